What follows belongs to an exercise in optimizing a design on an open flow for small area; a production flow would make more cautious choices.
RTL that was checked went through simulation tests only; none was proved equivalent to the original.
Runs are listed by start time; runs that overlapped did not see each other's results, and the first one shown may already differ from the original design.
Some runs may be left out. An edit can pass the tests and still lose a function that they never use.
The RTL of runs 4, 11 and 12 was laid out without a check of its function.
Power and IR drop assume default switching activity.

`flow/design.v`:
```
`timescale 1ns / 1ps
module display(
    input [3:0] number,
	 output reg [6:0] seg
	 );
	 always @* begin
		case(number)
			0: seg = 7'b1000000;
			1: seg = 7'b1111001;
			2: seg = 7'b0100100;
			3: seg = 7'b0110000;
			4: seg = 7'b0011001;
			5: seg = 7'b0010010;
			6: seg = 7'b0000010;
			7: seg = 7'b1111000;
			8: seg = 7'b0000000;
			9: seg = 7'b0010000;
			default: seg = 7'b1111111;  
		endcase
	 end
endmodule
`timescale 1ns / 1ps
module gamelogic(
    input master_clk,
	 input game_speed_clk,
	 input tick_rise,
	 input [1:0] direction,
	 input [9:0] index,
	 input rst,
	 output reg [9:0] score,
	 output reg won,
	 output reg lost,
	 output is_snake,
	 output is_food
	 );
parameter MAX = 30;
parameter WIN = 18;
reg [29:0] check_snake;
reg [9:0] snake_body [29:0];
reg [9:0] length;
reg [9:0] food;
reg [4:0] rng1;
reg [4:0] rng2;
reg [9:0] next_head;
integer i;
assign is_food = (food == index);
always @(posedge master_clk)
begin
	for (i=0; i<30; i=i+1) begin
		if (rst)
			check_snake[i] <= 1'b0;
		else
			check_snake[i] <= (index == snake_body[i]);
	end
end
assign is_snake = |check_snake;
wire game_over = (|check_snake[29:1] & check_snake[0]);
always @(posedge master_clk) begin
	if (rst)
		next_head <= 10'd0;
	else if (tick_rise) begin
		case(direction)
			2'd0:
			begin
				if ((snake_body[0] % 30) == 0)
					next_head <= snake_body[0] + 10'd29;
				else
					next_head <= snake_body[0] - 10'd1;
			end
			2'd1:
			begin
				if ((snake_body[0] % 30) == 29)
					next_head <= snake_body[0] - 10'd29;
				else
					next_head <= snake_body[0] + 10'd1;
			end
			2'd2:
			begin
				if ((snake_body[0] / 30) == 0)
					next_head <= snake_body[0] + 10'd870;
				else
					next_head <= snake_body[0] - 10'd30;
			end
			2'd3:
			begin
				if ((snake_body[0] / 30) == 29)
					next_head <= snake_body[0] - 10'd870;
				else
					next_head <= snake_body[0] + 10'd30;
			end
		endcase
	end
end
reg [9:0] snake_transition [29:1];
always @(posedge master_clk) begin
	if (rst) begin
		rng1 <= 5'd1;
		rng2 <= 5'd3;
		for (i=4; i<30; i=i+1) begin
			snake_body[i] <= 10'd1020;
		end
		food <= 10'd88;
		snake_body[0] <= 10'd3;
		snake_body[1] <= 10'd2;
		snake_body[2] <= 10'd1;
		snake_body[3] <= 10'd0;
		length <= 10'd4;
		won <= 0;
		lost <= 0;
		score <= 0;
	end
	else begin
		rng1 <= { rng1[3:0], rng1[4] ^ rng1[2]};
		rng2 <= { rng2[3:0], rng2[4] ^ rng2[2]};
		if (game_over) begin
			lost <= 1;
		end
		if (game_speed_clk & ~lost) begin
			if ((direction == 2'd0 && (snake_body[0] % 30) == 0) || (direction == 2'd1 && (snake_body[0] % 30) == 29) || (direction == 2'd2 && (snake_body[0] / 30) == 0) || (direction == 2'd3 && (snake_body[0] / 30) == 29)) begin
				lost <= 1;
			end
			else begin
				for (i=29; i!=0; i=i-1) begin
					if (i<length)
						snake_body[i] <= snake_transition[i];
				end
				snake_body[0] <= next_head;
			end
		end
		if (~game_speed_clk & ~lost) begin
			for (i=29; i!=0; i=i-1) begin
				if (i<length)
					snake_transition[i] <= snake_body[i-1];
			end
			if (next_head == food) begin
				length <= length + 1;
				score <= score + 1;
				food <= {rng1,rng2}%900;
			end
		end
	end
end
endmodule
`timescale 1ns / 1ps
module main(
	input clk,
	input rst,
	input btnu,
	input btnd,
	input btnl,
	input btnr,
	output reg [7:0] rgb,
	output hsync1,
	output vsync1,
	output reg [9:0] h_counter,
	output reg [9:0] v_counter,
	output reg [3:0] an,
	output reg [6:0] seg,
	output reg [1:0] direction
    );
	parameter BACKGROUND = 8'b00000000;
	parameter SNAKE_COLOR = 8'b00100011;
	parameter FOOD_COLOR = 8'b00000011;
	parameter WHITE = 8'b11111111;
	parameter MAX = 30;
	parameter WIN = 18;
	parameter TICK_HALF = 16383;
	parameter FAST_HALF = 12499;
	reg [31:0] count_2hz;
	reg clk_2hz;
	always @(posedge clk) begin
		if (rst) begin
			count_2hz <= 0;
			clk_2hz <= 0;
		end
		else if (count_2hz == TICK_HALF) begin
			count_2hz <= 0;
			clk_2hz <= ~clk_2hz;
		end
		else begin
			count_2hz <= count_2hz + 1;
		end
	end
	wire tick_rise = (count_2hz == TICK_HALF) & ~clk_2hz;
	reg [31:0] count_fast;
	reg clk_fast;
	always @(posedge clk) begin
		if (rst) begin
			count_fast <= 0;
			clk_fast <= 0;
		end
		else if (count_fast == FAST_HALF) begin
			count_fast <= 0;
			clk_fast <= ~clk_fast;
		end
		else begin
			count_fast <= count_fast + 1;
		end
	end
	wire fast_rise = (count_fast == FAST_HALF) & ~clk_fast;
	wire is_snake;
	wire is_food;
	reg in_display;
	reg is_border;
	always @(posedge clk) begin
		if (rst)
			in_display <= 0;
		else if (h_counter > 223 && h_counter < 705 && v_counter > 33 && v_counter <515)
			in_display <= 1;
		else
			in_display <= 0;
	end
	reg [9:0] index_reg;
	wire [9:0] index;
	assign index = index_reg;
	always @(posedge clk) begin
		if (rst)
			index_reg <= 0;
		else
			index_reg <= (h_counter - 224) / 16 + (v_counter - 35) / 16 * 30;
	end
	always @(posedge clk) begin
		if (rst)
			is_border <= 0;
		else if ((h_counter - 224) % 16 == 0 | (v_counter - 35) % 16 == 0 | v_counter == 514)
			is_border <= 1;
		else
			is_border <= 0;
	end
	wire won;
	wire lost;
	always @(posedge clk) begin
		if (rst)
			rgb <= BACKGROUND;
		else if (in_display) begin
			if (is_border)
				rgb <= WHITE;
			else if (is_snake)
				rgb <= SNAKE_COLOR;
			else if (is_food)
				rgb <= FOOD_COLOR;
			else
				rgb <= BACKGROUND;
		end
		else
			rgb <= BACKGROUND;
	end
	reg [1:0] next_direction;
	always @(posedge clk) begin
		if (rst) begin
			direction <= 2'd1;
			next_direction <= 2'd1;
		end
		else if (clk_2hz)
			direction <= next_direction;
		else if (btnr) begin
			if (direction != 2'd0)
				next_direction <= 2'd1;
		end
		else if (btnl) begin
			if (direction != 2'd1)
				next_direction <= 2'd0;
		end
		else if (btnu) begin
			if (direction != 2'd3)
				next_direction <= 2'd2;
		end
		else if (btnd) begin
			if (direction != 2'd2)
				next_direction <= 2'd3;
		end
	end
	wire [9:0] score;
	parameter hpixels = 800; 
	parameter vlines = 521;  
	parameter hpulse = 96; 	 
	parameter vpulse = 2; 	 
	always @(posedge clk)
	begin
		if (rst) begin
			h_counter <= 0;
			v_counter <= 0;
		end
		else if (h_counter < hpixels - 1)
			h_counter <= h_counter + 1;
		else
		begin
			h_counter <= 0;
			if (v_counter < vlines - 1)
				v_counter <= v_counter + 1;
			else
				v_counter <= 0;
		end
	end
	assign hsync1 = (h_counter < hpulse) ? 0:1;
	assign vsync1 = (v_counter < vpulse) ? 0:1;
	gamelogic gamelogic(
		.master_clk(clk),
		.game_speed_clk(clk_2hz),
		.tick_rise(tick_rise),
		.direction(direction),
		.index(index),
		.rst(rst),
		.score(score),
		.won(won),
		.lost(lost),
		.is_snake(is_snake),
		.is_food(is_food)
	);
	wire [6:0] seg_fourth_dig;
	wire [6:0] seg_third_dig;
	wire [6:0] seg_second_dig;
	wire [6:0] seg_first_dig;
	wire [3:0] first_dig;
	wire [3:0] second_dig;
	wire [3:0] third_dig;
	wire [3:0] fourth_dig;
	assign first_dig = score % 10;
	assign second_dig = (score / 10) % 10;
	assign third_dig = (score / 100) % 10;
	assign fourth_dig = (score / 1000) % 10;
	display firstdig(
		.number(first_dig),
		.seg(seg_first_dig)
	);
	display seconddig(
		.number(second_dig),
		.seg(seg_second_dig)
	);
	display thirddig(
		.number(third_dig),
		.seg(seg_third_dig)
	);
	display fourthdig(
		.number(fourth_dig),
		.seg(seg_fourth_dig)
	);
	reg [1:0] an_count;
	always @(posedge clk) begin
		if (rst) begin
			an_count <= 0;
			an <= 4'b1111;
			seg <= 7'b1111111;
		end
		else if (fast_rise) begin
			if (an_count ==0) begin
				an <= 4'b0111;
				an_count <= an_count + 1;
				seg <= seg_fourth_dig;
			end
			else if (an_count == 1) begin
				an <= 4'b1011;
				an_count <= an_count + 1;
				seg <= seg_third_dig;
			end
			else if (an_count == 2) begin
				an <= 4'b1101;
				an_count <= an_count + 1;
				seg <= seg_second_dig;
			end
			else begin
				an <= 4'b1110;
				an_count <= an_count + 1;
				seg <= seg_first_dig;
			end
		end
	end
endmodule
```
`flow/run.sh`:
```
#!/bin/bash
# synth_recipe.tcl (not shown) runs the flow's synth.tcl, then flattens the netlist and writes it again
# the make line also repeats each setting of config.mk as NAME=value (left out here)
make -C /OpenROAD-flow-scripts/flow DESIGN_CONFIG=/design/flow/config.mk WORK_HOME=/design/flow/orfs CLKGATE_MAP_FILE= SYNTH_SCRIPT=/design/flow/synth_recipe.tcl finish
```
`flow/config.mk`:
```
export PLATFORM = sky130hd
export DESIGN_NAME = main
export DESIGN_NICKNAME = main
export VERILOG_FILES = /design/flow/design.v
export SDC_FILE = /design/flow/constraint.sdc
export NUM_CORES = 4
export LEC_CHECK = 0
export CAP_MARGIN = 20
export CORE_MARGIN = 2
export CORE_UTILIZATION = 40
export PLACE_DENSITY = 0.6
export SLEW_MARGIN = 20
```
`flow/constraint.sdc`:
```
create_clock -name core_clock -period 12.0 [get_ports {clk}]
set_input_delay 2.4000 -clock core_clock [delete_from_list [all_inputs] [get_ports {clk}]]
set_output_delay 2.4000 -clock core_clock [all_outputs]
set_load 0.01 [all_outputs]
```
==> results by group, run 1 <==
Outcome
  – Status: timing/DRC/antenna clean

Final layout
  – Area grow syn2layout: 11.5%
  – Final core occ: 44.9%
  – Most frequent cells in the layout: dfxtp_1 (489), xnor2_1 (388), nand2_1 (372)
  – Layout net count: 3673
  – Share of cells above drive strength 1: 6.81%
  – Commonest non-fill, non-tap cell in the layout: dfxtp_1
  – Biggest registers after layout: gamelogic.snake_body x300, gamelogic.snake_transition x290
  – Max reg flops: 300
  – Largest reg by FF count: gamelogic.snake_body
  – N_diodes: 0

Placed design
  – IO buf count: 48
  – Gpl congestion: 0.846
  – Worst slack, placed: 3660 ps
  – DPL Wire Length: 52800 um

Setup path
  – Arr. time, crit path: 8990 ps
  – R2r endpoint: seg[6]
  – Critical path startpoint category: flip-flop
  – Slowest stage delay, CP: 790 ps
  – FF-to-FF path depth: 31
  – Worst reg-to-reg setup slack: 3570 ps
  – Crit Path Max Fanout: 24
  – Worst r2r src: gamelogic.score[7]
  – CP endpoint kind: flip-flop
  – Worst EP required: 12560 ps
  – Cell mode on critical path: ha_1
  – Slowest cell on crit path: dfxtp_1
  – Type of the worst setup path: reg2reg

Global route
  – Global-route wire length before repair: 131000 um
  – Pin count of the biggest net entering global routing: 86
  – Initial antenna violation count: 0
  – GRT Total Usage: 17.0%
  – Total congestion overflow: 0
  – Vias in the first global route: 24200

Clocking
  – Resize count post-CTS: 0
  – Clock sink total: 789
  – Total CTS buffers: 84
  – Post-CTS setup buffers: 0
  – CTS Hold Bufs: 0
  – Max clock buf depth: 3
  – Root buf cell: clkbuf_16
  – CTS tree: done
  – H-Tree Depth: 3
  – Clock-pin slew on the worst setup and hold paths: 60 ps
  – Worst skew pair latency: 640 ps

Floorplanning
  – CORE AREA: 91400 um^2
  – Die Area: 94500 um^2
  – Die height: 307 um
  – DIE WIDTH: 307 um
  – I/O pin count: 49
  – Site row count: 111
  – Initial core utilization: 40.3%

Synth
  – Top cell type's share of synthesized area: 27.1%
  – Yosys top cell by area: dfxtp_1
  – Post-synth EDFFs: 290
  – Netlist cell types: 110
  – Largest cells by area after synthesis: dfxtp_1 (27%), edfxtp_1 (24%), xnor2_1 (9.2%)
  – Syn Area/Cell: 10.2 um^2
  – Share of the yosys chip area belonging to registers: 50.8%
  – Ys async rst share: 0%
  – Cells after synthesis: 3600
  – Synth warnings: 5
  – Synth Register Bits: 789
  – Syn Nets: 3700
  – Area of the mapped netlist: 36800 um^2
  – Dominant synthesized flop cell: dfxtp_1

Pwr
  – Switching part of the total power: 21.2%
  – Peak VDD IR: 0.000112 V
  – Tot Pwr: 5440 uW
  – Int Pwr: 4290 uW
  – Reg power frac: 51.0%
  – Comb pwr share: 1.8%
  – Clock power share: 47.2%
  – Pleak: 0.0139 uW
  – Switching power: 1160 uW
  – Cell Pwr Density: 133 nW/um^2

STA
  – Slew margin rel.: 30.1%
  – Fin crit share: 70.3%
  – Hold Vio Cnt, Final: 0
  – Setup total negative slack: 0 ps
  – Setup clock skew after layout: 20.4 ps
  – Slew @ Worst Pin: 1030 ps
  – Worst hold slack: 442 ps
  – Setup violations, final: 0
  – Final setup margin: 3570 ps
  – Fin. max-slew vios: 0
  – Min cycle time layout: 8430 ps
  – Fmax: 119 MHz
  – Unrepaired setup endpoints after global routing: false

Worst hold path
  – Hold path startpoint: gamelogic.rng2[0]
  – Worst Hold Path EP: gamelogic.rng2[1]
  – Hold crit path type: reg2reg
  – Hold depth: 1

Detailed routing
  – Vias per cell: 5.15
  – DRC Markers: 0
  – Drt pass-1 iters: 5
  – Final wirelength: 81000 um
  – DR iter-0 viols: 1313
  – Post-route ant nets: 0
  – WL per Instance: 16.8 um
  – Via Count: 24875

Job
  – Max Cap Viol: 0
==> how the worst max path moves through the flow <==
stage | endpoint | from | slack (ps)
after detailed placement | seg[6] | gamelogic.score[7] | 3660
after global placement | seg[6] | gamelogic.score[7] | 3800
after global routing | seg[6] | gamelogic.score[7] | 2810
after CTS | seg[6] | gamelogic.score[7] | 3650
after floorplan | seg[6] | gamelogic.score[7] | 5190
final | seg[6] | gamelogic.score[7] | 3570
==> final cells by class <==
type / instances / area [um^2]
Inverter: 101 / 389
Timing Repair Buffer: 81 / 742
Sequential cell: 789 / 18700
Multi-Input combinational cell: 2516 / 16900
Clock buffer: 123 / 2440
Fill cell: 8612 / 50400
Clock inverter: 33 / 320
Tap cell: 1186 / 1480
==> metal layers <==
metal	vias to the layer above	track usage (%)	wire [um]	part of all wire [%]
met5	-	0	0	0
met2	381	27.2	36400	45
li1	12476	-	-	-
met3	112	2.43	2820	3.5
met1	11906	24.2	40200	50
met4	0	4.46	1650	2.0
==> kinds of logic (layout without fill, tap and decap cells) <==
family,after synthesis,count (layout),share of synthesized area [%]
multiplexers,287,287,7.85
buffers and inverters,295,338,3.23
AO/OA/AOI/OAI,469,469,8.15
XOR/XNOR,474,474,11.3
AND/OR/NAND/NOR,1190,1190,15.1
flip-flops,789,789,50.8
adder cells (fa/ha/maj),96,96,3.51
==> stage by stage <==
stage / instance area [um^2] / cells
detailed placement: 38200 / 4672
global placement: 38200 / 4671
global route: 41000 / 4829
finish: 41000 / 4829
CTS: 41000 / 4828
floorplan: 36800 / 3600
==> cell usage after synthesis, types with 31 or more instances <==
cell	count
nor2_1	341
dfxtp_1	499
edfxtp_1	290
ha_1	81
nand2_1	372
nand3_1	125
nand4_1	86
mux2i_1	282
xnor2_1	388
nor3_1	69
inv_1	95
a21oi_1	146
xor2_1	84
buf_1	31
clkbuf_1	129
o21ai_0	126
==> power groups by stage <==
stage	Sequential (uW)	Clock [uW]	Combinational, uW
final	2770	2570	99.2
after global routing	2770	2740	109
after CTS	2770	2640	100
after detailed placement	2830	0	99.9
after global placement	2830	0	99.1
after floorplan	2830	0	71.5
==> worst max-delay path, delay by kind of cell (launching register included) <==
family,cells,cell delay (ps)
compound gates,11,2330
xor+xnor,1,330
fa+ha+maj,3,950
buf+inv,3,320
flops,1,790
mux,2,400
simple gates,11,3240
==> run 2, diff against run 1 <==
==> flow/design.v (replaced) <==
`timescale 1ns / 1ps
module display(
	input [3:0] number,
	output reg [6:0] seg
	);
	always @* begin
		case(number)
			0: seg = 7'b1000000;
			1: seg = 7'b1111001;
			2: seg = 7'b0100100;
			3: seg = 7'b0110000;
			4: seg = 7'b0011001;
			5: seg = 7'b0010010;
			6: seg = 7'b0000010;
			7: seg = 7'b1111000;
			8: seg = 7'b0000000;
			9: seg = 7'b0010000;
			default: seg = 7'b1111111;  
		endcase
	end
endmodule
`timescale 1ns / 1ps
module gamelogic(
	input clk,
	input rst,
	input clk_2hz,
	input tick_move,
	input [1:0] direction,
	input [9:0] index,
	output reg sc_th,
	output reg [3:0] sc_hu,
	output reg [3:0] sc_te,
	output reg [3:0] sc_un,
	output reg is_snake,
	output is_food
	);
	reg [9:0] head;
	reg [4:0] hrow, hcol;
	reg [9:0] body [1:29];
	reg [9:0] food;
	reg [4:0] rng1, rng2;
	reg lost;
	reg game_over;
	integer i;
	assign is_food = (food == index);
	wire wall = (direction == 2'd0 && hcol == 5'd0) || (direction == 2'd1 && hcol == 5'd29) ||
	            (direction == 2'd2 && hrow == 5'd0) || (direction == 2'd3 && hrow == 5'd29);
	reg [9:0] nh;
	always @* begin
		case (direction)
			2'd0: nh = head - 10'd1;
			2'd1: nh = head + 10'd1;
			2'd2: nh = head - 10'd30;
			default: nh = head + 10'd30;
		endcase
	end
	wire [4:0] s_small = sc_te * 5'd10 + sc_un;
	wire in_small = ~sc_th && sc_hu == 4'd0 && sc_te <= 4'd2;
	wire wrapzone = sc_th && sc_hu == 4'd0 && sc_te == 4'd2;
	reg [4:0] k;
	always @* begin
		if (wrapzone)
			k = {1'b0, sc_un};
		else if (in_small && s_small < 5'd26)
			k = s_small + 5'd4;
		else
			k = 5'd30;
	end
	reg [29:1] hit;
	always @* begin
		for (i = 1; i < 30; i = i + 1)
			hit[i] = (index == body[i]);
	end
	wire hit0 = (index == head);
	always @(posedge clk) begin
		if (rst) begin
			is_snake <= 0;
			game_over <= 0;
		end
		else begin
			is_snake <= hit0 | (|hit);
			game_over <= hit0 & (|hit);
		end
	end
	wire eat = ~clk_2hz & ~lost & (head == food);
	wire move = tick_move & ~lost & ~wall;
	always @(posedge clk) begin
		if (rst) begin
			rng1 <= 5'd1;
			rng2 <= 5'd3;
			food <= 10'd88;
			head <= 10'd3;
			hrow <= 5'd0;
			hcol <= 5'd3;
			body[1] <= 10'd2;
			body[2] <= 10'd1;
			body[3] <= 10'd0;
			for (i = 4; i < 30; i = i + 1)
				body[i] <= 10'd1020;
			lost <= 0;
			sc_th <= 0;
			sc_hu <= 0;
			sc_te <= 0;
			sc_un <= 0;
		end
		else begin
			rng1 <= {rng1[3:0], rng1[4] ^ rng1[2]};
			rng2 <= {rng2[3:0], rng2[4] ^ rng2[2]};
			if (game_over | (clk_2hz & ~lost & wall))
				lost <= 1;
			if (move) begin
				head <= nh;
				case (direction)
					2'd0: hcol <= hcol - 5'd1;
					2'd1: hcol <= hcol + 5'd1;
					2'd2: hrow <= hrow - 5'd1;
					default: hrow <= hrow + 5'd1;
				endcase
				for (i = 1; i < 30; i = i + 1)
					if (i < k)
						body[i] <= (i == 1) ? head : body[i - 1];
			end
			if (eat) begin
				food <= {rng1, rng2} % 10'd900;
				if (sc_th && sc_hu == 4'd0 && sc_te == 4'd2 && sc_un == 4'd3) begin
					sc_th <= 0; sc_te <= 0; sc_un <= 0;
				end
				else if (sc_un != 4'd9)
					sc_un <= sc_un + 4'd1;
				else begin
					sc_un <= 0;
					if (sc_te != 4'd9)
						sc_te <= sc_te + 4'd1;
					else begin
						sc_te <= 0;
						if (sc_hu != 4'd9)
							sc_hu <= sc_hu + 4'd1;
						else begin
							sc_hu <= 0;
							sc_th <= 1;
						end
					end
				end
			end
		end
	end
endmodule
`timescale 1ns / 1ps
module main(
	input clk,
	input rst,
	input btnu,
	input btnd,
	input btnl,
	input btnr,
	output [7:0] rgb,
	output hsync1,
	output vsync1,
	output reg [9:0] h_counter,
	output reg [9:0] v_counter,
	output reg [3:0] an,
	output [6:0] seg,
	output reg [1:0] direction
    );
	reg [13:0] count_2hz;
	reg clk_2hz;
	always @(posedge clk) begin
		if (rst) begin
			count_2hz <= 0;
			clk_2hz <= 0;
		end
		else begin
			count_2hz <= count_2hz + 14'd1;
			if (&count_2hz)
				clk_2hz <= ~clk_2hz;
		end
	end
	wire tick_move = clk_2hz & (count_2hz == 14'd0);
	reg [13:0] count_fast;
	reg clk_fast;
	wire fast_wrap = (count_fast == 14'd12499);
	always @(posedge clk) begin
		if (rst) begin
			count_fast <= 0;
			clk_fast <= 0;
		end
		else if (fast_wrap) begin
			count_fast <= 0;
			clk_fast <= ~clk_fast;
		end
		else
			count_fast <= count_fast + 14'd1;
	end
	wire fast_rise = fast_wrap & ~clk_fast;
	always @(posedge clk) begin
		if (rst) begin
			h_counter <= 0;
			v_counter <= 0;
		end
		else if (h_counter < 10'd799)
			h_counter <= h_counter + 10'd1;
		else begin
			h_counter <= 0;
			if (v_counter < 10'd520)
				v_counter <= v_counter + 10'd1;
			else
				v_counter <= 0;
		end
	end
	assign hsync1 = ~(h_counter < 10'd96);
	assign vsync1 = ~(v_counter < 10'd2);
	reg in_display;
	reg is_border;
	reg [9:0] index_reg;
	wire [13:0] hq = {4'b0, h_counter} - 14'd224;
	wire [13:0] vq = {4'b0, v_counter} - 14'd35;
	wire [9:0] index_calc = hq[13:4] + vq[13:4] * 10'd30;
	always @(posedge clk) begin
		if (rst) begin
			in_display <= 0;
			is_border <= 0;
			index_reg <= 0;
		end
		else begin
			in_display <= (h_counter > 10'd223) && (h_counter < 10'd705) && (v_counter > 10'd33) && (v_counter < 10'd515);
			is_border <= (h_counter[3:0] == 4'd0) | (v_counter[3:0] == 4'd3) | (v_counter == 10'd514);
			index_reg <= index_calc;
		end
	end
	wire is_snake;
	wire is_food;
	reg rgb_w, rgb_s, rgb_f;
	always @(posedge clk) begin
		if (rst | ~in_display) begin
			rgb_w <= 0; rgb_s <= 0; rgb_f <= 0;
		end
		else begin
			rgb_w <= is_border;
			rgb_s <= is_border | is_snake;
			rgb_f <= is_border | is_snake | is_food;
		end
	end
	assign rgb = {rgb_w, rgb_w, rgb_s, rgb_w, rgb_w, rgb_w, rgb_f, rgb_f};
	reg [1:0] next_direction;
	always @(posedge clk) begin
		if (rst) begin
			direction <= 2'd1;
			next_direction <= 2'd1;
		end
		else if (clk_2hz)
			direction <= next_direction;
		else if (btnr) begin
			if (direction != 2'd0)
				next_direction <= 2'd1;
		end
		else if (btnl) begin
			if (direction != 2'd1)
				next_direction <= 2'd0;
		end
		else if (btnu) begin
			if (direction != 2'd3)
				next_direction <= 2'd2;
		end
		else if (btnd) begin
			if (direction != 2'd2)
				next_direction <= 2'd3;
		end
	end
	wire sc_th;
	wire [3:0] sc_hu, sc_te, sc_un;
	gamelogic gamelogic(
		.clk(clk),
		.rst(rst),
		.clk_2hz(clk_2hz),
		.tick_move(tick_move),
		.direction(direction),
		.index(index_reg),
		.sc_th(sc_th),
		.sc_hu(sc_hu),
		.sc_te(sc_te),
		.sc_un(sc_un),
		.is_snake(is_snake),
		.is_food(is_food)
	);
	wire [3:0] an_next = (&an) ? 4'b0111 : {an[0], an[3:1]};
	reg [3:0] digit;
	always @(posedge clk) begin
		if (rst) begin
			an <= 4'b1111;
			digit <= 4'hf;
		end
		else if (fast_rise) begin
			an <= an_next;
			digit <= ({4{~an_next[3]}} & {3'b0, sc_th})
			       | ({4{~an_next[2]}} & sc_hu)
			       | ({4{~an_next[1]}} & sc_te)
			       | ({4{~an_next[0]}} & sc_un);
		end
	end
	display segdisplay(
		.number(digit),
		.seg(seg)
	);
endmodule
==> run 2 against run 1 <==
Sequential power is 48% lower. Fmax grew 64%. Non-clock buffer count shrank 8. Clock-buffer cell count is 52 lower. Sequential share of layout area fell by 11 points. Synthesized cell count is 28% lower. Critical path type unchanged. Critical endpoint is now index_reg[9].
==> results by group, run 2 <==
Outcome
  – Status: timing/DRC/antenna clean (unchanged)

Placed design
  – Area after DPL: 23500 um^2 (was 38200 um^2)
  – DPL Wire Length: 36800 um (was 52800 um)
  – Gpl congestion: 0.812 (was 0.846)
  – IO buf count: 48 (unchanged)

Clocking
  – Clock sink total: 430 (was 789)
  – Resize count post-CTS: 0 (unchanged)
  – Max clock buf depth: 3 (unchanged)
  – Post-CTS setup buffers: 0 (unchanged)
  – Worst skew pair latency: 590 ps (was 640 ps)
  – H-Tree Depth: 2 (was 3)
  – Root buf cell: clkbuf_16 (unchanged)
  – Total CTS buffers: 48 (was 84)
  – Clock-pin slew on the worst setup and hold paths: 60 ps (about the same)
  – CTS tree: done (unchanged)
  – CTS Hold Bufs: 0 (unchanged)

Final layout
  – Layout net count: 2615 (was 3673)
  – Share of cells above drive strength 1: 6.33% (was 6.81%)
  – Largest reg by FF count: gamelogic.body (was gamelogic.snake_body)
  – Max reg flops: 290 (was 300)
  – Commonest non-fill, non-tap cell in the layout: dfxtp_1 (unchanged)
  – Area of the multi-input gates: 13000 um^2 (was 16900 um^2)
  – Biggest registers after layout: gamelogic.body x290, count_2hz x14, count_fast x14 (was gamelogic.snake_body x300, gamelogic.snake_transition x290)
  – Most frequent cells in the layout: dfxtp_1 (420), nor2_1 (303), xnor2_1 (242) (was dfxtp_1 (489), xnor2_1 (388), nand2_1 (372))
  – N_diodes: 0 (unchanged)
  – Fin area: 25100 um^2 (was 41000 um^2)
  – Register area: 8620 um^2 (was 18700 um^2)
  – Fillcell total: 5513 (was 8612)
  – Area grow syn2layout: 11.2% (was 11.5%)
  – Final core occ: 44.8% (was 44.9%)

STA
  – Slew margin rel.: 19.2% (was 30.1%)
  – Setup clock skew after layout: 31.6 ps (was 20.4 ps)
  – Fin. max-slew vios: 0 (unchanged)
  – Fmax: 195 MHz (was 119 MHz)
  – Fin crit share: 42.7% (was 70.3%)
  – Setup violations, final: 0 (unchanged)
  – Min cycle time layout: 5130 ps (was 8430 ps)
  – Setup total negative slack: 0 ps (unchanged)
  – Unrepaired setup endpoints after global routing: false (unchanged)
  – Hold Vio Cnt, Final: 0 (unchanged)
  – Slew @ Worst Pin: 1210 ps (was 1030 ps)

Synth
  – Synth warnings: 4 (was 5)
  – Dominant synthesized flop cell: dfxtp_1 (unchanged)
  – Count leader, synth: dfxtp_1 (unchanged)
  – Post-synth EDFFs: 0 (was 290)
  – Synth Register Bits: 430 (was 789)
  – Netlist cell types: 82 (was 110)
  – Yosys top cell by area: dfxtp_1 (unchanged)
  – Largest cells by area after synthesis: dfxtp_1 (38%), xnor2_1 (9.4%), mux2i_1 (8.0%) (was dfxtp_1 (27%), edfxtp_1 (24%), xnor2_1 (9.2%))
  – Post-synth top cells: dfxtp_1 (430), nor2_1 (303), xnor2_1 (242) (was dfxtp_1 (499), xnor2_1 (388), nand2_1 (372))
  – Syn Area/Cell: 8.72 um^2 (was 10.2 um^2)
  – Syn Nets: 2671 (was 3700)
  – Ys async rst share: 0% (unchanged)
  – Area of the mapped netlist: 22600 um^2 (was 36800 um^2)
  – Top cell type's share of synthesized area: 38.1% (was 27.1%)
  – Share of the yosys chip area belonging to registers: 38.1% (was 50.8%)
  – Cells after synthesis: 2591 (was 3600)

Setup path
  – Critical path startpoint: v_counter[1] (was gamelogic.score[7])
  – Worst reg-to-reg setup slack: 6870 ps (was 3570 ps)
  – Crit Path Max Fanout: 10 (was 24)
  – CP endpoint kind: flip-flop (unchanged)
  – Critical path startpoint category: flip-flop (unchanged)
  – Type of the worst setup path: reg2reg (unchanged)
  – Arr. time, crit path: 5640 ps (was 8990 ps)
  – R2r endpoint: index_reg[9] (was seg[6])
  – Worst r2r src: v_counter[1] (was gamelogic.score[7])
  – FF-to-FF path depth: 18 (was 31)
  – Worst EP required: 12510 ps (was 12560 ps)

Floorplanning
  – DIE WIDTH: 242 um (was 307 um)
  – I/O pin count: 49 (unchanged)
  – Die Area: 58400 um^2 (was 94500 um^2)
  – Initial core utilization: 40.2% (was 40.3%)
  – Die height: 242 um (was 307 um)
  – Site row count: 87 (was 111)
  – CORE AREA: 56200 um^2 (was 91400 um^2)

Detailed routing
  – Post-route ant nets: 0 (unchanged)
  – DR iter-0 viols: 1048 (was 1313)
  – Final wirelength: 55800 um (was 81000 um)
  – Vias per cell: 5.28 (was 5.15)
  – Drt pass-1 iters: 7 (was 5)
  – Via Count: 17585 (was 24875)
  – WL per Instance: 16.7 um (was 16.8 um)
  – DRC Markers: 0 (unchanged)

Worst hold path
  – Worst Hold Path EP: gamelogic.rng2[1] (unchanged)
  – Hold depth: 1 (unchanged)
  – Hold path startpoint: gamelogic.rng2[0] (unchanged)
  – Hold crit path type: reg2reg (unchanged)

Job
  – Max Cap Viol: 0 (unchanged)

Global route
  – Vias in the first global route: 17220 (was 24200)
  – Initial antenna violation count: 0 (unchanged)
  – Global-route wire length before repair: 91500 um (was 131000 um)
  – GRT Total Usage: 18.7% (was 17.0%)
  – Total congestion overflow: 0 (unchanged)
  – Pin count of the biggest net entering global routing: 242 (was 86)

Pwr
  – Peak VDD IR: 0.0000932 V (was 0.000112 V)
  – Pleak: 0.00912 uW (was 0.0139 uW)
  – Cell Pwr Density: 121 nW/um^2 (was 133 nW/um^2)
run 2: cell types whose count changed after synthesis, sizes merged, moves of 28 or more:
cell,before,now
nor2,355,303
xor2,84,168
xnor2,390,242
clkbuf,130,102
nor3,75,121
nand2,373,213
inv,99,58
nand3,126,56
edfxtp,290,0
o21ai,138,75
dfxtp,499,430
mux2i,283,180
nor4,25,54
run 2: how the worst max path moves through the flow:
stage	to	slack, ps
after global placement	count_fast[12]	6970
after global routing	index_reg[9]	6540
after detailed placement	count_fast[12]	6860
final	index_reg[9]	6870
after floorplan	index_reg[9]	7330
after CTS	index_reg[9]	6870
run 2: area by class of cell:
class                           instances  area share (%)
Inverter                               59           0.891
Tap cell                              756            3.76
Sequential cell                       430            34.3
Clock buffer                           71            5.53
Multi-Input combinational cell       1923            51.8
Timing Repair Buffer                   73            2.73
Clock inverter                         19           0.956
run 2: cell families after synthesis:
| kind of cell | synth area share, % |
|---|---|
| flops | 38.1 |
| mux | 8.22 |
| xor+xnor | 16.1 |
| buf+inv | 4.64 |
| fa+ha+maj | 4.49 |
| simple gates | 18.8 |
| compound gates | 9.65 |
run 2: layer usage:
layer  global-route usage [%]  share of wire [%]  vias to the layer above
li1                         -                  -                     8758
met1                     25.6                 47                     8431
met2                     31.3                 47                      319
met3                     2.21                3.9                       77
met4                     5.01                1.9                        0
met5                        0                  0                        -
run 2: critical path: stages, from the launching register on:
cell     delay, ps
dfxtp_1        390
ha_1           290
o41ai_1        520
nand2_1        140
xnor2_1        740
xnor2_1        160
ha_1           310
inv_1           50
fa_1           490
inv_1           40
ha_1           330
xnor2_1        150
ha_1           330
or2_2          290
a21oi_1        150
a31oi_1         60
and3_1         160
or3_1          330
mux2i_1        120
run 2: where the power goes:
group	internal [uW]	total [uW]	switching [uW]	leakage, uW
clock	912	1520	609	0.000798
sequential	1430	1440	8.13	0.00348
combinational	27.7	87.9	60.2	0.00484
run 2: per-stage QoR:
stage | power, uW | worst slack, ps | hold slack (ps) | instances
finish | 3050 | 6870 | 444 | 3331
global route | 3150 | 6540 | 465 | 3331
CTS | 3080 | 6870 | 444 | 3330
detailed placement | 1560 | 6860 | 427 | 3240
global placement | 1560 | 6970 | 426 | 3240
floorplan | 1540 | 7330 | 417 | 2591
==> run 3, diff against run 2 <==
--- a/flow/design.v
+++ b/flow/design.v
@@ -27,6 +27,7 @@
 	input tick_move,
 	input [1:0] direction,
 	input [9:0] index,
+	input [9:0] h_counter,
 	output reg sc_th,
 	output reg [3:0] sc_hu,
 	output reg [3:0] sc_te,
@@ -36,12 +37,10 @@
 	);
 	reg [9:0] head;
 	reg [4:0] hrow, hcol;
-	reg [9:0] body [1:29];
 	reg [9:0] food;
 	reg [4:0] rng1, rng2;
 	reg lost;
 	reg game_over;
-	integer i;
 	assign is_food = (food == index);
 	wire wall = (direction == 2'd0 && hcol == 5'd0) || (direction == 2'd1 && hcol == 5'd29) ||
 	            (direction == 2'd2 && hrow == 5'd0) || (direction == 2'd3 && hrow == 5'd29);
@@ -66,24 +65,96 @@
 		else
 			k = 5'd30;
 	end
-	reg [29:1] hit;
+	wire k2 = (k >= 5'd2);           
+	wire [4:0] kx = k - 5'd1;        
+	reg [9:0] ring [0:28];
+	reg [4:0] jin;                   
+	reg init;                        
+	reg pend;                        
+	reg strm;                        
+	reg [9:0] xhead;                 
+	wire [9:0] port_a = ring[28];
+	wire [9:0] port_b = ring[13];
+	wire [4:0] jb = (jin > 5'd14) ? jin - 5'd14 : jin + 5'd15;
+	wire window = (h_counter >= 10'd704) || (h_counter < 10'd176);
+	wire active = pend & (strm | (window & (jin == 5'd1)));
+	wire last = (jin == kx);
+	reg [9:0] port_out;
 	always @* begin
-		for (i = 1; i < 30; i = i + 1)
-			hit[i] = (index == body[i]);
+		if (init)
+			port_out = {{8{jin >= 5'd4}}, jin == 5'd2, jin == 5'd1};
+		else if (active)
+			port_out = xhead;
+		else
+			port_out = port_a;
 	end
-	wire hit0 = (index == head);
+	integer i;
+	always @(posedge clk) begin
+		for (i = 1; i < 29; i = i + 1)
+			ring[i] <= ring[i - 1];
+		ring[0] <= port_out;
+	end
+	wire move = tick_move & ~lost & ~wall;
 	always @(posedge clk) begin
 		if (rst) begin
-			is_snake <= 0;
-			game_over <= 0;
+			jin <= 5'd1;
+			init <= 1;
+			pend <= 0;
+			strm <= 0;
+		end
+		else begin
+			jin <= (jin == 5'd29) ? 5'd1 : jin + 5'd1;
+			if (jin == 5'd29)
+				init <= 0;
+			if (move & k2)
+				pend <= 1;
+			else if (active & last)
+				pend <= 0;
+			strm <= active & ~last;
+		end
+		if (move)
+			xhead <= head;
+		else if (active)
+			xhead <= port_a;
+	end
+	wire mask_a = k2 & (jin == kx);
+	wire mask_b = k2 & (jb == kx);
+	wire [9:0] target = index + 10'd1;
+	wire ma = (port_a == target);
+	wire mb = (port_b == target);
+	reg acc_all, acc_keep, cur_all, cur_keep;
+	always @(posedge clk) begin
+		if (h_counter[3:0] == 4'd0) begin
+			cur_all <= acc_all;
+			cur_keep <= acc_keep;
+			acc_all <= 0;
+			acc_keep <= 0;
 		end
 		else begin
-			is_snake <= hit0 | (|hit);
-			game_over <= hit0 & (|hit);
+			acc_all <= acc_all | ma | mb;
+			acc_keep <= acc_keep | (ma & ~mask_a) | (mb & ~mask_b);
 		end
 	end
+	reg acc_sc, selfcol_next, selfcol;
+	wire msc = (port_a == nh) & ~mask_a;
+	always @(posedge clk) begin
+		if (jin == 5'd29) begin
+			selfcol_next <= acc_sc | msc;
+			acc_sc <= 0;
+		end
+		else
+			acc_sc <= acc_sc | msc;
+	end
+	wire hit0 = (index == head);
+	wire hitx = (index == xhead);
+	always @(posedge clk) begin
+		is_snake <= (pend ? (cur_keep | hitx) : cur_all) | hit0;
+		if (rst)
+			game_over <= 0;
+		else
+			game_over <= hit0 & selfcol;
+	end
 	wire eat = ~clk_2hz & ~lost & (head == food);
-	wire move = tick_move & ~lost & ~wall;
 	always @(posedge clk) begin
 		if (rst) begin
 			rng1 <= 5'd1;
@@ -92,11 +163,7 @@
 			head <= 10'd3;
 			hrow <= 5'd0;
 			hcol <= 5'd3;
-			body[1] <= 10'd2;
-			body[2] <= 10'd1;
-			body[3] <= 10'd0;
-			for (i = 4; i < 30; i = i + 1)
-				body[i] <= 10'd1020;
+			selfcol <= 0;
 			lost <= 0;
 			sc_th <= 0;
 			sc_hu <= 0;
@@ -110,15 +177,13 @@
 				lost <= 1;
 			if (move) begin
 				head <= nh;
+				selfcol <= selfcol_next;
 				case (direction)
 					2'd0: hcol <= hcol - 5'd1;
 					2'd1: hcol <= hcol + 5'd1;
 					2'd2: hrow <= hrow - 5'd1;
 					default: hrow <= hrow + 5'd1;
 				endcase
-				for (i = 1; i < 30; i = i + 1)
-					if (i < k)
-						body[i] <= (i == 1) ? head : body[i - 1];
 			end
 			if (eat) begin
 				food <= {rng1, rng2} % 10'd900;
@@ -275,6 +340,7 @@
 		.tick_move(tick_move),
 		.direction(direction),
 		.index(index_reg),
+		.h_counter(h_counter),
 		.sc_th(sc_th),
 		.sc_hu(sc_hu),
 		.sc_te(sc_te),
==> run 3 against run 2 <==
Sequential power increased by 21%. Cell area decreased by 24%. Sequential cell count increased by 25. Sequential share of layout area increased by 14 points. Utilization increased by 2.1 points. Area after synthesis decreased by 26%. Clock-buffer cell count decreased by 13. Highest routed layer unchanged. Via count decreased by 39%. Cell count decreased by 35%. Still clean on timing, DRC and antenna. Clock power about the same. Routed wire length decreased by 43%.
==> results by group, run 3 <==
Placed design
  – IO buf count: 48 (unchanged)
  – Worst slack, placed: 6690 ps (was 6860 ps)
  – Gpl congestion: 0.850 (was 0.812)
  – DPL Wire Length: 21600 um (was 36800 um)

Synth
  – Area of the mapped netlist: 16700 um^2 (was 22600 um^2)
  – Post-synth top cells: dfxtp_1 (442), nor2_1 (129), xnor2_1 (97) (was dfxtp_1 (430), nor2_1 (303), xnor2_1 (242))
  – Syn Area/Cell: 10.6 um^2 (was 8.72 um^2)
  – Largest cells by area after synthesis: dfxtp_1 (53%), ha_1 (5.5%), xnor2_1 (5.1%) (was dfxtp_1 (38%), xnor2_1 (9.4%), mux2i_1 (8.0%))
  – Syn Nets: 1667 (was 2671)
  – Dominant synthesized flop cell: dfxtp_1 (unchanged)
  – Yosys top cell by area: dfxtp_1 (unchanged)
  – Synth warnings: 4 (unchanged)
  – Share of the yosys chip area belonging to registers: 55.2% (was 38.1%)
  – Top cell type's share of synthesized area: 52.9% (was 38.1%)
  – Post-synth EDFFs: 13 (was 0)
  – Cells after synthesis: 1576 (was 2591)
  – Count leader, synth: dfxtp_1 (unchanged)
  – Ys async rst share: 0% (unchanged)
  – Synth Register Bits: 455 (was 430)
  – Netlist cell types: 77 (was 82)

Clocking
  – Root buf cell: clkbuf_16 (unchanged)
  – Total CTS buffers: 45 (was 48)
  – Post-CTS setup buffers: 0 (unchanged)
  – Clock sink total: 455 (was 430)
  – Resize count post-CTS: 0 (unchanged)
  – CTS tree: done (unchanged)
  – CTS Hold Bufs: 0 (unchanged)
  – H-Tree Depth: 2 (unchanged)
  – Max clock buf depth: 3 (unchanged)
  – Clock-pin slew on the worst setup and hold paths: 60 ps (about the same)
  – Worst skew pair latency: 600 ps (was 590 ps)

Setup path
  – Worst path bufs/invs: 2 (unchanged)
  – Critical path startpoint category: flip-flop (unchanged)
  – CP Cell Sequence: ha_1, o41ai_1, xor2_1, fa_1, fa_1, inv_1, fa_1, inv_1, ha_1, o21ai_0, a21boi_0, o21ai_0, a21oi_1, o21ai_0, a21oi_1, o21ai_0, nor3b_1 (was ha_1, o41ai_1, nand2_1, xnor2_1, xnor2_1, ha_1, inv_1, fa_1, inv_1, ha_1, xnor2_1, ha_1, or2_2, a21oi_1, a31oi_1, and3_1, or3_1, mux2i_1)
  – FF-to-FF path depth: 17 (was 18)
  – Arr. time, crit path: 5890 ps (was 5640 ps)
  – CP endpoint kind: flip-flop (unchanged)
  – Slowest stage delay, CP: 750 ps (was 740 ps)
  – Slowest cell on crit path: o41ai_1 (was xnor2_1)
  – Worst reg-to-reg setup slack: 6530 ps (was 6870 ps)
  – Worst r2r src: v_counter[0] (was v_counter[1])
  – Type of the worst setup path: reg2reg (unchanged)
  – Cell mode on critical path: o21ai_0 (was ha_1)
  – Top delay family on crit path: adder cells (unchanged)
  – Crit Path Max Fanout: 10 (unchanged)
  – R2r endpoint: index_reg[9] (unchanged)
  – Worst EP required: 12420 ps (was 12510 ps)

STA
  – Fin. max-slew vios: 0 (unchanged)
  – Min cycle time layout: 5470 ps (was 5130 ps)
  – Setup violations, final: 0 (unchanged)
  – Worst hold slack: 299 ps (was 444 ps)
  – Slew @ Worst Pin: 1020 ps (was 1210 ps)
  – Slew margin rel.: 32.0% (was 19.2%)
  – Hold Vio Cnt, Final: 0 (unchanged)
  – Setup total negative slack: 0 ps (unchanged)
  – Unrepaired setup endpoints after global routing: false (unchanged)
  – Fmax: 183 MHz (was 195 MHz)
  – Final setup margin: 6530 ps (was 6870 ps)
  – Fin crit share: 45.6% (was 42.7%)
  – Setup clock skew after layout: 38.9 ps (was 31.6 ps)

Final layout
  – Largest reg by FF count: gamelogic.ring (was gamelogic.body)
  – Register area: 9240 um^2 (was 8620 um^2)
  – Layout net count: 1696 (was 2615)
  – Commonest non-fill, non-tap cell in the layout: dfxtp_1 (unchanged)
  – Fillcell total: 3753 (was 5513)
  – Biggest registers after layout: gamelogic.ring x290, count_2hz x14, count_fast x14 (was gamelogic.body x290, count_2hz x14, count_fast x14)
  – Share of cells above drive strength 1: 6.78% (was 6.33%)
  – Most frequent cells in the layout: dfxtp_1 (442), nor2_1 (128), xnor2_1 (97) (was dfxtp_1 (420), nor2_1 (303), xnor2_1 (242))
  – Area grow syn2layout: 14.9% (was 11.2%)
  – Area of the multi-input gates: 6910 um^2 (was 13000 um^2)
  – Max reg flops: 290 (unchanged)
  – N_diodes: 0 (unchanged)

Detailed routing
  – DRC Markers: 0 (unchanged)
  – WL per Instance: 14.6 um (was 16.7 um)
  – Final wirelength: 31700 um (was 55800 um)
  – Post-route ant nets: 0 (unchanged)
  – Drt pass-1 iters: 5 (was 7)
  – DR iter-0 viols: 625 (was 1048)
  – Vias per cell: 4.95 (was 5.28)
  – Via Count: 10731 (was 17585)

Global route
  – Pin count of the biggest net entering global routing: 82 (was 242)
  – GRT Total Usage: 14.8% (was 18.7%)
  – Initial antenna violation count: 0 (unchanged)
  – Vias in the first global route: 10314 (was 17220)
  – Global-route wire length before repair: 52500 um (was 91500 um)
  – Total congestion overflow: 0 (unchanged)

Floorplanning
  – DIE WIDTH: 208 um (was 242 um)
  – CORE AREA: 41000 um^2 (was 56200 um^2)
  – I/O pin count: 49 (unchanged)
  – Initial core utilization: 40.8% (was 40.2%)
  – Die Area: 43500 um^2 (was 58400 um^2)
  – Site row count: 74 (was 87)
  – Die height: 208 um (was 242 um)

Pwr
  – Tot Pwr: 3320 uW (was 3050 uW)
  – Comb pwr share: 2.6% (was 2.9%)
  – Cell Pwr Density: 173 nW/um^2 (was 121 nW/um^2)
  – Int Pwr: 2630 uW (was 2370 uW)
  – Reg power frac: 52.4% (was 47.3%)
  – Pleak: 0.00787 uW (was 0.00912 uW)
  – Peak VDD IR: 0.000161 V (was 0.0000932 V)
  – Clock power share: 45.0% (was 49.9%)
  – Switching power: 694 uW (was 677 uW)
  – Switching part of the total power: 20.9% (was 22.2%)

Outcome
  – Status: timing/DRC/antenna clean (unchanged)

Job
  – Max Cap Viol: 0 (unchanged)

Worst hold path
  – Hold crit path type: reg2reg (unchanged)
  – Worst Hold Path EP: gamelogic.ring[26][9] (was gamelogic.rng2[1])
  – Hold depth: 0 (was 1)
  – Hold path startpoint: gamelogic.ring[25][9] (was gamelogic.rng2[0])
## run 3: changes by cell type in the layout (fill, tap and decap cells not counted), sizes merged, moves of 23 or more
cell	before	now
nor2	303	129
nor4	54	18
o21ai	75	52
nand4	69	15
xor2	168	93
mux2i	180	33
nor3	121	35
nand2	213	83
a21oi	159	75
xnor2	242	98
## run 3: worst reg2reg max path: stages, from the launching register on
cell,delay [ps]
dfxtp_1,400
ha_1,350
o41ai_1,750
xor2_1,530
fa_1,560
fa_1,530
inv_1,60
fa_1,520
inv_1,50
ha_1,280
o21ai_0,110
a21boi_0,260
o21ai_0,140
a21oi_1,210
o21ai_0,130
a21oi_1,190
o21ai_0,110
nor3b_1,140
## run 3: per-layer routing
layer	vias to the layer above	GRT usage, %	routed length, um
met4	0	5.43	769
li1	5394	-	-
met1	5108	20.3	15600
met5	-	0	0
met2	175	23.1	13900
met3	54	2.84	1450
## run 3: worst max path at each step
stage	startpoint	slack [ps]	cells after the start	to
after floorplan	v_counter[0]	7190	18	index_reg[9]
after global placement	v_counter[0]	6810	17	index_reg[9]
after detailed placement	v_counter[0]	6690	17	index_reg[9]
after CTS	v_counter[0]	6570	17	index_reg[9]
after global routing	v_counter[0]	6050	17	index_reg[9]
final	v_counter[0]	6530	17	index_reg[9]
## run 3: final cells by class
class / instances / share of cell area, %
Clock buffer: 58 / 6.59
Multi-Input combinational cell: 978 / 36.0
Inverter: 71 / 1.39
Clock inverter: 21 / 1.84
Tap cell: 532 / 3.46
Sequential cell: 455 / 48.1
Timing Repair Buffer: 54 / 2.71
## run 3: kinds of logic (layout without fill, tap and decap cells)
kind of cell	after synthesis	in the layout	share of synthesized area [%]
muxes	43	43	2.65
buffers and inverters	143	204	3.46
DFF	455	455	55.2
AOI/OAI and AO/OA	230	230	8.90
and+or+nand+nor	425	425	12.3
xor gates and xnor gates	194	194	10.5
adders and majority gates	86	86	6.96
## run 3: stage by stage
| stage | cells | utilization, % | cell area (um^2) |
|---|---|---|---|
| floorplan | 1576 | - | 16700 |
| global placement | 2090 | 42.9 | 17600 |
| detailed placement | 2090 | 42.9 | 17600 |
| CTS | 2169 | 46.9 | 19200 |
| global route | 2169 | 46.9 | 19200 |
| finish | 2169 | 46.9 | 19200 |
## run 3: power by group through the flow
stage	registers, uW	clock network (uW)	logic, uW
2_1_floorplan	1750	0	69.6
3_3_place_gp	1770	0	85.9
3_5_place_dp	1780	0	87.1
4_1_cts	1750	1540	88.0
5_1_grt	1760	1600	98.1
6_report	1740	1490	87.3
==> run 4, diff against run 3 <==
--- a/flow/design.v
+++ b/flow/design.v
@@ -38,7 +38,8 @@
 	reg [9:0] head;
 	reg [4:0] hrow, hcol;
 	reg [9:0] food;
-	reg [4:0] rng1, rng2;
+	reg [4:0] rng1;
+	wire [4:0] rng2 = {rng1[3] ^ rng1[4], rng1[2] ^ rng1[3], rng1[1] ^ rng1[2], rng1[0] ^ rng1[1], rng1[0] ^ rng1[2] ^ rng1[4]};
 	reg lost;
 	reg game_over;
 	assign is_food = (food == index);
@@ -158,7 +159,6 @@
 	always @(posedge clk) begin
 		if (rst) begin
 			rng1 <= 5'd1;
-			rng2 <= 5'd3;
 			food <= 10'd88;
 			head <= 10'd3;
 			hrow <= 5'd0;
@@ -172,7 +172,6 @@
 		end
 		else begin
 			rng1 <= {rng1[3:0], rng1[4] ^ rng1[2]};
-			rng2 <= {rng2[3:0], rng2[4] ^ rng2[2]};
 			if (game_over | (clk_2hz & ~lost & wall))
 				lost <= 1;
 			if (move) begin
@@ -229,21 +228,23 @@
     );
 	reg [13:0] count_2hz;
 	reg clk_2hz;
+	wire c2_low0 = ~|count_2hz[12:0];
+	wire c2_wrap = count_2hz[13] & c2_low0;
 	always @(posedge clk) begin
 		if (rst) begin
 			count_2hz <= 0;
 			clk_2hz <= 0;
 		end
 		else begin
-			count_2hz <= count_2hz + 14'd1;
-			if (&count_2hz)
+			count_2hz <= {count_2hz[12:0], count_2hz[13] ^ count_2hz[12] ^ count_2hz[11] ^ count_2hz[1] ^ c2_low0};
+			if (c2_wrap)
 				clk_2hz <= ~clk_2hz;
 		end
 	end
-	wire tick_move = clk_2hz & (count_2hz == 14'd0);
+	wire tick_move = clk_2hz & ~count_2hz[13] & c2_low0;
 	reg [13:0] count_fast;
 	reg clk_fast;
-	wire fast_wrap = (count_fast == 14'd12499);
+	wire fast_wrap = (count_fast == 14'd10522);
 	always @(posedge clk) begin
 		if (rst) begin
 			count_fast <= 0;
@@ -254,7 +255,7 @@
 			clk_fast <= ~clk_fast;
 		end
 		else
-			count_fast <= count_fast + 14'd1;
+			count_fast <= {count_fast[12:0], ~(count_fast[13] ^ count_fast[12] ^ count_fast[11] ^ count_fast[1])};
 	end
 	wire fast_rise = fast_wrap & ~clk_fast;
 	always @(posedge clk) begin
@@ -277,19 +278,27 @@
 	reg in_display;
 	reg is_border;
 	reg [9:0] index_reg;
-	wire [13:0] hq = {4'b0, h_counter} - 14'd224;
-	wire [13:0] vq = {4'b0, v_counter} - 14'd35;
-	wire [9:0] index_calc = hq[13:4] + vq[13:4] * 10'd30;
+	reg [9:0] index_step;
+	always @* begin
+		if (h_counter != 10'd0)
+			index_step = {9'd0, h_counter[3:0] == 4'd0};
+		else if (v_counter == 10'd0)
+			index_step = -10'd15;
+		else if (v_counter[3:0] == 4'd3)
+			index_step = -10'd19;
+		else
+			index_step = -10'd49;
+	end
 	always @(posedge clk) begin
 		if (rst) begin
 			in_display <= 0;
 			is_border <= 0;
-			index_reg <= 0;
+			index_reg <= 10'd935;
 		end
 		else begin
 			in_display <= (h_counter > 10'd223) && (h_counter < 10'd705) && (v_counter > 10'd33) && (v_counter < 10'd515);
 			is_border <= (h_counter[3:0] == 4'd0) | (v_counter[3:0] == 4'd3) | (v_counter == 10'd514);
-			index_reg <= index_calc;
+			index_reg <= index_reg + index_step;
 		end
 	end
 	wire is_snake;
==> run 4 against run 3 <==
Largest cell class unchanged. Sequential power grew 2%. Highest routed layer unchanged. Sequential cell count fell by 5. Clock power barely moved. Worst hold slack improved by 17 ps. Cell count fell by 5.9%. Fmax up 6.3%. Global-route usage rose by 0.43 points. Power grew 5.0%. Combinational power grew to 2.8 times the previous value. Via count shrank 8.2%.
==> results by group, run 4 <==
Placed design
  – IO buf count: 48 (unchanged)
  – Worst slack, placed: 7420 ps (was 6690 ps)
  – Area after DPL: 16500 um^2 (was 17600 um^2)
  – DPL Wire Length: 20100 um (was 21600 um)
  – Gpl congestion: 0.822 (was 0.850)

Clocking
  – Clock-pin slew on the worst setup and hold paths: 60 ps (about the same)
  – Post-CTS setup buffers: 0 (unchanged)
  – Worst skew pair latency: 580 ps (was 600 ps)
  – H-Tree Depth: 2 (unchanged)
  – Resize count post-CTS: 0 (unchanged)
  – Max clock buf depth: 3 (unchanged)
  – Root buf cell: clkbuf_16 (unchanged)
  – Clock sink total: 450 (was 455)
  – CTS tree: done (unchanged)
  – CTS Hold Bufs: 0 (unchanged)
  – Total CTS buffers: 44 (was 45)

Final layout
  – Area grow syn2layout: 15.7% (was 14.9%)
  – Commonest non-fill, non-tap cell in the layout: dfxtp_1 (unchanged)
  – Share of cells above drive strength 1: 5.58% (was 6.78%)
  – Most frequent cells in the layout: dfxtp_1 (437), nand2_1 (122), nor2_1 (99) (was dfxtp_1 (442), nor2_1 (128), xnor2_1 (97))
  – N_diodes: 0 (unchanged)
  – Layout net count: 1571 (was 1696)
  – Biggest registers after layout: gamelogic.ring x290, count_2hz x14, count_fast x14 (unchanged)
  – Area of the multi-input gates: 6010 um^2 (was 6910 um^2)
  – Register area: 9140 um^2 (was 9240 um^2)
  – Largest reg by FF count: gamelogic.ring (unchanged)
  – Fin area: 18100 um^2 (was 19200 um^2)
  – Fillcell total: 3513 (was 3753)
  – Max reg flops: 290 (unchanged)

Synth
  – Dominant synthesized flop cell: dfxtp_1 (unchanged)
  – Share of the yosys chip area belonging to registers: 58.4% (was 55.2%)
  – Syn Area/Cell: 10.7 um^2 (was 10.6 um^2)
  – Synth Register Bits: 450 (was 455)
  – Ys async rst share: 0% (unchanged)
  – Yosys top cell by area: dfxtp_1 (unchanged)
  – Post-synth top cells: dfxtp_1 (437), nand2_1 (122), nor2_1 (99) (was dfxtp_1 (442), nor2_1 (129), xnor2_1 (97))
  – Syn Nets: 1534 (was 1667)
  – Largest cells by area after synthesis: dfxtp_1 (56%), xnor2_1 (5.4%), ha_1 (5.4%) (was dfxtp_1 (53%), ha_1 (5.5%), xnor2_1 (5.1%))
  – Synth warnings: 4 (unchanged)
  – Top cell type's share of synthesized area: 55.9% (was 52.9%)
  – Cells after synthesis: 1455 (was 1576)
  – Area of the mapped netlist: 15600 um^2 (was 16700 um^2)
  – Count leader, synth: dfxtp_1 (unchanged)
  – Post-synth EDFFs: 13 (unchanged)
  – Netlist cell types: 69 (was 77)

Global route
  – Grt met3 use: 3.05% (was 2.84%)
  – GRT busiest layer: met2 (unchanged)
  – Vias in the first global route: 9720 (was 10314)
  – Met1 Resource Use GR: 21.1% (was 20.3%)
  – Initial antenna violation count: 0 (unchanged)
  – Global-route wire length before repair: 50200 um (was 52500 um)
  – Pin count of the biggest net entering global routing: 77 (was 82)
  – GRT Total Usage: 15.2% (was 14.8%)
  – Met2 usage: 23.1% (about the same)
  – Total congestion overflow: 0 (unchanged)

STA
  – Unrepaired setup endpoints after global routing: false (unchanged)
  – Fmax: 194 MHz (was 183 MHz)
  – Slew @ Worst Pin: 1070 ps (was 1020 ps)
  – Slew margin rel.: 28.1% (was 32.0%)
  – Min cycle time layout: 5150 ps (was 5470 ps)
  – Fin crit share: 42.9% (was 45.6%)
  – Fin. max-slew vios: 0 (unchanged)
  – Final setup margin: 6850 ps (was 6530 ps)
  – Hold Vio Cnt, Final: 0 (unchanged)
  – Setup clock skew after layout: 23.8 ps (was 38.9 ps)
  – Setup total negative slack: 0 ps (unchanged)
  – Setup violations, final: 0 (unchanged)

Detailed routing
  – DRC Markers: 0 (unchanged)
  – Post-route ant nets: 0 (unchanged)
  – Final wirelength: 30000 um (was 31700 um)
  – Via Count: 9853 (was 10731)
  – Vias per cell: 4.83 (was 4.95)
  – DR iter-0 viols: 529 (was 625)
  – Drt pass-1 iters: 5 (unchanged)
  – WL per Instance: 14.7 um (was 14.6 um)

Floorplanning
  – DIE WIDTH: 202 um (was 208 um)
  – Die height: 202 um (was 208 um)
  – CORE AREA: 38600 um^2 (was 41000 um^2)
  – Initial core utilization: 40.5% (was 40.8%)
  – Die Area: 40700 um^2 (was 43500 um^2)
  – Site row count: 72 (was 74)
  – I/O pin count: 49 (unchanged)

Setup path
  – Slowest stage delay, CP: 480 ps (was 750 ps)
  – Cell mode on critical path: or3_1 (was o21ai_0)
  – CP endpoint kind: primary output (was flip-flop)
  – Critical path startpoint category: flip-flop (unchanged)
  – Type of the worst setup path: reg2out (was reg2reg)
  – Crit Path Max Fanout: 5 (was 10)
  – Worst EP required: 9600 ps (was 12420 ps)
  – Slowest cell on crit path: clkdlybuf4s50_1 (was o41ai_1)
  – Arr. time, crit path: 2750 ps (was 5890 ps)
  – CP Cell Sequence: or3_1, or3_1, or3_1, nor2_1, nand2_1, clkdlybuf4s50_1 (was ha_1, o41ai_1, xor2_1, fa_1, fa_1, inv_1, fa_1, inv_1, ha_1, o21ai_0, a21boi_0, o21ai_0, a21oi_1, o21ai_0, a21oi_1, o21ai_0, nor3b_1)

Outcome
  – Status: timing/DRC/antenna clean (unchanged)

Pwr
  – Cell Pwr Density: 193 nW/um^2 (was 173 nW/um^2)
  – Peak VDD IR: 0.000143 V (was 0.000161 V)
  – Tot Pwr: 3490 uW (was 3320 uW)
  – Pleak: 0.00734 uW (was 0.00787 uW)

Job
  – Max Cap Viol: 0 (unchanged)

Worst hold path
  – Hold crit path type: reg2reg (unchanged)
run 4: logic make-up (layout without fill, tap and decap cells):
| group | after synthesis | after routing | synth area share, % |
|---|---|---|---|
| multiplexers | 27 | 27 | 1.75 |
| AND/OR/NAND/NOR | 413 | 413 | 12.7 |
| AO/OA/AOI/OAI | 211 | 211 | 8.59 |
| adder cells (fa/ha/maj) | 73 | 73 | 6.13 |
| flip-flops | 450 | 450 | 58.4 |
| XOR/XNOR | 157 | 157 | 9.16 |
| buffers and inverters | 124 | 192 | 3.18 |
run 4: path summary, 6_finish.rpt:
path	startpoint	endpoint	slack [ps]	cells after the start
max	v_counter[6]	vsync1	6850	6
min	gamelogic.ring[5][1]	gamelogic.ring[6][1]	320	0
max reg2reg	direction[1]	gamelogic.selfcol_next	7990	12
min reg2reg	gamelogic.ring[5][1]	gamelogic.ring[6][1]	320	0
run 4: worst max-delay path, delay by kind of cell, from the launching register on:
kind	cells	cell delay, ps
and+or+nand+nor	5	1350
buffers and inverters	1	480
DFF	1	350
run 4: layer usage:
layer	routed length (um)	share of wire, %	up-vias
met2	13100	44	189
met5	0	0	-
li1	-	-	4969
met1	14700	49	4632
met4	758	2.5	0
met3	1470	4.9	63
run 4: layout make-up:
| cell class | instances | area share, % |
|---|---|---|
| clock buffers | 64 | 7.07 |
| clock inverters | 13 | 1.54 |
| inverters | 62 | 1.29 |
| multi-input cells | 881 | 33.2 |
| flip-flops and latches | 450 | 50.5 |
| well taps | 518 | 3.58 |
| repair buffers | 53 | 2.83 |
run 4: report_power, final:
group	total [uW]	switching [uW]	internal [uW]	leakage [uW]
registers	1780	102	1680	0.00371
logic	247	127	120	0.00288
clock network	1460	563	896	0.000748
total	3490	792	2700	0.00734
run 4: per-stage QoR:
stage,instances,hold slack (ps),util [%]
floorplan,1455,310,-
finish,2041,316,46.8
detailed placement,1964,312,42.8
global placement,1964,310,42.8
global route,2041,326,46.8
CTS,2041,316,46.8
==> run 5, diff against run 4 <==
--- a/flow/design.v
+++ b/flow/design.v
@@ -36,7 +36,7 @@
 	output is_food
 	);
 	reg [9:0] head;
-	reg [4:0] hrow, hcol;
+	reg [4:0] hcol;                  
 	reg [9:0] food;
 	reg [4:0] rng1;
 	wire [4:0] rng2 = {rng1[3] ^ rng1[4], rng1[2] ^ rng1[3], rng1[1] ^ rng1[2], rng1[0] ^ rng1[1], rng1[0] ^ rng1[2] ^ rng1[4]};
@@ -44,30 +44,33 @@
 	reg game_over;
 	assign is_food = (food == index);
 	wire wall = (direction == 2'd0 && hcol == 5'd0) || (direction == 2'd1 && hcol == 5'd29) ||
-	            (direction == 2'd2 && hrow == 5'd0) || (direction == 2'd3 && hrow == 5'd29);
-	reg [9:0] nh;
+	            (direction == 2'd2 && head < 10'd30) || (direction == 2'd3 && head >= 10'd870);
+	reg [9:0] nh_step;
 	always @* begin
 		case (direction)
-			2'd0: nh = head - 10'd1;
-			2'd1: nh = head + 10'd1;
-			2'd2: nh = head - 10'd30;
-			default: nh = head + 10'd30;
+			2'd0: nh_step = -10'd1;
+			2'd1: nh_step = 10'd1;
+			2'd2: nh_step = -10'd30;
+			default: nh_step = 10'd30;
 		endcase
 	end
-	wire [4:0] s_small = sc_te * 5'd10 + sc_un;
-	wire in_small = ~sc_th && sc_hu == 4'd0 && sc_te <= 4'd2;
-	wire wrapzone = sc_th && sc_hu == 4'd0 && sc_te == 4'd2;
-	reg [4:0] k;
+	wire [9:0] nh = head + nh_step;
+	wire low_score = ~sc_th && sc_hu == 4'd0;
+	wire wrapzone = sc_th && sc_hu == 4'd0 && sc_te == 4'd2;    
+	reg [4:0] kx;
 	always @* begin
 		if (wrapzone)
-			k = {1'b0, sc_un};
-		else if (in_small && s_small < 5'd26)
-			k = s_small + 5'd4;
+			kx = {1'b0, sc_un} - 5'd1;
+		else if (low_score && sc_te == 4'd0)
+			kx = {1'b0, sc_un} + 5'd3;
+		else if (low_score && sc_te == 4'd1)
+			kx = {1'b0, sc_un} + 5'd13;
+		else if (low_score && sc_te == 4'd2 && sc_un < 4'd6)
+			kx = {1'b0, sc_un} + 5'd23;
 		else
-			k = 5'd30;
+			kx = 5'd29;
 	end
-	wire k2 = (k >= 5'd2);           
-	wire [4:0] kx = k - 5'd1;        
+	wire k2 = (kx != 5'd31) && (kx != 5'd0);    
 	reg [9:0] ring [0:28];
 	reg [4:0] jin;                   
 	reg init;                        
@@ -118,8 +121,8 @@
 		else if (active)
 			xhead <= port_a;
 	end
-	wire mask_a = k2 & (jin == kx);
-	wire mask_b = k2 & (jb == kx);
+	wire mask_a = (jin == kx);
+	wire mask_b = (jb == kx);
 	wire [9:0] target = index + 10'd1;
 	wire ma = (port_a == target);
 	wire mb = (port_b == target);
@@ -161,7 +164,6 @@
 			rng1 <= 5'd1;
 			food <= 10'd88;
 			head <= 10'd3;
-			hrow <= 5'd0;
 			hcol <= 5'd3;
 			selfcol <= 0;
 			lost <= 0;
@@ -177,12 +179,8 @@
 			if (move) begin
 				head <= nh;
 				selfcol <= selfcol_next;
-				case (direction)
-					2'd0: hcol <= hcol - 5'd1;
-					2'd1: hcol <= hcol + 5'd1;
-					2'd2: hrow <= hrow - 5'd1;
-					default: hrow <= hrow + 5'd1;
-				endcase
+				if (~direction[1])
+					hcol <= hcol + {{4{~direction[0]}}, 1'b1};
 			end
 			if (eat) begin
 				food <= {rng1, rng2} % 10'd900;
@@ -242,22 +240,15 @@
 		end
 	end
 	wire tick_move = clk_2hz & ~count_2hz[13] & c2_low0;
-	reg [13:0] count_fast;
-	reg clk_fast;
-	wire fast_wrap = (count_fast == 14'd10522);
+	reg [11:0] fast_cnt;
+	wire fast_end = (fast_cnt == 12'd877);
 	always @(posedge clk) begin
-		if (rst) begin
-			count_fast <= 0;
-			clk_fast <= 0;
-		end
-		else if (fast_wrap) begin
-			count_fast <= 0;
-			clk_fast <= ~clk_fast;
-		end
+		if (rst | fast_end)
+			fast_cnt <= 0;
 		else
-			count_fast <= {count_fast[12:0], ~(count_fast[13] ^ count_fast[12] ^ count_fast[11] ^ count_fast[1])};
+			fast_cnt <= {fast_cnt[10:0], ~(fast_cnt[11] ^ fast_cnt[10] ^ fast_cnt[9] ^ fast_cnt[3])};
 	end
-	wire fast_rise = fast_wrap & ~clk_fast;
+	wire fast_rise = fast_end & (h_counter[2:0] == 3'd3);
 	always @(posedge clk) begin
 		if (rst) begin
 			h_counter <= 0;
@@ -275,8 +266,8 @@
 	end
 	assign hsync1 = ~(h_counter < 10'd96);
 	assign vsync1 = ~(v_counter < 10'd2);
-	reg in_display;
-	reg is_border;
+	wire in_display = (h_counter > 10'd224) && (h_counter < 10'd706) && (v_counter > 10'd33) && (v_counter < 10'd515);
+	wire is_border = (h_counter[3:0] == 4'd1) | (v_counter[3:0] == 4'd3) | (v_counter == 10'd514);
 	reg [9:0] index_reg;
 	reg [9:0] index_step;
 	always @* begin
@@ -290,16 +281,10 @@
 			index_step = -10'd49;
 	end
 	always @(posedge clk) begin
-		if (rst) begin
-			in_display <= 0;
-			is_border <= 0;
+		if (rst)
 			index_reg <= 10'd935;
-		end
-		else begin
-			in_display <= (h_counter > 10'd223) && (h_counter < 10'd705) && (v_counter > 10'd33) && (v_counter < 10'd515);
-			is_border <= (h_counter[3:0] == 4'd0) | (v_counter[3:0] == 4'd3) | (v_counter == 10'd514);
+		else
 			index_reg <= index_reg + index_step;
-		end
 	end
 	wire is_snake;
 	wire is_food;
--- a/flow/config.mk
+++ b/flow/config.mk
@@ -8,5 +8,8 @@
 export CAP_MARGIN = 20
 export CORE_MARGIN = 2
 export CORE_UTILIZATION = 40
+export CTS_BUF_LIST = sky130_fd_sc_hd__clkbuf_4
+export CTS_CLUSTER_DIAMETER = 40
+export CTS_CLUSTER_SIZE = 10
 export PLACE_DENSITY = 0.6
 export SLEW_MARGIN = 20
==> run 5 against run 4 <==
Power fell by 17%. Register-to-register slack improved by 130 ps. Cell area fell by 8.0%. Highest routed layer unchanged.
==> results by group, run 5 <==
Synth
  – Post-synth EDFFs: 13 (unchanged)
  – Largest cells by area after synthesis: dfxtp_1 (57%), ha_1 (4.9%), xnor2_1 (4.1%) (was dfxtp_1 (56%), xnor2_1 (5.4%), ha_1 (5.4%))
  – Dominant synthesized flop cell: dfxtp_1 (unchanged)
  – Ys async rst share: 0% (unchanged)
  – Top cell type's share of synthesized area: 56.9% (was 55.9%)
  – Synth Area in Compound Gates: 7.83% (was 8.59%)
  – Syn Nets: 1422 (was 1534)
  – Adder-cell share of the synthesized area: 5.31% (was 6.13%)
  – Area of the mapped netlist: 15000 um^2 (was 15600 um^2)
  – Syn Area/Cell: 11.1 um^2 (was 10.7 um^2)
  – Simple-Gate Fraction of Synth Area: 12.8% (was 12.7%)
  – XOR/XNOR Fraction of Synth Area: 8.42% (was 9.16%)
  – Count leader, synth: dfxtp_1 (unchanged)
  – Yosys top cell by area: dfxtp_1 (unchanged)
  – Cells after synthesis: 1354 (was 1455)
  – Main combinational cell family by area after synthesis: simple AND/OR/NAND/NOR gates (unchanged)
  – Synth warnings: 4 (unchanged)
  – Netlist cell types: 85 (was 69)
  – Post-synth top cells: dfxtp_1 (427), nor2_1 (107), nand2_1 (75) (was dfxtp_1 (437), nand2_1 (122), nor2_1 (99))
  – Mux share of post-synthesis cell area: 3.09% (was 1.75%)
  – Synth Register Bits: 440 (was 450)
  – Share of the yosys chip area belonging to registers: 59.5% (was 58.4%)

Detailed routing
  – Final wirelength: 27900 um (was 30000 um)
  – Via Count: 9299 (was 9853)
  – Drt pass-1 iters: 4 (was 5)
  – Post-route ant nets: 0 (unchanged)
  – DRC Markers: 0 (unchanged)
  – DR iter-0 viols: 446 (was 529)
  – WL per Instance: 14.6 um (was 14.7 um)
  – Vias per cell: 4.87 (was 4.83)

Clocking
  – CTS tree: done (unchanged)
  – CTS Hold Bufs: 0 (unchanged)
  – Worst skew pair latency: 790 ps (was 580 ps)
  – H-Tree Depth: 2 (unchanged)
  – Clock-pin slew on the worst setup and hold paths: 100 ps (was 60 ps)
  – Max clock buf depth: 3 (unchanged)
  – Clock sink total: 440 (was 450)
  – Post-CTS setup buffers: 0 (unchanged)
  – Total CTS buffers: 60 (was 44)
  – Root buf cell: clkbuf_4 (was clkbuf_16)
  – Resize count post-CTS: 0 (unchanged)

Placed design
  – Gpl congestion: 0.795 (was 0.822)
  – IO buf count: 48 (unchanged)
  – Worst slack, placed: 7430 ps (was 7420 ps)
  – Area after DPL: 15800 um^2 (was 16500 um^2)
  – DPL Wire Length: 18700 um (was 20100 um)

Pwr
  – Peak VDD IR: 0.0000900 V (was 0.000143 V)
  – Tot Pwr: 2890 uW (was 3490 uW)
  – Cell Pwr Density: 174 nW/um^2 (was 193 nW/um^2)
  – Pleak: 0.00669 uW (was 0.00734 uW)

Floorplanning
  – Die height: 198 um (was 202 um)
  – Initial core utilization: 40.9% (was 40.5%)
  – DIE WIDTH: 198 um (was 202 um)
  – Die Area: 39100 um^2 (was 40700 um^2)
  – Site row count: 70 (was 72)
  – I/O pin count: 49 (unchanged)
  – CORE AREA: 36800 um^2 (was 38600 um^2)

Setup path
  – Arr. time, crit path: 2970 ps (was 2750 ps)
  – Worst EP required: 9600 ps (about the same)
  – Cell mode on critical path: or3_1 (unchanged)
  – Crit Path Max Fanout: 5 (unchanged)
  – Critical path startpoint category: flip-flop (unchanged)
  – CP Cell Sequence: or3_1, or3_1, or3_1, nor2_1, nand2_1, clkdlybuf4s50_1 (unchanged)
  – CP endpoint kind: primary output (unchanged)
  – Type of the worst setup path: reg2out (unchanged)
  – Slowest stage delay, CP: 480 ps (about the same)
  – Slowest cell on crit path: clkdlybuf4s50_1 (unchanged)

Global route
  – Pin count of the biggest net entering global routing: 71 (was 77)
  – Met1 Resource Use GR: 18.7% (was 21.1%)
  – GRT busiest layer: met2 (unchanged)
  – Total congestion overflow: 0 (unchanged)
  – Grt met3 use: 3.34% (was 3.05%)
  – Global-route wire length before repair: 45200 um (was 50200 um)
  – Met2 usage: 23.6% (was 23.1%)
  – GRT Total Usage: 14.5% (was 15.2%)
  – Vias in the first global route: 8885 (was 9720)
  – Initial antenna violation count: 1 (was 0)

Final layout
  – Max reg flops: 290 (unchanged)
  – Largest reg by FF count: gamelogic.ring (unchanged)
  – Share of cells above drive strength 1: 8.46% (was 5.58%)
  – Fin area: 16600 um^2 (was 18100 um^2)
  – Layout net count: 1476 (was 1571)
  – Commonest non-fill, non-tap cell in the layout: dfxtp_1 (unchanged)
  – Area grow syn2layout: 10.8% (was 15.7%)
  – Biggest registers after layout: gamelogic.ring x290, count_2hz x14, fast_cnt x12 (was gamelogic.ring x290, count_2hz x14, count_fast x14)
  – Fillcell total: 3475 (was 3513)
  – Most frequent cells in the layout: dfxtp_1 (427), nor2_1 (107), nand2_1 (75) (was dfxtp_1 (437), nand2_1 (122), nor2_1 (99))

Outcome
  – Status: timing/DRC/antenna clean (unchanged)

Job
  – Max Cap Viol: 0 (unchanged)

STA
  – Fin. max-slew vios: 0 (unchanged)
  – Unrepaired setup endpoints after global routing: false (unchanged)
  – Hold Vio Cnt, Final: 0 (unchanged)
  – Setup clock skew after layout: 59.1 ps (was 23.8 ps)
  – Min cycle time layout: 5370 ps (was 5150 ps)
  – Final setup margin: 6630 ps (was 6850 ps)
  – Setup violations, final: 0 (unchanged)
  – Fmax: 186 MHz (was 194 MHz)
  – Setup total negative slack: 0 ps (unchanged)
  – Slew margin rel.: 46.6% (was 28.1%)
  – Slew @ Worst Pin: 801 ps (was 1070 ps)
  – Worst hold slack: 293 ps (was 316 ps)
  – Fin crit share: 44.8% (was 42.9%)

Worst hold path
  – Hold crit path type: reg2reg (unchanged)
[run 5: cell count changes in the layout (fill, tap and decap cells not counted), sizes merged, moves of 10 or more]
cell,previous run,this run
dfxtp,437,427
o21ai,57,40
nand3,39,26
inv,65,55
xor2,57,68
mux2i,24,34
clkinv,0,12
and2,6,17
nand2,122,75
nor2,99,109
xnor2,96,71
[run 5: final cells by class]
type,instances,area [um^2],area share (%)
tap,468,586,3.52
inverter,50,188,1.13
sequential,440,8940,53.7
clock buffer,68,510,3.07
multi-input combinational,804,5630,33.8
clock inverter,28,289,1.74
antenna,1,2.50,0.0150
timing repair buffer,52,505,3.04
[run 5: path summary, 6_finish.rpt]
path	startpoint	endpoint	slack, ps	depth (start not counted)
max	v_counter[6]	vsync1	6630	6
min	gamelogic.ring[16][9]	gamelogic.ring[17][9]	290	0
max reg2reg	v_counter[6]	index_reg[9]	8120	16
min reg2reg	gamelogic.ring[16][9]	gamelogic.ring[17][9]	290	0
[run 5: layer usage]
metal | routed length [um] | share of wire [%]
met1 | 13100 | 47
met5 | 0 | 0
met2 | 12800 | 46
met3 | 1330 | 4.8
met4 | 539 | 1.9
[run 5: kinds of logic after synthesis]
logic type                 count (synthesis)
muxes                                     45
adders and majority gates                 62
DFF                                      440
and+or+nand+nor                          376
AOI/OAI and AO/OA                        180
xor gates and xnor gates                 141
buffers and inverters                    110
[run 5: stage by stage]
step,std cells,utilization [%]
after floorplan,1354,-
after global placement,1814,43.1
after detailed placement,1814,43.1
after CTS,1910,45.2
after global routing,1911,45.3
final,1911,45.3
[run 5: power by group]
group | leakage [uW] | switching (uW) | internal [uW]
clock | 0.000443 | 499 | 388
combinational | 0.00262 | 122 | 122
sequential | 0.00363 | 108 | 1650
[run 5: worst max-delay path: cells and delay by family (launching register included)]
kind                   cells  cell delay, ps
buffers and inverters      1             480
and+or+nand+nor            5            1350
DFF                        1             360
==> run 6, diff against run 5 <==
--- a/flow/config.mk
+++ b/flow/config.mk
@@ -8,8 +8,8 @@
 export CAP_MARGIN = 20
 export CORE_MARGIN = 2
 export CORE_UTILIZATION = 40
-export CTS_BUF_LIST = sky130_fd_sc_hd__clkbuf_4
-export CTS_CLUSTER_DIAMETER = 40
-export CTS_CLUSTER_SIZE = 10
+export CTS_BUF_LIST = sky130_fd_sc_hd__clkbuf_8
+export CTS_CLUSTER_DIAMETER = 60
+export CTS_CLUSTER_SIZE = 16
 export PLACE_DENSITY = 0.6
 export SLEW_MARGIN = 20
==> run 6 against run 5 <==
Die area stayed put. Clock power is 2.6% lower. Area after synthesis stayed put. Worst hold slack better by 21 ps. Sequential share of layout area is 0.16 points higher. Critical path depth stayed put. Still clean. Synthesized cell count stayed put.
==> results by group, run 6 <==
Pwr
  – Tot Pwr: 2870 uW (was 2890 uW)
  – Pleak: 0.00662 uW (was 0.00669 uW)
  – Cell Pwr Density: 173 nW/um^2 (was 174 nW/um^2)
  – Peak VDD IR: 0.0000706 V (was 0.0000900 V)

Floorplanning
  – Initial core utilization: 40.9% (unchanged)
  – Die height: 198 um (unchanged)
  – Die Area: 39100 um^2 (unchanged)
  – DIE WIDTH: 198 um (unchanged)
  – CORE AREA: 36800 um^2 (unchanged)
  – I/O pin count: 49 (unchanged)
  – Site row count: 70 (unchanged)

Clocking
  – Clock sink total: 440 (unchanged)
  – CTS tree: done (unchanged)
  – H-Tree Depth: 2 (unchanged)
  – Clock-pin slew on the worst setup and hold paths: 90 ps (was 100 ps)
  – Max clock buf depth: 3 (unchanged)
  – Post-CTS setup buffers: 0 (unchanged)
  – Resize count post-CTS: 0 (unchanged)
  – Worst skew pair latency: 580 ps (was 790 ps)
  – Root buf cell: clkbuf_8 (was clkbuf_4)
  – CTS Hold Bufs: 0 (unchanged)
  – Total CTS buffers: 38 (was 60)

STA
  – Setup clock skew after layout: 27.1 ps (was 59.1 ps)
  – Slew @ Worst Pin: 798 ps (was 801 ps)
  – Unrepaired setup endpoints after global routing: false (unchanged)
  – Min cycle time layout: 5150 ps (was 5370 ps)
  – Fin crit share: 42.9% (was 44.8%)
  – Hold Vio Cnt, Final: 0 (unchanged)
  – Fin. max-slew vios: 0 (unchanged)
  – Slew margin rel.: 46.8% (was 46.6%)
  – Setup total negative slack: 0 ps (unchanged)
  – Setup violations, final: 0 (unchanged)
  – Fmax: 194 MHz (was 186 MHz)

Setup path
  – Crit Path Max Fanout: 5 (unchanged)
  – CP endpoint kind: primary output (unchanged)
  – Arr. time, crit path: 2750 ps (was 2970 ps)
  – Critical path startpoint category: flip-flop (unchanged)
  – Worst path bufs/invs: 1 (unchanged)
  – Slowest cell on crit path: clkdlybuf4s50_1 (unchanged)
  – Top delay family on crit path: simple AND/OR/NAND/NOR gates (unchanged)
  – Slowest stage delay, CP: 480 ps (about the same)
  – Type of the worst setup path: reg2out (unchanged)
  – Worst EP required: 9600 ps (about the same)
  – CP Cell Sequence: or3_1, or3_1, or3_1, nor2_1, nand2_1, clkdlybuf4s50_1 (unchanged)
  – Cell mode on critical path: or3_1 (unchanged)

Final layout
  – Layout net count: 1454 (was 1476)
  – Area grow syn2layout: 10.4% (was 10.8%)
  – Largest reg by FF count: gamelogic.ring (unchanged)
  – Share of cells above drive strength 1: 6.07% (was 8.46%)
  – Biggest registers after layout: gamelogic.ring x290, count_2hz x14, fast_cnt x12 (unchanged)
  – Fillcell total: 3478 (was 3475)
  – Final core occ: 45.1% (was 45.3%)
  – Commonest non-fill, non-tap cell in the layout: dfxtp_1 (unchanged)
  – Most frequent cells in the layout: dfxtp_1 (427), nor2_1 (107), nand2_1 (75) (unchanged)
  – Max reg flops: 290 (unchanged)
  – N_diodes: 0 (was 1)

Global route
  – Total congestion overflow: 0 (unchanged)
  – Global-route wire length before repair: 44600 um (was 45200 um)
  – GRT Total Usage: 14.1% (was 14.5%)
  – Initial antenna violation count: 0 (was 1)
  – Pin count of the biggest net entering global routing: 71 (unchanged)
  – Vias in the first global route: 8696 (was 8885)

Synth
  – Post-synth EDFFs: 13 (unchanged)
  – Syn Area/Cell: 11.1 um^2 (unchanged)
  – Share of the yosys chip area belonging to registers: 59.5% (unchanged)
  – Netlist cell types: 85 (unchanged)
  – Ys async rst share: 0% (unchanged)
  – Synth Register Bits: 440 (unchanged)
  – Count leader, synth: dfxtp_1 (unchanged)
  – Dominant synthesized flop cell: dfxtp_1 (unchanged)
  – Syn Nets: 1422 (unchanged)
  – Yosys top cell by area: dfxtp_1 (unchanged)
  – Top cell type's share of synthesized area: 56.9% (unchanged)
  – Post-synth top cells: dfxtp_1 (427), nor2_1 (107), nand2_1 (75) (unchanged)
  – Largest cells by area after synthesis: dfxtp_1 (57%), ha_1 (4.9%), xnor2_1 (4.1%) (unchanged)
  – Cells after synthesis: 1354 (unchanged)
  – Area of the mapped netlist: 15000 um^2 (unchanged)
  – Synth warnings: 4 (unchanged)

Placed design
  – Gpl congestion: 0.795 (unchanged)
  – IO buf count: 48 (unchanged)
  – DPL Wire Length: 18700 um (unchanged)

Detailed routing
  – WL per Instance: 14.7 um (was 14.6 um)
  – Final wirelength: 27600 um (was 27900 um)
  – DRC Markers: 0 (unchanged)
  – Vias per cell: 4.89 (was 4.87)
  – Via Count: 9135 (was 9299)
  – Post-route ant nets: 0 (unchanged)
  – DR iter-0 viols: 438 (was 446)
  – Drt pass-1 iters: 5 (was 4)

Worst hold path
  – Hold crit path type: reg2reg (unchanged)

Job
  – Max Cap Viol: 0 (unchanged)

Outcome
  – Status: timing/DRC/antenna clean (unchanged)
[run 6: cell count changes in the layout (fill, tap and decap cells not counted), sizes merged]
cell / previous run / this run
bufinv: 5 / 3
clkbuf: 68 / 41
clkinv: 12 / 4
clkinvlp: 6 / 5
diode: 1 / 0
inv: 55 / 52
[run 6: worst paths after layout]
path                               from                    end  slack [ps]  cells after the start
hold / removal    gamelogic.ring[20][6]  gamelogic.ring[21][6]         310                      0
hold reg to reg   gamelogic.ring[20][6]  gamelogic.ring[21][6]         310                      0
setup reg to reg           v_counter[6]           index_reg[9]        8110                     16
setup / recovery           v_counter[6]                 vsync1        6850                      6
[run 6: logic make-up (layout without fill, tap and decap cells)]
group / after synthesis / count (layout) / synth area share, %
AOI/OAI and AO/OA: 180 / 180 / 7.83
xor gates and xnor gates: 141 / 141 / 8.42
adders and majority gates: 62 / 62 / 5.31
buffers and inverters: 110 / 157 / 3.07
DFF: 440 / 440 / 59.5
muxes: 45 / 45 / 3.09
and+or+nand+nor: 376 / 376 / 12.8
[run 6: report_power, final]
group / leakage [uW] / internal (uW) / switching, uW / total [uW]
Clock: 0.000370 / 387 / 477 / 865
Combinational: 0.00262 / 122 / 122 / 244
Sequential: 0.00363 / 1650 / 108 / 1760
[run 6: area by class of cell]
| class | instances | area [um^2] | area share [%] |
|---|---|---|---|
| multi-input combinational | 804 | 5630 | 33.9 |
| clock buffer | 41 | 564 | 3.40 |
| tap | 468 | 586 | 3.53 |
| clock inverter | 14 | 188 | 1.13 |
| timing repair buffer | 52 | 505 | 3.05 |
| inverter | 50 | 188 | 1.13 |
| sequential | 440 | 8940 | 53.9 |
[run 6: worst register-to-register path: cells and delay by family, from the launching register on]
| kind | cells | cell delay (ps) |
|---|---|---|
| flip-flops | 1 | 360 |
| buffers and inverters | 1 | 50 |
| AO/OA/AOI/OAI | 6 | 1330 |
| XOR/XNOR | 1 | 180 |
| adder cells (fa/ha/maj) | 1 | 260 |
| AND/OR/NAND/NOR | 7 | 1600 |
[run 6: stage by stage]
stage	instances	hold slack, ps	instance area [um^2]	setup WS, ps
floorplan	1354	310	15000	7960
global placement	1814	310	15800	7450
finish	1869	314	16600	6850
detailed placement	1814	312	15800	7430
CTS	1869	317	16600	6810
global route	1869	313	16600	6670
[run 6: per-layer routing]
metal  routed length [um]  track usage (%)  up-vias
li1                     -                -     4645
met1                13300             18.9     4317
met2                12600             23.3      125
met3                 1110             2.64       48
met4                  543             4.29        0
met5                    0                0        -
==> run 7, diff against run 6 <==
==> flow/flow/run.sh (new file) <==
#!/bin/bash
# Layout flow: the standard ORFS flow (standard.sh, synthesis unchanged) with two
# changes: the clock tree is built without dummy load cells, and the port buffers that
# buffer_ports inserts are the smallest buffer cell. make's full output goes to flow.log
# here; ORFS keeps each step's own log under orfs/logs/.
set -euo pipefail
export CTS_ARGS="-sink_clustering_enable -repair_clock_nets -sink_clustering_size 16 -sink_clustering_max_diameter 60 -buf_list sky130_fd_sc_hd__clkbuf_8 -dont_use_dummy_load"
export BUFFER_PORTS_ARGS="-buffer_cell sky130_fd_sc_hd__buf_1"
bash standard.sh > flow.log 2>&1
==> flow/standard.sh (new file) <==
#!/bin/bash
# synth_recipe.tcl (not shown) runs the flow's synth.tcl, then flattens the netlist and writes it again
# the make line also repeats each setting of config.mk as NAME=value (left out here)
make -C /OpenROAD-flow-scripts/flow DESIGN_CONFIG=/design/flow/config.mk WORK_HOME=/design/flow/orfs CLKGATE_MAP_FILE= SYNTH_SCRIPT=/design/flow/synth_recipe.tcl "${@:-finish}"
--- a/flow/config.mk
+++ b/flow/config.mk
@@ -8,8 +8,5 @@
 export CAP_MARGIN = 20
 export CORE_MARGIN = 2
 export CORE_UTILIZATION = 40
-export CTS_BUF_LIST = sky130_fd_sc_hd__clkbuf_8
-export CTS_CLUSTER_DIAMETER = 60
-export CTS_CLUSTER_SIZE = 16
 export PLACE_DENSITY = 0.6
 export SLEW_MARGIN = 20
removed: flow/run.sh
==> run 7 against run 6 <==
Sequential cell count did not move. Global-route usage rose by 0.30 points. Largest power group unchanged. Critical path type unchanged. Power fell by 4.9%. Cell area fell by 3.1%. Critical path depth did not move.
==> results by group, run 7 <==
Worst hold path
  – Hold crit path type: reg2reg (unchanged)

Clocking
  – Clock-pin slew on the worst setup and hold paths: 100 ps (was 90 ps)
  – Post-CTS setup buffers: 0 (unchanged)
  – CTS tree: done (unchanged)
  – Resize count post-CTS: 0 (unchanged)
  – H-Tree Depth: 2 (unchanged)
  – Clock sink total: 440 (unchanged)
  – Worst skew pair latency: 570 ps (was 580 ps)
  – Root buf cell: clkbuf_8 (unchanged)
  – Max clock buf depth: 3 (unchanged)
  – Total CTS buffers: 39 (was 38)
  – CTS Hold Bufs: 0 (unchanged)

Final layout
  – Area grow syn2layout: 7.04% (was 10.4%)
  – Most frequent cells in the layout: dfxtp_1 (427), nor2_1 (107), nand2_1 (75) (unchanged)
  – Largest reg by FF count: gamelogic.ring (unchanged)
  – Fin area: 16100 um^2 (was 16600 um^2)
  – Share of cells above drive strength 1: 5.06% (was 6.07%)
  – Max reg flops: 290 (unchanged)
  – Layout net count: 1454 (unchanged)
  – Commonest non-fill, non-tap cell in the layout: dfxtp_1 (unchanged)
  – N_diodes: 0 (unchanged)
  – Biggest registers after layout: gamelogic.ring x290, count_2hz x14, fast_cnt x12 (unchanged)

STA
  – Worst hold slack: 280 ps (was 314 ps)
  – Fmax: 209 MHz (was 194 MHz)
  – Slew margin rel.: 47.9% (was 46.8%)
  – Setup violations, final: 0 (unchanged)
  – Unrepaired setup endpoints after global routing: false (unchanged)
  – Min cycle time layout: 4790 ps (was 5150 ps)
  – Slew @ Worst Pin: 782 ps (was 798 ps)
  – Setup clock skew after layout: 65.0 ps (was 27.1 ps)
  – Fin crit share: 39.9% (was 42.9%)
  – Setup total negative slack: 0 ps (unchanged)
  – Hold Vio Cnt, Final: 0 (unchanged)
  – Fin. max-slew vios: 0 (unchanged)

Floorplanning
  – DIE WIDTH: 198 um (unchanged)
  – Die Area: 39100 um^2 (unchanged)
  – Initial core utilization: 40.9% (unchanged)
  – CORE AREA: 36800 um^2 (unchanged)
  – I/O pin count: 49 (unchanged)
  – Site row count: 70 (unchanged)
  – Die height: 198 um (unchanged)

Setup path
  – Worst r2r src: v_counter[6] (unchanged)
  – Crit Path Max Fanout: 5 (unchanged)
  – CP endpoint kind: primary output (unchanged)
  – FF-to-FF path depth: 16 (unchanged)
  – Top delay family on crit path: simple AND/OR/NAND/NOR gates (unchanged)
  – Cell mode on critical path: or3_1 (unchanged)
  – Type of the worst setup path: reg2out (unchanged)
  – Worst reg-to-reg setup slack: 8080 ps (was 8110 ps)
  – Critical path startpoint: v_counter[6] (unchanged)
  – Critical path depth in cells: 6 (unchanged)
  – Critical path destination: vsync1 (unchanged)
  – Arr. time, crit path: 2390 ps (was 2750 ps)
  – Worst EP required: 9600 ps (about the same)
  – R2r endpoint: index_reg[9] (unchanged)
  – Slowest stage delay, CP: 400 ps (was 480 ps)
  – Slowest cell on crit path: or3_1 (was clkdlybuf4s50_1)
  – Worst path bufs/invs: 1 (unchanged)
  – Critical path startpoint category: flip-flop (unchanged)
  – CP Cell Sequence: or3_1, or3_1, or3_1, nor2_1, nand2_1, buf_1 (was or3_1, or3_1, or3_1, nor2_1, nand2_1, clkdlybuf4s50_1)

Synth
  – Post-synth EDFFs: 13 (unchanged)
  – Area of the mapped netlist: 15000 um^2 (unchanged)
  – Dominant synthesized flop cell: dfxtp_1 (unchanged)
  – Count leader, synth: dfxtp_1 (unchanged)
  – Cells after synthesis: 1354 (unchanged)
  – Share of the yosys chip area belonging to registers: 59.5% (unchanged)
  – Largest cells by area after synthesis: dfxtp_1 (57%), ha_1 (4.9%), xnor2_1 (4.1%) (unchanged)
  – Top cell type's share of synthesized area: 56.9% (unchanged)
  – Syn Nets: 1422 (unchanged)
  – Syn Area/Cell: 11.1 um^2 (unchanged)
  – Synth warnings: 4 (unchanged)
  – Ys async rst share: 0% (unchanged)
  – Netlist cell types: 85 (unchanged)
  – Post-synth top cells: dfxtp_1 (427), nor2_1 (107), nand2_1 (75) (unchanged)
  – Synth Register Bits: 440 (unchanged)
  – Yosys top cell by area: dfxtp_1 (unchanged)

Detailed routing
  – Via Count: 9157 (was 9135)
  – Drt pass-1 iters: 4 (was 5)
  – DRC Markers: 0 (unchanged)
  – Post-route ant nets: 0 (unchanged)
  – DR iter-0 viols: 541 (was 438)
  – Vias per cell: 4.94 (was 4.89)
  – WL per Instance: 15.0 um (was 14.7 um)
  – Final wirelength: 27800 um (was 27600 um)

Global route
  – Pin count of the biggest net entering global routing: 57 (was 71)
  – Global-route wire length before repair: 45400 um (was 44600 um)
  – Total congestion overflow: 0 (unchanged)
  – Vias in the first global route: 9029 (was 8696)
  – Initial antenna violation count: 0 (unchanged)
  – GRT Total Usage: 14.4% (was 14.1%)

Pwr
  – Pleak: 0.00641 uW (was 0.00662 uW)
  – Peak VDD IR: 0.0000755 V (was 0.0000706 V)
  – Cell Pwr Density: 169 nW/um^2 (was 173 nW/um^2)

Placed design
  – IO buf count: 48 (unchanged)
  – Area after DPL: 15500 um^2 (was 15800 um^2)
  – Gpl congestion: 0.796 (was 0.795)
  – DPL Wire Length: 19100 um (was 18700 um)

Outcome
  – Status: timing/DRC/antenna clean (unchanged)

Job
  – Max Cap Viol: 0 (unchanged)
## run 7: changes by cell type in the layout (fill, tap and decap cells not counted), sizes merged
| cell | change |
|---|---|
| clkdlybuf4s50 | -47 |
| buf | +45 |
| clkinvlp | -5 |
| bufinv | -3 |
| clkinv | -3 |
| inv | -3 |
| clkbuf | -1 |
## run 7: layout make-up
class / instances / area, um^2
flip-flops and latches: 440 / 8940
inverters: 50 / 188
clock buffers: 39 / 537
repair buffers: 51 / 204
fillers: 3498 / 20700
multi-input cells: 804 / 5630
well taps: 468 / 586
## run 7: worst reg2reg max path: cells and delay by family (launching register included)
kind	cells	cell delay, ps
DFF	1	360
buffers and inverters	1	50
xor gates and xnor gates	1	180
and+or+nand+nor	7	1590
AOI/OAI and AO/OA	6	1370
adders and majority gates	1	260
## run 7: cell families (layout without fill, tap and decap cells)
group / after synthesis / count (layout) / share of synthesized area (%)
DFF: 440 / 440 / 59.5
xor gates and xnor gates: 141 / 141 / 8.42
and+or+nand+nor: 376 / 376 / 12.8
buffers and inverters: 110 / 140 / 3.07
AOI/OAI and AO/OA: 180 / 180 / 7.83
adders and majority gates: 62 / 62 / 5.31
muxes: 45 / 45 / 3.09
## run 7: power by group
| group | internal [uW] | switching (uW) | total [uW] |
|---|---|---|---|
| combinational | 120 | 124 | 244 |
| clock | 291 | 433 | 724 |
| sequential | 1650 | 107 | 1760 |
## run 7: layer usage
metal | GRT usage (%) | vias to the layer above | part of all wire, %
li1 | - | 4610 | -
met1 | 18.7 | 4357 | 47
met2 | 23.8 | 141 | 46
met3 | 2.91 | 49 | 4.3
met4 | 5.54 | 0 | 2.7
met5 | 0 | - | 0
## run 7: worst min-delay path by stage
stage | from | cells past startpoint | endpoint | slack (ps)
final | gamelogic.ring[21][6] | 0 | gamelogic.ring[22][6] | 280
after global routing | gamelogic.ring[21][6] | 0 | gamelogic.ring[22][6] | 280
after CTS | gamelogic.ring[21][6] | 0 | gamelogic.ring[22][6] | 280
after detailed placement | gamelogic.ring[25][6] | 0 | gamelogic.ring[26][6] | 310
after global placement | gamelogic.ring[15][4] | 0 | gamelogic.ring[16][4] | 310
after floorplan | gamelogic.ring[9][0] | 0 | gamelogic.ring[10][0] | 310
## run 7: through the flow
| step | power (uW) | utilization, % | instances | setup WS [ps] |
|---|---|---|---|---|
| global placement | 2020 | 42.3 | 1813 | 7490 |
| floorplan | 1950 | - | 1354 | 7960 |
| CTS | 2770 | 43.7 | 1852 | 7160 |
| detailed placement | 2030 | 42.3 | 1813 | 7380 |
| finish | 2720 | 43.7 | 1852 | 7210 |
| global route | 2870 | 43.7 | 1852 | 7100 |
==> run 8, diff against run 7 <==
==> flow/flow/run.sh (replaced) <==
#!/bin/bash
# Layout flow: the standard ORFS flow (standard.sh, synthesis unchanged) with two
# changes: the clock tree is built without dummy load cells, and the port buffers that
# buffer_ports inserts are the smallest buffer cell. make's full output goes to flow.log
# here; ORFS keeps each step's own log under orfs/logs/.
set -euo pipefail
export CTS_ARGS="-sink_clustering_enable -repair_clock_nets -sink_clustering_size 14 -sink_clustering_max_diameter 50 -buf_list {sky130_fd_sc_hd__clkbuf_2 sky130_fd_sc_hd__clkbuf_4 sky130_fd_sc_hd__clkbuf_8} -dont_use_dummy_load"
export BUFFER_PORTS_ARGS="-buffer_cell sky130_fd_sc_hd__buf_1"
bash standard.sh > flow.log 2>&1
--- a/flow/config.mk
+++ b/flow/config.mk
@@ -7,6 +7,6 @@
 export LEC_CHECK = 0
 export CAP_MARGIN = 20
 export CORE_MARGIN = 2
-export CORE_UTILIZATION = 40
-export PLACE_DENSITY = 0.6
+export CORE_UTILIZATION = 55
+export PLACE_DENSITY = 0.75
 export SLEW_MARGIN = 20
==> run 8 against run 7 <==
Fmax up 0.60%. First-iteration DRC count decreased by 4.8%. Worst hold slack better by 22 ps. Via count grew 0.67%. Die area is 27% lower. Cell area fell by 0.73%. Sequential power barely moved. Sequential share of layout area up 0.41 points. Critical path type unchanged. Largest cell class unchanged. Largest power group unchanged.
==> results by group, run 8 <==
STA
  – Fin. max-slew vios: 0 (unchanged)
  – Slew margin rel.: 48.9% (was 47.9%)
  – Unrepaired setup endpoints after global routing: false (unchanged)
  – Fmax: 210 MHz (was 209 MHz)
  – Hold Vio Cnt, Final: 0 (unchanged)
  – Setup clock skew after layout: 58.7 ps (was 65.0 ps)
  – Setup total negative slack: 0 ps (unchanged)
  – Setup violations, final: 0 (unchanged)
  – Slew @ Worst Pin: 767 ps (was 782 ps)
  – Min cycle time layout: 4760 ps (was 4790 ps)
  – Fin crit share: 39.6% (was 39.9%)

Final layout
  – Most frequent cells in the layout: dfxtp_1 (427), nor2_1 (107), nand2_1 (75) (unchanged)
  – Share of cells above drive strength 1: 5.26% (was 5.06%)
  – Layout net count: 1457 (was 1454)
  – Largest reg by FF count: gamelogic.ring (unchanged)
  – Commonest non-fill, non-tap cell in the layout: dfxtp_1 (unchanged)
  – Area grow syn2layout: 6.25% (was 7.04%)
  – Max reg flops: 290 (unchanged)
  – Biggest registers after layout: gamelogic.ring x290, count_2hz x14, fast_cnt x12 (unchanged)
  – N_diodes: 0 (unchanged)
  – Post-route insts no fill: 1728 (was 1852)

Clocking
  – Worst skew pair latency: 550 ps (was 570 ps)
  – Root buf cell: clkbuf_8 (unchanged)
  – Post-CTS setup buffers: 0 (unchanged)
  – Clock-pin slew on the worst setup and hold paths: 80 ps (was 100 ps)
  – Resize count post-CTS: 0 (unchanged)
  – Total CTS buffers: 42 (was 39)
  – CTS tree: done (unchanged)
  – Max clock buf depth: 3 (unchanged)
  – Clock sink total: 440 (unchanged)
  – H-Tree Depth: 2 (unchanged)
  – CTS Hold Bufs: 0 (unchanged)

Setup path
  – R2r endpoint: index_reg[9] (unchanged)
  – Slowest stage delay, CP: 390 ps (was 400 ps)
  – Type of the worst setup path: reg2out (unchanged)
  – Critical path depth in cells: 6 (unchanged)
  – Worst path bufs/invs: 1 (unchanged)
  – Crit Path Max Fanout: 5 (unchanged)
  – Worst EP required: 9600 ps (about the same)
  – Arr. time, crit path: 2360 ps (was 2390 ps)
  – Slowest cell on crit path: or3_1 (unchanged)
  – Top delay family on crit path: simple AND/OR/NAND/NOR gates (unchanged)
  – Worst reg-to-reg setup slack: 8240 ps (was 8080 ps)
  – Cell mode on critical path: or3_1 (unchanged)
  – Critical path startpoint category: flip-flop (unchanged)
  – CP Cell Sequence: or3_1, or3_1, or3_1, nor2_1, nand2_1, buf_1 (unchanged)
  – Worst r2r src: v_counter[6] (unchanged)
  – FF-to-FF path depth: 16 (unchanged)
  – Critical path destination: vsync1 (unchanged)
  – Critical path startpoint: v_counter[6] (unchanged)
  – CP endpoint kind: primary output (unchanged)

Synth
  – Syn Nets: 1422 (unchanged)
  – Largest cells by area after synthesis: dfxtp_1 (57%), ha_1 (4.9%), xnor2_1 (4.1%) (unchanged)
  – Post-synth EDFFs: 13 (unchanged)
  – Syn Area/Cell: 11.1 um^2 (unchanged)
  – Yosys top cell by area: dfxtp_1 (unchanged)
  – Top cell type's share of synthesized area: 56.9% (unchanged)
  – Area of the mapped netlist: 15000 um^2 (unchanged)
  – Synth warnings: 4 (unchanged)
  – Count leader, synth: dfxtp_1 (unchanged)
  – Netlist cell types: 85 (unchanged)
  – Cells after synthesis: 1354 (unchanged)
  – Share of the yosys chip area belonging to registers: 59.5% (unchanged)
  – Dominant synthesized flop cell: dfxtp_1 (unchanged)
  – Synth Register Bits: 440 (unchanged)
  – Ys async rst share: 0% (unchanged)
  – Post-synth top cells: dfxtp_1 (427), nor2_1 (107), nand2_1 (75) (unchanged)

Detailed routing
  – WL per Instance: 15.5 um (was 15.0 um)
  – DRC Markers: 0 (unchanged)
  – Vias per cell: 5.33 (was 4.94)
  – DR iter-0 viols: 515 (was 541)
  – Final wirelength: 26700 um (was 27800 um)
  – Drt pass-1 iters: 4 (unchanged)
  – Via Count: 9218 (was 9157)
  – Post-route ant nets: 0 (unchanged)

Global route
  – Global-route wire length before repair: 43800 um (was 45400 um)
  – GRT Total Usage: 18.8% (was 14.4%)
  – Total congestion overflow: 0 (unchanged)
  – Vias in the first global route: 8876 (was 9029)
  – Pin count of the biggest net entering global routing: 69 (was 57)
  – Initial antenna violation count: 0 (unchanged)

Floorplanning
  – Site row count: 60 (was 70)
  – Die height: 169 um (was 198 um)
  – CORE AREA: 26900 um^2 (was 36800 um^2)
  – DIE WIDTH: 169 um (was 198 um)
  – Initial core utilization: 55.9% (was 40.9%)
  – Die Area: 28700 um^2 (was 39100 um^2)
  – I/O pin count: 49 (unchanged)

Pwr
  – Cell Pwr Density: 172 nW/um^2 (was 169 nW/um^2)
  – Pleak: 0.00643 uW (was 0.00641 uW)
  – Peak VDD IR: 0.0000877 V (was 0.0000755 V)

Placed design
  – IO buf count: 48 (unchanged)
  – DPL Wire Length: 18300 um (was 19100 um)
  – Gpl congestion: 0.834 (was 0.796)
  – Dpl cells: 1686 (was 1813)

Job
  – Max Cap Viol: 0 (unchanged)

Worst hold path
  – Hold crit path type: reg2reg (unchanged)

Outcome
  – Status: timing/DRC/antenna clean (unchanged)
[run 8: cell counts after synthesis]
Identical to the previous run, type by type.
[run 8: kinds of logic (layout without fill, tap and decap cells)]
kind of cell    count (synthesis)  after routing  share of synthesized area [%]
flops                         440            440                           59.5
simple gates                  376            376                           12.8
compound gates                180            180                           7.83
xor+xnor                      141            141                           8.42
buf+inv                       110            143                           3.07
fa+ha+maj                      62             62                           5.31
mux                            45             45                           3.09
[run 8: report_power, final]
group          switching, uW  total [uW]  leakage [uW]  internal, uW
Combinational            122         242       0.00250           120
Clock                    425         737      0.000302           312
Sequential               110        1760       0.00363          1650
[run 8: cell type report]
type                    count  area (um^2)
flip-flops and latches    440         8940
well taps                 341          427
fillers                  2209        10900
multi-input cells         804         5630
clock buffers              42          578
repair buffers             51          204
inverters                  50          188
[run 8: worst min path at each step]
stage / cells past startpoint / slack, ps / to / from
floorplan: 0 / 310 / gamelogic.ring[10][0] / gamelogic.ring[9][0]
CTS: 0 / 300 / gamelogic.ring[20][1] / gamelogic.ring[19][1]
global route: 0 / 300 / gamelogic.ring[24][3] / gamelogic.ring[23][3]
finish: 0 / 300 / gamelogic.ring[24][0] / gamelogic.ring[23][0]
detailed placement: 0 / 310 / gamelogic.ring[11][7] / gamelogic.ring[10][7]
global placement: 0 / 310 / gamelogic.ring[16][3] / gamelogic.ring[15][3]
[run 8: worst register-to-register path, delay by kind of cell, from the launching register on]
kind | cells | cell delay [ps]
buffers and inverters | 1 | 60
xor gates and xnor gates | 1 | 170
and+or+nand+nor | 7 | 1570
AOI/OAI and AO/OA | 6 | 1250
DFF | 1 | 350
adders and majority gates | 1 | 270
[run 8: layer usage]
| layer | track usage [%] | vias up | routed length, um |
|---|---|---|---|
| met1 | 24.4 | 4394 | 12300 |
| li1 | - | 4611 | - |
| met3 | 3.19 | 49 | 1080 |
| met4 | 6.13 | 0 | 610 |
| met2 | 32.0 | 164 | 12800 |
| met5 | 0 | - | 0 |
[run 8: per-stage QoR]
step	utilization, %	hold WS [ps]	total power (uW)	setup WS (ps)	area, um^2
2_1_floorplan	-	310	1950	7960	15000
3_3_place_gp	57.2	310	2020	7740	15400
3_5_place_dp	57.2	312	2030	7650	15400
4_1_cts	59.4	303	2770	7210	16000
5_1_grt	59.4	302	2870	7090	16000
6_report	59.4	302	2740	7240	16000
==> run 9, diff against run 8 <==
==> flow/flow/run.sh (replaced) <==
#!/bin/bash
# Layout flow: the standard ORFS flow (standard.sh, synthesis unchanged) with two
# changes: the clock tree is built without dummy load cells, and the port buffers that
# buffer_ports inserts are the smallest buffer cell. make's full output goes to flow.log
# here; ORFS keeps each step's own log under orfs/logs/.
set -euo pipefail
export CTS_ARGS="-sink_clustering_enable -repair_clock_nets -sink_clustering_size 12 -sink_clustering_max_diameter 50 -buf_list sky130_fd_sc_hd__clkbuf_4 -dont_use_dummy_load"
export BUFFER_PORTS_ARGS="-buffer_cell sky130_fd_sc_hd__buf_1"
bash standard.sh > flow.log 2>&1
--- a/flow/config.mk
+++ b/flow/config.mk
@@ -7,6 +7,6 @@
 export LEC_CHECK = 0
 export CAP_MARGIN = 20
 export CORE_MARGIN = 2
-export CORE_UTILIZATION = 55
-export PLACE_DENSITY = 0.75
+export CORE_UTILIZATION = 40
+export PLACE_DENSITY = 0.6
 export SLEW_MARGIN = 20
==> run 9 against run 8 <==
Via count decreased by 0.24%. Sequential power about the same. Utilization decreased by 16 points. Cell area decreased by 0.35%. Combinational power about the same. Synthesized cell count unchanged.
==> results by group, run 9 <==
Clocking
  – Total CTS buffers: 48 (was 42)
  – Clock-pin slew on the worst setup and hold paths: 120 ps (was 80 ps)
  – CTS Hold Bufs: 0 (unchanged)
  – Worst skew pair latency: 680 ps (was 550 ps)
  – H-Tree Depth: 2 (unchanged)
  – Post-CTS setup buffers: 0 (unchanged)
  – Max clock buf depth: 3 (unchanged)
  – Root buf cell: clkbuf_4 (was clkbuf_8)
  – Resize count post-CTS: 0 (unchanged)
  – CTS tree: done (unchanged)
  – Clock sink total: 440 (unchanged)

Detailed routing
  – Drt pass-1 iters: 7 (was 4)
  – Post-route ant nets: 0 (unchanged)
  – Final wirelength: 27700 um (was 26700 um)
  – WL per Instance: 14.9 um (was 15.5 um)
  – DR iter-0 viols: 535 (was 515)
  – DRC Markers: 0 (unchanged)
  – Via Count: 9196 (was 9218)
  – Vias per cell: 4.94 (was 5.33)

STA
  – Setup total negative slack: 0 ps (unchanged)
  – Fin crit share: 41.1% (was 39.6%)
  – Fin. max-slew vios: 0 (unchanged)
  – Slew margin rel.: 46.8% (was 48.9%)
  – Setup violations, final: 0 (unchanged)
  – Setup clock skew after layout: 58.6 ps (was 58.7 ps)
  – Slew @ Worst Pin: 797 ps (was 767 ps)
  – Fmax: 203 MHz (was 210 MHz)
  – Unrepaired setup endpoints after global routing: false (unchanged)
  – Min cycle time layout: 4940 ps (was 4760 ps)
  – Hold Vio Cnt, Final: 0 (unchanged)

Setup path
  – Slowest cell on crit path: or3_1 (unchanged)
  – Critical path startpoint category: flip-flop (unchanged)
  – Arr. time, crit path: 2540 ps (was 2360 ps)
  – Type of the worst setup path: reg2out (unchanged)
  – Cell mode on critical path: or3_1 (unchanged)
  – Slowest stage delay, CP: 400 ps (was 390 ps)
  – CP Cell Sequence: or3_1, or3_1, or3_1, nor2_1, nand2_1, buf_1 (unchanged)
  – Top delay family on crit path: simple AND/OR/NAND/NOR gates (unchanged)
  – Worst path bufs/invs: 1 (unchanged)
  – CP endpoint kind: primary output (unchanged)
  – Worst EP required: 9600 ps (about the same)
  – Crit Path Max Fanout: 5 (unchanged)

Synth
  – Count leader, synth: dfxtp_1 (unchanged)
  – Post-synth EDFFs: 13 (unchanged)
  – Dominant synthesized flop cell: dfxtp_1 (unchanged)
  – Ys async rst share: 0% (unchanged)
  – Largest cells by area after synthesis: dfxtp_1 (57%), ha_1 (4.9%), xnor2_1 (4.1%) (unchanged)
  – Synth Register Bits: 440 (unchanged)
  – Yosys top cell by area: dfxtp_1 (unchanged)
  – Post-synth top cells: dfxtp_1 (427), nor2_1 (107), nand2_1 (75) (unchanged)
  – Syn Area/Cell: 11.1 um^2 (unchanged)
  – Top cell type's share of synthesized area: 56.9% (unchanged)
  – Syn Nets: 1422 (unchanged)
  – Synth warnings: 4 (unchanged)
  – XOR/XNOR Fraction of Synth Area: 8.42% (unchanged)
  – Mux share of post-synthesis cell area: 3.09% (unchanged)
  – Main combinational cell family by area after synthesis: simple AND/OR/NAND/NOR gates (unchanged)
  – Area of the mapped netlist: 15000 um^2 (unchanged)
  – Synth Area in Compound Gates: 7.83% (unchanged)
  – Share of the yosys chip area belonging to registers: 59.5% (unchanged)
  – Simple-Gate Fraction of Synth Area: 12.8% (unchanged)
  – Cells after synthesis: 1354 (unchanged)
  – Netlist cell types: 85 (unchanged)
  – Adder-cell share of the synthesized area: 5.31% (unchanged)

Floorplanning
  – Site row count: 70 (was 60)
  – CORE AREA: 36800 um^2 (was 26900 um^2)
  – DIE WIDTH: 198 um (was 169 um)
  – I/O pin count: 49 (unchanged)
  – Initial core utilization: 40.9% (was 55.9%)
  – Die height: 198 um (was 169 um)
  – Die Area: 39100 um^2 (was 28700 um^2)

Final layout
  – Area grow syn2layout: 5.88% (was 6.25%)
  – Layout net count: 1463 (was 1457)
  – Post-route insts no fill: 1862 (was 1728)
  – Commonest non-fill, non-tap cell in the layout: dfxtp_1 (unchanged)
  – Final core occ: 43.3% (was 59.4%)
  – Largest reg by FF count: gamelogic.ring (unchanged)
  – Most frequent cells in the layout: dfxtp_1 (427), nor2_1 (107), nand2_1 (75) (unchanged)
  – Share of cells above drive strength 1: 5.67% (was 5.26%)
  – Max reg flops: 290 (unchanged)
  – Biggest registers after layout: gamelogic.ring x290, count_2hz x14, fast_cnt x12 (unchanged)

Placed design
  – Dpl cells: 1813 (was 1686)
  – Gpl congestion: 0.796 (was 0.834)
  – DPL Wire Length: 19100 um (was 18300 um)
  – IO buf count: 48 (unchanged)

Global route
  – Total congestion overflow: 0 (unchanged)
  – Vias in the first global route: 9043 (was 8876)
  – Pin count of the biggest net entering global routing: 57 (was 69)
  – GRT Total Usage: 14.3% (was 18.8%)
  – Global-route wire length before repair: 45100 um (was 43800 um)
  – Initial antenna violation count: 1 (was 0)

Pwr
  – Pleak: 0.00635 uW (was 0.00643 uW)
  – Peak VDD IR: 0.0000740 V (was 0.0000877 V)
  – Tot Pwr: 2600 uW (was 2740 uW)
  – Cell Pwr Density: 163 nW/um^2 (was 172 nW/um^2)

Worst hold path
  – Hold crit path type: reg2reg (unchanged)

Outcome
  – Status: timing/DRC/antenna clean (unchanged)

Job
  – Max Cap Viol: 0 (unchanged)
-- run 9: metrics by stage --
| stage | setup WS [ps] | hold slack, ps | instance area, um^2 |
|---|---|---|---|
| after CTS | 6990 | 261 | 15900 |
| after global routing | 6910 | 259 | 15900 |
| after detailed placement | 7380 | 312 | 15500 |
| after floorplan | 7960 | 310 | 15000 |
| after global placement | 7490 | 310 | 15500 |
| final | 7060 | 265 | 15900 |
-- run 9: metal layers --
layer,wire length [um],track usage (%)
met1,13100,18.6
met2,12500,23.4
met3,1380,3.20
met4,666,5.29
met5,0,0
-- run 9: power by group --
part | switching [uW] | leakage (uW) | total (uW) | internal (uW)
clock | 414 | 0.000221 | 598 | 184
combinational | 123 | 0.00250 | 243 | 120
sequential | 107 | 0.00363 | 1760 | 1650
total | 643 | 0.00635 | 2600 | 1950
-- run 9: kinds of logic after synthesis --
kind of cell,count (synthesis)
adder cells (fa/ha/maj),62
multiplexers,45
XOR/XNOR,141
AO/OA/AOI/OAI,180
flip-flops,440
buffers and inverters,110
AND/OR/NAND/NOR,376
-- run 9: final cells by class --
cell class / count / area [um^2]
Inverter: 50 / 188
Antenna cell: 1 / 2.50
Fill cell: 3537 / 20900
Multi-Input combinational cell: 804 / 5630
Tap cell: 468 / 586
Sequential cell: 440 / 8940
Clock buffer: 48 / 360
Timing Repair Buffer: 51 / 204
-- run 9: final timing paths --
check                         from                    end  slack [ps]  cells past startpoint
min          gamelogic.ring[26][0]  gamelogic.ring[27][0]         260                      0
max                   v_counter[6]                 vsync1        7060                      6
min reg2reg  gamelogic.ring[26][0]  gamelogic.ring[27][0]         260                      0
max reg2reg           v_counter[6]           index_reg[9]        8050                     16
==> run 10, diff against run 9 <==
==> flow/flow/run.sh (replaced) <==
#!/bin/bash
# Layout flow: the standard ORFS flow (standard.sh) with these changes:
#  - synthesis maps the logic with the area-oriented ABC script flow/abc_area_map.script
#    instead of ORFS's abc_speed.script (which also buffers and upsizes), and without
#    ORFS's half/full adder cell extraction; registers are mapped as in the standard
#    synthesis (dfflibmap runs before ABC), so they keep their names and cells;
#  - the clock tree is built from clkbuf_4 cells in clusters of at most 10 sinks,
#    without dummy load cells;
#  - the port buffers that buffer_ports inserts are buf_1 cells.
# The ORFS scripts are used from a copy that differs only in the ABC script. make's
# full output goes to flow.log here; ORFS keeps each step's own log under orfs/logs/.
set -euo pipefail
here=$(pwd)
rm -rf "$here/orfs_scripts"
cp -r "$FLOW_HOME/scripts" "$here/orfs_scripts"
cp "$here/flow/abc_area_map.script" "$here/orfs_scripts/abc_speed.script"
export SCRIPTS_DIR="$here/orfs_scripts"
export ADDER_MAP_FILE=
export CTS_ARGS="-sink_clustering_enable -repair_clock_nets -sink_clustering_size 10 -sink_clustering_max_diameter 40 -buf_list sky130_fd_sc_hd__clkbuf_4 -dont_use_dummy_load"
export BUFFER_PORTS_ARGS="-buffer_cell sky130_fd_sc_hd__buf_1"
bash standard.sh > flow.log 2>&1
==> flow/flow/abc_area_map.script (new file) <==
strash
ifraig
scorr
dc2
dretime
strash
dch -f
dc2
strash
&get -n
&dch -f
&nf -R 1000
&put
==> run 10 against run 9 <==
Still clean. First-iteration DRC count decreased by 19%. Die area decreased by 9.8%. Register-to-register slack improved by 140 ps. Worst hold slack improved by 2.8 ps. Critical path type unchanged. Largest power group unchanged.
==> results by group, run 10 <==
STA
  – Setup violations, final: 0 (unchanged)
  – Slew @ Worst Pin: 877 ps (was 797 ps)
  – Fin crit share: 37.2% (was 41.1%)
  – Setup total negative slack: 0 ps (unchanged)
  – Setup clock skew after layout: 90.9 ps (was 58.6 ps)
  – Fin. max-slew vios: 0 (unchanged)
  – Unrepaired setup endpoints after global routing: false (unchanged)
  – Slew margin rel.: 41.5% (was 46.8%)
  – Min cycle time layout: 4460 ps (was 4940 ps)
  – Fmax: 224 MHz (was 203 MHz)
  – Hold Vio Cnt, Final: 0 (unchanged)

Detailed routing
  – Drt pass-1 iters: 5 (was 7)
  – Final wirelength: 24700 um (was 27700 um)
  – Via Count: 8575 (was 9196)
  – Post-route ant nets: 0 (unchanged)
  – WL per Instance: 14.2 um (was 14.9 um)
  – Vias per cell: 4.93 (was 4.94)
  – DRC Markers: 0 (unchanged)
  – DR iter-0 viols: 433 (was 535)

Global route
  – Pin count of the biggest net entering global routing: 77 (was 57)
  – Total congestion overflow: 0 (unchanged)
  – Initial antenna violation count: 1 (unchanged)
  – GRT Total Usage: 14.0% (was 14.3%)
  – Global-route wire length before repair: 40500 um (was 45100 um)
  – Vias in the first global route: 7908 (was 9043)

Synth
  – Share of the yosys chip area belonging to registers: 66.1% (was 59.5%)
  – Post-synth top cells: dfxtp_1 (427), nor2_1 (101), nand2_1 (78) (was dfxtp_1 (427), nor2_1 (107), nand2_1 (75))
  – Area of the mapped netlist: 13500 um^2 (was 15000 um^2)
  – Syn Nets: 1196 (was 1422)
  – Cells after synthesis: 1190 (was 1354)
  – Netlist cell types: 61 (was 85)
  – Count leader, synth: dfxtp_1 (unchanged)
  – Syn Area/Cell: 11.4 um^2 (was 11.1 um^2)
  – Synth warnings: 4 (unchanged)
  – Yosys top cell by area: dfxtp_1 (unchanged)
  – Post-synth EDFFs: 13 (unchanged)
  – Ys async rst share: 0% (unchanged)
  – Top cell type's share of synthesized area: 63.2% (was 56.9%)
  – Dominant synthesized flop cell: dfxtp_1 (unchanged)
  – Synth Register Bits: 440 (unchanged)
  – Largest cells by area after synthesis: dfxtp_1 (63%), xnor2_1 (4.6%), edfxtp_1 (2.9%) (was dfxtp_1 (57%), ha_1 (4.9%), xnor2_1 (4.1%))

Clocking
  – Clock-pin slew on the worst setup and hold paths: 90 ps (was 120 ps)
  – Post-CTS setup buffers: 0 (unchanged)
  – H-Tree Depth: 2 (unchanged)
  – CTS tree: done (unchanged)
  – Root buf cell: clkbuf_4 (unchanged)
  – Worst skew pair latency: 730 ps (was 680 ps)
  – CTS Hold Bufs: 0 (unchanged)
  – Max clock buf depth: 3 (unchanged)
  – Total CTS buffers: 55 (was 48)
  – Resize count post-CTS: 0 (unchanged)
  – Clock sink total: 440 (unchanged)

Pwr
  – Pleak: 0.00559 uW (was 0.00635 uW)
  – Int Pwr: 1880 uW (was 1950 uW)
  – Clock power share: 25.6% (was 23.0%)
  – Peak VDD IR: 0.0000752 V (was 0.0000740 V)
  – Switching power: 583 uW (was 643 uW)
  – Tot Pwr: 2470 uW (was 2600 uW)
  – Switching part of the total power: 23.6% (was 24.8%)
  – Reg power frac: 67.7% (was 67.6%)
  – Comb pwr share: 6.7% (was 9.3%)
  – Cell Pwr Density: 168 nW/um^2 (was 163 nW/um^2)

Placed design
  – IO buf count: 48 (unchanged)
  – Gpl congestion: 0.837 (was 0.796)
  – DPL Wire Length: 16500 um (was 19100 um)

Final layout
  – Area grow syn2layout: 8.48% (was 5.88%)
  – Share of cells above drive strength 1: 4.88% (was 5.67%)
  – Biggest registers after layout: gamelogic.ring x290, count_2hz x14, fast_cnt x12 (unchanged)
  – Final core occ: 43.9% (was 43.3%)
  – Max reg flops: 290 (unchanged)
  – Layout net count: 1299 (was 1463)
  – Register area: 8940 um^2 (unchanged)
  – Fillcell total: 3170 (was 3537)
  – Area of the multi-input gates: 4400 um^2 (was 5630 um^2)
  – Commonest non-fill, non-tap cell in the layout: dfxtp_1 (unchanged)
  – Most frequent cells in the layout: dfxtp_1 (427), nor2_1 (100), nand2_1 (78) (was dfxtp_1 (427), nor2_1 (107), nand2_1 (75))
  – Largest reg by FF count: gamelogic.ring (unchanged)

Floorplanning
  – DIE WIDTH: 188 um (was 198 um)
  – CORE AREA: 33400 um^2 (was 36800 um^2)
  – Die Area: 35300 um^2 (was 39100 um^2)
  – Site row count: 67 (was 70)
  – I/O pin count: 49 (unchanged)
  – Initial core utilization: 40.5% (was 40.9%)
  – Die height: 188 um (was 198 um)

Setup path
  – CP Cell Sequence: nor3_1, nand2_1, or2_0, or3_1, buf_1 (was or3_1, or3_1, or3_1, nor2_1, nand2_1, buf_1)
  – Crit Path Max Fanout: 6 (was 5)
  – Worst path bufs/invs: 1 (unchanged)
  – Critical path startpoint category: flip-flop (unchanged)
  – CP endpoint kind: primary output (unchanged)
  – Worst EP required: 9600 ps (about the same)
  – Worst reg-to-reg setup slack: 8190 ps (was 8050 ps)
  – Slowest cell on crit path: dfxtp_1 (was or3_1)
  – Arr. time, crit path: 2060 ps (was 2540 ps)
  – Slowest stage delay, CP: 370 ps (was 400 ps)
  – Top delay family on crit path: simple AND/OR/NAND/NOR gates (unchanged)
  – Type of the worst setup path: reg2out (unchanged)

Job
  – Max Cap Viol: 0 (unchanged)

Worst hold path
  – Hold crit path type: reg2reg (unchanged)

Outcome
  – Status: timing/DRC/antenna clean (unchanged)
## run 10: layer usage
| layer | GRT usage [%] | share of wire [%] |
|---|---|---|
| met2 | 21.1 | 43 |
| met5 | 0 | 0 |
| met4 | 4.97 | 2.4 |
| met3 | 3.01 | 5.0 |
| met1 | 19.7 | 50 |
## run 10: final cells by class
cell class	count	share of cell area, %
Clock buffer	55	2.81
Timing Repair Buffer	54	1.54
Tap cell	448	3.82
Multi-Input combinational cell	705	30.0
Antenna cell	2	0.0341
Sequential cell	440	60.9
Inverter	37	0.946
## run 10: per-stage QoR
step	hold slack [ps]	area [um^2]	cells	setup WS (ps)
after floorplan	310	13500	1190	8240
after CTS	247	14700	1739	7490
after global routing	266	14700	1741	7350
after detailed placement	312	14300	1684	7630
after global placement	310	14300	1684	7700
final	268	14700	1741	7540
## run 10: power groups by stage
stage | Combinational, uW | Clock, uW | Sequential [uW]
4_1_cts | 167 | 670 | 1670
5_1_grt | 188 | 721 | 1680
2_1_floorplan | 133 | 0 | 1670
3_3_place_gp | 163 | 0 | 1700
6_report | 166 | 631 | 1670
3_5_place_dp | 166 | 0 | 1700
## run 10: worst paths after layout
kind,end,startpoint,cells past startpoint
worst max register to register,index_reg[9],h_counter[1],17
worst max-delay path,vsync1,v_counter[3],5
worst min-delay path,gamelogic.ring[13][8],gamelogic.ring[12][8],0
worst min register to register,gamelogic.ring[13][8],gamelogic.ring[12][8],0
## run 10: kinds of logic after synthesis
logic type	share of synthesized area, %
flip-flops	66.1
AND/OR/NAND/NOR	13.7
AO/OA/AOI/OAI	9.26
XOR/XNOR	7.38
buffers and inverters	1.47
multiplexers	2.02
adder cells (fa/ha/maj)	0.148
==> run 11, diff against run 10 <==
--- a/flow/design.v
+++ b/flow/design.v
@@ -80,7 +80,7 @@
 	wire [9:0] port_a = ring[28];
 	wire [9:0] port_b = ring[13];
 	wire [4:0] jb = (jin > 5'd14) ? jin - 5'd14 : jin + 5'd15;
-	wire window = (h_counter >= 10'd704) || (h_counter < 10'd176);
+	wire window = (h_counter[9] & h_counter[8]) | ~(h_counter[9] | h_counter[8] | h_counter[7]);    
 	wire active = pend & (strm | (window & (jin == 5'd1)));
 	wire last = (jin == kx);
 	reg [9:0] port_out;
@@ -224,22 +224,22 @@
 	output [6:0] seg,
 	output reg [1:0] direction
     );
-	reg [13:0] count_2hz;
+	reg [8:0] tick_cnt;
 	reg clk_2hz;
-	wire c2_low0 = ~|count_2hz[12:0];
-	wire c2_wrap = count_2hz[13] & c2_low0;
+	wire h_end32 = &h_counter[4:0];
+	wire tick_low0 = ~|tick_cnt[7:0];
 	always @(posedge clk) begin
 		if (rst) begin
-			count_2hz <= 0;
+			tick_cnt <= 0;
 			clk_2hz <= 0;
 		end
-		else begin
-			count_2hz <= {count_2hz[12:0], count_2hz[13] ^ count_2hz[12] ^ count_2hz[11] ^ count_2hz[1] ^ c2_low0};
-			if (c2_wrap)
+		else if (h_end32) begin
+			tick_cnt <= {tick_cnt[7:0], tick_cnt[8] ^ tick_cnt[4] ^ tick_low0};
+			if (tick_cnt[8] & tick_low0)
 				clk_2hz <= ~clk_2hz;
 		end
 	end
-	wire tick_move = clk_2hz & ~count_2hz[13] & c2_low0;
+	wire tick_move = clk_2hz & ~tick_cnt[8] & tick_low0 & (h_counter[4:0] == 5'd0);
 	reg [11:0] fast_cnt;
 	wire fast_end = (fast_cnt == 12'd877);
 	always @(posedge clk) begin
@@ -342,19 +342,34 @@
 		.is_snake(is_snake),
 		.is_food(is_food)
 	);
-	wire [3:0] an_next = (&an) ? 4'b0111 : {an[0], an[3:1]};
+	reg an_on;
+	reg [1:0] an_pos;
+	wire [1:0] an_pos_next = an_on ? an_pos + 2'd1 : 2'd0;
 	reg [3:0] digit;
+	always @* begin
+		case ({an_on, an_pos})
+			3'b100: an = 4'b0111;
+			3'b101: an = 4'b1011;
+			3'b110: an = 4'b1101;
+			3'b111: an = 4'b1110;
+			default: an = 4'b1111;
+		endcase
+	end
 	always @(posedge clk) begin
 		if (rst) begin
-			an <= 4'b1111;
+			an_on <= 0;
+			an_pos <= 0;
 			digit <= 4'hf;
 		end
 		else if (fast_rise) begin
-			an <= an_next;
-			digit <= ({4{~an_next[3]}} & {3'b0, sc_th})
-			       | ({4{~an_next[2]}} & sc_hu)
-			       | ({4{~an_next[1]}} & sc_te)
-			       | ({4{~an_next[0]}} & sc_un);
+			an_on <= 1;
+			an_pos <= an_pos_next;
+			case (an_pos_next)
+				2'd0: digit <= {3'b0, sc_th};
+				2'd1: digit <= sc_hu;
+				2'd2: digit <= sc_te;
+				default: digit <= sc_un;
+			endcase
 		end
 	end
 	display segdisplay(
==> run 11 against run 10 <==
Via count is 0.93% higher. First-iteration DRC count is 30% higher. Global-route usage is 0.24 points higher. Highest routed layer unchanged.
==> results by group, run 11 <==
STA
  – Min cycle time layout: 4980 ps (was 4460 ps)
  – Fin crit share: 41.5% (was 37.2%)
  – Fin. max-slew vios: 0 (unchanged)
  – Slew margin rel.: 34.2% (was 41.5%)
  – Unrepaired setup endpoints after global routing: false (unchanged)
  – Setup total negative slack: 0 ps (unchanged)
  – Fmax: 201 MHz (was 224 MHz)
  – Setup clock skew after layout: 97.6 ps (was 90.9 ps)
  – Hold Vio Cnt, Final: 0 (unchanged)
  – Slew @ Worst Pin: 985 ps (was 877 ps)
  – Setup violations, final: 0 (unchanged)

Pwr
  – Tot Pwr: 2480 uW (was 2470 uW)
  – Pleak: 0.00545 uW (was 0.00559 uW)
  – Peak VDD IR: 0.0000813 V (was 0.0000752 V)
  – Cell Pwr Density: 171 nW/um^2 (was 168 nW/um^2)

Setup path
  – Arr. time, crit path: 5580 ps (was 2060 ps)
  – Type of the worst setup path: reg2reg (was reg2out)
  – CP endpoint kind: flip-flop (was primary output)
  – Worst reg-to-reg setup slack: 7020 ps (was 8190 ps)
  – Critical path startpoint category: flip-flop (unchanged)
  – Worst EP required: 12600 ps (was 9600 ps)
  – Crit Path Max Fanout: 20 (was 6)

Synth
  – Top cell type's share of synthesized area: 62.9% (was 63.2%)
  – Dominant synthesized flop cell: dfxtp_1 (unchanged)
  – Ys async rst share: 0% (unchanged)
  – Netlist cell types: 57 (was 61)
  – Post-synth EDFFs: 13 (unchanged)
  – Largest cells by area after synthesis: dfxtp_1 (63%), xnor2_1 (4.4%), nor2_1 (3.0%) (was dfxtp_1 (63%), xnor2_1 (4.6%), edfxtp_1 (2.9%))
  – Synth Register Bits: 434 (was 440)
  – Synth warnings: 4 (unchanged)
  – Cells after synthesis: 1204 (was 1190)
  – Syn Area/Cell: 11.1 um^2 (was 11.4 um^2)
  – Share of the yosys chip area belonging to registers: 65.8% (was 66.1%)
  – Yosys top cell by area: dfxtp_1 (unchanged)
  – Syn Nets: 1210 (was 1196)
  – Area of the mapped netlist: 13400 um^2 (was 13500 um^2)
  – Count leader, synth: dfxtp_1 (unchanged)
  – Post-synth top cells: dfxtp_1 (421), nor2_1 (107), nand2_1 (97) (was dfxtp_1 (427), nor2_1 (101), nand2_1 (78))

Final layout
  – Layout net count: 1312 (was 1299)
  – Share of cells above drive strength 1: 4.75% (was 4.88%)
  – Final core occ: 43.7% (was 43.9%)
  – Biggest registers after layout: gamelogic.ring x290, fast_cnt x12 (was gamelogic.ring x290, count_2hz x14, fast_cnt x12)
  – Largest reg by FF count: gamelogic.ring (unchanged)
  – Fillcell total: 3204 (was 3170)
  – Area of the multi-input gates: 4400 um^2 (about the same)
  – Max reg flops: 290 (unchanged)
  – Register area: 8820 um^2 (was 8940 um^2)
  – Commonest non-fill, non-tap cell in the layout: dfxtp_1 (unchanged)
  – Area grow syn2layout: 8.52% (was 8.48%)
  – Most frequent cells in the layout: dfxtp_1 (421), nor2_1 (107), nand2_1 (97) (was dfxtp_1 (427), nor2_1 (100), nand2_1 (78))
  – Fin area: 14500 um^2 (was 14700 um^2)
  – Post-route insts no fill: 1753 (was 1741)

Floorplanning
  – I/O pin count: 49 (unchanged)
  – Die height: 187 um (was 188 um)
  – DIE WIDTH: 187 um (was 188 um)
  – CORE AREA: 33300 um^2 (was 33400 um^2)
  – Initial core utilization: 40.2% (was 40.5%)
  – Die Area: 35000 um^2 (was 35300 um^2)
  – Site row count: 67 (unchanged)

Placed design
  – Dpl cells: 1696 (was 1684)
  – IO buf count: 48 (unchanged)
  – Gpl congestion: 0.808 (was 0.837)
  – Area after DPL: 14100 um^2 (was 14300 um^2)
  – DPL Wire Length: 16700 um (was 16500 um)

Clocking
  – Clock-pin slew on the worst setup and hold paths: 90 ps (about the same)
  – Worst skew pair latency: 720 ps (was 730 ps)
  – CTS Hold Bufs: 0 (unchanged)
  – Root buf cell: clkbuf_4 (unchanged)
  – Resize count post-CTS: 0 (unchanged)
  – H-Tree Depth: 2 (unchanged)
  – Clock sink total: 434 (was 440)
  – Total CTS buffers: 56 (was 55)
  – CTS tree: done (unchanged)
  – Post-CTS setup buffers: 0 (unchanged)
  – Max clock buf depth: 3 (unchanged)

Detailed routing
  – WL per Instance: 14.1 um (was 14.2 um)
  – Post-route ant nets: 0 (unchanged)
  – DR iter-0 viols: 564 (was 433)
  – Drt pass-1 iters: 6 (was 5)
  – Final wirelength: 24700 um (about the same)
  – Vias per cell: 4.94 (was 4.93)
  – DRC Markers: 0 (unchanged)
  – Via Count: 8655 (was 8575)

Global route
  – Pin count of the biggest net entering global routing: 69 (was 77)
  – Vias in the first global route: 8059 (was 7908)
  – Total congestion overflow: 0 (unchanged)
  – GRT Total Usage: 14.2% (was 14.0%)
  – Global-route wire length before repair: 40800 um (was 40500 um)
  – Initial antenna violation count: 1 (unchanged)

Job
  – Max Cap Viol: 0 (unchanged)

Outcome
  – Status: timing/DRC/antenna clean (unchanged)

Worst hold path
  – Hold crit path type: reg2reg (unchanged)
==> run 11: cell types whose count changed after synthesis, moves of 7 or more <==
cell,change
and2_0,+7
and3_1,-12
nand3_1,+7
nand2_1,+19
a21oi_1,+19
o21ai_0,+8
nor2b_1,-14
==> run 11: report_power, final <==
group	internal [uW]	switching, uW
Combinational	80.0	88.5
Sequential	1600	83.2
Clock	214	421
==> run 11: cells by family (layout without fill, tap and decap cells) <==
| logic type | count (synthesis) | count (layout) | share of synthesized area [%] |
|---|---|---|---|
| xor gates and xnor gates | 112 | 112 | 7.32 |
| adders and majority gates | 4 | 4 | 0.299 |
| muxes | 22 | 22 | 1.74 |
| buffers and inverters | 41 | 141 | 1.37 |
| DFF | 434 | 434 | 65.8 |
| AOI/OAI and AO/OA | 207 | 207 | 9.62 |
| other | 0 | 1 | 0 |
| and+or+nand+nor | 384 | 384 | 13.8 |
==> run 11: final timing paths <==
kind                              from                   end  cells after the start
setup / recovery          direction[0]      gamelogic.acc_sc                     17
hold / removal    gamelogic.ring[7][1]  gamelogic.ring[8][1]                      0
setup reg to reg          direction[0]      gamelogic.acc_sc                     17
hold reg to reg   gamelogic.ring[7][1]  gamelogic.ring[8][1]                      0
==> run 11: through the flow <==
stage	hold WS (ps)	worst slack (ps)
after floorplan	310	7500
after global placement	310	7260
after detailed placement	312	7150
after CTS	215	7040
after global routing	210	6550
final	246	7020
==> run 11: cell type report <==
type | count | share of cell area (%)
diodes | 1 | 0.0172
clock buffers | 56 | 2.89
inverters | 33 | 0.852
multi-input cells | 729 | 30.3
flip-flops and latches | 434 | 60.7
well taps | 448 | 3.86
repair buffers | 52 | 1.45
==> run 11: worst max-delay path, cell delays in order, from the launching register on <==
cell and delay (ps):
dfxtp_1 820, clkinv_1 390, nor2_1 370, clkinv_1 120, maj3_1 380, maj3_1 400, maj3_1 400, nand2_1 100
a21oi_1 80, o21ai_0 80, o21ai_0 170, xnor2_1 230, a221o_1 360, nor4_1 220, o21ai_0 150, a221oi_1 300
or2_0 190, and2_0 120
==> run 11: layer usage <==
metal / up-vias / routed length (um) / global-route usage [%]
met4: 0 / 602 / 5.01
met3: 52 / 1220 / 2.98
li1: 4355 / - / -
met2: 178 / 10800 / 22.0
met1: 4070 / 12000 / 19.7
met5: - / 0 / 0
==> run 12, diff against run 11 <==
--- a/flow/flow/run.sh
+++ b/flow/flow/run.sh
@@ -4,7 +4,7 @@
 #    instead of ORFS's abc_speed.script (which also buffers and upsizes), and without
 #    ORFS's half/full adder cell extraction; registers are mapped as in the standard
 #    synthesis (dfflibmap runs before ABC), so they keep their names and cells;
-#  - the clock tree is built from clkbuf_4 cells in clusters of at most 10 sinks,
+#  - the clock tree is built from clkbuf_16 cells in clusters of at most 28 sinks,
 #    without dummy load cells;
 #  - the port buffers that buffer_ports inserts are buf_1 cells.
 # The ORFS scripts are used from a copy that differs only in the ABC script. make's
@@ -16,6 +16,6 @@
 cp "$here/flow/abc_area_map.script" "$here/orfs_scripts/abc_speed.script"
 export SCRIPTS_DIR="$here/orfs_scripts"
 export ADDER_MAP_FILE=
-export CTS_ARGS="-sink_clustering_enable -repair_clock_nets -sink_clustering_size 10 -sink_clustering_max_diameter 40 -buf_list sky130_fd_sc_hd__clkbuf_4 -dont_use_dummy_load"
+export CTS_ARGS="-sink_clustering_enable -repair_clock_nets -sink_clustering_size 28 -sink_clustering_max_diameter 70 -buf_list sky130_fd_sc_hd__clkbuf_16 -dont_use_dummy_load"
 export BUFFER_PORTS_ARGS="-buffer_cell sky130_fd_sc_hd__buf_1"
 bash standard.sh > flow.log 2>&1
==> run 12 against run 11 <==
Largest cell class unchanged. Sequential cell count is the same. Fmax rose by 0.33%. Critical endpoint unchanged. Highest routed layer unchanged. Register-to-register slack gained 20 ps. Power up 5.7%. Clock power rose by 22%. Area after synthesis unchanged. Still clean on timing, DRC and antenna. Cell area rose by 1.2%. Critical path depth unchanged.
==> results by group, run 12 <==
Outcome
  – Status: timing/DRC/antenna clean (unchanged)

STA
  – Fin crit share: 41.4% (was 41.5%)
  – Unrepaired setup endpoints after global routing: false (unchanged)
  – Final setup margin: 7040 ps (was 7020 ps)
  – Fmax: 201 MHz (about the same)
  – Setup total negative slack: 0 ps (unchanged)
  – Setup violations, final: 0 (unchanged)
  – Slew @ Worst Pin: 979 ps (was 985 ps)
  – Fin. max-slew vios: 0 (unchanged)
  – Setup clock skew after layout: 72.1 ps (was 97.6 ps)
  – Hold Vio Cnt, Final: 0 (unchanged)
  – Min cycle time layout: 4960 ps (was 4980 ps)
  – Slew margin rel.: 34.6% (was 34.2%)

Clocking
  – Post-CTS setup buffers: 0 (unchanged)
  – H-Tree Depth: 1 (was 2)
  – Worst skew pair latency: 560 ps (was 720 ps)
  – CTS tree: done (unchanged)
  – CTS Hold Bufs: 0 (unchanged)
  – Resize count post-CTS: 0 (unchanged)
  – Root buf cell: clkbuf_16 (was clkbuf_4)
  – Clock sink total: 434 (unchanged)
  – Max clock buf depth: 3 (unchanged)
  – Clock-pin slew on the worst setup and hold paths: 90 ps (about the same)
  – Total CTS buffers: 24 (was 56)

Pwr
  – Peak VDD IR: 0.000123 V (was 0.0000813 V)
  – Pleak: 0.00548 uW (was 0.00545 uW)
  – Tot Pwr: 2620 uW (was 2480 uW)
  – Cell Pwr Density: 178 nW/um^2 (was 171 nW/um^2)

Floorplanning
  – Site row count: 67 (unchanged)
  – Die height: 187 um (unchanged)
  – DIE WIDTH: 187 um (unchanged)
  – Die Area: 35000 um^2 (unchanged)
  – I/O pin count: 49 (unchanged)
  – Initial core utilization: 40.2% (unchanged)
  – CORE AREA: 33300 um^2 (unchanged)

Setup path
  – Crit Path Max Fanout: 20 (unchanged)
  – Critical path startpoint: direction[0] (unchanged)
  – FF-to-FF path depth: 17 (unchanged)
  – CP endpoint kind: flip-flop (unchanged)
  – Slowest stage delay, CP: 800 ps (was 820 ps)
  – Critical path startpoint category: flip-flop (unchanged)
  – Arr. time, crit path: 5400 ps (was 5580 ps)
  – CP Cell Sequence: clkinv_1, nor2_1, clkinv_1, maj3_1, maj3_1, maj3_1, nand2_1, a21oi_1, o21ai_0, o21ai_0, xnor2_1, a221o_1, nor4_1, o21ai_0, a221oi_1, or2_0, and2_0 (unchanged)
  – Type of the worst setup path: reg2reg (unchanged)
  – Worst r2r src: direction[0] (unchanged)
  – Slowest cell on crit path: dfxtp_1 (unchanged)
  – Worst EP required: 12430 ps (was 12600 ps)

Final layout
  – Area grow syn2layout: 9.84% (was 8.52%)
  – Commonest non-fill, non-tap cell in the layout: dfxtp_1 (unchanged)
  – Max reg flops: 290 (unchanged)
  – Share of cells above drive strength 1: 2.36% (was 4.75%)
  – Most frequent cells in the layout: dfxtp_1 (421), nor2_1 (107), nand2_1 (97) (unchanged)
  – Biggest registers after layout: gamelogic.ring x290, fast_cnt x12 (unchanged)
  – N_diodes: 0 (was 1)
  – Largest reg by FF count: gamelogic.ring (unchanged)
  – Layout net count: 1280 (was 1312)

Detailed routing
  – Vias per cell: 4.94 (about the same)
  – DRC Markers: 0 (unchanged)
  – Final wirelength: 24500 um (was 24700 um)
  – DR iter-0 viols: 568 (was 564)
  – Via Count: 8500 (was 8655)
  – DR WL met2: 10900 um (was 10800 um)
  – Post-route ant nets: 0 (unchanged)
  – WL per Instance: 14.2 um (was 14.1 um)
  – Drt pass-1 iters: 6 (unchanged)
  – Metal-1 WL: 12000 um (about the same)
  – Uppermost layer routed: met4 (unchanged)
  – DR WL met3: 1050 um (was 1220 um)

Worst hold path
  – Hold path startpoint: gamelogic.ring[18][6] (was gamelogic.ring[7][1])
  – Hold crit path type: reg2reg (unchanged)
  – Hold depth: 0 (unchanged)

Global route
  – Global-route wire length before repair: 40200 um (was 40800 um)
  – Pin count of the biggest net entering global routing: 69 (unchanged)
  – Vias in the first global route: 7791 (was 8059)
  – GRT Total Usage: 13.9% (was 14.2%)
  – Initial antenna violation count: 0 (was 1)
  – Total congestion overflow: 0 (unchanged)

Synth
  – Cells after synthesis: 1204 (unchanged)
  – Largest cells by area after synthesis: dfxtp_1 (63%), xnor2_1 (4.4%), nor2_1 (3.0%) (unchanged)
  – Yosys top cell by area: dfxtp_1 (unchanged)
  – Syn Nets: 1210 (unchanged)
  – Synth warnings: 4 (unchanged)
  – Synth Register Bits: 434 (unchanged)
  – Share of the yosys chip area belonging to registers: 65.8% (unchanged)
  – Top cell type's share of synthesized area: 62.9% (unchanged)
  – Dominant synthesized flop cell: dfxtp_1 (unchanged)
  – Post-synth EDFFs: 13 (unchanged)
  – Netlist cell types: 57 (unchanged)
  – Area of the mapped netlist: 13400 um^2 (unchanged)
  – Post-synth top cells: dfxtp_1 (421), nor2_1 (107), nand2_1 (97) (unchanged)
  – Ys async rst share: 0% (unchanged)
  – Count leader, synth: dfxtp_1 (unchanged)
  – Syn Area/Cell: 11.1 um^2 (unchanged)

Placed design
  – IO buf count: 48 (unchanged)
  – Worst slack, placed: 7150 ps (unchanged)
  – DPL Wire Length: 16700 um (unchanged)
  – Gpl congestion: 0.808 (unchanged)

Job
  – Max Cap Viol: 0 (unchanged)
run 12: cell count changes in the layout (fill, tap and decap cells not counted):
cell,change
clkbuf_16,+24
diode_2,-1
clkbuf_4,-56
run 12: worst max-delay path, delay by kind of cell, from the launching register on:
family | cells | cell delay [ps]
and+or+nand+nor | 5 | 1020
buffers and inverters | 2 | 510
xor gates and xnor gates | 1 | 220
AOI/OAI and AO/OA | 6 | 1170
DFF | 1 | 800
adders and majority gates | 3 | 1180
run 12: path summary, 6_finish.rpt:
kind | endpoint | slack (ps)
setup reg to reg | gamelogic.acc_sc | 7040
setup / recovery | gamelogic.acc_sc | 7040
hold reg to reg | gamelogic.ring[19][6] | 280
hold / removal | gamelogic.ring[19][6] | 280
run 12: stage by stage:
stage	util [%]	hold slack, ps	cell area (um^2)	instances
after floorplan	-	310	13400	1204
after global placement	42.4	310	14100	1696
after detailed placement	42.4	312	14100	1696
after CTS	44.2	281	14700	1720
after global routing	44.2	282	14700	1720
final	44.2	283	14700	1720
run 12: metal layers:
layer	global-route usage [%]	vias up
li1	-	4269
met1	19.6	4040
met2	22.3	146
met3	2.03	45
met4	3.82	0
met5	0	-
run 12: cells by family (layout without fill, tap and decap cells):
family	count (synthesis)	after routing	share of synthesized area, %
AOI/OAI and AO/OA	207	207	9.62
buffers and inverters	41	109	1.37
and+or+nand+nor	384	384	13.8
adders and majority gates	4	4	0.299
xor gates and xnor gates	112	112	7.32
muxes	22	22	1.74
DFF	434	434	65.8
run 12: layout make-up:
class	instances	area [um^2]
clock buffers	24	601
flip-flops and latches	434	8820
multi-input cells	729	4400
repair buffers	52	211
inverters	33	124
fillers	3162	18600
well taps	448	561
run 12: power by group:
part	internal [uW]	switching, uW	total, uW
registers	1600	83.9	1680
logic	80.0	88.6	169
clock network	355	419	774
total	2030	591	2620
==> run 13, diff against run 12 <==
--- a/flow/design.v
+++ b/flow/design.v
@@ -86,7 +86,7 @@
 	reg [9:0] port_out;
 	always @* begin
 		if (init)
-			port_out = {{8{jin >= 5'd4}}, jin == 5'd2, jin == 5'd1};
+			port_out = {{8{jin >= 5'd4}}, jin == 5'd1, jin == 5'd2};    
 		else if (active)
 			port_out = xhead;
 		else
--- a/flow/flow/run.sh
+++ b/flow/flow/run.sh
@@ -4,7 +4,7 @@
 #    instead of ORFS's abc_speed.script (which also buffers and upsizes), and without
 #    ORFS's half/full adder cell extraction; registers are mapped as in the standard
 #    synthesis (dfflibmap runs before ABC), so they keep their names and cells;
-#  - the clock tree is built from clkbuf_16 cells in clusters of at most 28 sinks,
+#  - the clock tree is built from clkbuf_4 cells in clusters of at most 10 sinks,
 #    without dummy load cells;
 #  - the port buffers that buffer_ports inserts are buf_1 cells.
 # The ORFS scripts are used from a copy that differs only in the ABC script. make's
@@ -16,6 +16,6 @@
 cp "$here/flow/abc_area_map.script" "$here/orfs_scripts/abc_speed.script"
 export SCRIPTS_DIR="$here/orfs_scripts"
 export ADDER_MAP_FILE=
-export CTS_ARGS="-sink_clustering_enable -repair_clock_nets -sink_clustering_size 28 -sink_clustering_max_diameter 70 -buf_list sky130_fd_sc_hd__clkbuf_16 -dont_use_dummy_load"
+export CTS_ARGS="-sink_clustering_enable -repair_clock_nets -sink_clustering_size 10 -sink_clustering_max_diameter 40 -buf_list sky130_fd_sc_hd__clkbuf_4 -dont_use_dummy_load"
 export BUFFER_PORTS_ARGS="-buffer_cell sky130_fd_sc_hd__buf_1"
 bash standard.sh > flow.log 2>&1
==> run 13 against run 12 <==
Global-route usage barely moved. Sequential share of layout area rose by 0.84 points. Worst hold slack got worse by 71 ps. Clock-buffer cell count rose by 31. Cell count rose by 0.93%. Via count rose by 0.59%. Largest power group unchanged.
==> results by group, run 13 <==
Final layout
  – Max reg flops: 290 (unchanged)
  – Largest reg by FF count: gamelogic.ring (unchanged)
  – Area grow syn2layout: 8.43% (was 9.84%)
  – Share of cells above drive strength 1: 4.80% (was 2.36%)
  – Commonest non-fill, non-tap cell in the layout: dfxtp_1 (unchanged)
  – Final core occ: 44.4% (was 44.2%)
  – Biggest registers after layout: gamelogic.ring x290, fast_cnt x12 (unchanged)
  – Post-route insts no fill: 1736 (was 1720)
  – Layout net count: 1301 (was 1280)
  – Most frequent cells in the layout: dfxtp_1 (421), nand2_1 (98), nor2_1 (97) (was dfxtp_1 (421), nor2_1 (107), nand2_1 (97))

STA
  – Fmax: 207 MHz (was 201 MHz)
  – Setup violations, final: 0 (unchanged)
  – Min cycle time layout: 4840 ps (was 4960 ps)
  – Fin crit share: 40.3% (was 41.4%)
  – Slew @ Worst Pin: 870 ps (was 979 ps)
  – Hold Vio Cnt, Final: 0 (unchanged)
  – Setup total negative slack: 0 ps (unchanged)
  – Unrepaired setup endpoints after global routing: false (unchanged)
  – Fin. max-slew vios: 0 (unchanged)
  – Slew margin rel.: 41.9% (was 34.6%)
  – Setup clock skew after layout: 146 ps (was 72.1 ps)

Detailed routing
  – DR iter-0 viols: 481 (was 568)
  – Vias per cell: 4.93 (was 4.94)
  – Post-route ant nets: 0 (unchanged)
  – Drt pass-1 iters: 6 (unchanged)
  – Via Count: 8550 (was 8500)
  – DRC Markers: 0 (unchanged)
  – WL per Instance: 14.1 um (was 14.2 um)
  – Final wirelength: 24600 um (was 24500 um)

Floorplanning
  – Die height: 187 um (about the same)
  – Die Area: 34900 um^2 (was 35000 um^2)
  – I/O pin count: 49 (unchanged)
  – DIE WIDTH: 187 um (about the same)
  – CORE AREA: 32700 um^2 (was 33300 um^2)
  – Site row count: 66 (was 67)
  – Initial core utilization: 40.9% (was 40.2%)

Pwr
  – Pleak: 0.00544 uW (was 0.00548 uW)
  – Peak VDD IR: 0.0000774 V (was 0.000123 V)
  – Cell Pwr Density: 171 nW/um^2 (was 178 nW/um^2)
  – Tot Pwr: 2470 uW (was 2620 uW)

Synth
  – Synth Register Bits: 434 (unchanged)
  – Netlist cell types: 57 (unchanged)
  – Ys async rst share: 0% (unchanged)
  – Share of the yosys chip area belonging to registers: 65.9% (was 65.8%)
  – Yosys top cell by area: dfxtp_1 (unchanged)
  – Dominant synthesized flop cell: dfxtp_1 (unchanged)
  – Count leader, synth: dfxtp_1 (unchanged)
  – Syn Area/Cell: 11.2 um^2 (was 11.1 um^2)
  – Area of the mapped netlist: 13400 um^2 (about the same)
  – Synth warnings: 4 (unchanged)
  – Largest cells by area after synthesis: dfxtp_1 (63%), xnor2_1 (4.6%), edfxtp_1 (2.9%) (was dfxtp_1 (63%), xnor2_1 (4.4%), nor2_1 (3.0%))
  – Syn Nets: 1200 (was 1210)
  – Cells after synthesis: 1194 (was 1204)
  – Post-synth top cells: dfxtp_1 (421), nand2_1 (98), nor2_1 (98) (was dfxtp_1 (421), nor2_1 (107), nand2_1 (97))
  – Post-synth EDFFs: 13 (unchanged)
  – Top cell type's share of synthesized area: 63.0% (was 62.9%)

Clocking
  – H-Tree Depth: 2 (was 1)
  – CTS tree: done (unchanged)
  – Clock sink total: 434 (unchanged)
  – Worst skew pair latency: 730 ps (was 560 ps)
  – Clock-pin slew on the worst setup and hold paths: 100 ps (was 90 ps)
  – Root buf cell: clkbuf_4 (was clkbuf_16)
  – CTS Hold Bufs: 0 (unchanged)
  – Post-CTS setup buffers: 0 (unchanged)
  – Max clock buf depth: 3 (unchanged)
  – Resize count post-CTS: 0 (unchanged)
  – Total CTS buffers: 55 (was 24)

Setup path
  – Crit Path Max Fanout: 23 (was 20)
  – Worst EP required: 12640 ps (was 12430 ps)
  – Type of the worst setup path: reg2reg (unchanged)
  – R2r endpoint: gamelogic.acc_sc (unchanged)
  – Worst reg-to-reg setup slack: 7160 ps (was 7040 ps)
  – Arr. time, crit path: 5480 ps (was 5400 ps)
  – Critical path startpoint category: flip-flop (unchanged)
  – CP endpoint kind: flip-flop (unchanged)
  – Worst r2r src: direction[0] (unchanged)
  – FF-to-FF path depth: 17 (unchanged)

Outcome
  – Status: timing/DRC/antenna clean (unchanged)

Placed design
  – Gpl congestion: 0.827 (was 0.808)
  – Dpl cells: 1680 (was 1696)
  – DPL Wire Length: 16400 um (was 16700 um)
  – IO buf count: 48 (unchanged)

Global route
  – Global-route wire length before repair: 40300 um (was 40200 um)
  – Pin count of the biggest net entering global routing: 68 (was 69)
  – Total congestion overflow: 0 (unchanged)
  – Initial antenna violation count: 1 (was 0)
  – GRT Total Usage: 14.0% (was 13.9%)
  – Vias in the first global route: 8090 (was 7791)

Worst hold path
  – Hold depth: 0 (unchanged)
  – Worst Hold Path EP: gamelogic.ring[6][7] (was gamelogic.ring[19][6])
  – Hold path startpoint: gamelogic.ring[5][7] (was gamelogic.ring[18][6])
  – Hold crit path type: reg2reg (unchanged)

Job
  – Max Cap Viol: 0 (unchanged)
run 13: changes by cell type in the layout (fill, tap and decap cells not counted), sizes merged, moves of 3 or more:
cell,before,now
clkbuf,25,56
nand2b,6,9
nand3,24,16
nor2,107,98
nor4,11,15
o22ai,3,6
o2bb2ai,3,0
xnor2,67,71
run 13: how the worst max path moves through the flow:
stage	cells past startpoint	end	start
6_report	17	gamelogic.acc_sc	direction[0]
3_3_place_gp	5	h_counter[6]	rst
2_1_floorplan	18	index_reg[8]	h_counter[1]
5_1_grt	17	gamelogic.acc_sc	direction[0]
3_5_place_dp	5	h_counter[6]	rst
4_1_cts	17	gamelogic.acc_sc	direction[0]
run 13: stage by stage:
| stage | hold WS (ps) | instance area [um^2] | worst slack, ps |
|---|---|---|---|
| after CTS | 200 | 14500 | 7190 |
| after detailed placement | 312 | 14100 | 7010 |
| after global placement | 310 | 14100 | 7100 |
| after floorplan | 310 | 13400 | 7500 |
| final | 212 | 14500 | 7160 |
| after global routing | 207 | 14500 | 6680 |
run 13: final cells by class:
cell class | instances | area (um^2)
Timing Repair Buffer | 52 | 211
Antenna cell | 1 | 2.50
Multi-Input combinational cell | 719 | 4390
Fill cell | 3126 | 18200
Inverter | 33 | 124
Clock buffer | 55 | 413
Tap cell | 442 | 553
Sequential cell | 434 | 8820
run 13: critical path, stage by stage, from the launching register on:
cell and delay, ps:
dfxtp_1 900, clkinv_1 380, nor2_1 340, clkinv_1 110, maj3_1 370, maj3_1 400
maj3_1 420, nand2_1 110, a21oi_1 80, o21ai_0 70, o21ai_0 170, xnor2_1 240
a221o_1 370, nor4_1 150, o21ai_0 120, a221oi_1 260, or2_0 170, and2_0 130
run 13: per-layer routing:
layer | part of all wire, % | vias up | global-route usage (%) | routed length (um)
li1 | - | 4333 | - | -
met2 | 44 | 136 | 21.1 | 10800
met5 | 0 | - | 0 | 0
met4 | 2.3 | 0 | 5.37 | 566
met3 | 3.9 | 46 | 2.93 | 960
met1 | 50 | 4035 | 19.5 | 12200
run 13: cell families after synthesis:
kind of cell               share of synthesized area (%)
adders and majority gates                          0.299
and+or+nand+nor                                     13.4
buffers and inverters                               1.37
muxes                                               1.90
DFF                                                 65.9
AOI/OAI and AO/OA                                   9.70
xor gates and xnor gates                            7.46
run 13: where the power goes:
group | leakage, uW | switching, uW | internal (uW)
sequential | 0.00358 | 79.4 | 1600
combinational | 0.00161 | 92.8 | 79.7
clock | 0.000253 | 415 | 210
==> run 14, diff against run 13 <==
==> flow/flow/abc_area_map.script (replaced) <==
strash
ifraig
scorr
dc2
dretime
strash
balance
rewrite -l
refactor -l
balance -l
rewrite -l
rewrite -z -l
balance -l
refactor -z -l
rewrite -z -l
balance -l
dch -f
dc2
strash
&get -n
&dch -f
&nf -R 1000 -p
&put
==> run 14 against run 13 <==
Still clean. Non-clock buffer count grew 2. Cell area is essentially flat. Register-to-register slack gained 320 ps. Clock skew decreased by 2.6 ps. Power shrank 1.2%. Fmax rose by 6.3%. Setup slack better by 290 ps. Synthesized cell count down 0.50%. Worst hold slack worse by 6.1 ps. Clock power grew 1%. Utilization barely moved. Largest cell class unchanged.
==> results by group, run 14 <==
Clocking
  – Post-CTS setup buffers: 0 (unchanged)
  – Worst skew pair latency: 760 ps (was 730 ps)
  – H-Tree Depth: 2 (unchanged)
  – CTS tree: done (unchanged)
  – Total CTS buffers: 57 (was 55)
  – Max clock buf depth: 3 (unchanged)
  – Clock-pin slew on the worst setup and hold paths: 100 ps (about the same)
  – Resize count post-CTS: 0 (unchanged)
  – Clock sink total: 434 (unchanged)
  – CTS Hold Bufs: 0 (unchanged)
  – Root buf cell: clkbuf_4 (unchanged)

STA
  – Slew @ Worst Pin: 948 ps (was 870 ps)
  – Hold Vio Cnt, Final: 0 (unchanged)
  – Setup violations, final: 0 (unchanged)
  – Fmax: 220 MHz (was 207 MHz)
  – Fin. max-slew vios: 0 (unchanged)
  – Unrepaired setup endpoints after global routing: false (unchanged)
  – Min cycle time layout: 4550 ps (was 4840 ps)
  – Slew margin rel.: 36.4% (was 41.9%)
  – Fin crit share: 37.9% (was 40.3%)
  – Setup total negative slack: 0 ps (unchanged)
  – Setup clock skew after layout: 143 ps (was 146 ps)

Synth
  – Area of the mapped netlist: 13300 um^2 (was 13400 um^2)
  – Synth Register Bits: 434 (unchanged)
  – Post-synth EDFFs: 13 (unchanged)
  – Yosys top cell by area: dfxtp_1 (unchanged)
  – Post-synth top cells: dfxtp_1 (421), nand2_1 (95), nor2_1 (93) (was dfxtp_1 (421), nand2_1 (98), nor2_1 (98))
  – Count leader, synth: dfxtp_1 (unchanged)
  – Largest cells by area after synthesis: dfxtp_1 (63%), xnor2_1 (4.6%), edfxtp_1 (2.9%) (unchanged)
  – Syn Area/Cell: 11.2 um^2 (about the same)
  – Dominant synthesized flop cell: dfxtp_1 (unchanged)
  – Top cell type's share of synthesized area: 63.2% (was 63.0%)
  – Share of the yosys chip area belonging to registers: 66.1% (was 65.9%)
  – Ys async rst share: 0% (unchanged)
  – Syn Nets: 1194 (was 1200)
  – Cells after synthesis: 1188 (was 1194)
  – Netlist cell types: 56 (was 57)
  – Synth warnings: 4 (unchanged)

Floorplanning
  – Die Area: 34800 um^2 (was 34900 um^2)
  – Die height: 187 um (about the same)
  – CORE AREA: 32700 um^2 (unchanged)
  – Initial core utilization: 40.8% (was 40.9%)
  – I/O pin count: 49 (unchanged)
  – Site row count: 66 (unchanged)
  – DIE WIDTH: 187 um (about the same)

Global route
  – Total congestion overflow: 0 (unchanged)
  – Initial antenna violation count: 1 (unchanged)
  – Vias in the first global route: 8285 (was 8090)
  – Global-route wire length before repair: 42000 um (was 40300 um)
  – GRT Total Usage: 14.6% (was 14.0%)
  – Pin count of the biggest net entering global routing: 70 (was 68)

Placed design
  – IO buf count: 48 (unchanged)
  – Gpl congestion: 0.862 (was 0.827)
  – DPL Wire Length: 17200 um (was 16400 um)
  – Area after DPL: 14100 um^2 (about the same)

Setup path
  – Worst r2r src: direction[0] (unchanged)
  – Type of the worst setup path: reg2out (was reg2reg)
  – Critical path destination: vsync1 (was gamelogic.acc_sc)
  – CP endpoint kind: primary output (was flip-flop)
  – Critical path startpoint category: flip-flop (unchanged)
  – FF-to-FF path depth: 13 (was 17)
  – CP Cell Sequence: nor3_1, nand2_1, or2_0, or3_1, buf_1 (was clkinv_1, nor2_1, clkinv_1, maj3_1, maj3_1, maj3_1, nand2_1, a21oi_1, o21ai_0, o21ai_0, xnor2_1, a221o_1, nor4_1, o21ai_0, a221oi_1, or2_0, and2_0)
  – Slowest cell on crit path: dfxtp_1 (unchanged)
  – Arr. time, crit path: 2150 ps (was 5480 ps)
  – Worst reg-to-reg setup slack: 7480 ps (was 7160 ps)
  – Worst EP required: 9600 ps (was 12640 ps)
  – Worst path bufs/invs: 1 (was 2)
  – Critical path depth in cells: 5 (was 17)
  – Slowest stage delay, CP: 400 ps (was 900 ps)
  – R2r endpoint: gamelogic.acc_sc (unchanged)
  – Crit Path Max Fanout: 7 (was 23)
  – Critical path startpoint: v_counter[5] (was direction[0])
  – Top delay family on crit path: simple AND/OR/NAND/NOR gates (was adder cells)

Outcome
  – Status: timing/DRC/antenna clean (unchanged)

Detailed routing
  – Drt pass-1 iters: 5 (was 6)
  – Via Count: 8605 (was 8550)
  – WL per Instance: 14.6 um (was 14.1 um)
  – DRC Markers: 0 (unchanged)
  – DR iter-0 viols: 609 (was 481)
  – Vias per cell: 4.96 (was 4.93)
  – Post-route ant nets: 0 (unchanged)
  – Final wirelength: 25200 um (was 24600 um)

Final layout
  – Most frequent cells in the layout: dfxtp_1 (421), nand2_1 (95), nor2_1 (93) (was dfxtp_1 (421), nand2_1 (98), nor2_1 (97))
  – Fin area: 14500 um^2 (about the same)
  – Max reg flops: 290 (unchanged)
  – Largest reg by FF count: gamelogic.ring (unchanged)
  – Area grow syn2layout: 8.76% (was 8.43%)
  – Biggest registers after layout: gamelogic.ring x290, fast_cnt x12 (unchanged)
  – Share of cells above drive strength 1: 5.19% (was 4.80%)
  – Layout net count: 1299 (was 1301)
  – Commonest non-fill, non-tap cell in the layout: dfxtp_1 (unchanged)

Worst hold path
  – Hold crit path type: reg2reg (unchanged)

Pwr
  – Pleak: 0.00541 uW (was 0.00544 uW)
  – Peak VDD IR: 0.0000760 V (was 0.0000774 V)
  – Cell Pwr Density: 169 nW/um^2 (was 171 nW/um^2)

Job
  – Max Cap Viol: 0 (unchanged)
run 14: layer usage:
metal  vias to the layer above  track usage (%)  share of wire [%]
li1                       4340                -                  -
met1                      4032             20.6                 49
met2                       179             22.3                 43
met3                        54             2.97                5.1
met4                         0             5.28                2.3
met5                         -                0                  0
run 14: final cells by class:
| type | instances | area (um^2) |
|---|---|---|
| timing repair buffer | 54 | 226 |
| tap | 442 | 553 |
| clock buffer | 57 | 428 |
| antenna | 1 | 2.50 |
| multi-input combinational | 713 | 4350 |
| inverter | 33 | 124 |
| fill | 3173 | 18200 |
| sequential | 434 | 8820 |
run 14: worst min-delay path by stage:
stage                                     start                    end  slack (ps)  cells after the start
after floorplan            gamelogic.ring[9][0]  gamelogic.ring[10][0]         310                      0
after global placement    gamelogic.ring[11][8]  gamelogic.ring[12][8]         310                      0
after detailed placement  gamelogic.ring[10][1]  gamelogic.ring[11][1]         310                      0
after CTS                  gamelogic.ring[6][7]   gamelogic.ring[7][7]         180                      0
after global routing       gamelogic.ring[6][7]   gamelogic.ring[7][7]         170                      0
final                      gamelogic.ring[6][7]   gamelogic.ring[7][7]         210                      0
run 14: kinds of logic after synthesis:
logic type,share of synthesized area (%)
buf+inv,1.38
simple gates,13.9
flops,66.1
mux,1.39
fa+ha+maj,0.526
xor+xnor,6.96
compound gates,9.68
run 14: metrics by stage:
| step | instances | hold slack [ps] | power [uW] | utilization, % | setup WS [ps] |
|---|---|---|---|---|---|
| global placement | 1676 | 310 | 1840 | 43.0 | 6740 |
| global route | 1734 | 174 | 2580 | 44.3 | 7230 |
| finish | 1734 | 205 | 2450 | 44.3 | 7450 |
| CTS | 1733 | 181 | 2480 | 44.3 | 7400 |
| floorplan | 1188 | 310 | 1780 | - | 6360 |
| detailed placement | 1676 | 312 | 1850 | 43.0 | 6710 |
run 14: power breakdown:
part | switching (uW) | internal (uW)
clock | 416 | 217
sequential | 68.4 | 1570
combinational | 94.1 | 79.4
total | 579 | 1870
==> run 15, diff against run 14 <==
==> flow/run.sh (new file) <==
#!/bin/bash
# synth_recipe.tcl (not shown) runs the flow's synth.tcl, then flattens the netlist and writes it again
# the make line also repeats each setting of config.mk as NAME=value (left out here)
make -C /OpenROAD-flow-scripts/flow DESIGN_CONFIG=/design/flow/config.mk WORK_HOME=/design/flow/orfs CLKGATE_MAP_FILE= SYNTH_SCRIPT=/design/flow/synth_recipe.tcl finish
--- a/flow/config.mk
+++ b/flow/config.mk
@@ -8,5 +8,8 @@
 export CAP_MARGIN = 20
 export CORE_MARGIN = 2
 export CORE_UTILIZATION = 40
+export CTS_BUF_LIST = sky130_fd_sc_hd__clkbuf_8
+export CTS_CLUSTER_DIAMETER = 60
+export CTS_CLUSTER_SIZE = 16
 export PLACE_DENSITY = 0.6
 export SLEW_MARGIN = 20
removed: flow/flow/run.sh
removed: flow/flow/abc_area_map.script
removed: flow/standard.sh
==> run 15 against run 14 <==
Still clean on timing, DRC and antenna. Global-route usage about the same. Clock power up about 30%. Via count up 9.3%. Register-to-register slack better by 420 ps. Worst hold slack better by 110 ps. First-iteration DRC count down 5.3%. Power up 15%. Clock skew down 110 ps. Clock-buffer cell count down 17. Routed wire length up 12%. Largest power group unchanged.
==> results by group, run 15 <==
Pwr
  – Pleak: 0.00673 uW (was 0.00541 uW)
  – Cell Pwr Density: 169 nW/um^2 (about the same)
  – Peak VDD IR: 0.0000972 V (was 0.0000760 V)
  – Comb pwr share: 9.3% (was 7.1%)
  – Reg power frac: 61.5% (was 67.0%)
  – Clock power share: 29.2% (was 25.9%)
  – Switching part of the total power: 25.3% (was 23.7%)
  – Int Pwr: 2100 uW (was 1870 uW)
  – Switching power: 713 uW (was 579 uW)

Floorplanning
  – Die height: 199 um (was 187 um)
  – Die Area: 39400 um^2 (was 34800 um^2)
  – CORE AREA: 37500 um^2 (was 32700 um^2)
  – I/O pin count: 49 (unchanged)
  – DIE WIDTH: 199 um (was 187 um)
  – Initial core utilization: 40.4% (was 40.8%)
  – Site row count: 71 (was 66)

Setup path
  – Arr. time, crit path: 2330 ps (was 2150 ps)
  – Top delay family on crit path: buffers and inverters (was simple AND/OR/NAND/NOR gates)
  – Worst EP required: 9600 ps (about the same)
  – Worst reg-to-reg setup slack: 7900 ps (was 7480 ps)
  – Slowest cell on crit path: dfxtp_1 (unchanged)
  – CP Cell Sequence: inv_1, ha_1, nor3_1, nand3b_1, clkdlybuf4s50_1 (was nor3_1, nand2_1, or2_0, or3_1, buf_1)
  – Crit Path Max Fanout: 12 (was 7)
  – Type of the worst setup path: reg2out (unchanged)
  – Worst path bufs/invs: 2 (was 1)
  – Slowest stage delay, CP: 580 ps (was 400 ps)
  – Critical path startpoint category: flip-flop (unchanged)
  – CP endpoint kind: primary output (unchanged)

Detailed routing
  – DR iter-0 viols: 577 (was 609)
  – Final wirelength: 28200 um (was 25200 um)
  – Via Count: 9406 (was 8605)
  – WL per Instance: 14.4 um (was 14.6 um)
  – Drt pass-1 iters: 5 (unchanged)
  – DRC Markers: 0 (unchanged)
  – Post-route ant nets: 0 (unchanged)
  – Vias per cell: 4.80 (was 4.96)

Synth
  – Adder-cell share of the synthesized area: 5.69% (was 0.526%)
  – Area of the mapped netlist: 15100 um^2 (was 13300 um^2)
  – Largest cells by area after synthesis: dfxtp_1 (56%), ha_1 (5.3%), xnor2_1 (4.7%) (was dfxtp_1 (63%), xnor2_1 (4.6%), edfxtp_1 (2.9%))
  – Synth Register Bits: 434 (unchanged)
  – Main combinational cell family by area after synthesis: simple AND/OR/NAND/NOR gates (unchanged)
  – Share of the yosys chip area belonging to registers: 58.3% (was 66.1%)
  – Mux share of post-synthesis cell area: 2.36% (was 1.39%)
  – Ys async rst share: 0% (unchanged)
  – Syn Nets: 1480 (was 1194)
  – Post-synth top cells: dfxtp_1 (421), nand2_1 (129), nor2_1 (99) (was dfxtp_1 (421), nand2_1 (95), nor2_1 (93))
  – Top cell type's share of synthesized area: 55.7% (was 63.2%)
  – Dominant synthesized flop cell: dfxtp_1 (unchanged)
  – Simple-Gate Fraction of Synth Area: 13.5% (was 13.9%)
  – Cells after synthesis: 1407 (was 1188)
  – Post-synth EDFFs: 13 (unchanged)
  – Yosys top cell by area: dfxtp_1 (unchanged)
  – Count leader, synth: dfxtp_1 (unchanged)
  – XOR/XNOR Fraction of Synth Area: 8.91% (was 6.96%)
  – Netlist cell types: 76 (was 56)
  – Synth warnings: 4 (unchanged)
  – Synth Area in Compound Gates: 7.96% (was 9.68%)
  – Syn Area/Cell: 10.8 um^2 (was 11.2 um^2)

Placed design
  – IO buf count: 48 (unchanged)
  – Dpl cells: 1904 (was 1676)
  – Gpl congestion: 0.808 (was 0.862)
  – DPL Wire Length: 19400 um (was 17200 um)
  – Worst slack, placed: 7120 ps (was 6710 ps)

STA
  – Setup violations, final: 0 (unchanged)
  – Slew @ Worst Pin: 903 ps (was 948 ps)
  – Unrepaired setup endpoints after global routing: false (unchanged)
  – Fin crit share: 39.4% (was 37.9%)
  – Min cycle time layout: 4730 ps (was 4550 ps)
  – Setup total negative slack: 0 ps (unchanged)
  – Worst hold slack: 315 ps (was 205 ps)
  – Fin. max-slew vios: 0 (unchanged)
  – Setup clock skew after layout: 32.4 ps (was 143 ps)
  – Final setup margin: 7270 ps (was 7450 ps)
  – Hold Vio Cnt, Final: 0 (unchanged)
  – Slew margin rel.: 38.9% (was 36.4%)
  – Fmax: 212 MHz (was 220 MHz)

Clocking
  – Root buf cell: clkbuf_8 (was clkbuf_4)
  – CTS tree: done (unchanged)
  – Max clock buf depth: 3 (unchanged)
  – Total CTS buffers: 38 (was 57)
  – Worst skew pair latency: 580 ps (was 760 ps)
  – Clock-pin slew on the worst setup and hold paths: 90 ps (was 100 ps)
  – H-Tree Depth: 2 (unchanged)
  – Resize count post-CTS: 0 (unchanged)
  – Clock sink total: 434 (unchanged)
  – CTS Hold Bufs: 0 (unchanged)
  – Post-CTS setup buffers: 0 (unchanged)

Final layout
  – Final core occ: 44.6% (was 44.3%)
  – Post-route insts no fill: 1960 (was 1734)
  – Most frequent cells in the layout: dfxtp_1 (421), nand2_1 (129), nor2_1 (99) (was dfxtp_1 (421), nand2_1 (95), nor2_1 (93))
  – Biggest registers after layout: gamelogic.ring x290, fast_cnt x12 (unchanged)
  – Max reg flops: 290 (unchanged)
  – Layout net count: 1506 (was 1299)
  – Share of cells above drive strength 1: 5.94% (was 5.19%)
  – N_diodes: 0 (was 1)
  – Area grow syn2layout: 10.4% (was 8.76%)
  – Largest reg by FF count: gamelogic.ring (unchanged)
  – Commonest non-fill, non-tap cell in the layout: dfxtp_1 (unchanged)

Global route
  – Vias in the first global route: 9083 (was 8285)
  – GRT Total Usage: 14.7% (was 14.6%)
  – Pin count of the biggest net entering global routing: 70 (unchanged)
  – Initial antenna violation count: 0 (was 1)
  – Global-route wire length before repair: 46500 um (was 42000 um)
  – Total congestion overflow: 0 (unchanged)

Worst hold path
  – Hold crit path type: reg2reg (unchanged)

Job
  – Max Cap Viol: 0 (unchanged)

Outcome
  – Status: timing/DRC/antenna clean (unchanged)
-- run 15: changes by cell type after synthesis, sizes merged, moves of 11 or more --
cell	delta
mux2i	+15
xor2	+24
inv	+55
o22ai	-13
ha	+64
xnor2	+11
nand2	+34
nand2b	-14
clkbuf	+52
clkinv	-33
-- run 15: stage by stage --
step / area (um^2) / total power (uW)
5_1_grt: 16700 / 2960
2_1_floorplan: 15100 / 1940
3_5_place_dp: 16000 / 2030
4_1_cts: 16700 / 2860
3_3_place_gp: 16000 / 2020
6_report: 16700 / 2820
-- run 15: logic make-up after synthesis --
group                      count (synthesis)
AOI/OAI and AO/OA                        186
muxes                                     34
buffers and inverters                    122
xor gates and xnor gates                 146
and+or+nand+nor                          418
adders and majority gates                 67
DFF                                      434
-- run 15: per-layer routing --
layer | part of all wire (%) | track usage (%)
met1 | 51 | 20.8
met2 | 44 | 23.0
met3 | 3.2 | 2.27
met4 | 2.3 | 4.59
met5 | 0 | 0
-- run 15: final cells by class --
class | count | area [um^2]
inverter | 55 | 206
multi-input combinational | 851 | 5830
sequential | 434 | 8820
timing repair buffer | 53 | 513
clock buffer | 40 | 551
tap | 511 | 639
fill | 3632 | 20800
clock inverter | 16 | 154
-- run 15: worst paths after layout --
| kind | cells past startpoint | endpoint | from |
|---|---|---|---|
| worst max register to register | 16 | index_reg[7] | h_counter[0] |
| worst min-delay path | 0 | gamelogic.ring[3][5] | gamelogic.ring[2][5] |
| worst min register to register | 0 | gamelogic.ring[3][5] | gamelogic.ring[2][5] |
| worst max-delay path | 5 | an[2] | an_pos[0] |
-- run 15: power by group through the flow --
stage | Combinational (uW) | Clock, uW | Sequential, uW
4_1_cts | 264 | 858 | 1740
3_3_place_gp | 256 | 0 | 1760
6_report | 263 | 823 | 1730
5_1_grt | 296 | 912 | 1750
2_1_floorplan | 250 | 0 | 1690
3_5_place_dp | 262 | 0 | 1770
==> run 16, diff against run 15 <==
==> flow/flow/run.sh (new file) <==
#!/bin/bash
# Layout flow: the standard ORFS flow (standard.sh) with these changes:
#  - synthesis maps the logic with the area-oriented ABC script flow/abc_area_map.script
#    instead of ORFS's abc_speed.script (which also buffers and upsizes), and without
#    ORFS's half/full adder cell extraction; registers are mapped as in the standard
#    synthesis (dfflibmap runs before ABC), so they keep their names and cells;
#  - the clock tree is built from clkbuf_4 cells in clusters of at most 10 sinks,
#    without dummy load cells;
#  - the port buffers that buffer_ports inserts are buf_1 cells.
# The ORFS scripts are used from a copy that differs only in the ABC script. make's
# full output goes to flow.log here; ORFS keeps each step's own log under orfs/logs/.
set -euo pipefail
here=$(pwd)
rm -rf "$here/orfs_scripts"
cp -r "$FLOW_HOME/scripts" "$here/orfs_scripts"
cp "$here/flow/abc_area_map.script" "$here/orfs_scripts/abc_speed.script"
export SCRIPTS_DIR="$here/orfs_scripts"
export ADDER_MAP_FILE=
export CTS_ARGS="-sink_clustering_enable -repair_clock_nets -sink_clustering_size 10 -sink_clustering_max_diameter 40 -buf_list sky130_fd_sc_hd__clkbuf_4 -dont_use_dummy_load"
export BUFFER_PORTS_ARGS="-buffer_cell sky130_fd_sc_hd__buf_1"
bash standard.sh > flow.log 2>&1
==> flow/flow/abc_area_map.script (new file) <==
strash
ifraig
scorr
dc2
dretime
strash
&get -n
&deepsyn -T 150
&put
dch -f
&get -n
&dch -f
&nf -R 1000 -p
&put
==> flow/standard.sh (new file) <==
#!/bin/bash
# synth_recipe.tcl (not shown) runs the flow's synth.tcl, then flattens the netlist and writes it again
# the make line also repeats each setting of config.mk as NAME=value (left out here)
make -C /OpenROAD-flow-scripts/flow DESIGN_CONFIG=/design/flow/config.mk WORK_HOME=/design/flow/orfs CLKGATE_MAP_FILE= SYNTH_SCRIPT=/design/flow/synth_recipe.tcl "${@:-finish}"
--- a/flow/config.mk
+++ b/flow/config.mk
@@ -8,8 +8,5 @@
 export CAP_MARGIN = 20
 export CORE_MARGIN = 2
 export CORE_UTILIZATION = 40
-export CTS_BUF_LIST = sky130_fd_sc_hd__clkbuf_8
-export CTS_CLUSTER_DIAMETER = 60
-export CTS_CLUSTER_SIZE = 16
 export PLACE_DENSITY = 0.6
 export SLEW_MARGIN = 20
removed: flow/run.sh
==> run 16 against run 15 <==
Still clean. First-iteration DRC count increased by 11%. Clock skew increased by 86 ps. Sequential share of layout area increased by 8.8 points. Power decreased by 13%. Worst hold slack got worse by 67 ps. Register-to-register slack about the same. Utilization decreased by 0.44 points. Synthesized cell count decreased by 17%. Non-clock buffer count unchanged. Largest cell class unchanged. Largest power group unchanged.
==> results by group, run 16 <==
Synth
  – Syn Area/Cell: 11.3 um^2 (was 10.8 um^2)
  – Post-synth EDFFs: 13 (unchanged)
  – Synth warnings: 4 (unchanged)
  – Synth Register Bits: 434 (unchanged)
  – Syn Nets: 1168 (was 1480)
  – Share of the yosys chip area belonging to registers: 66.9% (was 58.3%)
  – Cells after synthesis: 1162 (was 1407)
  – Dominant synthesized flop cell: dfxtp_1 (unchanged)
  – Post-synth top cells: dfxtp_1 (421), nor2_1 (102), a21oi_1 (66) (was dfxtp_1 (421), nand2_1 (129), nor2_1 (99))
  – Top cell type's share of synthesized area: 64.0% (was 55.7%)
  – Yosys top cell by area: dfxtp_1 (unchanged)
  – Netlist cell types: 56 (was 76)
  – Count leader, synth: dfxtp_1 (unchanged)
  – Ys async rst share: 0% (unchanged)
  – Area of the mapped netlist: 13200 um^2 (was 15100 um^2)
  – Largest cells by area after synthesis: dfxtp_1 (64%), xnor2_1 (3.9%), edfxtp_1 (3.0%) (was dfxtp_1 (56%), ha_1 (5.3%), xnor2_1 (4.7%))

Placed design
  – Gpl congestion: 0.873 (was 0.808)
  – DPL Wire Length: 17100 um (was 19400 um)
  – Worst slack, placed: 7740 ps (was 7120 ps)
  – IO buf count: 48 (unchanged)
  – Area after DPL: 13900 um^2 (was 16000 um^2)
  – Dpl cells: 1649 (was 1904)

STA
  – Hold Vio Cnt, Final: 0 (unchanged)
  – Fin. max-slew vios: 0 (unchanged)
  – Final setup margin: 7470 ps (was 7270 ps)
  – Setup violations, final: 0 (unchanged)
  – Min cycle time layout: 4530 ps (was 4730 ps)
  – Fmax: 221 MHz (was 212 MHz)
  – Slew @ Worst Pin: 863 ps (was 903 ps)
  – Slew margin rel.: 42.2% (was 38.9%)
  – Setup total negative slack: 0 ps (unchanged)
  – Worst hold slack: 248 ps (was 315 ps)
  – Fin crit share: 37.7% (was 39.4%)
  – Unrepaired setup endpoints after global routing: false (unchanged)
  – Setup clock skew after layout: 118 ps (was 32.4 ps)

Final layout
  – Share of cells above drive strength 1: 4.98% (was 5.94%)
  – Fillcell total: 3101 (was 3632)
  – Post-route insts no fill: 1707 (was 1960)
  – Most frequent cells in the layout: dfxtp_1 (421), nor2_1 (102), a21oi_1 (66) (was dfxtp_1 (421), nand2_1 (129), nor2_1 (99))
  – Largest reg by FF count: gamelogic.ring (unchanged)
  – Area of the multi-input gates: 4170 um^2 (was 5830 um^2)
  – Fin area: 14300 um^2 (was 16700 um^2)
  – Layout net count: 1272 (was 1506)
  – Biggest registers after layout: gamelogic.ring x290, fast_cnt x12 (unchanged)
  – Register area: 8820 um^2 (unchanged)
  – Commonest non-fill, non-tap cell in the layout: dfxtp_1 (unchanged)
  – Max reg flops: 290 (unchanged)
  – Area grow syn2layout: 8.67% (was 10.4%)

Clocking
  – Worst skew pair latency: 720 ps (was 580 ps)
  – Total CTS buffers: 57 (was 38)
  – H-Tree Depth: 2 (unchanged)
  – Clock sink total: 434 (unchanged)
  – Max clock buf depth: 3 (unchanged)
  – Clock-pin slew on the worst setup and hold paths: 110 ps (was 90 ps)
  – Post-CTS setup buffers: 0 (unchanged)
  – Resize count post-CTS: 0 (unchanged)
  – CTS Hold Bufs: 0 (unchanged)
  – Root buf cell: clkbuf_4 (was clkbuf_8)
  – CTS tree: done (unchanged)

Floorplanning
  – DIE WIDTH: 186 um (was 199 um)
  – Die Area: 34400 um^2 (was 39400 um^2)
  – Initial core utilization: 40.6% (was 40.4%)
  – Site row count: 66 (was 71)
  – Die height: 186 um (was 199 um)
  – I/O pin count: 49 (unchanged)
  – CORE AREA: 32500 um^2 (was 37500 um^2)

Detailed routing
  – DR iter-0 viols: 639 (was 577)
  – WL per Instance: 14.9 um (was 14.4 um)
  – Vias per cell: 5.02 (was 4.80)
  – Post-route ant nets: 0 (unchanged)
  – DRC Markers: 0 (unchanged)
  – Final wirelength: 25400 um (was 28200 um)
  – Via Count: 8569 (was 9406)
  – Drt pass-1 iters: 5 (unchanged)

Setup path
  – Arr. time, crit path: 2130 ps (was 2330 ps)
  – Type of the worst setup path: reg2out (unchanged)
  – Critical path startpoint category: flip-flop (unchanged)
  – Worst EP required: 9600 ps (about the same)
  – CP endpoint kind: primary output (unchanged)
  – Crit Path Max Fanout: 7 (was 12)

Global route
  – Global-route wire length before repair: 41200 um (was 46500 um)
  – Pin count of the biggest net entering global routing: 75 (was 70)
  – Initial antenna violation count: 1 (was 0)
  – Vias in the first global route: 8100 (was 9083)
  – Total congestion overflow: 0 (unchanged)
  – GRT Total Usage: 15.1% (was 14.7%)

Outcome
  – Status: timing/DRC/antenna clean (unchanged)

Job
  – Max Cap Viol: 0 (unchanged)

Worst hold path
  – Hold crit path type: reg2reg (unchanged)

Pwr
  – Peak VDD IR: 0.0000757 V (was 0.0000972 V)
  – Cell Pwr Density: 171 nW/um^2 (was 169 nW/um^2)
  – Pleak: 0.00531 uW (was 0.00673 uW)
-- run 16: cell count changes after synthesis, sizes merged, moves of 12 or more --
cell | before | now
nand2 | 129 | 61
ha | 64 | 0
inv | 55 | 0
clkbuf | 52 | 0
clkinv | 0 | 34
xor2 | 60 | 26
mux2i | 29 | 3
xnor2 | 81 | 59
nand2b | 6 | 25
nor3 | 31 | 46
a22o | 1 | 14
and2 | 14 | 26
-- run 16: layout make-up --
cell class / instances / share of cell area [%]
diodes: 1 / 0.0175
flip-flops and latches: 434 / 61.6
well taps: 442 / 3.86
clock buffers: 57 / 2.99
multi-input cells: 686 / 29.1
inverters: 34 / 0.891
repair buffers: 53 / 1.53
-- run 16: cells by family after synthesis --
kind of cell / after synthesis / share of synthesized area, %
AOI/OAI and AO/OA: 222 / 11.2
xor gates and xnor gates: 85 / 5.65
adders and majority gates: 1 / 0.0760
buffers and inverters: 42 / 1.42
DFF: 434 / 66.9
muxes: 9 / 0.741
and+or+nand+nor: 369 / 14.0
-- run 16: per-stage QoR --
| step | utilization, % | total power, uW |
|---|---|---|
| finish | 44.1 | 2440 |
| detailed placement | 42.8 | 1840 |
| floorplan | - | 1780 |
| global placement | 42.8 | 1840 |
| CTS | 44.1 | 2480 |
| global route | 44.1 | 2580 |
-- run 16: final timing paths --
check | endpoint | from | cells past startpoint | slack (ps)
worst max-delay path | an[3] | an_on | 4 | 7470
worst min-delay path | gamelogic.ring[11][1] | gamelogic.ring[10][1] | 0 | 250
worst max register to register | index_reg[9] | h_counter[0] | 17 | 7910
worst min register to register | gamelogic.ring[11][1] | gamelogic.ring[10][1] | 0 | 250
-- run 16: critical path, cell delays in order, from the launching register on --
cell and delay, ps:
dfxtp_1 380, nor2b_1 420, nor2b_1 390, clkinv_1 110
buf_1 140
-- run 16: where the power goes --
group          total (uW)  switching [uW]  internal, uW
Sequential           1670            74.3          1590
Clock                 633             416           217
Combinational         141            76.9          63.7
-- run 16: routing by layer --
layer  GRT usage, %  up-vias  share of wire [%]
li1               -     4261                  -
met1           20.5     4009                 47
met2           23.2      249                 43
met5              0        -                  0
met3           3.66       50                7.2
met4           5.68        0                2.1
==> run 17, diff against run 16 <==
==> flow/flow/abc_area_map.script (replaced) <==
strash
ifraig
scorr
dc2
dretime
strash
&get -n
&deepsyn -T 150
&put
dc2
&get -n
&deepsyn -T 150 -S 7
&put
dch -f
&get -n
&dch -f
&nf -R 1000 -p
&put
==> run 17 against run 16 <==
Critical endpoint is now seg[3]. Power decreased by 0.94%. Die area fell by 0.46%. First-iteration DRC count down 6.3%. Combinational power up 4%. Cell count about the same. Synthesized cell count about the same. Sequential share of layout area is 0.33 points higher. Fmax grew 2.4%. Clock skew up 53 ps. Area after synthesis down 0.47%.
==> results by group, run 17 <==
Synth
  – Top cell type's share of synthesized area: 64.3% (was 64.0%)
  – Synth Register Bits: 434 (unchanged)
  – Dominant synthesized flop cell: dfxtp_1 (unchanged)
  – Count leader, synth: dfxtp_1 (unchanged)
  – Largest cells by area after synthesis: dfxtp_1 (64%), xnor2_1 (3.1%), nor2_1 (3.1%) (was dfxtp_1 (64%), xnor2_1 (3.9%), edfxtp_1 (3.0%))
  – Share of the yosys chip area belonging to registers: 67.2% (was 66.9%)
  – Post-synth top cells: dfxtp_1 (421), nor2_1 (109), a21oi_1 (70) (was dfxtp_1 (421), nor2_1 (102), a21oi_1 (66))
  – Post-synth EDFFs: 13 (unchanged)
  – Ys async rst share: 0% (unchanged)
  – Area of the mapped netlist: 13100 um^2 (was 13200 um^2)
  – Syn Nets: 1169 (was 1168)
  – Synth warnings: 4 (unchanged)
  – Netlist cell types: 60 (was 56)
  – Yosys top cell by area: dfxtp_1 (unchanged)
  – Cells after synthesis: 1163 (was 1162)
  – Syn Area/Cell: 11.3 um^2 (about the same)

Placed design
  – IO buf count: 48 (unchanged)
  – Dpl cells: 1649 (unchanged)
  – DPL Wire Length: 16900 um (was 17100 um)
  – Area after DPL: 13800 um^2 (was 13900 um^2)
  – Gpl congestion: 0.841 (was 0.873)

Pwr
  – Pleak: 0.00532 uW (was 0.00531 uW)
  – Cell Pwr Density: 170 nW/um^2 (was 171 nW/um^2)
  – Peak VDD IR: 0.0000701 V (was 0.0000757 V)

STA
  – Fin. max-slew vios: 0 (unchanged)
  – Min cycle time layout: 4420 ps (was 4530 ps)
  – Hold Vio Cnt, Final: 0 (unchanged)
  – Unrepaired setup endpoints after global routing: false (unchanged)
  – Slew margin rel.: 39.7% (was 42.2%)
  – Setup clock skew after layout: 171 ps (was 118 ps)
  – Slew @ Worst Pin: 895 ps (was 863 ps)
  – Fin crit share: 36.8% (was 37.7%)
  – Setup violations, final: 0 (unchanged)
  – Setup total negative slack: 0 ps (unchanged)
  – Fmax: 226 MHz (was 221 MHz)

Detailed routing
  – DR iter-0 viols: 599 (was 639)
  – Via Count: 8429 (was 8569)
  – Drt pass-1 iters: 5 (unchanged)
  – WL per Instance: 14.5 um (was 14.9 um)
  – Final wirelength: 24800 um (was 25400 um)
  – Post-route ant nets: 0 (unchanged)
  – Vias per cell: 4.94 (was 5.02)
  – DRC Markers: 0 (unchanged)

Final layout
  – Share of cells above drive strength 1: 4.83% (was 4.98%)
  – Max reg flops: 290 (unchanged)
  – Commonest non-fill, non-tap cell in the layout: dfxtp_1 (unchanged)
  – Post-route insts no fill: 1706 (was 1707)
  – Area grow syn2layout: 8.59% (was 8.67%)
  – Biggest registers after layout: gamelogic.ring x290, fast_cnt x12 (unchanged)
  – Area of the multi-input gates: 4090 um^2 (was 4170 um^2)
  – Most frequent cells in the layout: dfxtp_1 (421), nor2_1 (109), a21oi_1 (70) (was dfxtp_1 (421), nor2_1 (102), a21oi_1 (66))
  – Register area: 8820 um^2 (unchanged)
  – Fin area: 14200 um^2 (was 14300 um^2)
  – Largest reg by FF count: gamelogic.ring (unchanged)
  – Layout net count: 1271 (was 1272)
  – Final core occ: 43.9% (was 44.1%)
  – Fillcell total: 3019 (was 3101)

Floorplanning
  – Site row count: 66 (unchanged)
  – Die height: 185 um (was 186 um)
  – CORE AREA: 32500 um^2 (unchanged)
  – DIE WIDTH: 185 um (was 186 um)
  – I/O pin count: 49 (unchanged)
  – Initial core utilization: 40.4% (was 40.6%)
  – Die Area: 34300 um^2 (was 34400 um^2)

Setup path
  – Slowest cell on crit path: clkinv_1 (was nor2b_1)
  – CP endpoint kind: flip-flop (was primary output)
  – Crit Path Max Fanout: 56 (was 7)
  – Worst path bufs/invs: 3 (was 2)
  – Critical path startpoint category: input pin (was flip-flop)
  – Worst EP required: 12560 ps (was 9600 ps)
  – Type of the worst setup path: in2reg (was reg2out)
  – Slowest stage delay, CP: 790 ps (was 420 ps)
  – Arr. time, crit path: 4980 ps (was 2130 ps)
  – CP Cell Sequence: clkbuf_2, buf_4, clkinv_1, nand2_1, or3_1, nand3b_1, a21oi_1, or2_0, o21ai_0 (was nor2b_1, nor2b_1, clkinv_1, buf_1)
  – Top delay family on crit path: buffers and inverters (was simple AND/OR/NAND/NOR gates)

Clocking
  – Clock sink total: 434 (unchanged)
  – CTS Hold Bufs: 0 (unchanged)
  – Total CTS buffers: 56 (was 57)
  – Max clock buf depth: 3 (unchanged)
  – Worst skew pair latency: 710 ps (was 720 ps)
  – CTS tree: done (unchanged)
  – Resize count post-CTS: 0 (unchanged)
  – Root buf cell: clkbuf_4 (unchanged)
  – H-Tree Depth: 2 (unchanged)
  – Post-CTS setup buffers: 0 (unchanged)
  – Clock-pin slew on the worst setup and hold paths: 100 ps (was 110 ps)

Global route
  – Global-route wire length before repair: 39700 um (was 41200 um)
  – Total congestion overflow: 0 (unchanged)
  – Initial antenna violation count: 1 (unchanged)
  – GRT Total Usage: 14.5% (was 15.1%)
  – Pin count of the biggest net entering global routing: 57 (was 75)
  – Vias in the first global route: 7805 (was 8100)

Outcome
  – Status: timing/DRC/antenna clean (unchanged)

Worst hold path
  – Hold crit path type: reg2reg (unchanged)

Job
  – Max Cap Viol: 0 (unchanged)
==> run 17: worst paths after layout <==
path | from | endpoint | slack (ps) | cells after the start
worst max-delay path | rst | seg[3] | 7580 | 9
worst min-delay path | gamelogic.ring[24][8] | gamelogic.ring[25][8] | 220 | 0
worst max register to register | direction[0] | gamelogic.acc_sc | 7800 | 14
worst min register to register | gamelogic.ring[24][8] | gamelogic.ring[25][8] | 220 | 0
==> run 17: worst register-to-register path, stage by stage (launching register included) <==
cell and delay [ps]:
dfxtp_1 580, nor2b_1 280, o21ai_0 380, and2_0 360, a21boi_0 600, nor2_1 100
a21oi_1 320, nor2_1 70, a21oi_1 380, o21ai_0 230, nor2_1 250, nand2_1 80
nand4_1 100, o21bai_1 90, and2_0 150
==> run 17: metal layers <==
metal	global-route usage, %	wire (um)	vias to the layer above
met5	0	0	-
met4	5.24	536	0
met3	2.99	1270	43
met2	22.4	10600	196
met1	20.3	12300	3913
li1	-	-	4277
==> run 17: cell families after synthesis <==
| kind of cell | count (synthesis) | share of synthesized area (%) |
|---|---|---|
| buffers and inverters | 49 | 1.63 |
| adder cells (fa/ha/maj) | 1 | 0.0763 |
| multiplexers | 9 | 0.734 |
| XOR/XNOR | 84 | 5.61 |
| AND/OR/NAND/NOR | 357 | 13.3 |
| flip-flops | 434 | 67.2 |
| AO/OA/AOI/OAI | 229 | 11.4 |
==> run 17: final cells by class <==
class	count	share of cell area [%]
clock buffer	56	2.95
sequential	434	61.9
antenna	1	0.0176
multi-input combinational	680	28.7
timing repair buffer	52	1.48
tap	442	3.88
inverter	41	1.08
==> run 17: power by group <==
| part | total [uW] | internal, uW | switching [uW] |
|---|---|---|---|
| clock | 623 | 213 | 410 |
| combinational | 147 | 64.0 | 82.7 |
| sequential | 1650 | 1580 | 72.8 |
| total | 2420 | 1850 | 565 |
==> run 17: through the flow <==
step / hold WS, ps / power [uW] / setup WS, ps
after floorplan: 310 / 1760 / 8160
after global placement: 310 / 1820 / 6910
after detailed placement: 312 / 1830 / 6830
after CTS: 195 / 2460 / 7590
after global routing: 198 / 2550 / 7270
final: 216 / 2420 / 7580
==> run 18, diff against run 17 <==
--- a/flow/flow/run.sh
+++ b/flow/flow/run.sh
@@ -1,9 +1,10 @@
 #!/bin/bash
 # Layout flow: the standard ORFS flow (standard.sh) with these changes:
 #  - synthesis maps the logic with the area-oriented ABC script flow/abc_area_map.script
-#    instead of ORFS's abc_speed.script (which also buffers and upsizes), and without
-#    ORFS's half/full adder cell extraction; registers are mapped as in the standard
-#    synthesis (dfflibmap runs before ABC), so they keep their names and cells;
+#    (two rounds of ABC's &deepsyn, 150 s each, then area-relaxed &nf mapping) instead
+#    of ORFS's abc_speed.script (which also buffers and upsizes), and without ORFS's
+#    half/full adder cell extraction; registers are mapped as in the standard synthesis
+#    (dfflibmap runs before ABC), so they keep their names and cells;
 #  - the clock tree is built from clkbuf_4 cells in clusters of at most 10 sinks,
 #    without dummy load cells;
 #  - the port buffers that buffer_ports inserts are buf_1 cells.
==> run 18 against run 17 <==
Still clean. Worst hold slack is the same. Clock power hardly changed. Sequential share of layout area stayed put. Cell count did not move. Sequential power about the same. Sequential cell count unchanged. Critical endpoint unchanged. Largest power group unchanged.
==> results by group, run 18 <==
Setup path
  – Critical path startpoint category: input pin (unchanged)
  – Arr. time, crit path: 4980 ps (about the same)
  – Worst path bufs/invs: 3 (unchanged)
  – CP Cell Sequence: clkbuf_2, buf_4, clkinv_1, nand2_1, or3_1, nand3b_1, a21oi_1, or2_0, o21ai_0 (unchanged)
  – FF-to-FF path depth: 14 (unchanged)
  – Type of the worst setup path: in2reg (unchanged)
  – Worst EP required: 12560 ps (about the same)
  – Crit Path Max Fanout: 56 (unchanged)
  – Slowest cell on crit path: clkinv_1 (unchanged)
  – CP endpoint kind: flip-flop (unchanged)
  – Slowest stage delay, CP: 790 ps (about the same)
  – Top delay family on crit path: buffers and inverters (unchanged)
  – Critical path depth in cells: 9 (unchanged)

Final layout
  – Share of cells above drive strength 1: 4.83% (unchanged)
  – Max reg flops: 290 (unchanged)
  – Commonest non-fill, non-tap cell in the layout: dfxtp_1 (unchanged)
  – Area grow syn2layout: 8.59% (unchanged)
  – Layout net count: 1271 (unchanged)
  – Fillcell total: 3019 (unchanged)
  – Register area: 8820 um^2 (unchanged)
  – Area of the multi-input gates: 4090 um^2 (unchanged)
  – Largest reg by FF count: gamelogic.ring (unchanged)
  – Most frequent cells in the layout: dfxtp_1 (421), nor2_1 (109), a21oi_1 (70) (unchanged)
  – Biggest registers after layout: gamelogic.ring x290, fast_cnt x12 (unchanged)

Global route
  – Initial antenna violation count: 1 (unchanged)
  – Global-route wire length before repair: 39700 um (unchanged)
  – Total congestion overflow: 0 (unchanged)
  – Pin count of the biggest net entering global routing: 57 (unchanged)
  – GRT Total Usage: 14.5% (unchanged)
  – Vias in the first global route: 7805 (unchanged)

Clocking
  – Root buf cell: clkbuf_4 (unchanged)
  – Clock-pin slew on the worst setup and hold paths: 100 ps (about the same)
  – Post-CTS setup buffers: 0 (unchanged)
  – Max clock buf depth: 3 (unchanged)
  – Clock sink total: 434 (unchanged)
  – H-Tree Depth: 2 (unchanged)
  – Resize count post-CTS: 0 (unchanged)
  – CTS tree: done (unchanged)
  – Total CTS buffers: 56 (unchanged)
  – CTS Hold Bufs: 0 (unchanged)
  – Worst skew pair latency: 710 ps (about the same)

Placed design
  – Gpl congestion: 0.841 (unchanged)
  – DPL Wire Length: 16900 um (unchanged)
  – Worst slack, placed: 6830 ps (unchanged)
  – IO buf count: 48 (unchanged)

Pwr
  – Peak VDD IR: 0.0000701 V (unchanged)
  – Switching power: 565 uW (unchanged)
  – Clock power share: 25.8% (about the same)
  – Pleak: 0.00532 uW (unchanged)
  – Reg power frac: 68.2% (about the same)
  – Switching part of the total power: 23.4% (unchanged)
  – Comb pwr share: 6.1% (about the same)
  – Int Pwr: 1850 uW (unchanged)
  – Cell Pwr Density: 170 nW/um^2 (unchanged)

STA
  – Fmax: 226 MHz (unchanged)
  – Unrepaired setup endpoints after global routing: false (unchanged)
  – Setup total negative slack: 0 ps (unchanged)
  – Setup violations, final: 0 (unchanged)
  – Hold Vio Cnt, Final: 0 (unchanged)
  – Final setup margin: 7580 ps (unchanged)
  – Slew @ Worst Pin: 895 ps (unchanged)
  – Slew margin rel.: 39.7% (unchanged)
  – Fin. max-slew vios: 0 (unchanged)
  – Setup clock skew after layout: 171 ps (unchanged)
  – Min cycle time layout: 4420 ps (unchanged)
  – Fin crit share: 36.8% (unchanged)

Synth
  – Top cell type's share of synthesized area: 64.3% (unchanged)
  – Syn Nets: 1169 (unchanged)
  – Post-synth top cells: dfxtp_1 (421), nor2_1 (109), a21oi_1 (70) (unchanged)
  – Cells after synthesis: 1163 (unchanged)
  – Synth Register Bits: 434 (unchanged)
  – Post-synth EDFFs: 13 (unchanged)
  – Yosys top cell by area: dfxtp_1 (unchanged)
  – Netlist cell types: 60 (unchanged)
  – Count leader, synth: dfxtp_1 (unchanged)
  – Dominant synthesized flop cell: dfxtp_1 (unchanged)
  – Share of the yosys chip area belonging to registers: 67.2% (unchanged)
  – Synth warnings: 4 (unchanged)
  – Largest cells by area after synthesis: dfxtp_1 (64%), xnor2_1 (3.1%), nor2_1 (3.1%) (unchanged)
  – Ys async rst share: 0% (unchanged)
  – Syn Area/Cell: 11.3 um^2 (unchanged)
  – Area of the mapped netlist: 13100 um^2 (unchanged)

Floorplanning
  – I/O pin count: 49 (unchanged)
  – DIE WIDTH: 185 um (unchanged)
  – Site row count: 66 (unchanged)
  – Initial core utilization: 40.4% (unchanged)
  – Die height: 185 um (unchanged)
  – CORE AREA: 32500 um^2 (unchanged)
  – Die Area: 34300 um^2 (unchanged)

Worst hold path
  – Hold depth: 0 (unchanged)
  – Hold crit path type: reg2reg (unchanged)

Detailed routing
  – Via Count: 8429 (unchanged)
  – Drt pass-1 iters: 5 (unchanged)
  – Final wirelength: 24800 um (unchanged)
  – Vias per cell: 4.94 (unchanged)
  – WL per Instance: 14.5 um (unchanged)
  – DRC Markers: 0 (unchanged)
  – DR iter-0 viols: 599 (unchanged)
  – Post-route ant nets: 0 (unchanged)

Outcome
  – Status: timing/DRC/antenna clean (unchanged)

Job
  – Max Cap Viol: 0 (unchanged)
==> run 18: cell counts after synthesis <==
Identical to the previous run, type by type.
==> run 18: power by group through the flow <==
| stage | registers, uW | clock network [uW] | logic [uW] |
|---|---|---|---|
| after floorplan | 1650 | 0 | 113 |
| final | 1650 | 623 | 147 |
| after detailed placement | 1680 | 0 | 146 |
| after CTS | 1650 | 658 | 147 |
| after global placement | 1680 | 0 | 144 |
| after global routing | 1660 | 719 | 164 |
==> run 18: kinds of logic after synthesis <==
family,after synthesis,share of synthesized area [%]
adder cells (fa/ha/maj),1,0.0763
flip-flops,434,67.2
AO/OA/AOI/OAI,229,11.4
buffers and inverters,49,1.63
XOR/XNOR,84,5.61
AND/OR/NAND/NOR,357,13.3
multiplexers,9,0.734
==> run 18: worst paths after layout <==
path	from	endpoint	slack, ps
setup reg to reg	direction[0]	gamelogic.acc_sc	7800
setup / recovery	rst	seg[3]	7580
hold reg to reg	gamelogic.ring[24][8]	gamelogic.ring[25][8]	220
hold / removal	gamelogic.ring[24][8]	gamelogic.ring[25][8]	220
==> run 18: through the flow <==
stage          util [%]  power (uW)  hold slack [ps]  area (um^2)  instances
2_1_floorplan         -        1760              310        13100       1163
3_3_place_gp       42.6        1820              310        13800       1649
6_report           43.9        2420              216        14200       1706
4_1_cts            43.9        2460              195        14200       1705
3_5_place_dp       42.6        1830              312        13800       1649
5_1_grt            43.9        2550              198        14200       1706
==> run 18: cell type report <==
| type | count | share of cell area, % |
|---|---|---|
| inverters | 41 | 1.08 |
| flip-flops and latches | 434 | 61.9 |
| well taps | 442 | 3.88 |
| clock buffers | 56 | 2.95 |
| multi-input cells | 680 | 28.7 |
| repair buffers | 52 | 1.48 |
| diodes | 1 | 0.0176 |
==> run 18: metal layers <==
layer | track usage, % | vias to the layer above | share of wire, %
met2 | 22.4 | 196 | 43
li1 | - | 4277 | -
met5 | 0 | - | 0
met4 | 5.24 | 0 | 2.2
met3 | 2.99 | 43 | 5.1
met1 | 20.3 | 3913 | 50
==> run 19, diff against run 18 <==
--- a/flow/flow/run.sh
+++ b/flow/flow/run.sh
@@ -5,7 +5,7 @@
 #    of ORFS's abc_speed.script (which also buffers and upsizes), and without ORFS's
 #    half/full adder cell extraction; registers are mapped as in the standard synthesis
 #    (dfflibmap runs before ABC), so they keep their names and cells;
-#  - the clock tree is built from clkbuf_4 cells in clusters of at most 10 sinks,
+#  - the clock tree is built from clkbuf_4 cells in clusters of at most 12 sinks,
 #    without dummy load cells;
 #  - the port buffers that buffer_ports inserts are buf_1 cells.
 # The ORFS scripts are used from a copy that differs only in the ABC script. make's
@@ -17,6 +17,6 @@
 cp "$here/flow/abc_area_map.script" "$here/orfs_scripts/abc_speed.script"
 export SCRIPTS_DIR="$here/orfs_scripts"
 export ADDER_MAP_FILE=
-export CTS_ARGS="-sink_clustering_enable -repair_clock_nets -sink_clustering_size 10 -sink_clustering_max_diameter 40 -buf_list sky130_fd_sc_hd__clkbuf_4 -dont_use_dummy_load"
+export CTS_ARGS="-sink_clustering_enable -repair_clock_nets -sink_clustering_size 12 -sink_clustering_max_diameter 45 -buf_list sky130_fd_sc_hd__clkbuf_4 -dont_use_dummy_load"
 export BUFFER_PORTS_ARGS="-buffer_cell sky130_fd_sc_hd__buf_1"
 bash standard.sh > flow.log 2>&1
==> run 19 against run 18 <==
Cell count down 0.47%. Power decreased by 1.3%. Via count grew 0.42%. Worst hold slack better by 65 ps. Sequential cell count unchanged. Utilization fell by 0.19 points. Fmax shrank 0.12%. Setup slack got worse by 5.3 ps. Register-to-register slack barely moved. Critical endpoint unchanged. Largest cell class unchanged. Still clean on timing, DRC and antenna. Combinational power hardly changed.
==> results by group, run 19 <==
Outcome
  – Status: timing/DRC/antenna clean (unchanged)

STA
  – Slew @ Worst Pin: 867 ps (was 895 ps)
  – Fin crit share: 36.9% (was 36.8%)
  – Setup violations, final: 0 (unchanged)
  – Min cycle time layout: 4420 ps (about the same)
  – Hold Vio Cnt, Final: 0 (unchanged)
  – Fmax: 226 MHz (about the same)
  – Unrepaired setup endpoints after global routing: false (unchanged)
  – Setup clock skew after layout: 118 ps (was 171 ps)
  – Slew margin rel.: 41.6% (was 39.7%)
  – Setup total negative slack: 0 ps (unchanged)
  – Worst hold slack: 281 ps (was 216 ps)
  – Fin. max-slew vios: 0 (unchanged)

Detailed routing
  – DR iter-0 viols: 606 (was 599)
  – WL per Instance: 14.6 um (was 14.5 um)
  – Post-route ant nets: 0 (unchanged)
  – Via Count: 8464 (was 8429)
  – Final wirelength: 24900 um (was 24800 um)
  – Drt pass-1 iters: 5 (unchanged)
  – DRC Markers: 0 (unchanged)
  – Vias per cell: 4.98 (was 4.94)

Final layout
  – Largest reg by FF count: gamelogic.ring (unchanged)
  – Share of cells above drive strength 1: 4.22% (was 4.83%)
  – Max reg flops: 290 (unchanged)
  – Fillcell total: 3012 (was 3019)
  – Commonest non-fill, non-tap cell in the layout: dfxtp_1 (unchanged)
  – Biggest registers after layout: gamelogic.ring x290, fast_cnt x12 (unchanged)
  – Area grow syn2layout: 8.14% (was 8.59%)
  – Layout net count: 1263 (was 1271)
  – Fin area: 14200 um^2 (about the same)
  – Most frequent cells in the layout: dfxtp_1 (421), nor2_1 (109), a21oi_1 (70) (unchanged)

Synth
  – Count leader, synth: dfxtp_1 (unchanged)
  – Syn Nets: 1169 (unchanged)
  – Post-synth EDFFs: 13 (unchanged)
  – Top cell type's share of synthesized area: 64.3% (unchanged)
  – Post-synth top cells: dfxtp_1 (421), nor2_1 (109), a21oi_1 (70) (unchanged)
  – Netlist cell types: 60 (unchanged)
  – Area of the mapped netlist: 13100 um^2 (unchanged)
  – Synth Register Bits: 434 (unchanged)
  – Largest cells by area after synthesis: dfxtp_1 (64%), xnor2_1 (3.1%), nor2_1 (3.1%) (unchanged)
  – Syn Area/Cell: 11.3 um^2 (unchanged)
  – Share of the yosys chip area belonging to registers: 67.2% (unchanged)
  – Synth warnings: 4 (unchanged)
  – Yosys top cell by area: dfxtp_1 (unchanged)
  – Dominant synthesized flop cell: dfxtp_1 (unchanged)
  – Cells after synthesis: 1163 (unchanged)
  – Ys async rst share: 0% (unchanged)

Setup path
  – Arr. time, crit path: 4990 ps (was 4980 ps)
  – Critical path destination: seg[3] (unchanged)
  – Worst reg-to-reg setup slack: 7790 ps (was 7800 ps)
  – Worst r2r src: gamelogic.head[1] (was direction[0])
  – Critical path depth in cells: 9 (unchanged)
  – Critical path startpoint: rst (unchanged)
  – Type of the worst setup path: in2reg (unchanged)
  – Crit Path Max Fanout: 56 (unchanged)
  – CP Cell Sequence: clkbuf_2, buf_4, clkinv_1, nand2_1, or3_1, nand3b_1, a21oi_1, or2_0, o21ai_0 (unchanged)
  – Top delay family on crit path: buffers and inverters (unchanged)
  – Slowest cell on crit path: clkinv_1 (unchanged)
  – FF-to-FF path depth: 15 (was 14)
  – R2r endpoint: gamelogic.sc_hu[3] (was gamelogic.acc_sc)
  – Slowest stage delay, CP: 790 ps (about the same)
  – CP endpoint kind: flip-flop (unchanged)
  – Worst EP required: 12560 ps (about the same)
  – Critical path startpoint category: input pin (unchanged)
  – Worst path bufs/invs: 3 (unchanged)

Clocking
  – Clock-pin slew on the worst setup and hold paths: 120 ps (was 100 ps)
  – Clock sink total: 434 (unchanged)
  – CTS tree: done (unchanged)
  – Worst skew pair latency: 720 ps (was 710 ps)
  – H-Tree Depth: 2 (unchanged)
  – Total CTS buffers: 48 (was 56)
  – CTS Hold Bufs: 0 (unchanged)
  – Resize count post-CTS: 0 (unchanged)
  – Max clock buf depth: 3 (unchanged)
  – Root buf cell: clkbuf_4 (unchanged)
  – Post-CTS setup buffers: 0 (unchanged)

Floorplanning
  – I/O pin count: 49 (unchanged)
  – Initial core utilization: 40.4% (unchanged)
  – Site row count: 66 (unchanged)
  – CORE AREA: 32500 um^2 (unchanged)
  – Die Area: 34300 um^2 (unchanged)
  – DIE WIDTH: 185 um (unchanged)
  – Die height: 185 um (unchanged)

Global route
  – Vias in the first global route: 7725 (was 7805)
  – Global-route wire length before repair: 39800 um (was 39700 um)
  – Total congestion overflow: 0 (unchanged)
  – GRT Total Usage: 14.7% (was 14.5%)
  – Pin count of the biggest net entering global routing: 57 (unchanged)
  – Initial antenna violation count: 1 (unchanged)

Placed design
  – DPL Wire Length: 16900 um (unchanged)
  – Area after DPL: 13800 um^2 (unchanged)
  – Gpl congestion: 0.841 (unchanged)
  – IO buf count: 48 (unchanged)

Pwr
  – Peak VDD IR: 0.0000709 V (was 0.0000701 V)
  – Cell Pwr Density: 168 nW/um^2 (was 170 nW/um^2)
  – Tot Pwr: 2390 uW (was 2420 uW)
  – Pleak: 0.00528 uW (was 0.00532 uW)

Worst hold path
  – Hold path startpoint: gamelogic.ring[14][0] (was gamelogic.ring[24][8])
  – Hold crit path type: reg2reg (unchanged)

Job
  – Max Cap Viol: 0 (unchanged)
[run 19: changes by cell type in the layout (fill, tap and decap cells not counted)]
cell	before	now
clkbuf_4	56	48
[run 19: cell families (layout without fill, tap and decap cells)]
kind of cell / count (synthesis) / after routing / synth area share [%]
flops: 434 / 434 / 67.2
simple gates: 357 / 357 / 13.3
compound gates: 229 / 229 / 11.4
xor+xnor: 84 / 84 / 5.61
buf+inv: 49 / 141 / 1.63
mux: 9 / 9 / 0.734
fa+ha+maj: 1 / 1 / 0.0763
other cells: 0 / 1 / 0
[run 19: layout make-up]
class                      count  area, um^2  share of cell area [%]
multi-input combinational    680        4090                    28.8
timing repair buffer          52         211                    1.49
clock buffer                  48         360                    2.54
tap                          442         553                    3.90
sequential                   434        8820                    62.2
antenna                        1        2.50                  0.0176
inverter                      41         154                    1.08
[run 19: report_power, final]
part / total (uW) / switching, uW / leakage (uW) / internal, uW
Combinational: 147 / 83.5 / 0.00148 / 64.0
Clock: 590 / 406 / 0.000221 / 184
Sequential: 1650 / 72.9 / 0.00359 / 1580
Total: 2390 / 562 / 0.00528 / 1820
[run 19: through the flow]
stage | instances | utilization, % | setup slack [ps]
2_1_floorplan | 1163 | - | 8160
3_3_place_gp | 1649 | 42.6 | 6910
3_5_place_dp | 1649 | 42.6 | 6830
4_1_cts | 1697 | 43.7 | 7610
6_report | 1698 | 43.7 | 7580
5_1_grt | 1698 | 43.7 | 7220
[run 19: metal layers]
layer | GRT usage [%] | wire [um] | vias to the layer above
met2 | 22.4 | 10700 | 206
met1 | 20.3 | 12200 | 3949
met3 | 3.38 | 1460 | 42
li1 | - | - | 4267
met4 | 5.40 | 498 | 0
met5 | 0 | 0 | -
[run 19: worst min path at each step]
stage          depth (start not counted)  slack (ps)                     to
3_5_place_dp                           0         310  gamelogic.ring[17][8]
5_1_grt                                0         290  gamelogic.ring[18][4]
4_1_cts                                0         280  gamelogic.ring[15][0]
3_3_place_gp                           0         310   gamelogic.ring[6][9]
2_1_floorplan                          0         310  gamelogic.ring[10][0]
6_report                               0         280  gamelogic.ring[15][0]

==> afterwards: timing with drivers on the ports <==
How much do the figures lean on ideal ports? The routed layouts below were timed once more, with nothing changed but the port constraints. Step 1 assumes that a clkbuf_16 drives the clock port and a buf_2 every other input. Step 2 also shifts input and output timing later by t, the mid clock arrival at the registers, as if the neighbouring blocks saw the same clock. a / b / c = ideal / step 1 / step 2; a / b = the first two.
| run | t, ns | setup slack, ns | slew at the worst register clock pin (ns) |
|---|---|---|---|
| run 1 | 0.701 | 3.568 / 3.568 / 3.568 | 0.06 / 0.06 |
| run 2 | 0.634 | 6.873 / 6.873 / 6.836 | 0.07 / 0.07 |
| run 3 | 0.635 | 6.529 / 6.529 / 6.529 | 0.06 / 0.06 |
| run 4 | 0.613 | 6.855 / 6.805 / 7.418 | 0.06 / 0.06 |
| run 5 | 0.807 | 6.628 / 6.583 / 7.390 | 0.11 / 0.11 |
| run 6 | 0.601 | 6.851 / 6.805 / 7.406 | 0.10 / 0.10 |
| run 7 | 0.588 | 7.214 / 7.164 / 7.560 | 0.10 / 0.10 |
| run 8 | 0.571 | 7.243 / 7.198 / 7.743 | 0.09 / 0.09 |
| run 9 | 0.710 | 7.064 / 7.018 / 7.583 | 0.12 / 0.12 |
| run 10 | 0.731 | 7.542 / 7.498 / 7.625 | 0.11 / 0.11 |
| run 11 | 0.710 | 7.021 / 7.021 / 7.021 | 0.11 / 0.11 |
| run 12 | 0.572 | 7.037 / 7.037 / 7.037 | 0.10 / 0.10 |
| run 13 | 0.687 | 7.163 / 7.163 / 7.120 | 0.10 / 0.10 |
| run 14 | 0.722 | 7.448 / 7.400 / 6.783 | 0.10 / 0.10 |
| run 15 | 0.605 | 7.274 / 7.228 / 7.156 | 0.10 / 0.10 |
| run 16 | 0.712 | 7.474 / 7.429 / 7.759 | 0.11 / 0.11 |
| run 17 | 0.667 | 7.581 / 7.600 / 6.933 | 0.11 / 0.11 |
| run 18 | 0.667 | 7.581 / 7.600 / 6.933 | 0.11 / 0.11 |
| run 19 | 0.708 | 7.575 / 7.595 / 6.887 | 0.12 / 0.12 |
After both steps every run listed still meets setup and hold. The setup slack of run 19, which loses most, moves by +0.020 ns with the drivers and by -0.688 ns with both steps.
